Context: an optimization exercise on an open-source flow, tuned for small area. The choices shown serve that exercise and are no tape-out recipe.
Where RTL was checked, it was by simulation tests only, not by an equivalence proof against the original.
Runs are listed by start time; runs that overlapped did not see each other's results, and the first one shown may already differ from the original design.
The series may have gaps, and a smaller design here may also do less where the tests do not look.
Only the layout flow was run in runs 10, 13 and 14; the RTL was not checked for function there.
Power figures rest on the tool's default switching activity, not on a simulated workload.

$ cat design/flow/run.sh
#!/bin/bash
# synth_recipe.tcl (not shown) runs the flow's synth.tcl, then flattens the netlist and writes it again
# the make line also repeats each setting of config.mk as NAME=value (left out here)
make -C /OpenROAD-flow-scripts/flow DESIGN_CONFIG=/design/flow/config.mk WORK_HOME=/design/flow/orfs CLKGATE_MAP_FILE= SYNTH_SCRIPT=/design/flow/synth_recipe.tcl finish
$ cat design/flow/design.v
`timescale 1ns / 1ps
`default_nettype none
module axis_fir_15 #
    (
        parameter integer C_S00_AXIS_TDATA_WIDTH    = 64,
        parameter integer C_M00_AXIS_TDATA_WIDTH    = 64
    )
    (
        input wire  s00_axis_aclk, s00_axis_aresetn,
        input wire  s00_axis_tlast, s00_axis_tvalid,
        input wire [C_S00_AXIS_TDATA_WIDTH-1 : 0] s00_axis_tdata,
        input wire [(C_S00_AXIS_TDATA_WIDTH/8)-1: 0] s00_axis_tstrb,
        output logic  s00_axis_tready,
        input wire  m00_axis_aclk, m00_axis_aresetn,
        input wire  m00_axis_tready,
        output logic  m00_axis_tvalid, m00_axis_tlast,
        output logic [C_M00_AXIS_TDATA_WIDTH-1 : 0] m00_axis_tdata,
        output logic [(C_M00_AXIS_TDATA_WIDTH/8)-1: 0] m00_axis_tstrb
    );
    localparam integer N = 102;      
    localparam integer AW = 41;    
    logic [31:0] xs [0:N-1];        
    logic [6:0]  cnt;               
    logic signed [AW-1:0] acc;      
    wire accept = s00_axis_tvalid & m00_axis_tready;
    assign s00_axis_tready = m00_axis_tready;
    assign m00_axis_tdata = {{(64-AW){acc[AW-1]}}, acc};
    always_ff @(posedge s00_axis_aclk) begin
        if (accept) begin
            xs[0] <= s00_axis_tdata[63:32];
            for (int i = 1; i < N; i++) xs[i] <= xs[i-1];
        end
    end
    wire signed [AW-1:0] t0 = (cnt > 7'd0) ? AW'($signed(xs[0])) : AW'(0);
    wire signed [AW-1:0] t1 = (cnt > 7'd1) ? AW'($signed(xs[1])) : AW'(0);
    wire signed [AW-1:0] t4 = (cnt > 7'd4) ? AW'($signed(xs[4])) : AW'(0);
    wire signed [AW-1:0] t10 = (cnt > 7'd10) ? AW'($signed(xs[10])) : AW'(0);
    wire signed [AW-1:0] t23 = (cnt > 7'd23) ? AW'($signed(xs[23])) : AW'(0);
    wire signed [AW-1:0] t27 = (cnt > 7'd27) ? AW'($signed(xs[27])) : AW'(0);
    wire signed [AW-1:0] t30 = (cnt > 7'd30) ? AW'($signed(xs[30])) : AW'(0);
    wire signed [AW-1:0] t33 = (cnt > 7'd33) ? AW'($signed(xs[33])) : AW'(0);
    wire signed [AW-1:0] t35 = (cnt > 7'd35) ? AW'($signed(xs[35])) : AW'(0);
    wire signed [AW-1:0] t37 = (cnt > 7'd37) ? AW'($signed(xs[37])) : AW'(0);
    wire signed [AW-1:0] t40 = (cnt > 7'd40) ? AW'($signed(xs[40])) : AW'(0);
    wire signed [AW-1:0] t42 = (cnt > 7'd42) ? AW'($signed(xs[42])) : AW'(0);
    wire signed [AW-1:0] t46 = (cnt > 7'd46) ? AW'($signed(xs[46])) : AW'(0);
    wire signed [AW-1:0] t55 = (cnt > 7'd55) ? AW'($signed(xs[55])) : AW'(0);
    wire signed [AW-1:0] t59 = (cnt > 7'd59) ? AW'($signed(xs[59])) : AW'(0);
    wire signed [AW-1:0] t61 = (cnt > 7'd61) ? AW'($signed(xs[61])) : AW'(0);
    wire signed [AW-1:0] t64 = (cnt > 7'd64) ? AW'($signed(xs[64])) : AW'(0);
    wire signed [AW-1:0] t66 = (cnt > 7'd66) ? AW'($signed(xs[66])) : AW'(0);
    wire signed [AW-1:0] t68 = (cnt > 7'd68) ? AW'($signed(xs[68])) : AW'(0);
    wire signed [AW-1:0] t71 = (cnt > 7'd71) ? AW'($signed(xs[71])) : AW'(0);
    wire signed [AW-1:0] t74 = (cnt > 7'd74) ? AW'($signed(xs[74])) : AW'(0);
    wire signed [AW-1:0] t78 = (cnt > 7'd78) ? AW'($signed(xs[78])) : AW'(0);
    wire signed [AW-1:0] t91 = (cnt > 7'd91) ? AW'($signed(xs[91])) : AW'(0);
    wire signed [AW-1:0] t97 = (cnt > 7'd97) ? AW'($signed(xs[97])) : AW'(0);
    wire signed [AW-1:0] t100 = (cnt > 7'd100) ? AW'($signed(xs[100])) : AW'(0);
    wire signed [AW-1:0] t101 = (cnt > 7'd101) ? AW'($signed(xs[101])) : AW'(0);
    wire signed [AW-1:0] delta = - 3*t0 + 2*t1 - t4 - t10 + t23 + t27 + t30 + t33 + t35 + t37 + t40 + t42 + t46 - t55 - t59 - t61 - t64 - t66 - t68 - t71 - t74 - t78 + t91 + t97 - 2*t100 + 3*t101;
    always_ff @(posedge s00_axis_aclk) begin
        if (s00_axis_aresetn == 0) begin
            m00_axis_tvalid <= 1'b0;
            acc <= '0;
            cnt <= '0;
        end else if (accept) begin
            m00_axis_tvalid <= 1'b1;
            acc <= acc + delta;
            if (cnt != 7'(N)) cnt <= cnt + 7'd1;
        end else if (m00_axis_tvalid & m00_axis_tready) begin
            m00_axis_tvalid <= 1'b0;
        end
    end
    always_ff @(posedge s00_axis_aclk) begin
        if (accept) begin
            m00_axis_tlast <= s00_axis_tlast;
            m00_axis_tstrb <= s00_axis_tstrb;
        end
    end
endmodule
`default_nettype wire
$ cat design/flow/config.mk
export PLATFORM = sky130hd
export DESIGN_NAME = axis_fir_15
export DESIGN_NICKNAME = axis_fir_15
export VERILOG_FILES = /design/flow/design.v
export SDC_FILE = /design/flow/constraint.sdc
export NUM_CORES = 8
export LEC_CHECK = 0
export CAP_MARGIN = 20
export CORE_MARGIN = 2
export CORE_UTILIZATION = 40
export SLEW_MARGIN = 20
$ cat design/flow/constraint.sdc
create_clock -name core_clock -period 12.0 [get_ports {s00_axis_aclk}]
set_input_delay 2.4000 -clock core_clock [delete_from_list [all_inputs] [get_ports {s00_axis_aclk}]]
set_output_delay 2.4000 -clock core_clock [all_outputs]
set_load 0.01 [all_outputs]
==> results of run 1 <==
[layout make-up]
type                    instances  area, um2
fillers                     27168     174000
flip-flops and latches       3322      99300
multi-input cells            2298      26700
clock buffers                 416       8910
well taps                    4305       5390
inverters                     835       3140
repair buffers                204       2040
clock inverters               190       2000
diodes                          9       22.5
[where the power goes]
part,internal [uW],switching (uW),leakage [uW]
Clock,6060,4340,0.00531
Sequential,13300,223,0.0311
Combinational,3760,6360,0.0144
[worst max-delay path: cells and delay by family, from the launching register on]
family	cells	cell delay [ns]
adder cells (fa/ha/maj)	10	4.64
AND/OR/NAND/NOR	7	2.43
AO/OA/AOI/OAI	6	2.40
buffers and inverters	5	0.70
flip-flops	1	0.46
[metal layers]
layer / global-route usage, % / wire, um / vias to the layer above
li1: - / - / 23767
met1: 23.7 / 120000 / 29215
met2: 22.6 / 113000 / 1327
met3: 2.55 / 13300 / 354
met4: 3.82 / 5120 / 0
met5: 0 / 0 / -
[cell usage in the layout, fill, tap and decap left out, types with 17 or more instances in the layout]
cell,instances
buf_4,66
edfxtp_1,3273
clkinv_2,59
a21oi_1,34
inv_1,834
dfxtp_1,49
nor2_1,23
bufinv_16,35
clkinv_1,59
and3_1,22
nand2_1,640
clkbuf_1,70
fa_1,930
xnor2_1,38
and2_1,272
nand3_1,17
o21ai_0,36
clkbuf_16,345
ha_1,127
clkdlybuf4s50_1,118
[per-stage QoR]
| stage | hold slack [ns] | std cells |
|---|---|---|
| 5_1_grt | 0.393 | 11571 |
| 4_1_cts | 0.389 | 11570 |
| 2_1_floorplan | 0.400 | 6581 |
| 3_3_place_gp | 0.400 | 10963 |
| 3_5_place_dp | 0.405 | 10964 |
| 6_report | 0.387 | 11579 |
[cells by family after synthesis]
group,Yosys count,synth area share [%]
mux,2,0.0164
compound gates,159,0.821
simple gates,1027,3.66
flops,3322,76.7
xor+xnor,53,0.359
fa+ha+maj,1057,15.6
buf+inv,961,2.86
[flip-flops by register name (all words and copies together), names as in the netlist]
register,flops
acc,41
m00_axis_tlast,1
m00_axis_tvalid,1
xs,3264
m00_axis_tstrb,8
cnt,7
[path summary, 6_finish.rpt]
check | from | endpoint | slack, ns | depth (start not counted)
max | cnt[1] | acc[36] | 1.27 | 28
min | xs[96][20] | xs[97][20] | 0.39 | 0
max reg2reg | cnt[1] | acc[36] | 1.27 | 28
min reg2reg | xs[96][20] | xs[97][20] | 0.39 | 0
==> impl_metrics.csv, run 1 <==
group,metric,value,unit
sta,tns,0,ns
yosys,synth_top_area_cell,"edfxtp_1",
cts,root_buffer,"clkbuf_16",
grt,grt_pass1_wl,376,mm
cts,cts_hold_buf,0,
yosys,synth_common_cells,"edfxtp_1, fa_1, inv_1, nand2_1, and2_1",
worst_hold_path,hold_class,"reg2reg",
place,gp_congestion,0.836,
sta,setup_viol_count_final,0,
place,placement.io_buffers,119,
drt,drc,0,
floorplanning,coreArea,0.322,mm2
run,maxCapViolCount,0,
setup_path,critical_path.max_stage_delay,0.75,ns
cts,path_clk_slew,0.06,ns
cts,cts_tree,"built",
sta,min_period_over_period,89.4,%
status,status,"no timing/DRC/antenna violations",
cts,cts_sinks,3322,
yosys,synth_seq_cells,3322,
sta,final.setup_skew,0.0552,ns
grt,antenna_found_initial,13,
sta,tightest_slew,1.21,ns
yosys,netlist_top_cells_area,"edfxtp_1, fa_1, inv_1",
place,place_ws,1.25,ns
floorplanning,die_w,573,um
yosys,async_reset_ff_share,0,%
floorplanning,dieArea,0.328,mm2
cts,post_cts_buffers,0,
grt,grt_max_degree,199,
layout,final_cell_area,0.147,mm2
yosys,synth_warnings,2,
sta,hold_viol_final,0,
setup_path,cp.arrival,11.52,ns
cts,cts_buffer_depth,4,
setup_path,cp-end-kind,"register",
drt,totalWireLength,252,mm
yosys,synth_flop_cell,"edfxtp_1",
cts,post_cts_resized,0,
sta,slew_headroom,19.2,%
drt,dr.first_iter.drc_count,5639,
grt,grt_pass1_vias,56964,
yosys,syn_avg_cell_area,19.7,um2
sta,drv_slew,0,
place,place_area,0.136,mm2
pwr,ir_worst_vdd,415,uV
sta,rsz0062_at_grt,"false",
grt,grt_usage,15.3,%
layout,nNetsFinal,8132,
yosys,yosysSeqAreaShare,76.7,%
floorplanning,ios,154,
cts,cts_htree_levels,5,
layout,drive_gt1_share,8.34,%
sta,fin_crit,10.73,ns
layout,fin_util,45.8,%
setup_path,cp_slowest_cell,"a311oi_2",
drt,antenna_left,0,
drt,via_count,54663,
drt,drt-vias-per-instance,4.72,
setup_path,crit_top_cell,"fa_1",
yosys,netlist_instances,6581,
grt,grt_overflow,0,
sta,fin_ws,1.27,ns
cts,clk_latency,0.89,ns
yosys,synth.most_common_cell,"edfxtp_1",
layout,area_delta_synth_final,13.9,%
setup_path,start_kind,"register",
floorplanning,die_h,573,um
setup_path,crit_type,"reg2reg",
pwr,p_leak,0.0508,uW
floorplanning,fp-row-count,208,
setup_path,cp.required,12.80,ns
place,hpwl,165,mm
yosys,syn_area,0.129,mm2
floorplanning,start_util,40.2,%
setup_path,critical_path_peak_fanout,14,
pwr,total_power,34000,uW
sta,max_freq,93.2,MHz
yosys,synth_top_area_share,75.9,%
yosys,synth_edf_count,3273,
cts,cts_buffers,335,
yosys,ys_types,62,
pwr,powerDensity,231,mW/mm2
drt,wire_per_inst,21.7,um
drt,firstDrtPassIters,5,
--- run 2: outline of the changes from run 1 ---
design/flow/design.v: 81 -> 2880 lines; modules unchanged: 0
  axis_fir_15: edited, 78 -> 2873 lines, shown in part
  fa_cell: new, 4 lines
==> module axis_fir_15 as of run 2, first 45 of 2873 lines <==
module axis_fir_15 #
    (
        parameter integer C_S00_AXIS_TDATA_WIDTH    = 64,
        parameter integer C_M00_AXIS_TDATA_WIDTH    = 64
    )
    (
        input wire  s00_axis_aclk, s00_axis_aresetn,
        input wire  s00_axis_tlast, s00_axis_tvalid,
        input wire [C_S00_AXIS_TDATA_WIDTH-1 : 0] s00_axis_tdata,
        input wire [(C_S00_AXIS_TDATA_WIDTH/8)-1: 0] s00_axis_tstrb,
        output logic  s00_axis_tready,
        input wire  m00_axis_aclk, m00_axis_aresetn,
        input wire  m00_axis_tready,
        output logic  m00_axis_tvalid, m00_axis_tlast,
        output logic [C_M00_AXIS_TDATA_WIDTH-1 : 0] m00_axis_tdata,
        output logic [(C_M00_AXIS_TDATA_WIDTH/8)-1: 0] m00_axis_tstrb
    );
    localparam integer N = 102;      
    localparam integer AW = 41;    
    logic [31:0] xs [0:N-1];        
    logic [6:0]  cnt;               
    logic signed [AW-1:0] acc;      
    wire accept = s00_axis_tvalid & m00_axis_tready;
    assign s00_axis_tready = m00_axis_tready;
    assign m00_axis_tdata = {{(64-AW){acc[AW-1]}}, acc};
    always_ff @(posedge s00_axis_aclk) begin
        if (accept) begin
            xs[0] <= s00_axis_tdata[63:32];
            for (int i = 1; i < N; i++) xs[i] <= xs[i-1];
        end
    end
    wire m0 = (cnt > 7'd0);
    wire [31:0] n0 = ~({32{m0}} & xs[0]);   
    wire m1 = (cnt > 7'd1);
    wire [31:0] n1 = ~({32{m1}} & xs[1]);   
    wire m4 = (cnt > 7'd4);
    wire [31:0] n4 = ~({32{m4}} & xs[4]);   
    wire m10 = (cnt > 7'd10);
    wire [31:0] n10 = ~({32{m10}} & xs[10]);   
    wire m23 = (cnt > 7'd23);
    wire [31:0] n23 = ~({32{m23}} & xs[23]);   
    wire m27 = (cnt > 7'd27);
    wire [31:0] n27 = ~({32{m27}} & xs[27]);   
    wire m30 = (cnt > 7'd30);
    wire [31:0] n30 = ~({32{m30}} & xs[30]);   
==> module fa_cell as of run 2 <==
module fa_cell (input wire a, b, c, output wire s, co);
    assign s = a ^ b ^ c;
    assign co = (a & b) | (a & c) | (b & c);
endmodule
--- a/design/flow/config.mk
+++ b/design/flow/config.mk
@@ -7,5 +7,9 @@
 export LEC_CHECK = 0
 export CAP_MARGIN = 20
 export CORE_MARGIN = 2
-export CORE_UTILIZATION = 40
+export CORE_UTILIZATION = 60
+export CTS_BUF_LIST = sky130_fd_sc_hd__clkbuf_4
+export CTS_CLUSTER_DIAMETER = 40
+export CTS_CLUSTER_SIZE = 8
 export SLEW_MARGIN = 20
+export SYNTH_HIERARCHICAL = 1
==> impl_metrics.csv, run 2 <==
group,metric,value,unit
place,place_ws,2.28,ns
drt,drc,0,
drt,dr.first_iter.drc_count,5459,
floorplanning,coreArea,0.207,mm2
sta,drv_slew,0,
layout,final_cell_mix,"edfxtp_1, nand2_1, fa_1",
grt,grt_overflow,0,
run,maxCapViolCount,0,
setup_path,cp-end-kind,"register",
sta,fin_ws,2.13,ns
cts,root_buffer,"clkbuf_4",
yosys,synth_warnings,9,
setup_path,critical-path-top-delay-family,"compound AO/OA/AOI/OAI gates",
sta,setup_viol_count_final,0,
setup_path,crit_type,"reg2reg",
pwr,total_power,24400,uW
grt,antenna_found_initial,10,
yosys,synth_common_cells,"edfxtp_1, nand2_1, fa_1, inv_1, clkbuf_1",
layout,finalNonFillerCells,9326,
setup_path,critical_path_peak_fanout,19,
floorplanning,start_util,60.3,%
place,placement.io_buffers,119,
worst_hold_path,hold_class,"reg2reg",
pwr,p_leak,0.0418,uW
yosys,synth_top_area_cell,"edfxtp_1",
sta,tightest_slew,1.12,ns
sta,slew_headroom,25.4,%
sta,tns,0,ns
grt,grt_usage,23.4,%
place,hpwl,155,mm
grt,grt_max_degree,217,
setup_path,cp.required,13.17,ns
floorplanning,dieArea,0.211,mm2
layout,area_delta_synth_final,8.57,%
cts,post_cts_buffers,0,
setup_path,cp_cell_sequence,"o21ai_0, o21ai_0, nor2b_4, nand2_1, fa_1, fa_1, inv_1, fa_1, fa_1, fa_1, fa_1, fa_1, ha_1, a21oi_1, o211ai_2, o221ai_1, a21oi_1, a211oi_1, o21bai_1, xnor2_1, o21ai_0",
yosys,synth.most_common_cell,"edfxtp_1",
yosys,netlist_top_cells_area,"edfxtp_1, fa_1, nand2_1",
layout,drive_gt1_share,12.0,%
status,status,"no timing/DRC/antenna violations",
floorplanning,die_w,460,um
sta,final.setup_skew,0.0869,ns
yosys,synth_flop_cell,"edfxtp_1",
layout,n_fill_cell,14040,
layout,nNetsFinal,7463,
setup_path,crit_top_cell,"fa_1",
sta,fin_crit,9.87,ns
yosys,syn_avg_cell_area,21.3,um2
setup_path,cp.arrival,11.04,ns
sta,max_freq,101,MHz
drt,drt-vias-per-instance,5.67,
yosys,synth_seq_cells,3322,
cts,cts_hold_buf,0,
yosys,netlist_instances,5857,
cts,clk_latency,1.36,ns
grt,grt_pass1_vias,54293,
drt,firstDrtPassIters,5,
pwr,ir_worst_vdd,155,uV
grt,grt_pass1_wl,353,mm
cts,post_cts_resized,0,
layout,multi_input_area,0.0245,mm2
cts,path_clk_slew,0.09,ns
yosys,ys_types,68,
sta,hold_viol_final,0,
layout,final_common_cell,"edfxtp_1",
floorplanning,die_h,460,um
sta,rsz0062_at_grt,"false",
setup_path,cp_slowest_cell,"nor2b_4",
place,dpl.cell_count,8603,
cts,cts_tree,"built",
yosys,synth_edf_count,3273,
drt,via_count,52925,
yosys,syn_area,0.125,mm2
setup_path,start_kind,"register",
floorplanning,fp-row-count,167,
pwr,powerDensity,180,mW/mm2
cts,cts_htree_levels,6,
floorplanning,ios,154,
yosys,synth_top_area_share,78.8,%
yosys,async_reset_ff_share,0,%
place,gp_congestion,0.850,
cts,cts_buffers,533,
setup_path,critPathBufInv,1,
layout,reg.largest.list,"xs: 3264 flops, acc: 41 flops, m00_axis_tstrb: 8 flops",
cts,cts_buffer_depth,4,
drt,totalWireLength,242,mm
sta,min_period_over_period,82.2,%
setup_path,critical_path.max_stage_delay,0.92,ns
layout,seq_area,0.0993,mm2
yosys,yosysSeqAreaShare,79.6,%
layout,top_register,"xs",
drt,antenna_left,0,
cts,cts_sinks,3322,
drt,wire_per_inst,26.0,um
layout,largest_reg_flops,3264,
-- run 2: changes by cell type in the layout (fill, tap and decap cells not counted), moves of 35 or more --
cell,before,now
ha_1,127,87
and2_1,272,25
clkbuf_16,345,0
inv_1,834,131
fa_1,930,861
clkbuf_4,0,600
nand2_1,640,903
clkinv_2,59,24
clkbuf_1,70,0
-- run 2: final cells by class --
cell class	instances	share of cell area, %
diodes	11	0.0203
repair buffers	187	1.42
clock inverters	110	0.923
multi-input cells	2260	18.1
well taps	2704	2.50
inverters	132	0.372
clock buffers	600	3.33
flip-flops and latches	3322	73.3
-- run 2: final timing paths --
kind / cells past startpoint / from / to / slack, ns
hold reg to reg: 0 / xs[73][17] / xs[74][17] / 0.38
setup reg to reg: 21 / cnt[2] / acc[37] / 2.13
hold / removal: 0 / xs[73][17] / xs[74][17] / 0.38
setup / recovery: 21 / cnt[2] / acc[37] / 2.13
-- run 2: kinds of logic after synthesis --
logic type | Yosys count | synth area share, %
AOI/OAI and AO/OA | 216 | 1.15
xor gates and xnor gates | 28 | 0.197
adders and majority gates | 948 | 14.7
buffers and inverters | 276 | 0.916
DFF | 3322 | 79.6
muxes | 2 | 0.0161
other | 1 | 0.00301
and+or+nand+nor | 1064 | 3.42
-- run 2: report_power, final --
group          switching, uW  internal [uW]
Combinational           2630           1580
Clock                   3750           2980
Sequential               247          13200
-- run 2: routing by layer --
layer | up-vias | track usage (%) | wire (um)
met5 | - | 0 | 0
met4 | 0 | 7.21 | 6460
met3 | 422 | 4.45 | 14800
met2 | 1818 | 34.3 | 110000
met1 | 27989 | 36.4 | 111000
li1 | 22696 | - | -
-- run 2: stage by stage --
stage	utilization, %	hold slack (ns)	area, um2
finish	65.4	0.384	135000
global route	65.4	0.365	135000
CTS	65.4	0.368	135000
detailed placement	62.6	0.405	130000
global placement	62.6	0.400	130000
floorplan	-	0.400	125000
-- run 2: per-module statistics from Yosys (local to each module, per instance) --
module	flops+latches	copies in the design
fa_cell	0	860
axis_fir_15	3322	1
==> run 3, diff against run 2 <==
--- a/design/flow/config.mk
+++ b/design/flow/config.mk
@@ -8,8 +8,8 @@
 export CAP_MARGIN = 20
 export CORE_MARGIN = 2
 export CORE_UTILIZATION = 60
-export CTS_BUF_LIST = sky130_fd_sc_hd__clkbuf_4
-export CTS_CLUSTER_DIAMETER = 40
-export CTS_CLUSTER_SIZE = 8
+export CTS_BUF_LIST = sky130_fd_sc_hd__clkbuf_8
+export CTS_CLUSTER_DIAMETER = 50
+export CTS_CLUSTER_SIZE = 12
 export SLEW_MARGIN = 20
 export SYNTH_HIERARCHICAL = 1
==> impl_metrics.csv, run 3 <==
group,metric,value,unit
setup_path,r2r-end,"acc[37]",
grt,grt_overflow,0,
sta,hold_viol_final,0,
sta,tightest_slew,1.10,ns
yosys,synth.most_common_cell,"edfxtp_1",
yosys,yosysSeqAreaShare,79.6,%
cts,cts_htree_levels,5,
yosys,syn_avg_cell_area,21.3,um2
yosys,ys_types,68,
setup_path,r2r-start,"cnt[2]",
setup_path,cp-endpoint,"acc[37]",
sta,tns,0,ns
floorplanning,start_util,60.3,%
sta,final.setup_skew,0.0487,ns
yosys,synth_top_area_share,78.8,%
pwr,ir_worst_vdd,144,uV
cts,post_cts_buffers,0,
yosys,synth_common_cells,"edfxtp_1, nand2_1, fa_1, inv_1, clkbuf_1",
layout,n_fill_cell,13883,
layout,area_delta_synth_final,8.46,%
layout,final_cell_mix,"edfxtp_1, nand2_1, fa_1",
drt,antenna_left,0,
drt,drc,0,
cts,cts_sinks,3322,
floorplanning,fp-row-count,167,
sta,setup_viol_count_final,0,
cts,cts_hold_buf,0,
yosys,syn_area,0.125,mm2
sta,slew_headroom,26.5,%
grt,grt_max_degree,217,
sta,fin_ws,2.29,ns
yosys,netlist_instances,5857,
setup_path,cp.arrival,10.62,ns
setup_path,cp-end-kind,"register",
sta,holdWs,0.391,ns
layout,drive_gt1_share,8.13,%
yosys,netlist_top_cells_area,"edfxtp_1, fa_1, nand2_1",
sta,fin_crit,9.71,ns
place,gp_congestion,0.850,
layout,final_cell_area,0.135,mm2
grt,grt_pass1_vias,52415,
grt,grt_util_met1,36.5,%
drt,firstDrtPassIters,5,
grt,met2_usage,34.2,%
drt,totalWireLength,240,mm
floorplanning,die_w,460,um
yosys,synth_top_area_cell,"edfxtp_1",
grt,grt_pass1_wl,348,mm
yosys,synth_flop_cell,"edfxtp_1",
cts,post_cts_resized,0,
floorplanning,ios,154,
layout,largest_reg_flops,3264,
run,maxCapViolCount,0,
yosys,synth_warnings,9,
grt,grtUsageMet3,3.49,%
floorplanning,dieArea,0.211,mm2
cts,path_clk_slew,0.09,ns
sta,drv_slew,0,
pwr,p_leak,0.0414,uW
cts,cts_tree,"built",
cts,cts_buffers,348,
setup_path,r2r_slack,2.29,ns
setup_path,crit_type,"reg2reg",
sta,max_freq,103,MHz
setup_path,critPathLaunch,"cnt[2]",
grt,grt.busiest_layer,"met1",
drt,drt-vias-per-instance,5.71,
place,placement.io_buffers,119,
cts,clk_latency,1.06,ns
cts,cts_buffer_depth,4,
pwr,powerDensity,179,mW/mm2
layout,final_common_cell,"edfxtp_1",
drt,wire_per_inst,26.4,um
place,place_area,0.130,mm2
cts,root_buffer,"clkbuf_8",
layout,nNetsFinal,7278,
drt,dr.first_iter.drc_count,5524,
setup_path,cp.required,12.91,ns
layout,reg.largest.list,"xs: 3264 flops, acc: 41 flops, m00_axis_tstrb: 8 flops",
sta,min_period_over_period,80.9,%
place,place_ws,2.28,ns
floorplanning,die_h,460,um
place,hpwl,155,mm
yosys,async_reset_ff_share,0,%
floorplanning,coreArea,0.207,mm2
setup_path,rr_worst_depth,21,
worst_hold_path,hold_class,"reg2reg",
sta,rsz0062_at_grt,"false",
grt,antenna_found_initial,10,
setup_path,start_kind,"register",
grt,grt_usage,23.1,%
yosys,synth_edf_count,3273,
setup_path,critical_path_peak_fanout,19,
layout,fin_util,65.4,%
status,status,"no timing/DRC/antenna violations",
worst_hold_path,holdCritStartpoint,"xs[73][31]",
layout,top_register,"xs",
drt,via_count,51791,
yosys,synth_seq_cells,3322,
[run 3: cell counts after synthesis]
Identical to the previous run, type by type.
[run 3: cells by family (layout without fill, tap and decap cells)]
| logic type | count (synthesis) | count (layout) | synth area share, % |
|---|---|---|---|
| other | 1 | 9 | 0.00301 |
| and+or+nand+nor | 1064 | 1064 | 3.42 |
| muxes | 2 | 2 | 0.0161 |
| AOI/OAI and AO/OA | 216 | 216 | 1.15 |
| xor gates and xnor gates | 28 | 28 | 0.197 |
| DFF | 3322 | 3322 | 79.6 |
| buffers and inverters | 276 | 777 | 0.916 |
| adders and majority gates | 948 | 948 | 14.7 |
[run 3: critical path: stages, from the launching register on]
cell and delay [ns]:
dfxtp_1 0.58, o21ai_0 0.42, o21ai_0 0.36, nor2b_4 0.92, nand2_1 0.29, fa_1 0.47, fa_1 0.55, inv_1 0.06
fa_1 0.55, fa_1 0.43, fa_1 0.42, fa_1 0.55, fa_1 0.42, ha_1 0.36, a21oi_1 0.51, o211ai_2 0.39
o221ai_1 0.84, a21oi_1 0.45, a211oi_1 0.60, o21bai_1 0.15, xnor2_1 0.15, o21ai_0 0.09
[run 3: worst min-delay path by stage]
stage / to / depth (start not counted) / slack [ns]
after floorplan: xs[100][0] / 0 / 0.40
after global placement: xs[10][17] / 0 / 0.40
after detailed placement: xs[10][20] / 0 / 0.40
after CTS: xs[57][29] / 0 / 0.38
after global routing: xs[8][30] / 0 / 0.40
final: xs[74][31] / 0 / 0.39
[run 3: layout make-up]
cell class	count	area, um2	area share, %
antenna	7	17.5	0.0130
clock buffer	355	4890	3.61
clock inverter	103	749	0.554
inverter	132	503	0.372
multi-input combinational	2260	24500	18.1
sequential	3322	99300	73.4
tap	2704	3380	2.50
timing repair buffer	187	1920	1.42
[run 3: per-layer routing]
| metal | share of wire (%) | wire length, um |
|---|---|---|
| met1 | 46 | 110000 |
| met3 | 5.5 | 13100 |
| met5 | 0 | 0 |
| met2 | 46 | 110000 |
| met4 | 2.7 | 6470 |
[run 3: power breakdown]
group	internal, uW	leakage, uW	switching, uW
Clock	2890	0.00303	3670
Sequential	13200	0.0311	245
Combinational	1580	0.00730	2620
Total	17700	0.0414	6530
[run 3: per-module statistics from Yosys (local to each module, per instance)]
| module | cells inside | area (um2) | copies in the design |
|---|---|---|---|
| fa_cell | 1 | 20.0 | 860 |
| axis_fir_15 | 4997 | 107000 | 1 |
[run 3: through the flow]
| stage | cells | total power (uW) |
|---|---|---|
| 6_report | 9070 | 24200 |
| 2_1_floorplan | 5858 | 16600 |
| 3_3_place_gp | 8603 | 17800 |
| 5_1_grt | 9067 | 25300 |
| 3_5_place_dp | 8603 | 17900 |
| 4_1_cts | 9061 | 24500 |
==> run 4, diff against run 3 <==
--- a/design/flow/config.mk
+++ b/design/flow/config.mk
@@ -8,8 +8,8 @@
 export CAP_MARGIN = 20
 export CORE_MARGIN = 2
 export CORE_UTILIZATION = 60
-export CTS_BUF_LIST = sky130_fd_sc_hd__clkbuf_8
-export CTS_CLUSTER_DIAMETER = 50
-export CTS_CLUSTER_SIZE = 12
+export CTS_BUF_LIST = sky130_fd_sc_hd__clkbuf_16
+export CTS_CLUSTER_DIAMETER = 80
+export CTS_CLUSTER_SIZE = 24
 export SLEW_MARGIN = 20
 export SYNTH_HIERARCHICAL = 1
==> impl_metrics.csv, run 4 <==
group,metric,value,unit
yosys,synth.area.mux_share,0.0161,%
sta,fin_ws,2.24,ns
cts,post_cts_resized,0,
floorplanning,die_w,460,um
setup_path,cp_cell_sequence,"o21ai_0, o21ai_0, nor2b_4, nand2_1, fa_1, fa_1, inv_1, fa_1, fa_1, fa_1, fa_1, fa_1, ha_1, a21oi_1, o211ai_2, o221ai_1, a21oi_1, a211oi_1, o21bai_1, xnor2_1, o21ai_0",
sta,min_period_over_period,81.3,%
cts,root_buffer,"clkbuf_16",
layout,top_register,"xs",
floorplanning,fp-row-count,167,
yosys,synth_flop_cell,"edfxtp_1",
sta,rsz0062_at_grt,"false",
yosys,syn_area,0.125,mm2
floorplanning,ios,154,
pwr,p_leak,0.0409,uW
drt,via_count,50623,
setup_path,critical_path.max_stage_delay,0.92,ns
layout,largest_reg_flops,3264,
setup_path,start_kind,"register",
place,hpwl,155,mm
sta,tns,0,ns
pwr,power.switching,6400,uW
cts,path_clk_slew,0.10,ns
grt,grt_overflow,0,
setup_path,r2r-end,"acc[37]",
drt,totalWireLength,236,mm
setup_path,crit_top_cell,"fa_1",
pwr,ir_worst_vdd,166,uV
floorplanning,dieArea,0.211,mm2
place,place_area,0.130,mm2
yosys,synth_compound_area_share,1.15,%
sta,max_freq,103,MHz
place,placement.io_buffers,119,
layout,area_delta_synth_final,7.89,%
drt,wire_per_inst,26.7,um
cts,cts_buffer_depth,3,
pwr,pwr-share-comb,17.5,%
drt,drc,0,
sta,setup_viol_count_final,0,
grt,grt_pass1_wl,342,mm
grt,antenna_found_initial,9,
yosys,netlist_instances,5857,
setup_path,cp.required,12.69,ns
floorplanning,coreArea,0.207,mm2
setup_path,r2r_slack,2.24,ns
yosys,synth_seq_cells,3322,
sta,fin_crit,9.76,ns
grt,grt_pass1_vias,50842,
sta,slew_headroom,23.7,%
layout,final_cell_area,0.135,mm2
layout,nNetsFinal,7097,
sta,tightest_slew,1.14,ns
yosys,ys_types,68,
yosys,synth-xor-area-share,0.197,%
cts,cts_htree_levels,4,
drt,antenna_left,0,
yosys,synth_edf_count,3273,
floorplanning,die_h,460,um
drt,dr.first_iter.drc_count,5501,
drt,drt-vias-per-instance,5.73,
run,maxCapViolCount,0,
cts,cts_buffers,167,
yosys,synth_top_area_cell,"edfxtp_1",
setup_path,cp_slowest_cell,"nor2b_4",
yosys,netlist_top_cells_area,"edfxtp_1, fa_1, nand2_1",
yosys,synth_warnings,9,
yosys,synth-simple-area-share,3.42,%
status,status,"no timing/DRC/antenna violations",
cts,clk_latency,0.84,ns
sta,hold_viol_final,0,
cts,cts_sinks,3322,
grt,grt.busiest_layer,"met1",
layout,final_common_cell,"edfxtp_1",
sta,final.setup_skew,0.0288,ns
pwr,clock_power_share,26.1,%
setup_path,critical-path-top-delay-family,"compound AO/OA/AOI/OAI gates",
place,place_ws,2.28,ns
drt,firstDrtPassIters,5,
pwr,total_power,23900,uW
worst_hold_path,min_to,"xs[80][16]",
yosys,synth_top_family_by_area,"adder cells",
yosys,synth_top_area_share,78.8,%
yosys,async_reset_ff_share,0,%
setup_path,critical_path_peak_fanout,19,
grt,grt_usage,22.7,%
cts,post_cts_buffers,0,
sta,drv_slew,0,
worst_hold_path,holdCritStartpoint,"xs[79][16]",
yosys,syn_avg_cell_area,21.3,um2
floorplanning,start_util,60.3,%
grt,grt_util_met1,36.2,%
layout,n_fill_cell,13849,
worst_hold_path,whs_path_depth,0,
yosys,synth.most_common_cell,"edfxtp_1",
yosys,yosysSeqAreaShare,79.6,%
layout,drive_gt1_share,5.30,%
place,gp_congestion,0.850,
setup_path,critPathBufInv,1,
grt,grt_max_degree,217,
layout,reg.largest.list,"xs: 3264 flops, acc: 41 flops, m00_axis_tstrb: 8 flops",
grt,met2_usage,34.0,%
worst_hold_path,hold_class,"reg2reg",
yosys,synth_fa_ha_area_share,14.7,%
cts,cts_tree,"built",
cts,cts_hold_buf,0,
setup_path,r2r-start,"cnt[2]",
setup_path,cp.arrival,10.45,ns
pwr,internal_power,17500,uW
layout,final_cell_mix,"edfxtp_1, nand2_1, fa_1",
pwr,switching_share,26.7,%
yosys,synth_common_cells,"edfxtp_1, nand2_1, fa_1, inv_1, clkbuf_1",
setup_path,rr_worst_depth,21,
grt,grtUsageMet3,3.06,%
pwr,powerDensity,178,mW/mm2
setup_path,cp-end-kind,"register",
pwr,pwr-share-seq,56.3,%
setup_path,crit_type,"reg2reg",
run 4: cell counts after synthesis:
Identical to the previous run, type by type.
run 4: worst register-to-register path: stages (launching register included):
cell      delay, ns
dfxtp_1        0.59
o21ai_0        0.43
o21ai_0        0.36
nor2b_4        0.92
nand2_1        0.31
fa_1           0.47
fa_1           0.55
inv_1          0.06
fa_1           0.55
fa_1           0.43
fa_1           0.42
fa_1           0.55
fa_1           0.42
ha_1           0.36
a21oi_1        0.50
o211ai_2       0.40
o221ai_1       0.85
a21oi_1        0.46
a211oi_1       0.60
o21bai_1       0.15
xnor2_1        0.15
o21ai_0        0.09
run 4: stage by stage:
step	utilization, %	hold WS [ns]	std cells
floorplan	-	0.400	5858
global placement	62.6	0.400	8603
detailed placement	62.6	0.405	8603
CTS	65.0	0.412	8833
global route	65.0	0.404	8836
finish	65.0	0.408	8838
run 4: logic make-up (layout without fill, tap and decap cells):
group,count (synthesis),in the layout
compound gates,216,216
xor+xnor,28,28
fa+ha+maj,948,948
buf+inv,276,549
flops,3322,3322
mux,2,2
other cells,1,5
simple gates,1064,1064
run 4: Yosys stat by module (local to each module, per instance):
| module | times used | area, um2 | cells | flops+latches |
|---|---|---|---|---|
| fa_cell | 860 | 20.0 | 1 | 0 |
| axis_fir_15 | 1 | 107000 | 4997 | 3322 |
run 4: power by group through the flow:
stage	Sequential (uW)	Clock, uW	Combinational (uW)
2_1_floorplan	13800	0	2820
3_3_place_gp	13700	0	4090
3_5_place_dp	13700	0	4150
4_1_cts	13500	6470	4180
5_1_grt	13500	6820	4580
6_report	13500	6250	4200
run 4: area by class of cell:
class	count	area, um2	share of cell area [%]
diodes	3	7.51	0.00558
clock buffers	167	4180	3.11
clock inverters	63	749	0.557
inverters	132	503	0.374
multi-input cells	2260	24500	18.2
flip-flops and latches	3322	99300	73.8
well taps	2704	3380	2.51
repair buffers	187	1920	1.43
run 4: worst max path at each step:
stage | from | end | slack (ns) | depth (start not counted)
final | cnt[2] | acc[37] | 2.24 | 21
after global routing | cnt[2] | acc[37] | 1.84 | 21
after CTS | cnt[2] | acc[37] | 2.26 | 21
after detailed placement | cnt[2] | acc[37] | 2.28 | 21
after global placement | cnt[2] | acc[37] | 2.35 | 21
after floorplan | s00_axis_tvalid | acc[40] | 0.05 | 6
run 4: per-layer routing:
metal / wire length (um) / part of all wire [%]
met1: 110000 / 47
met2: 108000 / 46
met3: 12000 / 5.1
met4: 5900 / 2.5
met5: 0 / 0
==> run 5, diff against run 4 <==
--- a/design/flow/config.mk
+++ b/design/flow/config.mk
@@ -8,8 +8,8 @@
 export CAP_MARGIN = 20
 export CORE_MARGIN = 2
 export CORE_UTILIZATION = 60
-export CTS_BUF_LIST = sky130_fd_sc_hd__clkbuf_16
-export CTS_CLUSTER_DIAMETER = 80
-export CTS_CLUSTER_SIZE = 24
+export CTS_BUF_LIST = sky130_fd_sc_hd__clkbuf_8
+export CTS_CLUSTER_DIAMETER = 60
+export CTS_CLUSTER_SIZE = 16
 export SLEW_MARGIN = 20
 export SYNTH_HIERARCHICAL = 1
==> impl_metrics.csv, run 5 <==
group,metric,value,unit
setup_path,critical-path-top-delay-family,"compound AO/OA/AOI/OAI gates",
sta,tns,0,ns
cts,cts_buffer_depth,3,
yosys,synth_flop_cell,"edfxtp_1",
setup_path,cp-end-kind,"register",
pwr,internal_power,16800,uW
sta,tightest_slew,1.11,ns
grt,grt_pass1_wl,345,mm
place,gp_congestion,0.850,
drt,antenna_left,0,
yosys,netlist_instances,5857,
setup_path,critPathBufInv,1,
grt,grt_max_degree,217,
grt,grt_overflow,0,
cts,post_cts_resized,0,
setup_path,crit_top_cell,"fa_1",
floorplanning,start_util,60.3,%
layout,drive_gt1_share,6.44,%
floorplanning,fp-row-count,167,
cts,cts_htree_levels,4,
sta,final.setup_skew,0.0501,ns
place,dpl.cell_count,8603,
yosys,synth.most_common_cell,"edfxtp_1",
cts,path_clk_slew,0.11,ns
floorplanning,coreArea,0.207,mm2
yosys,synth_top_area_share,78.8,%
yosys,ys_types,68,
sta,rsz0062_at_grt,"false",
pwr,power.switching,6330,uW
worst_hold_path,hold_class,"reg2reg",
yosys,synth_warnings,9,
yosys,synth_edf_count,3273,
setup_path,critical_path.max_stage_delay,0.91,ns
cts,post_cts_buffers,0,
drt,totalWireLength,238,mm
drt,drc,0,
floorplanning,ios,154,
drt,drt-vias-per-instance,5.71,
setup_path,critical_path_peak_fanout,19,
grt,antenna_found_initial,9,
cts,root_buffer,"clkbuf_8",
yosys,synth_top_area_cell,"edfxtp_1",
setup_path,cp_cell_sequence,"o21ai_0, o21ai_0, nor2b_4, nand2_1, fa_1, fa_1, inv_1, fa_1, fa_1, fa_1, fa_1, fa_1, ha_1, a21oi_1, o211ai_2, o221ai_1, a21oi_1, a211oi_1, o21bai_1, xnor2_1, o21ai_0",
floorplanning,die_w,460,um
setup_path,cp_slowest_cell,"nor2b_4",
run,maxCapViolCount,0,
sta,holdWs,0.393,ns
cts,cts_hold_buf,0,
grt,grt_usage,22.9,%
cts,cts_sinks,3322,
yosys,netlist_top_cells_area,"edfxtp_1, fa_1, nand2_1",
grt,grt_pass1_vias,51487,
layout,reg.largest.list,"xs: 3264 flops, acc: 41 flops, m00_axis_tstrb: 8 flops",
drt,wire_per_inst,26.5,um
yosys,synth_seq_cells,3322,
yosys,syn_avg_cell_area,21.3,um2
pwr,switching_share,27.3,%
sta,min_period_over_period,81.2,%
setup_path,crit_type,"reg2reg",
cts,cts_buffers,238,
setup_path,cp.required,12.91,ns
drt,firstDrtPassIters,6,
sta,hold_viol_final,0,
pwr,pwr-share-seq,58.2,%
yosys,synth_common_cells,"edfxtp_1, nand2_1, fa_1, inv_1, clkbuf_1",
sta,setup_viol_count_final,0,
setup_path,start_kind,"register",
place,placement.io_buffers,119,
sta,max_freq,103,MHz
layout,top_register,"xs",
layout,final_common_cell,"edfxtp_1",
pwr,p_leak,0.0407,uW
layout,largest_reg_flops,3264,
drt,via_count,51170,
cts,cts_tree,"built",
pwr,pwr-share-comb,18.1,%
pwr,clock_power_share,23.7,%
place,hpwl,155,mm
sta,drv_slew,0,
layout,nNetsFinal,7168,
sta,fin_crit,9.75,ns
layout,area_delta_synth_final,7.24,%
setup_path,cp.arrival,10.66,ns
floorplanning,dieArea,0.211,mm2
pwr,powerDensity,173,mW/mm2
yosys,yosysSeqAreaShare,79.6,%
drt,dr.first_iter.drc_count,5500,
pwr,ir_worst_vdd,144,uV
layout,finalNonFillerCells,8960,
layout,final_cell_mix,"edfxtp_1, nand2_1, fa_1",
sta,slew_headroom,26.0,%
yosys,async_reset_ff_share,0,%
status,status,"no timing/DRC/antenna violations",
floorplanning,die_h,460,um
cts,clk_latency,1.04,ns
layout,n_fill_cell,13991,
yosys,syn_area,0.125,mm2
run 5: cell families after synthesis:
group           after synthesis  synth area share [%]
other cells                   1               0.00301
mux                           2                0.0161
simple gates               1064                  3.42
xor+xnor                     28                 0.197
compound gates              216                  1.15
fa+ha+maj                   948                  14.7
flops                      3322                  79.6
buf+inv                     276                 0.916
run 5: per-module statistics from Yosys (local to each module, per instance):
| module | cells inside | times used | cell area, um2 | flip-flops and latches |
|---|---|---|---|---|
| fa_cell | 1 | 860 | 20.0 | 0 |
| axis_fir_15 | 4997 | 1 | 107000 | 3322 |
run 5: layout make-up:
type	instances	area, um2	area share, %
sequential	3322	99300	74.2
multi-input combinational	2260	24500	18.3
timing repair buffer	187	1920	1.44
clock inverter	95	668	0.500
antenna	11	27.5	0.0206
tap	2704	3380	2.53
inverter	132	503	0.376
clock buffer	249	3430	2.56
run 5: worst reg2reg max path, cell delays in order (launching register included):
cell      delay, ns
dfxtp_1        0.58
o21ai_0        0.43
o21ai_0        0.36
nor2b_4        0.91
nand2_1        0.31
fa_1           0.47
fa_1           0.55
inv_1          0.06
fa_1           0.55
fa_1           0.43
fa_1           0.42
fa_1           0.54
fa_1           0.42
ha_1           0.36
a21oi_1        0.56
o211ai_2       0.41
o221ai_1       0.82
a21oi_1        0.46
a211oi_1       0.60
o21bai_1       0.14
xnor2_1        0.15
o21ai_0        0.09
run 5: power groups by stage:
| stage | Clock, uW | Combinational [uW] | Sequential [uW] |
|---|---|---|---|
| floorplan | 0 | 2820 | 13800 |
| global placement | 0 | 4090 | 13700 |
| detailed placement | 0 | 4150 | 13700 |
| CTS | 5710 | 4180 | 13500 |
| global route | 6070 | 4580 | 13500 |
| finish | 5490 | 4200 | 13500 |
run 5: worst paths after layout:
| kind | from | endpoint | slack (ns) | cells past startpoint |
|---|---|---|---|---|
| setup / recovery | cnt[2] | acc[37] | 2.25 | 21 |
| hold / removal | xs[96][9] | xs[97][9] | 0.39 | 0 |
| setup reg to reg | cnt[2] | acc[37] | 2.25 | 21 |
| hold reg to reg | xs[96][9] | xs[97][9] | 0.39 | 0 |
run 5: routing by layer:
metal	wire, um	up-vias	global-route usage [%]
met5	0	-	0
met4	5970	0	5.99
met3	12000	305	3.21
met2	109000	1342	34.1
met1	111000	27691	36.4
li1	-	21832	-
run 5: metrics by stage:
step           cell area (um2)  worst slack, ns  power (uW)  utilization [%]
2_1_floorplan           125000           0.0490       16600                -
3_5_place_dp            130000             2.28       17900             62.6
4_1_cts                 134000             2.29       23400             64.6
5_1_grt                 134000             1.87       24200             64.6
3_3_place_gp            130000             2.35       17800             62.6
6_report                134000             2.25       23200             64.6
==> run 6, diff against run 5 <==
--- a/design/flow/config.mk
+++ b/design/flow/config.mk
@@ -7,9 +7,10 @@
 export LEC_CHECK = 0
 export CAP_MARGIN = 20
 export CORE_MARGIN = 2
-export CORE_UTILIZATION = 60
+export CORE_UTILIZATION = 70
 export CTS_BUF_LIST = sky130_fd_sc_hd__clkbuf_8
 export CTS_CLUSTER_DIAMETER = 60
 export CTS_CLUSTER_SIZE = 16
+export GPL_TIMING_DRIVEN = 0
 export SLEW_MARGIN = 20
 export SYNTH_HIERARCHICAL = 1
==> impl_metrics.csv, run 6 <==
group,metric,value,unit
status,status,"no timing/DRC/antenna violations",
floorplanning,die_h,426,um
layout,area_delta_synth_final,6.92,%
grt,antenna_found_initial,14,
setup_path,crit_type,"reg2reg",
yosys,synth_warnings,9,
setup_path,start_kind,"register",
sta,setup_viol_count_final,0,
yosys,syn_area,0.125,mm2
grt,grt_overflow,0,
cts,cts_buffer_depth,3,
cts,cts_tree,"built",
setup_path,cp_slowest_cell,"o311ai_1",
cts,cts_htree_levels,4,
setup_path,cp.arrival,11.72,ns
grt,grt_pass1_vias,51875,
sta,final.setup_skew,0.0436,ns
layout,final_cell_mix,"edfxtp_1, nand2_1, fa_1",
yosys,synth_top_area_cell,"edfxtp_1",
cts,cts_buffers,234,
layout,largest_reg_flops,3264,
sta,min_period_over_period,90.1,%
yosys,ys_types,68,
yosys,yosysSeqAreaShare,79.6,%
run,maxCapViolCount,0,
drt,firstDrtPassIters,5,
grt,grt_usage,27.1,%
sta,holdWs,0.395,ns
setup_path,cp.required,12.92,ns
cts,cts_sinks,3322,
drt,totalWireLength,239,mm
drt,m1WireLength,105,mm
layout,final_common_cell,"edfxtp_1",
drt,antenna_left,0,
yosys,syn_avg_cell_area,21.3,um2
cts,post_cts_resized,0,
yosys,synth_top_area_share,78.8,%
sta,slew_headroom,18.8,%
floorplanning,ios,154,
place,placement.io_buffers,119,
grt,grt_max_degree,171,
setup_path,rr_worst_depth,24,
drt,routed-wl-met3,21.0,mm
grt,grt_pass1_wl,345,mm
yosys,synth_edf_count,3273,
worst_hold_path,whs_path_depth,0,
layout,finalNonFillerCells,8653,
setup_path,crit_top_cell,"fa_1",
place,place_ws,1.49,ns
sta,tightest_slew,1.22,ns
layout,drive_gt1_share,5.82,%
floorplanning,start_util,70.7,%
setup_path,critical_path.max_stage_delay,0.91,ns
layout,nNetsFinal,7263,
yosys,synth.most_common_cell,"edfxtp_1",
drt,via_count,51800,
place,dpl.cell_count,8340,
floorplanning,coreArea,0.176,mm2
setup_path,critical_path_peak_fanout,10,
sta,max_freq,92.5,MHz
layout,top_register,"xs",
drt,highest_layer,"met5",
place,gp_congestion,0.895,
floorplanning,dieArea,0.182,mm2
drt,drt-vias-per-instance,5.99,
pwr,p_leak,0.0407,uW
pwr,powerDensity,172,mW/mm2
yosys,synth_seq_cells,3322,
drt,dr.first_iter.drc_count,6103,
yosys,synth_common_cells,"edfxtp_1, nand2_1, fa_1, inv_1, clkbuf_1",
yosys,netlist_instances,5857,
sta,hold_viol_final,0,
floorplanning,fp-row-count,154,
layout,reg.largest.list,"xs: 3264 flops, acc: 41 flops, m00_axis_tstrb: 8 flops",
sta,fin_ws,1.19,ns
cts,cts_hold_buf,0,
floorplanning,die_w,426,um
cts,root_buffer,"clkbuf_8",
cts,clk_latency,1.05,ns
pwr,ir_worst_vdd,157,uV
sta,rsz0062_at_grt,"false",
yosys,synth_flop_cell,"edfxtp_1",
cts,path_clk_slew,0.10,ns
place,hpwl,164,mm
drt,drc,0,
drt,wl_met2,107,mm
drt,wire_per_inst,27.6,um
cts,post_cts_buffers,0,
layout,fin_util,75.5,%
sta,drv_slew,0,
setup_path,cp_cell_sequence,"clkbuf_1, inv_1, ha_1, o21ai_1, clkbuf_1, nand2_1, fa_1, fa_1, fa_1, fa_1, inv_1, fa_1, fa_1, fa_1, fa_1, ha_1, o211ai_1, o21ai_0, o211ai_1, o311ai_1, a21boi_0, o311ai_1, mux2i_1, o311ai_0",
yosys,async_reset_ff_share,0,%
setup_path,cp-end-kind,"register",
worst_hold_path,hold_class,"reg2reg",
sta,fin_crit,10.81,ns
yosys,netlist_top_cells_area,"edfxtp_1, fa_1, nand2_1",
run 6: power by group:
| part | switching (uW) | leakage [uW] | total [uW] | internal, uW |
|---|---|---|---|---|
| Clock | 3360 | 0.00204 | 5240 | 1880 |
| Sequential | 244 | 0.0311 | 13500 | 13200 |
| Combinational | 2610 | 0.00750 | 4230 | 1610 |
run 6: path summary, 6_finish.rpt:
check	startpoint	endpoint	slack (ns)
hold / removal	xs[85][7]	xs[86][7]	0.39
setup / recovery	cnt[1]	acc[31]	1.19
setup reg to reg	cnt[1]	acc[31]	1.19
hold reg to reg	xs[85][7]	xs[86][7]	0.39
run 6: cell families (layout without fill, tap and decap cells):
| logic type | count (synthesis) | in the layout | share of synthesized area (%) |
|---|---|---|---|
| buf+inv | 276 | 724 | 0.916 |
| flops | 3322 | 3322 | 79.6 |
| mux | 2 | 2 | 0.0161 |
| simple gates | 1064 | 1064 | 3.42 |
| compound gates | 216 | 216 | 1.15 |
| xor+xnor | 28 | 28 | 0.197 |
| other cells | 1 | 9 | 0.00301 |
| fa+ha+maj | 948 | 948 | 14.7 |
run 6: stage by stage:
| step | setup TNS, ns | power (uW) | area [um2] |
|---|---|---|---|
| after floorplan | 0 | 16600 | 125000 |
| after global placement | -8838.95 | 18000 | 129000 |
| after detailed placement | 0 | 17900 | 130000 |
| after CTS | 0 | 23100 | 133000 |
| after global routing | 0 | 23900 | 133000 |
| final | 0 | 22900 | 133000 |
run 6: Yosys stat by module, one instance, submodules excluded:
module,flip-flops and latches,area (um2)
axis_fir_15,3322,107000
fa_cell,0,20.0
run 6: critical path, delay by kind of cell (launching register included):
kind	cells	cell delay, ns
AO/OA/AOI/OAI	8	3.36
buffers and inverters	4	1.33
adder cells (fa/ha/maj)	10	4.91
AND/OR/NAND/NOR	1	0.43
multiplexers	1	0.24
flip-flops	1	0.37
run 6: metal layers:
metal  vias up  global-route usage (%)
met2      2166                    39.0
li1      22002                       -
met4         2                    6.86
met5         -                       0
met3       320                    5.72
met1     27310                    44.0
run 6: layout make-up:
type / instances / area [um2]
Antenna cell: 7 / 17.5
Buffer: 144 / 698
Clock buffer: 236 / 3250
Clock inverter: 70 / 543
Fill cell: 9615 / 43200
Inverter: 132 / 495
Multi-Input combinational cell: 2260 / 24300
Sequential cell: 3322 / 99300
Tap cell: 2340 / 2930
Timing Repair Buffer: 142 / 1820
==> run 7, diff against run 6 <==
==> design/flow/flow/run.sh (new file) <==
#!/bin/bash
set -euo pipefail
export BUFFER_PORTS_ARGS="-buffer_cell sky130_fd_sc_hd__buf_1"
export CTS_ARGS="-sink_clustering_enable -repair_clock_nets -buf_list sky130_fd_sc_hd__clkbuf_8 -sink_clustering_size 16 -sink_clustering_max_diameter 60 -dont_use_dummy_load"
bash standard.sh > standard.log 2>&1
==> design/flow/standard.sh (new file) <==
#!/bin/bash
# synth_recipe.tcl (not shown) runs the flow's synth.tcl, then flattens the netlist and writes it again
# the make line also repeats each setting of config.mk as NAME=value (left out here)
make -C /OpenROAD-flow-scripts/flow DESIGN_CONFIG=/design/flow/config.mk WORK_HOME=/design/flow/orfs CLKGATE_MAP_FILE= SYNTH_SCRIPT=/design/flow/synth_recipe.tcl "${@:-finish}"
--- a/design/flow/config.mk
+++ b/design/flow/config.mk
@@ -7,10 +7,9 @@
 export LEC_CHECK = 0
 export CAP_MARGIN = 20
 export CORE_MARGIN = 2
-export CORE_UTILIZATION = 70
+export CORE_UTILIZATION = 60
 export CTS_BUF_LIST = sky130_fd_sc_hd__clkbuf_8
 export CTS_CLUSTER_DIAMETER = 60
 export CTS_CLUSTER_SIZE = 16
-export GPL_TIMING_DRIVEN = 0
 export SLEW_MARGIN = 20
 export SYNTH_HIERARCHICAL = 1
removed: design/flow/run.sh
==> impl_metrics.csv, run 7 <==
group,metric,value,unit
grt,grt_pass1_vias,50933,
grt,grt_usage,22.9,%
pwr,p_leak,0.0398,uW
status,status,"no timing/DRC/antenna violations",
floorplanning,die_w,460,um
grt,grt_overflow,0,
layout,final_common_cell,"edfxtp_1",
sta,tns,0,ns
setup_path,r2r-start,"cnt[0]",
drt,totalWireLength,239,mm
yosys,async_reset_ff_share,0,%
sta,slew_headroom,21.7,%
pwr,power.switching,6120,uW
sta,fin_crit,9.81,ns
cts,cts_hold_buf,0,
drt,drc,0,
setup_path,crit_type,"reg2reg",
yosys,synth_seq_cells,3322,
setup_path,cp-end-kind,"register",
worst_hold_path,hold_class,"reg2reg",
layout,final_cell_mix,"edfxtp_1, nand2_1, fa_1",
yosys,netlist_top_cells_area,"edfxtp_1, fa_1, nand2_1",
floorplanning,die_h,460,um
floorplanning,fp-row-count,167,
grt,grt_pass1_wl,344,mm
yosys,synth.most_common_cell,"edfxtp_1",
sta,min_period_over_period,81.8,%
sta,tightest_slew,1.17,ns
place,hpwl,154,mm
sta,holdWs,0.365,ns
sta,max_freq,102,MHz
setup_path,critPathLaunch,"cnt[0]",
worst_hold_path,whs_path_depth,0,
pwr,switching_share,27.0,%
setup_path,r2r-end,"acc[37]",
setup_path,rr_worst_depth,24,
yosys,ys_types,68,
cts,cts_tree,"built",
yosys,synth_warnings,9,
drt,wire_per_inst,27.0,um
drt,drt-vias-per-instance,5.75,
pwr,internal_power,16500,uW
yosys,synth_flop_cell,"edfxtp_1",
run,maxCapViolCount,0,
pwr,powerDensity,171,mW/mm2
cts,post_cts_buffers,0,
sta,setup_viol_count_final,0,
yosys,synth_top_area_cell,"edfxtp_1",
setup_path,r2r_slack,2.19,ns
drt,via_count,50891,
yosys,syn_avg_cell_area,21.3,um2
layout,nNetsFinal,7170,
layout,top_register,"xs",
layout,drive_gt1_share,5.73,%
cts,cts_htree_levels,4,
setup_path,critical_path_peak_fanout,15,
cts,path_clk_slew,0.09,ns
cts,clk_latency,1.01,ns
pwr,pwr-share-comb,18.3,%
grt,antenna_found_initial,14,
drt,firstDrtPassIters,6,
cts,post_cts_resized,0,
grt,grt_max_degree,213,
drt,antenna_left,0,
yosys,synth_common_cells,"edfxtp_1, nand2_1, fa_1, inv_1, clkbuf_1",
yosys,syn_area,0.125,mm2
cts,cts_sinks,3322,
setup_path,start_kind,"register",
yosys,yosysSeqAreaShare,79.6,%
setup_path,cp.arrival,10.62,ns
layout,area_delta_synth_final,6.00,%
layout,reg.largest.list,"xs: 3264 flops, acc: 41 flops, m00_axis_tstrb: 8 flops",
sta,hold_viol_final,0,
pwr,pwr-share-seq,59.5,%
layout,largest_reg_flops,3264,
pwr,clock_power_share,22.2,%
floorplanning,ios,154,
setup_path,cp.required,12.81,ns
sta,final.setup_skew,0.0745,ns
floorplanning,dieArea,0.211,mm2
cts,cts_buffer_depth,3,
cts,cts_buffers,240,
yosys,synth_top_area_share,78.8,%
pwr,ir_worst_vdd,168,uV
place,placement.io_buffers,119,
yosys,synth_edf_count,3273,
setup_path,cp-endpoint,"acc[37]",
place,gp_congestion,0.848,
sta,drv_slew,0,
sta,rsz0062_at_grt,"false",
drt,dr.first_iter.drc_count,5944,
yosys,netlist_instances,5857,
floorplanning,start_util,60.3,%
floorplanning,coreArea,0.207,mm2
cts,root_buffer,"clkbuf_8",
## run 7: cell counts after synthesis
No cell type changed its count.
## run 7: how the worst min path moves through the flow
stage,slack (ns),endpoint,start
floorplan,0.40,xs[100][0],xs[99][0]
global placement,0.40,xs[82][31],xs[81][31]
detailed placement,0.40,xs[100][17],xs[99][17]
CTS,0.34,xs[57][28],xs[56][28]
global route,0.36,xs[68][27],xs[67][27]
finish,0.36,xs[57][28],xs[56][28]
## run 7: per-stage QoR
step / power (uW) / utilization, % / area [um2] / cells / setup slack (ns)
floorplan: 16600 / - / 125000 / 5858 / 0.0490
global placement: 17800 / 62.3 / 129000 / 8602 / 2.08
detailed placement: 17800 / 62.3 / 129000 / 8603 / 2.11
CTS: 22900 / 63.9 / 132000 / 8843 / 2.01
global route: 23700 / 63.9 / 132000 / 8847 / 1.76
finish: 22600 / 63.9 / 132000 / 8852 / 2.19
## run 7: area by class of cell
class                   instances  area [um2]
fillers                     13964       74700
clock buffers                 240        3300
diodes                          7        17.5
multi-input cells            2260       24500
flip-flops and latches       3322       99300
inverters                     132         503
well taps                    2704        3380
repair buffers                187        1190
## run 7: power by group through the flow
stage                     Sequential [uW]  Clock [uW]  Combinational [uW]
after floorplan                     13800           0                2820
after global placement              13700           0                4070
after detailed placement            13700           0                4110
after CTS                           13500        5270                4140
after global routing                13500        5630                4550
final                               13500        5030                4140
## run 7: logic make-up after synthesis
kind of cell / after synthesis / share of synthesized area (%)
buf+inv: 276 / 0.916
flops: 3322 / 79.6
simple gates: 1064 / 3.42
fa+ha+maj: 948 / 14.7
compound gates: 216 / 1.15
mux: 2 / 0.0161
xor+xnor: 28 / 0.197
other cells: 1 / 0.00301
## run 7: per-module statistics from Yosys (local to each module, per instance)
module	area (um2)	flip-flops and latches	copies in the design	cells inside
fa_cell	20.0	0	860	1
axis_fir_15	107000	3322	1	4997
## run 7: layer usage
layer | up-vias | GRT usage (%) | routed length, um
met4 | 0 | 6.21 | 6470
met5 | - | 0 | 0
li1 | 21712 | - | -
met1 | 27316 | 36.6 | 110000
met3 | 356 | 3.58 | 13900
met2 | 1507 | 33.6 | 108000
## run 7: critical path, stage by stage (launching register included)
cell and delay, ns:
dfxtp_1 0.43, ha_1 0.29, inv_1 0.09, a31oi_1 0.25, o21ai_4 0.87, buf_4 0.42, nand2_1 0.11, fa_1 0.48
fa_1 0.50, fa_1 0.51, inv_1 0.07, fa_1 0.55, fa_1 0.44, fa_1 0.43, fa_1 0.55, fa_1 0.43
ha_1 0.36, a21oi_1 0.44, o211ai_2 0.32, o221ai_1 0.62, a21oi_1 0.47, a211oi_1 0.58, o21bai_1 0.14, xnor2_1 0.16
o21ai_0 0.09
==> run 8, diff against run 7 <==
==> design/flow/flow/run.sh (replaced) <==
#!/bin/bash
set -euo pipefail
export BUFFER_PORTS_ARGS="-buffer_cell sky130_fd_sc_hd__buf_1"
export CTS_ARGS="-sink_clustering_enable -repair_clock_nets -buf_list sky130_fd_sc_hd__clkbuf_16 -sink_clustering_size 30 -sink_clustering_max_diameter 80 -dont_use_dummy_load"
bash standard.sh > standard.log 2>&1
==> impl_metrics.csv, run 8 <==
group,metric,value,unit
status,status,"no timing/DRC/antenna violations",
yosys,synth_flop_cell,"edfxtp_1",
sta,fin_crit,9.88,ns
yosys,synth_common_cells,"edfxtp_1, nand2_1, fa_1, inv_1, clkbuf_1",
layout,top_register,"xs",
floorplanning,dieArea,0.211,mm2
cts,cts_sinks,3322,
cts,post_cts_resized,0,
yosys,synth_top_area_cell,"edfxtp_1",
layout,largest_reg_flops,3264,
pwr,pwr-share-comb,18.0,%
drt,wire_per_inst,27.0,um
yosys,ys_types,68,
drt,drc,0,
place,placement.io_buffers,119,
floorplanning,ios,154,
layout,final_common_cell,"edfxtp_1",
drt,dr.first_iter.drc_count,5811,
layout,drive_gt1_share,4.30,%
sta,setup_viol_count_final,0,
yosys,synth_warnings,9,
setup_path,cp.arrival,10.53,ns
grt,grt_pass1_wl,341,mm
pwr,p_leak,0.0399,uW
cts,cts_tree,"built",
layout,final_cell_mix,"edfxtp_1, nand2_1, fa_1",
floorplanning,start_util,60.3,%
sta,slew_headroom,15.7,%
yosys,syn_area,0.125,mm2
pwr,powerDensity,174,mW/mm2
layout,nNetsFinal,7078,
pwr,ir_worst_vdd,166,uV
cts,root_buffer,"clkbuf_16",
pwr,internal_power,17000,uW
worst_hold_path,hold_class,"reg2reg",
drt,drt-vias-per-instance,5.76,
drt,via_count,50403,
place,hpwl,154,mm
sta,final.setup_skew,0.0644,ns
pwr,clock_power_share,23.6,%
setup_path,crit_type,"reg2reg",
grt,grt_usage,22.7,%
drt,firstDrtPassIters,5,
cts,cts_htree_levels,4,
setup_path,critical_path_peak_fanout,15,
yosys,yosysSeqAreaShare,79.6,%
yosys,synth_edf_count,3273,
sta,drv_slew,0,
layout,n_fill_cell,13890,
drt,totalWireLength,237,mm
cts,path_clk_slew,0.11,ns
cts,cts_buffers,148,
layout,reg.largest.list,"xs: 3264 flops, acc: 41 flops, m00_axis_tstrb: 8 flops",
drt,antenna_left,0,
grt,grt_max_degree,213,
sta,min_period_over_period,82.4,%
run,maxCapViolCount,0,
cts,post_cts_buffers,0,
sta,hold_viol_final,0,
place,gp_congestion,0.848,
yosys,synth_seq_cells,3322,
floorplanning,coreArea,0.207,mm2
floorplanning,fp-row-count,167,
pwr,switching_share,26.4,%
floorplanning,die_w,460,um
sta,tightest_slew,1.26,ns
pwr,power.switching,6090,uW
grt,antenna_found_initial,11,
grt,grt_pass1_vias,49965,
yosys,synth_top_area_share,78.8,%
sta,tns,0,ns
yosys,synth.most_common_cell,"edfxtp_1",
cts,clk_latency,0.83,ns
layout,area_delta_synth_final,6.32,%
cts,cts_buffer_depth,3,
sta,max_freq,101,MHz
setup_path,cp.required,12.65,ns
cts,cts_hold_buf,0,
yosys,netlist_instances,5857,
sta,rsz0062_at_grt,"false",
grt,grt_overflow,0,
yosys,async_reset_ff_share,0,%
pwr,total_power,23100,uW
floorplanning,die_h,460,um
yosys,netlist_top_cells_area,"edfxtp_1, fa_1, nand2_1",
yosys,syn_avg_cell_area,21.3,um2
setup_path,cp-end-kind,"register",
pwr,pwr-share-seq,58.4,%
setup_path,start_kind,"register",
## run 8: cell count changes in the layout (fill, tap and decap cells not counted)
cell | previous run | this run
diode_2 | 7 | 3
clkbuf_16 | 0 | 148
clkbuf_8 | 240 | 0
## run 8: area by class of cell
class / instances / area, um2 / area share [%]
clock buffers: 148 / 3700 / 2.79
repair buffers: 187 / 1190 / 0.895
diodes: 3 / 7.51 / 0.00566
flip-flops and latches: 3322 / 99300 / 74.9
inverters: 132 / 503 / 0.379
multi-input cells: 2260 / 24500 / 18.5
well taps: 2704 / 3380 / 2.55
## run 8: worst max-delay path, stage by stage (launching register included)
cell and delay [ns]:
dfxtp_1 0.44, ha_1 0.29, inv_1 0.09, a31oi_1 0.23
o21ai_4 0.90, buf_4 0.43, nand2_1 0.11, fa_1 0.48
fa_1 0.50, fa_1 0.51, inv_1 0.07, fa_1 0.55
fa_1 0.44, fa_1 0.43, fa_1 0.55, fa_1 0.43
ha_1 0.36, a21oi_1 0.46, o211ai_2 0.33, o221ai_1 0.63
a21oi_1 0.49, a211oi_1 0.59, o21bai_1 0.14, xnor2_1 0.16
o21ai_0 0.09
## run 8: final timing paths
check | startpoint | end | slack [ns] | cells past startpoint
setup / recovery | cnt[0] | acc[37] | 2.12 | 24
setup reg to reg | cnt[0] | acc[37] | 2.12 | 24
hold reg to reg | xs[31][29] | xs[32][29] | 0.38 | 0
hold / removal | xs[31][29] | xs[32][29] | 0.38 | 0
## run 8: power by group through the flow
stage | combinational (uW) | clock [uW] | sequential [uW]
4_1_cts | 4140 | 5650 | 13500
3_3_place_gp | 4070 | 0 | 13700
5_1_grt | 4550 | 6000 | 13500
6_report | 4140 | 5440 | 13500
3_5_place_dp | 4110 | 0 | 13700
2_1_floorplan | 2820 | 0 | 13800
## run 8: through the flow
stage | cell area (um2) | hold slack [ns] | setup slack [ns] | cells | util (%)
after floorplan | 125000 | 0.400 | 0.0490 | 5858 | -
after global placement | 129000 | 0.400 | 2.08 | 8602 | 62.3
after detailed placement | 129000 | 0.405 | 2.11 | 8603 | 62.3
after CTS | 133000 | 0.381 | 2.01 | 8751 | 64.1
after global routing | 133000 | 0.381 | 1.81 | 8754 | 64.1
final | 133000 | 0.380 | 2.12 | 8756 | 64.1
## run 8: metal layers
metal | global-route usage, % | routed length [um] | vias to the layer above
met3 | 3.12 | 12700 | 289
met5 | 0 | 0 | -
li1 | - | - | 21571
met1 | 36.5 | 110000 | 27169
met4 | 5.98 | 6410 | 0
met2 | 33.5 | 107000 | 1374
## run 8: logic make-up after synthesis
family | synth area share [%]
xor gates and xnor gates | 0.197
other | 0.00301
and+or+nand+nor | 3.42
AOI/OAI and AO/OA | 1.15
DFF | 79.6
muxes | 0.0161
adders and majority gates | 14.7
buffers and inverters | 0.916
## run 8: Yosys stat by module, one instance, submodules excluded
| module | flip-flops and latches | cell area (um2) | times used |
|---|---|---|---|
| axis_fir_15 | 3322 | 107000 | 1 |
| fa_cell | 0 | 20.0 | 860 |
==> run 9, diff against run 8 <==
==> design/flow/flow/run.sh (replaced) <==
#!/bin/bash
set -euo pipefail
export BUFFER_PORTS_ARGS="-buffer_cell sky130_fd_sc_hd__buf_1"
export CTS_ARGS="-sink_clustering_enable -repair_clock_nets -buf_list sky130_fd_sc_hd__clkbuf_8 -sink_clustering_size 20 -sink_clustering_max_diameter 50 -dont_use_dummy_load"
bash standard.sh > standard.log 2>&1
==> impl_metrics.csv, run 9 <==
group,metric,value,unit
sta,rsz0062_at_grt,"false",
setup_path,cp-end-kind,"register",
grt,met2_usage,33.5,%
yosys,yosysSeqAreaShare,79.6,%
setup_path,critical_path_peak_fanout,15,
floorplanning,coreArea,0.207,mm2
sta,tightest_slew,1.12,ns
yosys,synth-xor-area-share,0.197,%
cts,cts_buffers,283,
pwr,ir_worst_vdd,169,uV
grt,grt_pass1_vias,51238,
yosys,synth_compound_area_share,1.15,%
place,placement.io_buffers,119,
yosys,synth-simple-area-share,3.42,%
layout,largest_reg_flops,3264,
drt,dr.first_iter.drc_count,5636,
yosys,synth_top_family_by_area,"adder cells",
sta,drv_slew,0,
yosys,async_reset_ff_share,0,%
yosys,synth_seq_cells,3322,
place,hpwl,154,mm
cts,post_cts_buffers,0,
place,place_area,0.129,mm2
cts,post_cts_resized,0,
drt,antenna_left,0,
layout,final_cell_mix,"edfxtp_1, nand2_1, fa_1",
place,place_ws,2.11,ns
drt,firstDrtPassIters,6,
cts,cts_hold_buf,0,
grt,grt_util_met1,36.5,%
yosys,synth_fa_ha_area_share,14.7,%
setup_path,start_kind,"register",
layout,reg.largest.list,"xs: 3264 flops, acc: 41 flops, m00_axis_tstrb: 8 flops",
yosys,synth_top_area_share,78.8,%
setup_path,cp.arrival,10.69,ns
cts,cts_sinks,3322,
layout,nNetsFinal,7213,
sta,fin_crit,9.82,ns
layout,top_register,"xs",
layout,n_fill_cell,13885,
drt,drc,0,
yosys,synth.most_common_cell,"edfxtp_1",
yosys,ys_types,68,
yosys,synth_flop_cell,"edfxtp_1",
drt,via_count,51141,
sta,holdWs,0.335,ns
yosys,synth_warnings,9,
yosys,synth_top_area_cell,"edfxtp_1",
drt,wire_per_inst,26.9,um
floorplanning,ios,154,
place,gp_congestion,0.848,
worst_hold_path,hold_class,"reg2reg",
drt,drt-vias-per-instance,5.75,
floorplanning,die_w,460,um
layout,multi_input_area,0.0245,mm2
sta,max_freq,102,MHz
run,maxCapViolCount,0,
yosys,synth.area.mux_share,0.0161,%
layout,area_delta_synth_final,6.48,%
sta,setup_viol_count_final,0,
sta,hold_viol_final,0,
grt,grt.busiest_layer,"met1",
sta,fin_ws,2.18,ns
sta,min_period_over_period,81.8,%
grt,grt_max_degree,213,
pwr,p_leak,0.0402,uW
pwr,powerDensity,174,mW/mm2
layout,final_common_cell,"edfxtp_1",
grt,grtUsageMet3,3.45,%
yosys,netlist_instances,5857,
cts,root_buffer,"clkbuf_8",
grt,antenna_found_initial,12,
layout,fin_util,64.2,%
cts,path_clk_slew,0.11,ns
yosys,syn_avg_cell_area,21.3,um2
grt,grt_usage,23.0,%
yosys,synth_common_cells,"edfxtp_1, nand2_1, fa_1, inv_1, clkbuf_1",
yosys,synth_edf_count,3273,
floorplanning,die_h,460,um
cts,clk_latency,1.04,ns
yosys,netlist_top_cells_area,"edfxtp_1, fa_1, nand2_1",
floorplanning,fp-row-count,167,
grt,grt_overflow,0,
yosys,syn_area,0.125,mm2
grt,grt_pass1_wl,345,mm
cts,cts_buffer_depth,4,
layout,seq_area,0.0993,mm2
sta,slew_headroom,25.1,%
sta,tns,0,ns
setup_path,cp.required,12.87,ns
cts,cts_htree_levels,5,
status,status,"no timing/DRC/antenna violations",
cts,cts_tree,"built",
floorplanning,dieArea,0.211,mm2
layout,final_cell_area,0.133,mm2
sta,final.setup_skew,0.0870,ns
floorplanning,start_util,60.3,%
setup_path,crit_type,"reg2reg",
layout,drive_gt1_share,6.39,%
drt,totalWireLength,240,mm
-- run 9: kinds of logic after synthesis --
logic type,count (synthesis)
adder cells (fa/ha/maj),948
other,1
buffers and inverters,276
AO/OA/AOI/OAI,216
multiplexers,2
XOR/XNOR,28
flip-flops,3322
AND/OR/NAND/NOR,1064
-- run 9: Yosys stat by module, one instance, submodules excluded --
module | area [um2] | flip-flops and latches
axis_fir_15 | 107000 | 3322
fa_cell | 20.0 | 0
-- run 9: per-layer routing --
metal  vias to the layer above  share of wire (%)
li1                      21794                  -
met1                     27260                 46
met2                      1666                 45
met3                       421                6.0
met4                         0                3.3
met5                         -                  0
-- run 9: worst paths after layout --
path              startpoint    endpoint  cells after the start  slack (ns)
hold / removal    xs[63][30]  xs[64][30]                      0        0.33
hold reg to reg   xs[63][30]  xs[64][30]                      0        0.33
setup / recovery      cnt[0]     acc[37]                     24        2.18
setup reg to reg      cnt[0]     acc[37]                     24        2.18
-- run 9: stage by stage --
step | cells | power, uW
after detailed placement | 8603 | 17800
after CTS | 8886 | 23300
after global placement | 8602 | 17800
after floorplan | 5858 | 16600
final | 8896 | 23100
after global routing | 8891 | 24100
-- run 9: layout make-up --
type / count / share of cell area [%]
Antenna cell: 8 / 0.0151
Clock buffer: 283 / 2.93
Inverter: 132 / 0.379
Multi-Input combinational cell: 2260 / 18.5
Sequential cell: 3322 / 74.8
Tap cell: 2704 / 2.55
Timing Repair Buffer: 187 / 0.893
-- run 9: power by group --
| group | leakage, uW | switching (uW) | internal, uW | total [uW] |
|---|---|---|---|---|
| registers | 0.0311 | 230 | 13200 | 13500 |
| clock network | 0.00203 | 3360 | 2120 | 5480 |
| logic | 0.00700 | 2640 | 1510 | 4140 |
| total | 0.0402 | 6230 | 16900 | 23100 |
-- run 9: worst max-delay path, stage by stage (launching register included) --
cell and delay (ns):
dfxtp_1 0.43, ha_1 0.29, inv_1 0.09, a31oi_1 0.23, o21ai_4 0.92, buf_4 0.43, nand2_1 0.11, fa_1 0.48
fa_1 0.50, fa_1 0.51, inv_1 0.07, fa_1 0.55, fa_1 0.44, fa_1 0.43, fa_1 0.55, fa_1 0.43
ha_1 0.36, a21oi_1 0.42, o211ai_2 0.31, o221ai_1 0.62, a21oi_1 0.47, a211oi_1 0.59, o21bai_1 0.14, xnor2_1 0.15
o21ai_0 0.08
==> run 10, diff against run 9 <==
--- a/design/flow/design.v
+++ b/design/flow/design.v
@@ -25,12 +25,17 @@
     wire accept = s00_axis_tvalid & m00_axis_tready;
     assign s00_axis_tready = m00_axis_tready;
     assign m00_axis_tdata = {{(64-AW){acc[AW-1]}}, acc};
-    always_ff @(posedge s00_axis_aclk) begin
-        if (accept) begin
-            xs[0] <= s00_axis_tdata[63:32];
-            for (int i = 1; i < N; i++) xs[i] <= xs[i-1];
+    wire accept_n = ~accept;
+    logic [31:0] xs_d [0:N-1];
+    for (genvar i = 0; i < N; i++) begin : g_line
+        for (genvar j = 0; j < 32; j++) begin : g_bit
+            hold1 u_h (.d(i == 0 ? s00_axis_tdata[32+j] : xs[i-1][j]), .q(xs[i][j]),
+                       .en(accept), .en_n(accept_n), .y(xs_d[i][j]));
         end
     end
+    always_ff @(posedge s00_axis_aclk) begin
+        for (int i = 0; i < N; i++) xs[i] <= xs_d[i];
+    end
     wire m0 = (cnt > 7'd0);
     wire [31:0] n0 = ~({32{m0}} & xs[0]);   
     wire m1 = (cnt > 7'd1);
@@ -395,7 +400,7 @@
     fa_cell u_s185 (.a(n71[4]), .b(n74[4]), .c(n78[4]), .s(s185), .co(c186));
     wire s187;
     wire c188;
-    fa_cell u_s187 (.a(n100[3]), .b(acc[4]), .c(1'b1), .s(s187), .co(c188));
+    fa_cell u_s187 (.a(n100[3]), .b(~n101[3]), .c(acc[4]), .s(s187), .co(c188));
     wire s189;
     wire c190;
     fa_cell u_s189 (.a(c8), .b(s11), .c(n30[5]), .s(s189), .co(c190));
@@ -1195,16 +1200,16 @@
     fa_cell u_s717 (.a(c160), .b(s171), .c(s173), .s(s717), .co(c718));
     wire s719;
     wire c720;
-    fa_cell u_s719 (.a(s175), .b(s177), .c(n101[3]), .s(s719), .co(c720));
+    fa_cell u_s719 (.a(c162), .b(c164), .c(c166), .s(s719), .co(c720));
     wire s721;
     wire c722;
-    fa_cell u_s721 (.a(c162), .b(c164), .c(c166), .s(s721), .co(c722));
+    fa_cell u_s721 (.a(c168), .b(c170), .c(s179), .s(s721), .co(c722));
     wire s723;
     wire c724;
-    fa_cell u_s723 (.a(c168), .b(c170), .c(s179), .s(s723), .co(c724));
+    fa_cell u_s723 (.a(s181), .b(s183), .c(s185), .s(s723), .co(c724));
     wire s725;
     wire c726;
-    fa_cell u_s725 (.a(s181), .b(s183), .c(s185), .s(s725), .co(c726));
+    fa_cell u_s725 (.a(~s175), .b(~s177), .c(s187), .s(s725), .co(c726));
     wire s727;
     wire c728;
     fa_cell u_s727 (.a(c172), .b(c174), .c(c176), .s(s727), .co(c728));
@@ -1752,25 +1757,25 @@
     fa_cell u_s1087 (.a(c704), .b(c706), .c(c708), .s(s1087), .co(c1088));
     wire s1089;
     wire c1090;
-    fa_cell u_s1089 (.a(s715), .b(s717), .c(s719), .s(s1089), .co(c1090));
+    fa_cell u_s1089 (.a(c710), .b(c712), .c(c714), .s(s1089), .co(c1090));
     wire s1091;
     wire c1092;
-    fa_cell u_s1091 (.a(c710), .b(c712), .c(c714), .s(s1091), .co(c1092));
+    fa_cell u_s1091 (.a(s719), .b(s721), .c(s723), .s(s1091), .co(c1092));
     wire s1093;
     wire c1094;
-    fa_cell u_s1093 (.a(s721), .b(s723), .c(s725), .s(s1093), .co(c1094));
+    fa_cell u_s1093 (.a(~s715), .b(~s717), .c(s725), .s(s1093), .co(c1094));
     wire s1095;
     wire c1096;
-    fa_cell u_s1095 (.a(c716), .b(c718), .c(c720), .s(s1095), .co(c1096));
+    fa_cell u_s1095 (.a(c716), .b(c718), .c(s727), .s(s1095), .co(c1096));
     wire s1097;
     wire c1098;
-    fa_cell u_s1097 (.a(s727), .b(s729), .c(s731), .s(s1097), .co(c1098));
+    fa_cell u_s1097 (.a(c720), .b(c722), .c(c724), .s(s1097), .co(c1098));
     wire s1099;
     wire c1100;
-    fa_cell u_s1099 (.a(c722), .b(c724), .c(c726), .s(s1099), .co(c1100));
+    fa_cell u_s1099 (.a(c726), .b(s733), .c(s735), .s(s1099), .co(c1100));
     wire s1101;
     wire c1102;
-    fa_cell u_s1101 (.a(s733), .b(s735), .c(s737), .s(s1101), .co(c1102));
+    fa_cell u_s1101 (.a(~s729), .b(~s731), .c(s737), .s(s1101), .co(c1102));
     wire s1103;
     wire c1104;
     fa_cell u_s1103 (.a(c728), .b(c730), .c(c732), .s(s1103), .co(c1104));
@@ -2136,31 +2141,32 @@
     fa_cell u_s1341 (.a(~c1072), .b(~s1079), .c(acc[3]), .s(s1341), .co(c1342));
     wire s1343;
     wire c1344;
-    fa_cell u_s1343 (.a(c1080), .b(s1087), .c(s1089), .s(s1343), .co(c1344));
+    fa_cell u_s1343 (.a(c1082), .b(c1084), .c(c1086), .s(s1343), .co(c1344));
     wire s1345;
     wire c1346;
-    fa_cell u_s1345 (.a(c1082), .b(c1084), .c(c1086), .s(s1345), .co(c1346));
+    fa_cell u_s1345 (.a(s1089), .b(s1091), .c(s1093), .s(s1345), .co(c1346));
     wire s1347;
     wire c1348;
-    fa_cell u_s1347 (.a(s1091), .b(s1093), .c(s187), .s(s1347), .co(c1348));
+    assign s1347 = ~c1080 ^ ~s1087 ^ 1'b1;
+    assign c1348 = (~c1080 & ~s1087) | (~c1080 & 1'b1) | (~s1087 & 1'b1);
     wire s1349;
     wire c1350;
-    fa_cell u_s1349 (.a(c1088), .b(c1090), .c(s1095), .s(s1349), .co(c1350));
+    fa_cell u_s1349 (.a(c1090), .b(c1092), .c(c1094), .s(s1349), .co(c1350));
     wire s1351;
     wire c1352;
-    fa_cell u_s1351 (.a(c1092), .b(c1094), .c(s1099), .s(s1351), .co(c1352));
+    fa_cell u_s1351 (.a(s1097), .b(s1099), .c(s1101), .s(s1351), .co(c1352));
     wire s1353;
     wire c1354;
-    fa_cell u_s1353 (.a(~s1097), .b(s1101), .c(s205), .s(s1353), .co(c1354));
+    fa_cell u_s1353 (.a(~c1088), .b(~s1095), .c(s205), .s(s1353), .co(c1354));
     wire s1355;
     wire c1356;
-    fa_cell u_s1355 (.a(c1096), .b(c1098), .c(s1103), .s(s1355), .co(c1356));
+    fa_cell u_s1355 (.a(c1096), .b(s1103), .c(s1105), .s(s1355), .co(c1356));
     wire s1357;
     wire c1358;
-    fa_cell u_s1357 (.a(c1100), .b(c1102), .c(s1107), .s(s1357), .co(c1358));
+    fa_cell u_s1357 (.a(c1098), .b(c1100), .c(c1102), .s(s1357), .co(c1358));
     wire s1359;
     wire c1360;
-    fa_cell u_s1359 (.a(~s1105), .b(s1109), .c(s223), .s(s1359), .co(c1360));
+    fa_cell u_s1359 (.a(s1107), .b(s1109), .c(s223), .s(s1359), .co(c1360));
     wire s1361;
     wire c1362;
     fa_cell u_s1361 (.a(c1104), .b(c1106), .c(s1111), .s(s1361), .co(c1362));
@@ -2431,19 +2437,19 @@
     fa_cell u_s1537 (.a(c1338), .b(c1340), .c(c1342), .s(s1537), .co(c1538));
     wire s1539;
     wire c1540;
-    fa_cell u_s1539 (.a(~s1343), .b(s1345), .c(s1347), .s(s1539), .co(c1540));
+    fa_cell u_s1539 (.a(s1343), .b(s1345), .c(s1347), .s(s1539), .co(c1540));
     wire s1541;
     wire c1542;
-    fa_cell u_s1541 (.a(c1346), .b(c1348), .c(s1351), .s(s1541), .co(c1542));
+    fa_cell u_s1541 (.a(c1344), .b(c1346), .c(c1348), .s(s1541), .co(c1542));
     wire s1543;
     wire c1544;
-    fa_cell u_s1543 (.a(~c1344), .b(~s1349), .c(s1353), .s(s1543), .co(c1544));
+    fa_cell u_s1543 (.a(s1349), .b(s1351), .c(s1353), .s(s1543), .co(c1544));
     wire s1545;
     wire c1546;
-    fa_cell u_s1545 (.a(c1352), .b(c1354), .c(s1357), .s(s1545), .co(c1546));
+    fa_cell u_s1545 (.a(c1350), .b(c1352), .c(c1354), .s(s1545), .co(c1546));
     wire s1547;
     wire c1548;
-    fa_cell u_s1547 (.a(~c1350), .b(~s1355), .c(s1359), .s(s1547), .co(c1548));
+    fa_cell u_s1547 (.a(~s1355), .b(s1357), .c(s1359), .s(s1547), .co(c1548));
     wire s1549;
     wire c1550;
     fa_cell u_s1549 (.a(c1358), .b(c1360), .c(s1363), .s(s1549), .co(c1550));
@@ -2834,7 +2840,8 @@
     fa_cell u_s1803 (.a(c1730), .b(s1731), .c(acc[35]), .s(s1803), .co(c1804));
     wire s1805;
     wire c1806;
-    fa_cell u_s1805 (.a(c1732), .b(acc[36]), .c(1'b1), .s(s1805), .co(c1806));
+    assign s1805 = c1732 ^ acc[36] ^ 1'b1;
+    assign c1806 = (c1732 & acc[36]) | (c1732 & 1'b1) | (acc[36] & 1'b1);
     wire s1807;
     wire c1808;
     assign s1807 = acc[37] ^ 1'b1;
@@ -2878,3 +2885,6 @@
     assign s = a ^ b ^ c;
     assign co = (a & b) | (a & c) | (b & c);
 endmodule
+module hold1 (input wire d, q, en, en_n, output wire y);
+    assign y = (d & en) | (q & en_n);
+endmodule
==> design/flow/flow/run.sh (replaced) <==
#!/bin/bash
set -euo pipefail
export BUFFER_PORTS_ARGS="-buffer_cell sky130_fd_sc_hd__buf_1"
export CTS_ARGS="-sink_clustering_enable -repair_clock_nets -buf_list sky130_fd_sc_hd__clkbuf_8 -sink_clustering_size 16 -sink_clustering_max_diameter 60 -dont_use_dummy_load"
bash standard.sh > standard.log 2>&1
==> impl_metrics.csv, run 10 <==
group,metric,value,unit
status,status,"no timing/DRC/antenna violations",
cts,cts_sinks,3322,
cts,post_cts_resized,0,
cts,path_clk_slew,0.10,ns
layout,final_common_cell,"dfxtp_1",
layout,top_register,"xs",
grt,grt_usage,26.6,%
yosys,yosysSeqAreaShare,55.2,%
run,maxCapViolCount,0,
cts,cts_buffers,235,
cts,cts_hold_buf,0,
sta,min_period_over_period,78.6,%
drt,dr.first_iter.drc_count,6786,
floorplanning,start_util,60.3,%
cts,cts_buffer_depth,3,
setup_path,start_kind,"register",
setup_path,cp-end-kind,"register",
pwr,clock_power_share,23.1,%
setup_path,rr_worst_depth,20,
floorplanning,dieArea,0.205,mm2
floorplanning,fp-row-count,164,
grt,grt_max_degree,264,
floorplanning,ios,154,
layout,final_cell_mix,"dfxtp_1, a22o_1, nand2_1",
pwr,powerDensity,170,mW/mm2
yosys,netlist_top_cells_area,"dfxtp_1, a22o_1, fa_1",
drt,via_count,75264,
floorplanning,die_w,452,um
place,gp_congestion,0.869,
grt,grt_overflow,0,
yosys,synth_top_area_share,55.0,%
setup_path,crit_type,"reg2reg",
layout,reg.largest.list,"xs: 3264 flops, acc: 41 flops, m00_axis_tstrb: 8 flops",
sta,drv_slew,0,
cts,cts_htree_levels,4,
sta,tightest_slew,1.24,ns
cts,post_cts_buffers,0,
setup_path,cp.required,12.77,ns
cts,root_buffer,"clkbuf_8",
grt,antenna_found_initial,12,
sta,slew_headroom,17.0,%
drt,firstDrtPassIters,5,
floorplanning,die_h,452,um
yosys,ys_types,67,
yosys,syn_area,0.121,mm2
pwr,switching_share,30.8,%
pwr,pwr-share-seq,54.0,%
yosys,synth_common_cells,"dfxtp_1, a22o_1, nand2_1, fa_1, inv_1",
grt,grt_pass1_wl,432,mm
sta,setup_viol_count_final,0,
yosys,synth_flop_cell,"dfxtp_1",
layout,seq_area,0.0666,mm2
layout,fin_util,64.0,%
place,hpwl,174,mm
layout,drive_gt1_share,3.91,%
yosys,synth_top_area_cell,"dfxtp_1",
layout,area_delta_synth_final,6.13,%
worst_hold_path,hold_class,"reg2reg",
pwr,internal_power,15000,uW
yosys,synth_seq_cells,3322,
sta,rsz0062_at_grt,"false",
yosys,synth_warnings,10,
sta,fin_crit,9.44,ns
cts,cts_tree,"built",
drt,antenna_left,0,
setup_path,critical_path_peak_fanout,32,
place,placement.io_buffers,119,
grt,grt_pass1_vias,73200,
drt,wire_per_inst,22.8,um
drt,totalWireLength,275,mm
setup_path,cp.arrival,10.21,ns
drt,drc,0,
layout,multi_input_area,0.0530,mm2
yosys,synth_edf_count,9,
sta,hold_viol_final,0,
pwr,ir_worst_vdd,223,uV
pwr,p_leak,0.0461,uW
floorplanning,coreArea,0.200,mm2
layout,largest_reg_flops,3264,
layout,nNetsFinal,10446,
yosys,synth.most_common_cell,"dfxtp_1",
layout,n_fill_cell,15441,
sta,max_freq,106,MHz
sta,final.setup_skew,0.105,ns
drt,drt-vias-per-instance,6.23,
yosys,syn_avg_cell_area,13.2,um2
cts,clk_latency,1.01,ns
yosys,netlist_instances,9124,
yosys,async_reset_ff_share,0,%
pwr,power.switching,6710,uW
sta,tns,0,ns
worst_hold_path,whs_path_depth,1,
pwr,pwr-share-comb,22.9,%
[run 10: logic make-up after synthesis]
| kind of cell | Yosys count | synth area share (%) |
|---|---|---|
| adders and majority gates | 948 | 15.2 |
| AOI/OAI and AO/OA | 3475 | 24.9 |
| DFF | 3322 | 55.2 |
| and+or+nand+nor | 1067 | 3.49 |
| muxes | 7 | 0.0581 |
| xor gates and xnor gates | 24 | 0.174 |
| buffers and inverters | 281 | 1.01 |
[run 10: per-module statistics from Yosys, one instance, submodules excluded]
module | cell area [um2] | cells inside | copies in the design | flops+latches
axis_fir_15 | 74800 | 5002 | 1 | 3322
fa_cell | 20.0 | 1 | 858 | 0
hold1 | 8.76 | 1 | 3264 | 0
[run 10: worst paths after layout]
kind | start | end | slack (ns)
worst max register to register | cnt[5] | acc[31] | 2.56
worst min-delay path | xs[39][24] | xs[40][24] | 0.45
worst min register to register | xs[39][24] | xs[40][24] | 0.45
worst max-delay path | cnt[5] | acc[31] | 2.56
[run 10: layout make-up]
| type | instances | share of cell area (%) |
|---|---|---|
| multi-input combinational | 5521 | 41.4 |
| sequential | 3322 | 52.0 |
| timing repair buffer | 200 | 0.999 |
| clock buffer | 235 | 2.53 |
| inverter | 139 | 0.413 |
| antenna | 6 | 0.0117 |
| tap | 2656 | 2.60 |
[run 10: through the flow]
step                      instances  hold slack (ns)  setup WS [ns]  power (uW)  cell area, um2
final                         12079            0.454           2.56       21800          128000
after global routing          12077            0.472           2.28       22800          128000
after CTS                     12072            0.446           2.64       21900          128000
after detailed placement      11837            0.455           2.68       16900          125000
after global placement        11836            0.455           2.72       16800          125000
after floorplan                9124            0.442           2.08       15400          121000
[run 10: power by group through the flow]
stage	clock [uW]	sequential [uW]	combinational, uW
3_5_place_dp	0	12000	4890
3_3_place_gp	0	12000	4830
5_1_grt	5600	11800	5380
2_1_floorplan	0	11900	3530
4_1_cts	5210	11700	4930
6_report	5030	11700	4970
[run 10: per-layer routing]
layer	part of all wire (%)	GRT usage [%]	vias up
li1	-	-	34959
met1	47	39.3	38135
met2	46	41.3	1751
met3	4.4	3.08	419
met4	3.0	8.11	0
met5	0	0	-
[run 10: critical path, stage by stage (launching register included)]
cell and delay [ns]:
dfxtp_1 0.43, nor2_1 0.85, nand3_4 0.94, nand2_1 0.47, ha_1 0.31, fa_1 0.52
fa_1 0.59, fa_1 0.44, fa_1 0.52, fa_1 0.44, fa_1 0.51, fa_1 0.54
ha_1 0.30, a21o_1 0.13, nand4_1 0.37, a21oi_1 0.64, o21ai_1 0.27, a21oi_1 0.34
a21boi_0 0.27, xnor2_1 0.23, a21oi_1 0.09
## Run 11: large edit since run 10, in outline
design/flow/design.v: 2890 -> 3172 lines; modules unchanged: 2
  axis_fir_15: edited, 2880 -> 3162 lines, shown in part
==> module axis_fir_15, changes in run 11, first 41 of 3526 lines <==
@@ -15,1128 +15,1422 @@
         output logic [C_M00_AXIS_TDATA_WIDTH-1 : 0] m00_axis_tdata,
         output logic [(C_M00_AXIS_TDATA_WIDTH/8)-1: 0] m00_axis_tstrb
     );
-    localparam integer N = 102;      
-    localparam integer AW = 41;    
-    logic [31:0] xs [0:N-1];        
-    logic [6:0]  cnt;               
-    logic signed [AW-1:0] acc;      
+    localparam integer N = 102;
+    localparam integer AW = 41;
     wire accept = s00_axis_tvalid & m00_axis_tready;
+    wire rst = ~s00_axis_aresetn;
     assign s00_axis_tready = m00_axis_tready;
-    assign m00_axis_tdata = {{(64-AW){acc[AW-1]}}, acc};
-    wire accept_n = ~accept;
+    logic [6:0] cnt;                 
+    always_ff @(posedge s00_axis_aclk) begin
+        if (rst) cnt <= '0;
+        else if (accept && cnt != 7'(N)) cnt <= cnt + 7'd1;
+    end
+    always_ff @(posedge s00_axis_aclk) begin
+        if (rst) m00_axis_tvalid <= 1'b0;
+        else if (accept) m00_axis_tvalid <= 1'b1;
+        else if (m00_axis_tready) m00_axis_tvalid <= 1'b0;
+    end
+    wire hold = ~accept;
+    wire hold_r = ~accept & ~rst;
+    wire load_r = accept & ~rst;
+    logic [31:0] xs [0:N-1];
     logic [31:0] xs_d [0:N-1];
-    for (genvar i = 0; i < N; i++) begin : g_line
-        for (genvar j = 0; j < 32; j++) begin : g_bit
-            hold1 u_h (.d(i == 0 ? s00_axis_tdata[32+j] : xs[i-1][j]), .q(xs[i][j]),
-                       .en(accept), .en_n(accept_n), .y(xs_d[i][j]));
-        end
+    for (genvar j = 0; j < 32; j++) begin : g_x0
+        hold1 u_h (.d(s00_axis_tdata[32+j]), .q(xs[0][j]), .en(load_r), .en_n(hold_r), .y(xs_d[0][j]));
+    end
+    wire ld1 = load_r & (cnt >= 7'd1);
+    for (genvar j = 0; j < 32; j++) begin : g_x1
==> impl_metrics.csv, run 11 <==
group,metric,value,unit
place,gp_congestion,0.831,
sta,tns,0,ns
yosys,syn_avg_cell_area,14.4,um2
sta,drv_slew,0,
drt,antenna_left,0,
cts,cts_tree,"built",
yosys,yosysSeqAreaShare,56.9,%
pwr,powerDensity,151,mW/mm2
grt,grt_usage,26.9,%
floorplanning,start_util,60.5,%
layout,reg.largest.list,"xs: 3264 flops, acc: 41 flops, m00_axis_tstrb: 8 flops",
pwr,total_power,18800,uW
place,placement.io_buffers,119,
sta,rsz0062_at_grt,"false",
cts,cts_buffers,232,
setup_path,r2r-start,"xs[0][3]",
pwr,ir_worst_vdd,229,uV
worst_hold_path,holdCritStartpoint,"xs[41][3]",
sta,hold_viol_final,0,
floorplanning,die_w,445,um
cts,cts_hold_buf,0,
floorplanning,fp-row-count,161,
yosys,netlist_top_cells_area,"dfxtp_1, a22o_1, fa_1",
cts,cts_htree_levels,4,
worst_hold_path,whs_path_depth,1,
sta,fin_crit,8.05,ns
sta,max_freq,124,MHz
drt,totalWireLength,268,mm
floorplanning,ios,154,
grt,grt_pass1_vias,69760,
run,maxCapViolCount,0,
layout,finalNonFillerCells,11057,
setup_path,critical_path_peak_fanout,6,
layout,final_cell_mix,"dfxtp_1, a22o_1, fa_1",
yosys,synth_flop_cell,"dfxtp_1",
setup_path,r2r-end,"acc[39]",
pwr,p_leak,0.0501,uW
drt,drt-vias-per-instance,6.37,
setup_path,crit_type,"reg2reg",
yosys,ys_types,57,
floorplanning,die_h,445,um
status,status,"no timing/DRC/antenna violations",
yosys,synth_seq_cells,3322,
layout,drive_gt1_share,4.26,%
drt,via_count,70392,
drt,dr.first_iter.drc_count,5862,
setup_path,cp.required,12.89,ns
yosys,synth_top_area_share,56.9,%
grt,antenna_found_initial,6,
floorplanning,coreArea,0.193,mm2
setup_path,rr_worst_depth,20,
layout,top_register,"xs",
sta,setup_viol_count_final,0,
worst_hold_path,hold_class,"reg2reg",
worst_hold_path,min_to,"xs[42][3]",
setup_path,start_kind,"register",
yosys,synth_edf_count,0,
cts,root_buffer,"clkbuf_8",
yosys,synth_warnings,10,
drt,drc,0,
place,dpl.cell_count,10814,
drt,wire_per_inst,24.3,um
layout,largest_reg_flops,3264,
setup_path,cp.arrival,8.94,ns
cts,cts_sinks,3322,
layout,n_fill_cell,14595,
cts,path_clk_slew,0.11,ns
setup_path,r2r_slack,3.95,ns
grt,grt_max_degree,243,
layout,nNetsFinal,9551,
sta,tightest_slew,1.12,ns
layout,final_common_cell,"dfxtp_1",
drt,firstDrtPassIters,5,
cts,post_cts_buffers,0,
yosys,async_reset_ff_share,0,%
sta,final.setup_skew,0.0807,ns
sta,min_period_over_period,67.1,%
sta,slew_headroom,25.3,%
setup_path,cp-end-kind,"register",
yosys,syn_area,0.117,mm2
yosys,synth_common_cells,"dfxtp_1, a22o_1, fa_1, inv_1, ha_1",
floorplanning,dieArea,0.198,mm2
yosys,synth.most_common_cell,"dfxtp_1",
place,hpwl,165,mm
yosys,netlist_instances,8136,
yosys,synth_top_area_cell,"dfxtp_1",
grt,grt_pass1_wl,421,mm
cts,clk_latency,1.04,ns
grt,grt_overflow,0,
layout,area_delta_synth_final,6.51,%
cts,post_cts_resized,0,
cts,cts_buffer_depth,3,
## run 11: report_power, final
part           switching, uW  internal, uW
clock network           3300          1720
registers               86.3         11100
logic                   1690           968
total                   5080         13800
## run 11: how the worst max path moves through the flow
stage / from / endpoint / slack (ns) / depth (start not counted)
3_5_place_dp: xs[0][3] / acc[39] / 3.96 / 20
2_1_floorplan: s00_axis_tvalid / xs[101][0] / -75.64 / 8
5_1_grt: xs[0][3] / acc[39] / 3.74 / 20
6_report: xs[0][3] / acc[39] / 3.95 / 20
3_3_place_gp: xs[0][3] / acc[39] / 4.01 / 20
4_1_cts: xs[0][3] / acc[39] / 3.91 / 20
## run 11: cell type report
type                    count  area (um2)  share of cell area, %
flip-flops and latches   3322       66500                   53.4
clock buffers             232        3190                   2.57
inverters                 188         721                  0.579
well taps                2526        3160                   2.54
repair buffers            198        1270                   1.02
diodes                      9        22.5                 0.0181
multi-input cells        4582       49600                   39.8
## run 11: metal layers
| layer | global-route usage [%] | vias to the layer above | part of all wire, % |
|---|---|---|---|
| met5 | 0 | - | 0 |
| met4 | 7.58 | 0 | 2.8 |
| met3 | 3.51 | 395 | 4.4 |
| met2 | 42.0 | 1608 | 46 |
| met1 | 39.6 | 36221 | 47 |
| li1 | - | 32168 | - |
## run 11: modules after synthesis, one instance, submodules excluded
module	flops+latches	copies in the design
axis_fir_15	3322	1
fa_cell	0	858
hold1	0	3314
## run 11: logic make-up after synthesis
group,Yosys count,share of synthesized area [%]
AOI/OAI and AO/OA,3459,25.7
buffers and inverters,232,0.844
and+or+nand+nor,133,0.546
adders and majority gates,948,15.7
xor gates and xnor gates,42,0.315
DFF,3322,56.9
## run 11: stage by stage
stage,hold slack (ns),instance area (um2),utilization (%),worst slack (ns)
global route,0.437,124000,64.5,3.74
floorplan,0.443,117000,-,-75.64
CTS,0.412,124000,64.4,3.91
detailed placement,0.455,121000,62.8,3.96
global placement,0.454,121000,62.8,4.01
finish,0.430,124000,64.5,3.95
## run 11: critical path, cell delays in order, from the launching register on
cell and delay [ns]:
dfxtp_1 0.54, fa_1 0.50, fa_1 0.49, fa_1 0.51, inv_1 0.08, fa_1 0.58
fa_1 0.44, fa_1 0.43, fa_1 0.56, fa_1 0.42, ha_1 0.33, o21ai_1 0.39
inv_1 0.14, o21ai_1 0.32, nor2_1 0.17, a21oi_1 0.40, o21a_1 0.58, o211ai_1 0.25
a221o_1 0.39, xor2_1 0.15, a22o_1 0.22
==> run 12, diff against run 11 <==
==> design/flow/flow/run.sh (replaced) <==
#!/bin/bash
set -euo pipefail
export BUFFER_PORTS_ARGS="-buffer_cell sky130_fd_sc_hd__buf_1"
export CTS_ARGS="-sink_clustering_enable -repair_clock_nets -buf_list sky130_fd_sc_hd__clkbuf_8 -sink_clustering_size 20 -sink_clustering_max_diameter 60 -dont_use_dummy_load"
bash standard.sh > standard.log 2>&1
--- a/design/flow/config.mk
+++ b/design/flow/config.mk
@@ -7,7 +7,7 @@
 export LEC_CHECK = 0
 export CAP_MARGIN = 20
 export CORE_MARGIN = 2
-export CORE_UTILIZATION = 60
+export CORE_UTILIZATION = 75
 export CTS_BUF_LIST = sky130_fd_sc_hd__clkbuf_8
 export CTS_CLUSTER_DIAMETER = 60
 export CTS_CLUSTER_SIZE = 16
==> impl_metrics.csv, run 12 <==
group,metric,value,unit
sta,tightest_slew,1.32,ns
sta,rsz0062_at_grt,"false",
layout,fin_util,79.8,%
yosys,synth_edf_count,0,
drt,firstDrtPassIters,8,
place,place_area,0.121,mm2
worst_hold_path,whs_path_depth,1,
drt,drc,0,
drt,via_count,71728,
cts,post_cts_resized,0,
sta,drv_slew,0,
sta,final.setup_skew,0.0856,ns
cts,cts_tree,"built",
cts,cts_hold_buf,0,
cts,cts_buffers,194,
pwr,pwr-share-seq,60.5,%
worst_hold_path,holdCritStartpoint,"xs[3][6]",
layout,drive_gt1_share,3.81,%
sta,tns,0,ns
floorplanning,die_w,399,um
sta,min_period_over_period,65.4,%
floorplanning,dieArea,0.159,mm2
cts,cts_sinks,3322,
place,place_ws,4.23,ns
cts,root_buffer,"clkbuf_8",
yosys,synth_seq_cells,3322,
floorplanning,ios,154,
yosys,synth.most_common_cell,"dfxtp_1",
place,placement.io_buffers,119,
yosys,synth_warnings,10,
yosys,syn_avg_cell_area,14.4,um2
yosys,synth_common_cells,"dfxtp_1, a22o_1, fa_1, inv_1, ha_1",
pwr,powerDensity,150,mW/mm2
pwr,ir_worst_vdd,253,uV
yosys,async_reset_ff_share,0,%
sta,fin_crit,7.85,ns
layout,final_cell_mix,"dfxtp_1, a22o_1, fa_1",
pwr,pwr-share-comb,14.5,%
sta,setup_viol_count_final,0,
yosys,ys_types,57,
setup_path,cp.arrival,8.66,ns
run,maxCapViolCount,0,
worst_hold_path,min_to,"xs[4][6]",
layout,final_common_cell,"dfxtp_1",
yosys,netlist_top_cells_area,"dfxtp_1, a22o_1, fa_1",
yosys,synth_flop_cell,"dfxtp_1",
cts,cts_buffer_depth,3,
setup_path,r2r-end,"acc[39]",
floorplanning,coreArea,0.154,mm2
setup_path,start_kind,"register",
setup_path,r2r-start,"xs[0][3]",
floorplanning,start_util,75.7,%
layout,largest_reg_flops,3264,
drt,drt-vias-per-instance,6.81,
sta,fin_ws,4.15,ns
pwr,clock_power_share,25.0,%
pwr,switching_share,26.8,%
yosys,netlist_instances,8136,
cts,clk_latency,0.96,ns
pwr,internal_power,13500,uW
cts,cts_htree_levels,4,
yosys,syn_area,0.117,mm2
drt,antenna_left,0,
sta,slew_headroom,12.1,%
layout,final_cell_area,0.123,mm2
yosys,synth_top_area_cell,"dfxtp_1",
setup_path,crit_type,"reg2reg",
setup_path,cp.required,12.81,ns
grt,grt_overflow,0,
drt,dr.first_iter.drc_count,7146,
grt,grt_usage,33.3,%
sta,max_freq,127,MHz
sta,holdWs,0.437,ns
setup_path,r2r_slack,4.15,ns
setup_path,critical_path_peak_fanout,6,
layout,top_register,"xs",
place,gp_congestion,0.894,
setup_path,rr_worst_depth,20,
layout,nNetsFinal,9511,
grt,grt_max_degree,250,
floorplanning,fp-row-count,144,
layout,reg.largest.list,"xs: 3264 flops, acc: 41 flops, m00_axis_tstrb: 8 flops",
grt,grt_pass1_wl,417,mm
grt,grt_pass1_vias,71073,
place,hpwl,164,mm
sta,hold_viol_final,0,
grt,antenna_found_initial,4,
cts,path_clk_slew,0.11,ns
floorplanning,die_h,399,um
yosys,yosysSeqAreaShare,56.9,%
drt,wire_per_inst,25.1,um
cts,post_cts_buffers,0,
worst_hold_path,hold_class,"reg2reg",
layout,area_delta_synth_final,5.50,%
drt,totalWireLength,264,mm
status,status,"no timing/DRC/antenna violations",
pwr,power.switching,4940,uW
yosys,synth_top_area_share,56.9,%
setup_path,cp-end-kind,"register",
pwr,p_leak,0.0498,uW
## run 12: cell counts after synthesis
Identical to the previous run, type by type.
## run 12: through the flow
stage          power [uW]  std cells
6_report            18400      10532
5_1_grt             19100      10529
4_1_cts             18500      10526
3_5_place_dp        14000      10332
3_3_place_gp        14000      10330
2_1_floorplan       13300       8136
## run 12: per-layer routing
metal | part of all wire [%] | track usage, % | vias up
li1 | - | - | 32079
met1 | 44 | 48.5 | 36805
met2 | 47 | 52.1 | 2355
met3 | 6.2 | 4.84 | 489
met4 | 3.4 | 10.4 | 0
met5 | 0 | 0 | -
## run 12: layout make-up
cell class	instances	area, um2
flip-flops and latches	3322	66500
multi-input cells	4582	49600
fillers	9142	31200
clock buffers	194	2670
well taps	2044	2560
repair buffers	196	1210
inverters	188	721
diodes	6	15.0
## run 12: cells by family (layout without fill, tap and decap cells)
family	Yosys count	count (layout)	share of synthesized area [%]
AOI/OAI and AO/OA	3459	3459	25.7
xor gates and xnor gates	42	42	0.315
buffers and inverters	232	578	0.844
and+or+nand+nor	133	133	0.546
adders and majority gates	948	948	15.7
other	0	6	0
DFF	3322	3322	56.9
## run 12: worst max path at each step
stage / startpoint / to / slack [ns] / cells after the start
3_3_place_gp: xs[0][3] / acc[39] / 4.30 / 20
3_5_place_dp: xs[0][3] / acc[39] / 4.23 / 20
6_report: xs[0][3] / acc[39] / 4.15 / 20
2_1_floorplan: s00_axis_tvalid / xs[101][0] / -75.64 / 8
5_1_grt: xs[0][3] / acc[39] / 3.96 / 20
4_1_cts: xs[0][3] / acc[39] / 4.12 / 20
## run 12: Yosys stat by module, one instance, submodules excluded
module	cells	copies in the design	flip-flops and latches
axis_fir_15	3964	1	3322
hold1	1	3314	0
fa_cell	1	858	0
## run 12: power by group through the flow
stage | logic (uW) | clock network, uW | registers, uW
global placement | 2550 | 0 | 11400
global route | 2890 | 5060 | 11200
finish | 2680 | 4610 | 11200
floorplan | 1890 | 0 | 11400
CTS | 2630 | 4680 | 11200
detailed placement | 2610 | 0 | 11400
## run 12: critical path, stage by stage (launching register included)
cell,delay (ns)
dfxtp_1,0.52
fa_1,0.50
fa_1,0.50
fa_1,0.51
inv_1,0.06
fa_1,0.57
fa_1,0.45
fa_1,0.43
fa_1,0.55
fa_1,0.43
ha_1,0.33
o21ai_1,0.38
inv_1,0.18
o21ai_1,0.26
nor2_1,0.14
a21oi_1,0.35
o21a_1,0.54
o211ai_1,0.23
a221o_1,0.39
xor2_1,0.15
a22o_1,0.23
==> run 13: too many edits to list; what changed since run 12 <==
design/flow/design.v: 3172 -> 3165 lines; modules unchanged: 2
  axis_fir_15: edited, 3162 -> 3155 lines, shown in part
==> module axis_fir_15, changes in run 13, first 42 of 4780 lines <==
@@ -382,2776 +382,2769 @@
     logic [AW-1:0] acc;             
     wire s1;
     wire c2;
-    assign s1 = ~xs[0][1] ^ ~xs[0][0];
-    assign c2 = ~xs[0][1] & ~xs[0][0];
+    fa_cell u_s1 (.a(xs[0][0]), .b(xs[4][0]), .c(xs[10][0]), .s(s1), .co(c2));
     wire s3;
     wire c4;
-    fa_cell u_s3 (.a(xs[0][2]), .b(xs[0][1]), .c(xs[4][2]), .s(s3), .co(c4));
+    fa_cell u_s3 (.a(xs[55][0]), .b(xs[59][0]), .c(xs[61][0]), .s(s3), .co(c4));
     wire s5;
     wire c6;
-    fa_cell u_s5 (.a(xs[0][3]), .b(xs[0][2]), .c(xs[4][3]), .s(s5), .co(c6));
+    fa_cell u_s5 (.a(xs[64][0]), .b(xs[66][0]), .c(xs[68][0]), .s(s5), .co(c6));
     wire s7;
     wire c8;
-    fa_cell u_s7 (.a(xs[0][4]), .b(xs[0][3]), .c(xs[4][4]), .s(s7), .co(c8));
+    fa_cell u_s7 (.a(xs[71][0]), .b(xs[74][0]), .c(xs[78][0]), .s(s7), .co(c8));
     wire s9;
     wire c10;
-    assign s9 = xs[1][3] ^ ~xs[10][4];
-    assign c10 = xs[1][3] & ~xs[10][4];
+    fa_cell u_s9 (.a(xs[0][1]), .b(xs[0][0]), .c(xs[4][1]), .s(s9), .co(c10));
     wire s11;
     wire c12;
-    fa_cell u_s11 (.a(xs[0][5]), .b(xs[0][4]), .c(xs[4][5]), .s(s11), .co(c12));
+    fa_cell u_s11 (.a(xs[10][1]), .b(xs[55][1]), .c(xs[59][1]), .s(s11), .co(c12));
     wire s13;
     wire c14;
-    assign s13 = xs[1][4] ^ ~xs[10][5];
-    assign c14 = xs[1][4] & ~xs[10][5];
+    fa_cell u_s13 (.a(xs[61][1]), .b(xs[64][1]), .c(xs[66][1]), .s(s13), .co(c14));
     wire s15;
     wire c16;
-    fa_cell u_s15 (.a(xs[0][6]), .b(xs[0][5]), .c(xs[4][6]), .s(s15), .co(c16));
+    fa_cell u_s15 (.a(xs[68][1]), .b(xs[71][1]), .c(xs[74][1]), .s(s15), .co(c16));
     wire s17;
     wire c18;
-    assign s17 = xs[1][5] ^ ~xs[10][6];
-    assign c18 = xs[1][5] & ~xs[10][6];
+    fa_cell u_s17 (.a(xs[0][2]), .b(xs[0][1]), .c(xs[4][2]), .s(s17), .co(c18));
==> design/flow/flow/run.sh (replaced) <==
#!/bin/bash
set -euo pipefail
export BUFFER_PORTS_ARGS="-buffer_cell sky130_fd_sc_hd__buf_1"
export CTS_ARGS="-sink_clustering_enable -repair_clock_nets -buf_list sky130_fd_sc_hd__clkbuf_8 -sink_clustering_size 16 -sink_clustering_max_diameter 60 -dont_use_dummy_load"
bash standard.sh > standard.log 2>&1
--- a/design/flow/config.mk
+++ b/design/flow/config.mk
@@ -7,7 +7,7 @@
 export LEC_CHECK = 0
 export CAP_MARGIN = 20
 export CORE_MARGIN = 2
-export CORE_UTILIZATION = 75
+export CORE_UTILIZATION = 60
 export CTS_BUF_LIST = sky130_fd_sc_hd__clkbuf_8
 export CTS_CLUSTER_DIAMETER = 60
 export CTS_CLUSTER_SIZE = 16
==> impl_metrics.csv, run 13 <==
group,metric,value,unit
drt,via_count,69856,
pwr,switching_share,27.7,%
layout,reg.largest.list,"xs: 3264 flops, acc: 41 flops, m00_axis_tstrb: 8 flops",
floorplanning,die_w,444,um
yosys,synth_seq_cells,3322,
setup_path,cp-end-kind,"register",
drt,dr.first_iter.drc_count,6535,
sta,min_period_over_period,86.1,%
sta,slew_headroom,12.4,%
pwr,powerDensity,155,mW/mm2
place,gp_congestion,0.861,
layout,fin_util,64.3,%
grt,grt_usage,27.0,%
floorplanning,dieArea,0.197,mm2
layout,multi_input_area,0.0493,mm2
cts,cts_buffer_depth,3,
setup_path,critPathBufInv,1,
drt,totalWireLength,267,mm
setup_path,critical-path-top-delay-family,"adder cells",
cts,cts_htree_levels,4,
yosys,synth_edf_count,0,
setup_path,cp-endpoint,"acc[34]",
sta,rsz0062_at_grt,"false",
setup_path,cp.required,12.89,ns
grt,grt_overflow,0,
cts,cts_buffers,231,
setup_path,critical_path_depth,23,
cts,post_cts_buffers,0,
setup_path,crit_type,"reg2reg",
worst_hold_path,hold_class,"reg2reg",
grt,grt_max_degree,265,
sta,fin_crit,10.34,ns
cts,root_buffer,"clkbuf_8",
yosys,synth.most_common_cell,"dfxtp_1",
grt,grt_pass1_wl,420,mm
pwr,pwr-share-seq,58.2,%
setup_path,critPathLaunch,"xs[0][3]",
yosys,ys_types,58,
layout,final_cell_area,0.124,mm2
drt,antenna_left,0,
pwr,p_leak,0.0506,uW
setup_path,critical_path_peak_fanout,5,
setup_path,crit_top_cell,"fa_1",
setup_path,cp.arrival,11.23,ns
yosys,synth_top_area_cell,"dfxtp_1",
floorplanning,start_util,60.3,%
layout,area_delta_synth_final,6.48,%
pwr,internal_power,13900,uW
sta,tns,0,ns
sta,tightest_slew,1.31,ns
layout,top_register,"xs",
drt,drt-vias-per-instance,6.38,
layout,n_fill_cell,14534,
status,status,"no timing/DRC/antenna violations",
place,placement.io_buffers,119,
grt,antenna_found_initial,10,
sta,drv_slew,0,
drt,firstDrtPassIters,5,
grt,grt_pass1_vias,69029,
pwr,pwr-share-comb,15.7,%
yosys,synth_common_cells,"dfxtp_1, a22o_1, fa_1, inv_1, ha_1",
setup_path,start_kind,"register",
sta,hold_viol_final,0,
setup_path,r2r-end,"acc[34]",
setup_path,critical_path.max_stage_delay,0.87,ns
pwr,power.switching,5330,uW
run,maxCapViolCount,0,
yosys,netlist_instances,8031,
floorplanning,ios,154,
sta,max_freq,96.7,MHz
setup_path,rr_worst_depth,23,
layout,drive_gt1_share,4.23,%
pwr,total_power,19200,uW
drt,drc,0,
yosys,async_reset_ff_share,0,%
floorplanning,fp-row-count,161,
cts,cts_hold_buf,0,
pwr,clock_power_share,26.1,%
floorplanning,coreArea,0.193,mm2
sta,final.setup_skew,0.0958,ns
layout,largest_reg_flops,3264,
yosys,synth_top_area_share,57.2,%
cts,path_clk_slew,0.11,ns
sta,setup_viol_count_final,0,
place,hpwl,162,mm
floorplanning,die_h,444,um
yosys,yosysSeqAreaShare,57.2,%
yosys,netlist_top_cells_area,"dfxtp_1, a22o_1, fa_1",
setup_path,r2r_slack,1.66,ns
layout,final_cell_mix,"dfxtp_1, a22o_1, fa_1",
yosys,synth_flop_cell,"dfxtp_1",
cts,clk_latency,1.05,ns
drt,wire_per_inst,24.4,um
pwr,ir_worst_vdd,109,uV
layout,seq_area,0.0665,mm2
yosys,syn_area,0.116,mm2
setup_path,cp_cell_sequence,"fa_1, fa_1, fa_1, fa_1, fa_1, fa_1, inv_1, fa_1, fa_1, fa_1, fa_1, fa_1, fa_1, ha_1, o211ai_1, o21ai_2, nand4_1, a311oi_1, o2111ai_1, a21oi_1, a31oi_1, xnor2_1, a22o_1",
cts,cts_sinks,3322,
yosys,syn_avg_cell_area,14.5,um2
layout,nNetsFinal,9400,
yosys,synth_warnings,10,
cts,cts_tree,"built",
place,place_area,0.120,mm2
setup_path,r2r-start,"xs[0][3]",
cts,post_cts_resized,0,
layout,final_common_cell,"dfxtp_1",
setup_path,cp_slowest_cell,"a21oi_1",
run 13: cell types whose count changed after synthesis, sizes merged, moves of 3 or more:
cell | before | now
o21ai | 28 | 23
nor2 | 41 | 33
ha | 89 | 52
nand2 | 34 | 38
xnor2 | 29 | 33
buf | 33 | 40
a31oi | 4 | 11
clkbuf | 11 | 16
inv | 188 | 84
nand2b | 4 | 8
or3 | 4 | 1
nand4 | 7 | 16
and3 | 4 | 12
run 13: stage by stage:
| stage | setup slack [ns] | cells | hold slack [ns] |
|---|---|---|---|
| 2_1_floorplan | -75.54 | 8031 | 0.443 |
| 3_3_place_gp | 1.86 | 10699 | 0.454 |
| 3_5_place_dp | 1.82 | 10701 | 0.455 |
| 4_1_cts | 1.81 | 10932 | 0.421 |
| 5_1_grt | 1.55 | 10939 | 0.445 |
| 6_report | 1.66 | 10942 | 0.431 |
run 13: area by class of cell:
class / count / area share, %
diodes: 9 / 0.0182
clock buffers: 231 / 2.57
inverters: 84 / 0.267
multi-input cells: 4569 / 39.8
flip-flops and latches: 3322 / 53.7
well taps: 2526 / 2.55
repair buffers: 201 / 1.02
run 13: kinds of logic (layout without fill, tap and decap cells):
group / count (synthesis) / in the layout / synth area share, %
xor gates and xnor gates: 46 / 46 / 0.347
AOI/OAI and AO/OA: 3462 / 3462 / 25.8
buffers and inverters: 140 / 516 / 0.572
other: 0 / 9 / 0
adders and majority gates: 912 / 912 / 15.4
muxes: 1 / 1 / 0.00861
and+or+nand+nor: 148 / 148 / 0.639
DFF: 3322 / 3322 / 57.2
run 13: metal layers:
layer	share of wire, %	routed length [um]	track usage, %	up-vias
li1	-	-	-	31923
met1	47	125000	40.5	35868
met2	45	121000	41.3	1705
met4	2.7	7100	7.18	0
met5	0	0	0	-
met3	5.0	13300	3.64	360
run 13: Yosys stat by module, one instance, submodules excluded:
module / cell area (um2) / cells inside
axis_fir_15: 70000 / 3858
fa_cell: 20.0 / 1
hold1: 8.76 / 1
run 13: worst min path at each step:
stage	from	end	slack (ns)	cells after the start
after detailed placement	xs[21][0]	xs[21][0]	0.46	1
after global routing	xs[38][13]	xs[39][13]	0.45	1
after floorplan	xs[12][0]	xs[12][0]	0.44	1
final	xs[38][13]	xs[39][13]	0.43	1
after CTS	xs[38][13]	xs[39][13]	0.42	1
after global placement	m00_axis_tstrb[5]	m00_axis_tstrb[5]	0.45	1
run 13: worst register-to-register path, cell delays in order, from the launching register on:
cell,delay [ns]
dfxtp_1,0.49
fa_1,0.47
fa_1,0.49
fa_1,0.43
fa_1,0.61
fa_1,0.46
fa_1,0.52
inv_1,0.06
fa_1,0.52
fa_1,0.58
fa_1,0.44
fa_1,0.43
fa_1,0.56
fa_1,0.43
ha_1,0.39
o211ai_1,0.13
o21ai_2,0.30
nand4_1,0.29
a311oi_1,0.78
o2111ai_1,0.29
a21oi_1,0.87
a31oi_1,0.24
xnor2_1,0.19
a22o_1,0.24
run 13: power by group through the flow:
stage               Combinational [uW]  Sequential, uW  Clock [uW]
floorplan                         2120           11400           0
global placement                  2950           11400           0
detailed placement                2980           11400           0
CTS                               3000           11200        5160
global route                      3280           11200        5550
finish                            3010           11200        5010
==> run 14, diff against run 13 <==
--- a/design/flow/config.mk
+++ b/design/flow/config.mk
@@ -5,11 +5,11 @@
 export SDC_FILE = /design/flow/constraint.sdc
 export NUM_CORES = 8
 export LEC_CHECK = 0
-export CAP_MARGIN = 20
+export CAP_MARGIN = 0
 export CORE_MARGIN = 2
 export CORE_UTILIZATION = 60
 export CTS_BUF_LIST = sky130_fd_sc_hd__clkbuf_8
 export CTS_CLUSTER_DIAMETER = 60
 export CTS_CLUSTER_SIZE = 16
-export SLEW_MARGIN = 20
+export SLEW_MARGIN = 0
 export SYNTH_HIERARCHICAL = 1
==> impl_metrics.csv, run 14 <==
group,metric,value,unit
sta,slew_headroom,9.74,%
setup_path,cp_cell_sequence,"fa_1, fa_1, fa_1, fa_1, fa_1, fa_1, inv_1, fa_1, fa_1, fa_1, fa_1, fa_1, fa_1, ha_1, o211ai_1, o21ai_2, nand4_1, a311oi_1, o2111ai_1, a21oi_1, a31oi_1, xnor2_1, a22o_1",
yosys,async_reset_ff_share,0,%
grt,antenna_found_initial,9,
layout,final_common_cell,"dfxtp_1",
setup_path,critical-path-top-delay-family,"adder cells",
sta,max_freq,96.1,MHz
yosys,synth_warnings,10,
layout,largest_reg_flops,3264,
setup_path,cp.arrival,11.29,ns
sta,min_period_over_period,86.7,%
sta,final.setup_skew,0.0807,ns
yosys,synth_edf_count,0,
yosys,synth_flop_cell,"dfxtp_1",
yosys,synth_common_cells,"dfxtp_1, a22o_1, fa_1, inv_1, ha_1",
grt,grt_max_degree,265,
drt,totalWireLength,268,mm
setup_path,crit_type,"reg2reg",
setup_path,r2r-end,"acc[34]",
floorplanning,start_util,60.3,%
setup_path,rr_worst_depth,23,
cts,cts_sinks,3322,
grt,grt_pass1_wl,421,mm
drt,antenna_left,0,
pwr,internal_power,13900,uW
setup_path,start_kind,"register",
floorplanning,fp-row-count,161,
layout,seq_area,0.0665,mm2
layout,multi_input_area,0.0493,mm2
drt,wire_per_inst,24.5,um
cts,cts_htree_levels,4,
sta,rsz0062_at_grt,"false",
floorplanning,ios,154,
sta,setup_viol_count_final,0,
drt,drc,0,
setup_path,r2r_slack,1.60,ns
sta,tightest_slew,1.35,ns
worst_hold_path,min_to,"xs[80][3]",
yosys,ys_types,58,
place,placement.io_buffers,119,
sta,drv_slew,0,
setup_path,cp.required,12.89,ns
place,hpwl,161,mm
layout,reg.largest.list,"xs: 3264 flops, acc: 41 flops, m00_axis_tstrb: 8 flops",
cts,cts_buffers,233,
cts,post_cts_resized,0,
pwr,ir_worst_vdd,110,uV
grt,grt_overflow,0,
setup_path,cp-end-kind,"register",
sta,fin_crit,10.40,ns
cts,clk_latency,1.04,ns
yosys,netlist_top_cells_area,"dfxtp_1, a22o_1, fa_1",
pwr,pwr-share-comb,15.7,%
pwr,pwr-share-seq,58.1,%
yosys,yosysSeqAreaShare,57.2,%
pwr,power.switching,5340,uW
setup_path,cp_slowest_cell,"a21oi_1",
yosys,synth_top_area_cell,"dfxtp_1",
worst_hold_path,hold_class,"reg2reg",
layout,nNetsFinal,9399,
yosys,syn_avg_cell_area,14.5,um2
layout,top_register,"xs",
cts,cts_tree,"built",
floorplanning,die_w,444,um
cts,post_cts_buffers,0,
drt,dr.first_iter.drc_count,6219,
drt,drt-vias-per-instance,6.37,
setup_path,critPathBufInv,1,
grt,grt_usage,27.1,%
cts,path_clk_slew,0.09,ns
floorplanning,dieArea,0.197,mm2
setup_path,crit_top_cell,"fa_1",
yosys,netlist_instances,8031,
worst_hold_path,holdCritStartpoint,"xs[79][3]",
floorplanning,coreArea,0.193,mm2
drt,via_count,69660,
worst_hold_path,whs_path_depth,1,
pwr,switching_share,27.8,%
status,status,"no timing/DRC/antenna violations",
cts,cts_buffer_depth,3,
yosys,synth.most_common_cell,"dfxtp_1",
cts,cts_hold_buf,0,
setup_path,critical_path_peak_fanout,5,
layout,area_delta_synth_final,6.43,%
yosys,syn_area,0.116,mm2
floorplanning,die_h,444,um
pwr,clock_power_share,26.2,%
layout,fin_util,64.2,%
cts,root_buffer,"clkbuf_8",
setup_path,critical_path.max_stage_delay,0.84,ns
pwr,powerDensity,155,mW/mm2
place,gp_congestion,0.861,
layout,n_fill_cell,14543,
pwr,p_leak,0.0506,uW
setup_path,r2r-start,"xs[0][3]",
yosys,synth_top_area_share,57.2,%
yosys,synth_seq_cells,3322,
sta,hold_viol_final,0,
sta,tns,0,ns
place,place_area,0.120,mm2
grt,grt_pass1_vias,69108,
run,maxCapViolCount,0,
layout,final_cell_area,0.124,mm2
drt,firstDrtPassIters,5,
layout,final_cell_mix,"dfxtp_1, a22o_1, fa_1",
layout,drive_gt1_share,4.22,%
run 14: cell counts after synthesis:
No cell type changed its count.
run 14: how the worst max path moves through the flow:
| stage | from | end | depth (start not counted) |
|---|---|---|---|
| floorplan | s00_axis_tvalid | xs[97][0] | 8 |
| global placement | xs[0][1] | acc[34] | 23 |
| detailed placement | xs[0][0] | acc[38] | 23 |
| CTS | xs[0][3] | acc[34] | 23 |
| global route | xs[0][3] | acc[34] | 23 |
| finish | xs[0][3] | acc[34] | 23 |
run 14: metrics by stage:
| stage | cells | hold WS [ns] | total power, uW | setup WS (ns) |
|---|---|---|---|---|
| final | 10938 | 0.443 | 19200 | 1.60 |
| after floorplan | 8031 | 0.443 | 13500 | -75.54 |
| after global placement | 10699 | 0.454 | 14400 | 1.86 |
| after global routing | 10936 | 0.453 | 20100 | 1.47 |
| after CTS | 10932 | 0.445 | 19400 | 1.76 |
| after detailed placement | 10699 | 0.452 | 14400 | 1.83 |
run 14: cell families (layout without fill, tap and decap cells):
logic type / after synthesis / in the layout / synth area share (%)
xor+xnor: 46 / 46 / 0.347
compound gates: 3462 / 3462 / 25.8
flops: 3322 / 3322 / 57.2
mux: 1 / 1 / 0.00861
buf+inv: 140 / 515 / 0.572
other cells: 0 / 6 / 0
simple gates: 148 / 148 / 0.639
fa+ha+maj: 912 / 912 / 15.4
run 14: power groups by stage:
stage | clock network [uW] | registers, uW | logic [uW]
after global placement | 0 | 11400 | 2950
final | 5040 | 11200 | 3010
after CTS | 5190 | 11200 | 3000
after detailed placement | 0 | 11400 | 2980
after floorplan | 0 | 11400 | 2120
after global routing | 5580 | 11200 | 3280
run 14: modules after synthesis, one instance, submodules excluded:
module       cell area, um2  times used  cells inside
axis_fir_15           70000           1          3858
hold1                  8.76        3314             1
fa_cell                20.0         859             1
run 14: layer usage:
metal  part of all wire, %  GRT usage, %  vias to the layer above  wire [um]
met4                   2.3          6.45                        0       6080
met1                    47          40.8                    35819     126000
li1                      -             -                    31882          -
met3                   4.9          3.49                      351      13100
met2                    46          41.8                     1608     123000
met5                     0             0                        -          0
run 14: area by class of cell:
class	instances	share of cell area [%]
Clock buffer	233	2.59
Timing Repair Buffer	198	0.952
Multi-Input combinational cell	4569	39.8
Sequential cell	3322	53.8
Inverter	84	0.267
Antenna cell	6	0.0121
Tap cell	2526	2.56
run 14: worst register-to-register path: cells and delay by family, from the launching register on:
family	cells	cell delay, ns
compound gates	7	2.90
xor+xnor	1	0.19
fa+ha+maj	13	6.35
buf+inv	1	0.06
flops	1	0.49
simple gates	1	0.26
## Run 15: large edit since run 14, in outline
design/flow/design.v: 3165 -> 3148 lines; modules unchanged: 2
  axis_fir_15: edited, 3155 -> 3138 lines, shown in part
==> module axis_fir_15 as of run 15, first 43 of 3138 lines <==
module axis_fir_15 #
    (
        parameter integer C_S00_AXIS_TDATA_WIDTH    = 64,
        parameter integer C_M00_AXIS_TDATA_WIDTH    = 64
    )
    (
        input wire  s00_axis_aclk, s00_axis_aresetn,
        input wire  s00_axis_tlast, s00_axis_tvalid,
        input wire [C_S00_AXIS_TDATA_WIDTH-1 : 0] s00_axis_tdata,
        input wire [(C_S00_AXIS_TDATA_WIDTH/8)-1: 0] s00_axis_tstrb,
        output logic  s00_axis_tready,
        input wire  m00_axis_aclk, m00_axis_aresetn,
        input wire  m00_axis_tready,
        output logic  m00_axis_tvalid, m00_axis_tlast,
        output logic [C_M00_AXIS_TDATA_WIDTH-1 : 0] m00_axis_tdata,
        output logic [(C_M00_AXIS_TDATA_WIDTH/8)-1: 0] m00_axis_tstrb
    );
    localparam integer N = 102;
    localparam integer AW = 41;
    wire accept = s00_axis_tvalid & m00_axis_tready;
    wire rst = ~s00_axis_aresetn;
    assign s00_axis_tready = m00_axis_tready;
    logic [6:0] cnt;                 
    always_ff @(posedge s00_axis_aclk) begin
        if (rst) cnt <= '0;
        else if (accept && cnt != 7'(N)) cnt <= cnt + 7'd1;
    end
    always_ff @(posedge s00_axis_aclk) begin
        if (rst) m00_axis_tvalid <= 1'b0;
        else if (accept) m00_axis_tvalid <= 1'b1;
        else if (m00_axis_tready) m00_axis_tvalid <= 1'b0;
    end
    wire hold = ~accept;
    wire hold_r = ~accept & ~rst;
    wire load_r = accept & ~rst;
    logic [31:0] xs [0:N-1];
    logic [31:0] xs_d [0:N-1];
    for (genvar j = 0; j < 32; j++) begin : g_x0
        hold1 u_h (.d(s00_axis_tdata[32+j]), .q(xs[0][j]), .en(load_r), .en_n(hold_r), .y(xs_d[0][j]));
    end
    wire ld1 = load_r & (cnt >= 7'd1);
    for (genvar j = 0; j < 32; j++) begin : g_x1
        hold1 u_h (.d(xs[0][j]), .q(xs[1][j]), .en(ld1), .en_n(hold_r), .y(xs_d[1][j]));
--- a/design/flow/config.mk
+++ b/design/flow/config.mk
@@ -5,11 +5,11 @@
 export SDC_FILE = /design/flow/constraint.sdc
 export NUM_CORES = 8
 export LEC_CHECK = 0
-export CAP_MARGIN = 0
+export CAP_MARGIN = 20
 export CORE_MARGIN = 2
 export CORE_UTILIZATION = 60
 export CTS_BUF_LIST = sky130_fd_sc_hd__clkbuf_8
 export CTS_CLUSTER_DIAMETER = 60
 export CTS_CLUSTER_SIZE = 16
-export SLEW_MARGIN = 0
+export SLEW_MARGIN = 20
 export SYNTH_HIERARCHICAL = 1
==> impl_metrics.csv, run 15 <==
group,metric,value,unit
drt,firstDrtPassIters,5,
yosys,async_reset_ff_share,0,%
sta,fin_ws,4.26,ns
cts,cts_tree,"built",
yosys,synth_edf_count,0,
sta,final.setup_skew,0.0879,ns
place,gp_congestion,0.919,
layout,drive_gt1_share,4.10,%
floorplanning,start_util,60.3,%
yosys,synth_top_area_share,57.4,%
cts,cts_sinks,3322,
sta,rsz0062_at_grt,"false",
grt,grt_pass1_vias,69975,
run,maxCapViolCount,0,
setup_path,r2r_slack,4.26,ns
floorplanning,die_w,444,um
pwr,clock_power_share,26.2,%
floorplanning,ios,154,
pwr,internal_power,13800,uW
grt,antenna_found_initial,11,
drt,drt-vias-per-instance,6.38,
cts,post_cts_buffers,0,
sta,max_freq,129,MHz
setup_path,cp-end-kind,"register",
cts,clk_latency,1.04,ns
setup_path,start_kind,"register",
sta,tns,0,ns
yosys,synth.most_common_cell,"dfxtp_1",
sta,tightest_slew,1.16,ns
setup_path,cp-endpoint,"acc[38]",
pwr,switching_share,27.6,%
layout,finalNonFillerCells,10917,
pwr,ir_worst_vdd,216,uV
layout,area_delta_synth_final,6.51,%
drt,wire_per_inst,25.6,um
setup_path,cp.required,12.87,ns
yosys,synth_flop_cell,"dfxtp_1",
sta,fin_crit,7.74,ns
yosys,synth_seq_cells,3322,
layout,final_cell_area,0.123,mm2
pwr,pwr-share-comb,15.3,%
yosys,netlist_top_cells_area,"dfxtp_1, a22o_1, fa_1",
setup_path,r2r-start,"xs[0][1]",
pwr,powerDensity,155,mW/mm2
layout,nNetsFinal,9367,
place,hpwl,176,mm
yosys,ys_types,53,
layout,fin_util,64.2,%
sta,hold_viol_final,0,
drt,via_count,69703,
yosys,syn_avg_cell_area,14.5,um2
status,status,"no timing/DRC/antenna violations",
cts,cts_buffers,232,
yosys,synth_top_area_cell,"dfxtp_1",
setup_path,cp.arrival,8.61,ns
grt,grt_overflow,0,
sta,drv_slew,0,
drt,totalWireLength,279,mm
cts,path_clk_slew,0.10,ns
setup_path,cp_slowest_cell,"fa_1",
cts,root_buffer,"clkbuf_8",
yosys,yosysSeqAreaShare,57.4,%
pwr,power.switching,5280,uW
cts,post_cts_resized,0,
setup_path,crit_type,"reg2reg",
setup_path,critPathLaunch,"xs[0][1]",
floorplanning,dieArea,0.197,mm2
floorplanning,die_h,444,um
pwr,pwr-share-seq,58.4,%
worst_hold_path,hold_class,"reg2reg",
setup_path,critical_path_peak_fanout,4,
place,dpl.cell_count,10675,
floorplanning,coreArea,0.192,mm2
place,placement.io_buffers,119,
setup_path,critical_path.max_stage_delay,0.61,ns
setup_path,critical-path-top-delay-family,"adder cells",
worst_hold_path,whs_path_depth,1,
drt,dr.first_iter.drc_count,5462,
layout,largest_reg_flops,3264,
layout,final_common_cell,"dfxtp_1",
cts,cts_htree_levels,4,
setup_path,r2r-end,"acc[38]",
grt,grt_usage,28.2,%
sta,min_period_over_period,64.5,%
cts,cts_hold_buf,0,
setup_path,cp_cell_sequence,"fa_1, fa_1, fa_1, fa_1, fa_1, inv_1, fa_1, fa_1, fa_1, inv_1, fa_1, nor2b_1, o2111ai_1, nand2_1, a21oi_2, a21oi_1, a31oi_1, o221ai_1, xor2_1, a22o_1",
yosys,syn_area,0.116,mm2
cts,cts_buffer_depth,3,
place,place_ws,4.48,ns
setup_path,crit_top_cell,"fa_1",
grt,grt_max_degree,248,
drt,drc,0,
layout,reg.largest.list,"xs: 3264 flops, acc: 41 flops, m00_axis_tstrb: 8 flops",
yosys,synth_warnings,10,
setup_path,rr_worst_depth,20,
grt,grt_pass1_wl,432,mm
floorplanning,fp-row-count,161,
place,place_area,0.120,mm2
layout,final_cell_mix,"dfxtp_1, a22o_1, fa_1",
layout,n_fill_cell,14475,
yosys,netlist_instances,8005,
setup_path,critPathBufInv,2,
layout,top_register,"xs",
drt,antenna_left,0,
pwr,p_leak,0.0507,uW
yosys,synth_common_cells,"dfxtp_1, a22o_1, fa_1, inv_1, a21oi_1",
sta,setup_viol_count_final,0,
sta,slew_headroom,22.4,%
setup_path,critical_path_depth,20,
## run 15: cell types whose count changed in the layout (fill, tap and decap cells not counted), moves of 4 or more
cell,change
buf_4,-11
or3_1,+4
fa_1,+5
nor2b_1,+6
xnor2_1,-9
inv_1,+5
ha_1,-13
a21o_1,-12
a21oi_1,+6
a31oi_1,-5
nor2_1,+15
and3_1,-8
## run 15: worst min-delay path by stage
stage                           start           endpoint  slack [ns]
detailed placement  m00_axis_tstrb[7]  m00_axis_tstrb[7]        0.45
global placement    m00_axis_tstrb[4]  m00_axis_tstrb[4]        0.45
CTS                        xs[29][31]         xs[30][31]        0.44
floorplan                   xs[12][0]          xs[12][0]        0.44
finish                     xs[43][23]         xs[44][23]        0.44
global route                xs[39][9]          xs[40][9]        0.45
## run 15: kinds of logic after synthesis
| kind of cell | after synthesis | share of synthesized area [%] |
|---|---|---|
| buffers and inverters | 136 | 0.541 |
| AOI/OAI and AO/OA | 3448 | 25.8 |
| adders and majority gates | 904 | 15.4 |
| DFF | 3322 | 57.4 |
| muxes | 3 | 0.0259 |
| xor gates and xnor gates | 39 | 0.295 |
| and+or+nand+nor | 153 | 0.630 |
## run 15: through the flow
step	hold WS [ns]	power (uW)
4_1_cts	0.438	19200
3_5_place_dp	0.454	14300
5_1_grt	0.446	19900
3_3_place_gp	0.454	14300
2_1_floorplan	0.443	13500
6_report	0.436	19100
## run 15: cell type report
type	count	area (um2)	area share, %
flip-flops and latches	3322	66500	53.9
multi-input cells	4547	49000	39.7
clock buffers	232	3190	2.59
well taps	2526	3160	2.56
repair buffers	192	1180	0.960
inverters	89	349	0.283
diodes	9	22.5	0.0182
## run 15: routing by layer
layer	track usage [%]	routed length (um)
met1	37.2	117000
met3	3.48	11400
met2	47.3	138000
met4	11.6	12600
met5	0	0
## run 15: modules after synthesis (local to each module, per instance)
module	area, um2	cells inside	copies in the design	flip-flops and latches
axis_fir_15	69600	3827	1	3322
hold1	8.76	1	3314	0
fa_cell	20.0	1	864	0
## run 15: power by group through the flow
stage / Combinational (uW) / Sequential (uW) / Clock, uW
2_1_floorplan: 2070 / 11400 / 0
3_3_place_gp: 2830 / 11400 / 0
3_5_place_dp: 2850 / 11400 / 0
4_1_cts: 2870 / 11200 / 5170
5_1_grt: 3180 / 11200 / 5540
6_report: 2930 / 11200 / 5020
==> run 16, diff against run 15 <==
==> design/flow/flow/run.sh (replaced) <==
#!/bin/bash
set -euo pipefail
export BUFFER_PORTS_ARGS="-buffer_cell sky130_fd_sc_hd__buf_1"
export CTS_ARGS="-sink_clustering_enable -repair_clock_nets -buf_list sky130_fd_sc_hd__clkbuf_8 -sink_clustering_size 18 -sink_clustering_max_diameter 60 -dont_use_dummy_load"
bash standard.sh > standard.log 2>&1
--- a/design/flow/config.mk
+++ b/design/flow/config.mk
@@ -7,7 +7,7 @@
 export LEC_CHECK = 0
 export CAP_MARGIN = 20
 export CORE_MARGIN = 2
-export CORE_UTILIZATION = 60
+export CORE_UTILIZATION = 75
 export CTS_BUF_LIST = sky130_fd_sc_hd__clkbuf_8
 export CTS_CLUSTER_DIAMETER = 60
 export CTS_CLUSTER_SIZE = 16
==> impl_metrics.csv, run 16 <==
group,metric,value,unit
grt,grt_pass1_vias,71495,
floorplanning,coreArea,0.154,mm2
cts,clk_latency,0.95,ns
pwr,pwr-share-seq,59.2,%
drt,routed-wl-met3,15.3,mm
pwr,p_leak,0.0506,uW
drt,wire_per_inst,25.9,um
sta,drv_slew,0,
sta,hold_viol_final,0,
yosys,async_reset_ff_share,0,%
drt,totalWireLength,270,mm
drt,drt-vias-per-instance,6.83,
drt,dr.first_iter.drc_count,6396,
sta,fin_crit,7.85,ns
layout,area_delta_synth_final,5.68,%
setup_path,crit_type,"reg2reg",
place,placement.io_buffers,119,
yosys,synth.most_common_cell,"dfxtp_1",
layout,largest_reg_flops,3264,
setup_path,start_kind,"register",
yosys,netlist_top_cells_area,"dfxtp_1, a22o_1, fa_1",
layout,final_cell_area,0.122,mm2
yosys,yosysSeqAreaShare,57.4,%
layout,multi_input_area,0.0490,mm2
yosys,netlist_instances,8005,
drt,drc,0,
place,gp_congestion,0.928,
layout,n_fill_cell,9078,
pwr,power.switching,5190,uW
floorplanning,start_util,75.4,%
setup_path,cp.required,12.76,ns
layout,final_cell_mix,"dfxtp_1, a22o_1, fa_1",
yosys,synth_top_area_cell,"dfxtp_1",
worst_hold_path,hold_class,"reg2reg",
drt,highest_layer,"met5",
floorplanning,fp-row-count,144,
place,place_area,0.120,mm2
cts,post_cts_buffers,0,
setup_path,cp.arrival,8.61,ns
cts,cts_buffer_depth,3,
cts,cts_buffers,210,
drt,via_count,71058,
pwr,powerDensity,154,mW/mm2
cts,root_buffer,"clkbuf_8",
cts,cts_hold_buf,0,
layout,nNetsFinal,9341,
yosys,synth_warnings,10,
cts,post_cts_resized,0,
grt,grt_overflow,0,
cts,cts_sinks,3322,
grt,grt_pass1_wl,421,mm
yosys,synth_top_area_share,57.4,%
sta,tightest_slew,1.26,ns
run,maxCapViolCount,0,
sta,tns,0,ns
sta,setup_viol_count_final,0,
yosys,ys_types,53,
pwr,ir_worst_vdd,248,uV
layout,reg.largest.list,"xs: 3264 flops, acc: 41 flops, m00_axis_tstrb: 8 flops",
layout,drive_gt1_share,3.81,%
yosys,syn_area,0.116,mm2
drt,antenna_left,0,
pwr,clock_power_share,25.2,%
cts,cts_tree,"built",
floorplanning,dieArea,0.158,mm2
sta,min_period_over_period,65.4,%
setup_path,critical_path_peak_fanout,4,
floorplanning,die_h,397,um
layout,final_common_cell,"dfxtp_1",
cts,cts_htree_levels,4,
pwr,pwr-share-comb,15.6,%
floorplanning,ios,154,
drt,firstDrtPassIters,6,
pwr,internal_power,13700,uW
layout,seq_area,0.0665,mm2
cts,path_clk_slew,0.10,ns
drt,wl_met2,131,mm
drt,m1WireLength,109,mm
sta,final.setup_skew,0.0948,ns
pwr,switching_share,27.5,%
place,hpwl,170,mm
yosys,synth_seq_cells,3322,
sta,max_freq,127,MHz
sta,rsz0062_at_grt,"false",
grt,grt_usage,34.2,%
grt,antenna_found_initial,5,
yosys,synth_edf_count,0,
floorplanning,die_w,397,um
status,status,"no timing/DRC/antenna violations",
sta,slew_headroom,16.1,%
setup_path,cp-end-kind,"register",
yosys,synth_flop_cell,"dfxtp_1",
grt,grt_max_degree,258,
layout,top_register,"xs",
yosys,synth_common_cells,"dfxtp_1, a22o_1, fa_1, inv_1, a21oi_1",
yosys,syn_avg_cell_area,14.5,um2
## run 16: cell types whose count changed in the layout (fill, tap and decap cells not counted), sizes merged
| cell | delta |
|---|---|
| clkbuf | -22 |
| diode | -7 |
| buf | -4 |
## run 16: worst paths after layout
path	from	end	slack [ns]	cells past startpoint
worst max register to register	xs[0][1]	acc[38]	4.15	20
worst min register to register	xs[87][25]	xs[88][25]	0.44	1
worst min-delay path	xs[87][25]	xs[88][25]	0.44	1
worst max-delay path	xs[0][1]	acc[38]	4.15	20
## run 16: routing by layer
| metal | vias up | track usage, % |
|---|---|---|
| met2 | 2233 | 55.6 |
| met5 | - | 0 |
| met3 | 578 | 5.28 |
| met4 | 6 | 16.5 |
| met1 | 36513 | 45.4 |
| li1 | 31728 | - |
## run 16: worst max-delay path, stage by stage, from the launching register on
cell and delay [ns]:
dfxtp_1 0.53, fa_1 0.50, fa_1 0.50, fa_1 0.56
fa_1 0.51, fa_1 0.47, fa_1 0.55, inv_1 0.05
fa_1 0.45, fa_1 0.63, inv_1 0.10, fa_1 0.45
nor2b_1 0.21, o2111ai_1 0.30, nand2_1 0.30, a21oi_2 0.16
a21oi_1 0.46, a31oi_1 0.30, o221ai_1 0.28, xor2_1 0.11
a22o_1 0.23
## run 16: logic make-up after synthesis
group,after synthesis,synth area share [%]
AOI/OAI and AO/OA,3448,25.8
xor gates and xnor gates,39,0.295
adders and majority gates,904,15.4
buffers and inverters,136,0.541
DFF,3322,57.4
muxes,3,0.0259
and+or+nand+nor,153,0.630
## run 16: cell type report
cell class                      instances  share of cell area [%]
Timing Repair Buffer                  188                   0.943
Tap cell                             2044                    2.09
Antenna cell                            2                 0.00409
Multi-Input combinational cell       4547                    40.0
Inverter                               89                   0.285
Sequential cell                      3322                    54.3
Clock buffer                          210                    2.36
## run 16: per-stage QoR
step	utilization [%]	total power, uW	hold WS, ns	instances	worst slack (ns)
2_1_floorplan	-	13500	0.443	8005	-75.56
3_3_place_gp	77.8	14200	0.454	10189	4.34
3_5_place_dp	77.8	14300	0.455	10189	4.22
4_1_cts	79.7	18800	0.436	10399	4.28
5_1_grt	79.7	19600	0.451	10402	3.98
6_report	79.7	18900	0.437	10402	4.15
## run 16: modules after synthesis, one instance, submodules excluded
module,area (um2),times used,cells inside
hold1,8.76,3314,1
fa_cell,20.0,864,1
axis_fir_15,69600,1,3827
## run 16: power groups by stage
stage | combinational [uW] | clock (uW) | sequential, uW
finish | 2940 | 4760 | 11200
global route | 3170 | 5220 | 11200
CTS | 2850 | 4830 | 11200
detailed placement | 2830 | 0 | 11400
global placement | 2800 | 0 | 11400
floorplan | 2070 | 0 | 11400
==> run 17, diff against run 16 <==
--- a/design/flow/design.v
+++ b/design/flow/design.v
@@ -3130,7 +3130,14 @@
     assign c1805 = acc[40] & 1'b1;
     wire [AW-1:0] ra = {c1803, c1801, c1799, c1797, s1796, c1787, c1785, c1783, c1781, c1779, c1777, c1775, c1773, c1771, c1769, c1767, c1765, c1763, c1761, c1759, c1757, c1755, c1753, c1751, c1749, c1747, c1745, c1743, c1741, c1739, c1737, c1735, c1733, c1731, c1729, c1795, s1794, s1792, s1790, s1726, s1662};
     wire [AW-1:0] rb = {s1804, s1802, s1800, s1798, 1'b1, s1788, s1786, s1784, s1782, s1780, s1778, s1776, s1774, s1772, s1770, s1768, s1766, s1764, s1762, s1760, s1758, s1756, s1754, s1752, s1750, s1748, s1746, s1744, s1742, s1740, s1738, s1736, s1734, s1732, s1730, s1728, 1'b1, 1'b0, 1'b0, 1'b0, 1'b0};
-    wire [AW-1:0] sum = ra + rb;
+    wire [11:0] rc;
+    wire [AW-1:0] sum;
+    assign sum[0] = ra[0] ^ rb[0];
+    assign rc[0] = ra[0] & rb[0];
+    for (genvar j = 1; j < 12; j++) begin : g_rip
+        fa_cell u_r (.a(ra[j]), .b(rb[j]), .c(rc[j-1]), .s(sum[j]), .co(rc[j]));
+    end
+    assign sum[AW-1:12] = ra[AW-1:12] + rb[AW-1:12] + {{(AW-12-1){1'b0}}, rc[11]};
     logic [AW-1:0] acc_d;
     for (genvar j = 0; j < AW; j++) begin : g_acc
         hold1 u_h (.d(sum[j]), .q(acc[j]), .en(load_r), .en_n(hold_r), .y(acc_d[j]));
==> impl_metrics.csv, run 17 <==
group,metric,value,unit
cts,cts_hold_buf,0,
floorplanning,ios,154,
layout,reg.largest.list,"xs: 3264 flops, acc: 41 flops, m00_axis_tstrb: 8 flops",
floorplanning,die_h,396,um
drt,via_count,70215,
cts,path_clk_slew,0.12,ns
yosys,synth_top_area_share,57.6,%
place,gp_congestion,0.906,
drt,routed-wl-met3,14.2,mm
cts,cts_htree_levels,4,
setup_path,cp.arrival,11.69,ns
sta,final.setup_skew,0.0689,ns
place,hpwl,172,mm
drt,wire_per_inst,26.0,um
cts,post_cts_buffers,0,
setup_path,critical_path_peak_fanout,4,
yosys,synth_seq_cells,3322,
sta,hold_viol_final,0,
layout,finalNonFillerCells,10319,
cts,clk_latency,0.95,ns
floorplanning,coreArea,0.154,mm2
layout,nNetsFinal,9259,
yosys,async_reset_ff_share,0,%
floorplanning,fp-row-count,144,
yosys,synth_top_area_cell,"dfxtp_1",
grt,grt_overflow,0,
sta,setup_viol_count_final,0,
grt,grt_usage,34.3,%
drt,m1WireLength,108,mm
pwr,powerDensity,150,mW/mm2
drt,drc,0,
yosys,synth_flop_cell,"dfxtp_1",
drt,wl_met2,128,mm
setup_path,cp-end-kind,"register",
cts,post_cts_resized,0,
grt,grt_max_degree,267,
grt,grt_pass1_vias,71188,
yosys,synth_warnings,10,
drt,highest_layer,"met4",
setup_path,cp.required,12.81,ns
floorplanning,start_util,75.3,%
status,status,"no timing/DRC/antenna violations",
sta,tns,0,ns
sta,rsz0062_at_grt,"false",
sta,min_period_over_period,90.7,%
sta,max_freq,91.9,MHz
drt,antenna_left,0,
cts,cts_buffers,208,
setup_path,crit_type,"reg2reg",
yosys,synth_edf_count,0,
grt,grt_pass1_wl,422,mm
drt,dr.first_iter.drc_count,6328,
layout,final_common_cell,"dfxtp_1",
place,dpl.cell_count,10105,
cts,cts_buffer_depth,3,
layout,final_cell_mix,"dfxtp_1, a22o_1, fa_1",
yosys,syn_avg_cell_area,14.6,um2
yosys,ys_types,59,
sta,slew_headroom,18.2,%
drt,firstDrtPassIters,6,
layout,largest_reg_flops,3264,
sta,tightest_slew,1.23,ns
drt,drt-vias-per-instance,6.80,
layout,drive_gt1_share,3.92,%
yosys,synth_common_cells,"dfxtp_1, a22o_1, fa_1, inv_1, nor2_1",
yosys,syn_area,0.116,mm2
sta,drv_slew,0,
yosys,yosysSeqAreaShare,57.6,%
floorplanning,die_w,396,um
pwr,total_power,18300,uW
cts,cts_tree,"built",
drt,totalWireLength,269,mm
pwr,ir_worst_vdd,150,uV
pwr,p_leak,0.0504,uW
yosys,netlist_top_cells_area,"dfxtp_1, a22o_1, fa_1",
setup_path,start_kind,"register",
layout,top_register,"xs",
sta,fin_crit,10.88,ns
place,placement.io_buffers,119,
grt,antenna_found_initial,4,
worst_hold_path,hold_class,"reg2reg",
yosys,synth.most_common_cell,"dfxtp_1",
floorplanning,dieArea,0.157,mm2
layout,area_delta_synth_final,5.69,%
yosys,netlist_instances,7907,
cts,cts_sinks,3322,
cts,root_buffer,"clkbuf_8",
run,maxCapViolCount,0,
[run 17: cell count changes after synthesis, sizes merged, moves of 7 or more]
| cell | change |
|---|---|
| a21oi | -22 |
| buf | -8 |
| fa | +12 |
| ha | -8 |
| inv | -10 |
| nand2 | -11 |
| nor2b | -7 |
[run 17: layer usage]
layer	up-vias	track usage (%)
li1	31427	-
met1	35959	45.5
met2	2208	54.8
met3	621	4.78
met4	0	19.7
met5	-	0
[run 17: worst max-delay path, stage by stage (launching register included)]
cell and delay (ns):
dfxtp_1 0.49, fa_1 0.48, fa_1 0.50, fa_1 0.56
fa_1 0.46, fa_1 0.53, inv_1 0.05, fa_1 0.41
fa_1 0.46, fa_1 0.56, fa_1 0.48, fa_1 0.40
fa_1 0.44, fa_1 0.40, fa_1 0.43, fa_1 0.44
fa_1 0.41, fa_1 0.41, fa_1 0.45, fa_1 0.43
a21o_1 0.22, a221oi_2 0.62, nor2_1 0.09, o21ba_1 0.26
o22ai_2 0.25, o41ai_2 0.09, xor2_1 0.15, a22o_1 0.24
[run 17: Yosys stat by module, one instance, submodules excluded]
module,cells inside,flip-flops and latches,copies in the design,cell area (um2)
fa_cell,1,0,875,20.0
hold1,1,0,3314,8.76
axis_fir_15,3718,3322,1,69000
[run 17: cell families (layout without fill, tap and decap cells)]
kind of cell / count (synthesis) / in the layout / share of synthesized area, %
other cells: 2 / 10 / 0.00650
fa+ha+maj: 908 / 908 / 15.5
xor+xnor: 34 / 34 / 0.258
mux: 1 / 1 / 0.00866
flops: 3322 / 3322 / 57.6
simple gates: 119 / 119 / 0.499
buf+inv: 115 / 475 / 0.467
compound gates: 3406 / 3406 / 25.7
[run 17: power by group]
group / leakage (uW) / switching (uW) / total [uW] / internal (uW)
clock: 0.00150 / 3200 / 4750 / 1550
combinational: 0.0221 / 1510 / 2390 / 881
sequential: 0.0268 / 89.0 / 11200 / 11100
total: 0.0504 / 4800 / 18300 / 13500
[run 17: path summary, 6_finish.rpt]
path	slack, ns	cells past startpoint	endpoint	from
hold / removal	0.44	1	xs[6][25]	xs[5][25]
setup reg to reg	1.12	27	acc[38]	xs[0][1]
hold reg to reg	0.44	1	xs[6][25]	xs[5][25]
setup / recovery	1.12	27	acc[38]	xs[0][1]
[run 17: stage by stage]
step	hold slack, ns	setup slack [ns]	utilization (%)	area (um2)
floorplan	0.443	-75.55	-	116000
global placement	0.454	1.41	77.6	119000
detailed placement	0.453	1.30	77.6	119000
CTS	0.445	1.12	79.5	122000
global route	0.470	0.839	79.5	122000
finish	0.444	1.12	79.5	122000
[run 17: layout make-up]
class,instances,area [um2]
fill,9123,31400
clock buffer,208,2860
sequential,3322,66500
inverter,79,312
antenna,5,12.5
tap,2044,2560
multi-input combinational,4473,48700
timing repair buffer,188,1130
==> run 18, diff against run 17 <==
==> design/flow/flow/run.sh (replaced) <==
#!/bin/bash
set -euo pipefail
export BUFFER_PORTS_ARGS="-buffer_cell sky130_fd_sc_hd__buf_1"
export CTS_ARGS="-sink_clustering_enable -repair_clock_nets -buf_list sky130_fd_sc_hd__clkbuf_16 -sink_clustering_size 32 -sink_clustering_max_diameter 60 -dont_use_dummy_load"
bash standard.sh > standard.log 2>&1
==> impl_metrics.csv, run 18 <==
group,metric,value,unit
status,status,"no timing/DRC/antenna violations",
layout,fin_util,80.2,%
place,hpwl,172,mm
cts,post_cts_buffers,0,
sta,final.setup_skew,0.0843,ns
cts,cts_tree,"built",
drt,firstDrtPassIters,6,
cts,cts_hold_buf,0,
yosys,syn_area,0.116,mm2
sta,fin_crit,10.78,ns
layout,final_cell_mix,"dfxtp_1, a22o_1, fa_1",
yosys,yosysSeqAreaShare,57.6,%
cts,root_buffer,"clkbuf_16",
grt,grt_overflow,0,
yosys,async_reset_ff_share,0,%
yosys,synth_seq_cells,3322,
place,gp_congestion,0.906,
floorplanning,ios,154,
setup_path,start_kind,"register",
drt,wire_per_inst,26.3,um
layout,top_register,"xs",
pwr,total_power,19100,uW
yosys,netlist_instances,7907,
cts,path_clk_slew,0.11,ns
grt,grt_max_degree,267,
sta,tns,0,ns
cts,post_cts_resized,0,
layout,final_common_cell,"dfxtp_1",
sta,max_freq,92.8,MHz
grt,grt_pass1_vias,70735,
yosys,syn_avg_cell_area,14.6,um2
layout,multi_input_area,0.0487,mm2
grt,grt_usage,34.4,%
sta,slew_headroom,9.38,%
pwr,powerDensity,156,mW/mm2
pwr,p_leak,0.0508,uW
cts,cts_buffers,157,
drt,drt-vias-per-instance,6.83,
sta,setup_viol_count_final,0,
yosys,synth_common_cells,"dfxtp_1, a22o_1, fa_1, inv_1, nor2_1",
floorplanning,die_h,396,um
yosys,synth_flop_cell,"dfxtp_1",
cts,clk_latency,0.83,ns
cts,cts_sinks,3322,
drt,routed-wl-met3,13.8,mm
layout,nNetsFinal,9207,
drt,antenna_left,0,
grt,antenna_found_initial,3,
yosys,synth_warnings,10,
setup_path,crit_type,"reg2reg",
drt,dr.first_iter.drc_count,6686,
drt,m1WireLength,109,mm
layout,n_fill_cell,8919,
yosys,ys_types,59,
floorplanning,start_util,75.3,%
layout,drive_gt1_share,3.31,%
sta,rsz0062_at_grt,"false",
drt,wl_met2,129,mm
yosys,netlist_top_cells_area,"dfxtp_1, a22o_1, fa_1",
sta,hold_viol_final,0,
drt,highest_layer,"met4",
place,placement.io_buffers,119,
yosys,synth.most_common_cell,"dfxtp_1",
layout,reg.largest.list,"xs: 3264 flops, acc: 41 flops, m00_axis_tstrb: 8 flops",
yosys,synth_top_area_cell,"dfxtp_1",
grt,grt_pass1_wl,423,mm
yosys,synth_top_area_share,57.6,%
sta,tightest_slew,1.36,ns
floorplanning,die_w,396,um
layout,finalNonFillerCells,10263,
cts,cts_htree_levels,4,
sta,min_period_over_period,89.8,%
drt,via_count,70087,
layout,largest_reg_flops,3264,
cts,cts_buffer_depth,3,
floorplanning,dieArea,0.157,mm2
yosys,synth_edf_count,0,
pwr,ir_worst_vdd,160,uV
worst_hold_path,hold_class,"reg2reg",
place,dpl.cell_count,10105,
drt,drc,0,
layout,area_delta_synth_final,6.58,%
setup_path,critical_path_peak_fanout,4,
setup_path,cp.required,12.67,ns
setup_path,cp.arrival,11.45,ns
setup_path,cp-end-kind,"register",
floorplanning,coreArea,0.154,mm2
drt,totalWireLength,270,mm
floorplanning,fp-row-count,144,
layout,seq_area,0.0665,mm2
run,maxCapViolCount,0,
sta,drv_slew,0,
==> run 18: cell count changes in the layout (fill, tap and decap cells not counted), sizes merged <==
cell    previous run  this run
diode              5         1
buf              188       187
clkbuf           208       157
==> run 18: worst max-delay path: stages, from the launching register on <==
cell	delay, ns
dfxtp_1	0.40
fa_1	0.48
fa_1	0.56
fa_1	0.59
fa_1	0.46
fa_1	0.53
inv_1	0.05
fa_1	0.41
fa_1	0.46
fa_1	0.53
fa_1	0.46
fa_1	0.40
fa_1	0.43
fa_1	0.40
fa_1	0.41
fa_1	0.42
fa_1	0.41
fa_1	0.41
fa_1	0.45
fa_1	0.43
a21o_1	0.22
a221oi_2	0.65
nor2_1	0.09
o21ba_1	0.26
o22ai_2	0.25
o41ai_2	0.09
xor2_1	0.15
a22o_1	0.25
==> run 18: cell families after synthesis <==
group | share of synthesized area (%)
adders and majority gates | 15.5
buffers and inverters | 0.467
other | 0.00650
and+or+nand+nor | 0.499
xor gates and xnor gates | 0.258
muxes | 0.00866
AOI/OAI and AO/OA | 25.7
DFF | 57.6
==> run 18: worst paths after layout <==
check,from,end,slack (ns),depth (start not counted)
worst min-delay path,xs[93][9],xs[94][9],0.44,1
worst max register to register,xs[0][1],acc[38],1.22,27
worst max-delay path,xs[0][1],acc[38],1.22,27
worst min register to register,xs[93][9],xs[94][9],0.44,1
==> run 18: layout make-up <==
class,count,area share (%)
Tap cell,2044,2.08
Clock buffer,157,3.19
Multi-Input combinational cell,4473,39.6
Sequential cell,3322,54.0
Antenna cell,1,0.00203
Inverter,79,0.253
Timing Repair Buffer,187,0.892
==> run 18: per-module statistics from Yosys, one instance, submodules excluded <==
module	flops+latches	cells
axis_fir_15	3322	3718
fa_cell	0	1
hold1	0	1
==> run 18: metrics by stage <==
| step | instance area, um2 | setup slack [ns] | hold slack, ns |
|---|---|---|---|
| final | 123000 | 1.22 | 0.439 |
| after detailed placement | 119000 | 1.30 | 0.453 |
| after floorplan | 116000 | -75.55 | 0.443 |
| after global routing | 123000 | 0.941 | 0.438 |
| after CTS | 123000 | 1.23 | 0.441 |
| after global placement | 119000 | 1.41 | 0.454 |
==> run 18: per-layer routing <==
layer	up-vias	GRT usage (%)
li1	31366	-
met1	35944	45.5
met2	2180	55.0
met3	597	4.61
met4	0	20.2
met5	-	0
==> run 18: where the power goes <==
group	internal [uW]	switching (uW)	leakage [uW]	total [uW]
sequential	11100	88.2	0.0268	11200
combinational	879	1510	0.0221	2390
clock	2340	3250	0.00193	5590
total	14300	4850	0.0508	19100
==> run 19, diff against run 18 <==
==> design/flow/flow/run.sh (replaced) <==
#!/bin/bash
set -euo pipefail
export BUFFER_PORTS_ARGS="-buffer_cell sky130_fd_sc_hd__buf_1"
export CTS_ARGS="-sink_clustering_enable -repair_clock_nets -buf_list {sky130_fd_sc_hd__clkbuf_4 sky130_fd_sc_hd__clkbuf_8} -sink_clustering_buffer sky130_fd_sc_hd__clkbuf_4 -sink_clustering_size 10 -sink_clustering_max_diameter 40 -dont_use_dummy_load"
bash standard.sh > standard.log 2>&1
==> impl_metrics.csv, run 19 <==
group,metric,value,unit
yosys,synth_fa_ha_area_share,15.5,%
drt,wire_per_inst,25.8,um
setup_path,r2r-start,"xs[0][1]",
yosys,synth_common_cells,"dfxtp_1, a22o_1, fa_1, inv_1, nor2_1",
grt,grt_max_degree,267,
cts,path_clk_slew,0.10,ns
yosys,synth-simple-area-share,0.499,%
setup_path,crit_type,"reg2reg",
cts,cts_htree_levels,5,
layout,reg.largest.list,"xs: 3264 flops, acc: 41 flops, m00_axis_tstrb: 8 flops",
run,maxCapViolCount,0,
sta,rsz0062_at_grt,"false",
grt,grt_pass1_vias,72729,
grt,grt_overflow,0,
drt,via_count,71496,
cts,cts_buffers,411,
floorplanning,ios,154,
drt,drt-vias-per-instance,6.80,
floorplanning,start_util,75.3,%
layout,multi_input_area,0.0487,mm2
cts,cts_sinks,3322,
layout,area_delta_synth_final,6.18,%
setup_path,start_kind,"register",
sta,drv_slew,0,
layout,largest_reg_flops,3264,
yosys,async_reset_ff_share,0,%
floorplanning,fp-row-count,144,
yosys,synth_edf_count,0,
sta,hold_viol_final,0,
sta,tns,0,ns
yosys,netlist_instances,7907,
yosys,synth.most_common_cell,"dfxtp_1",
yosys,synth_top_family_by_area,"compound AO/OA/AOI/OAI gates",
setup_path,critical_path_peak_fanout,4,
setup_path,critical-path-top-delay-family,"adder cells",
sta,min_period_over_period,89.8,%
cts,root_buffer,"clkbuf_8",
setup_path,cp.arrival,11.63,ns
cts,cts_buffer_depth,4,
cts,cts_tree,"built",
cts,post_cts_resized,0,
drt,dr.first_iter.drc_count,6525,
drt,drc,0,
grt,grt_pass1_wl,426,mm
yosys,synth_warnings,10,
yosys,syn_avg_cell_area,14.6,um2
yosys,synth_flop_cell,"dfxtp_1",
floorplanning,die_w,396,um
layout,top_register,"xs",
yosys,syn_area,0.116,mm2
layout,nNetsFinal,9464,
place,gp_congestion,0.906,
status,status,"no timing/DRC/antenna violations",
setup_path,critical_path.max_stage_delay,0.63,ns
layout,n_fill_cell,9088,
cts,clk_latency,1.03,ns
floorplanning,die_h,396,um
sta,tightest_slew,1.24,ns
cts,post_cts_buffers,0,
worst_hold_path,hold_class,"reg2reg",
yosys,synth.area.mux_share,0.00866,%
place,place_area,0.119,mm2
cts,cts_hold_buf,0,
floorplanning,coreArea,0.154,mm2
drt,firstDrtPassIters,8,
pwr,powerDensity,152,mW/mm2
setup_path,cp.required,12.85,ns
worst_hold_path,min_to,"xs[64][28]",
pwr,total_power,18700,uW
sta,slew_headroom,17.3,%
sta,setup_viol_count_final,0,
setup_path,r2r_slack,1.22,ns
layout,final_cell_mix,"dfxtp_1, a22o_1, fa_1",
sta,max_freq,92.8,MHz
yosys,ys_types,59,
grt,grt_usage,34.6,%
layout,fin_util,79.9,%
drt,antenna_left,0,
sta,final.setup_skew,0.0803,ns
place,placement.io_buffers,119,
yosys,yosysSeqAreaShare,57.6,%
setup_path,cp-end-kind,"register",
setup_path,crit_top_cell,"fa_1",
setup_path,critPathBufInv,1,
layout,drive_gt1_share,6.24,%
drt,totalWireLength,271,mm
yosys,synth_compound_area_share,25.7,%
yosys,synth-xor-area-share,0.258,%
floorplanning,dieArea,0.157,mm2
layout,seq_area,0.0665,mm2
layout,final_common_cell,"dfxtp_1",
yosys,synth_seq_cells,3322,
setup_path,rr_worst_depth,27,
yosys,synth_top_area_cell,"dfxtp_1",
worst_hold_path,holdCritStartpoint,"xs[63][28]",
grt,antenna_found_initial,6,
place,hpwl,172,mm
setup_path,r2r-end,"acc[40]",
yosys,netlist_top_cells_area,"dfxtp_1, a22o_1, fa_1",
pwr,ir_worst_vdd,150,uV
sta,fin_crit,10.78,ns
worst_hold_path,whs_path_depth,1,
yosys,synth_top_area_share,57.6,%
layout,final_cell_area,0.123,mm2
pwr,p_leak,0.0509,uW
setup_path,cp_slowest_cell,"a221oi_2",
-- run 19: cell count changes in the layout (fill, tap and decap cells not counted), sizes merged --
cell | before | now
clkbuf | 157 | 411
buf | 187 | 190
diode | 1 | 2
-- run 19: worst max-delay path by stage --
stage	cells past startpoint	endpoint	startpoint
finish	27	acc[40]	xs[0][1]
global route	27	acc[38]	xs[0][1]
CTS	27	acc[40]	xs[0][1]
detailed placement	27	acc[38]	xs[0][1]
global placement	27	acc[38]	xs[0][1]
floorplan	8	xs[100][0]	s00_axis_tvalid
-- run 19: per-module statistics from Yosys (local to each module, per instance) --
module | cells inside | flip-flops and latches
axis_fir_15 | 3718 | 3322
fa_cell | 1 | 0
hold1 | 1 | 0
-- run 19: kinds of logic after synthesis --
logic type | Yosys count
flip-flops | 3322
other | 2
AND/OR/NAND/NOR | 119
AO/OA/AOI/OAI | 3406
multiplexers | 1
buffers and inverters | 115
adder cells (fa/ha/maj) | 908
XOR/XNOR | 34
-- run 19: stage by stage --
stage	instances	hold WS (ns)	setup slack [ns]
2_1_floorplan	7910	0.443	-75.55
3_3_place_gp	10105	0.454	1.41
3_5_place_dp	10105	0.453	1.30
4_1_cts	10516	0.416	1.21
5_1_grt	10521	0.430	0.922
6_report	10521	0.429	1.22
-- run 19: routing by layer --
| layer | vias to the layer above | global-route usage, % | part of all wire, % |
|---|---|---|---|
| met3 | 669 | 5.19 | 5.3 |
| li1 | 31962 | - | - |
| met4 | 2 | 20.7 | 6.7 |
| met2 | 2403 | 55.0 | 48 |
| met5 | - | 0 | 0.0066 |
| met1 | 36460 | 45.5 | 40 |
-- run 19: worst register-to-register path, delay by kind of cell (launching register included) --
family	cells	cell delay (ns)
fa+ha+maj	18	8.16
compound gates	6	1.66
flops	1	0.49
buf+inv	1	0.05
xor+xnor	1	0.16
simple gates	1	0.12
-- run 19: cell type report --
type,instances,area share [%]
multi-input combinational,4473,39.7
clock buffer,411,2.77
tap,2044,2.08
sequential,3322,54.2
antenna,2,0.00408
inverter,79,0.254
timing repair buffer,190,0.963
-- run 19: power breakdown --
group	switching [uW]	internal, uW	total (uW)	leakage (uW)
sequential	88.9	11100	11200	0.0268
clock	3370	1770	5140	0.00202
combinational	1510	881	2390	0.0221
total	4970	13700	18700	0.0509
==> run 20, diff against run 19 <==
--- a/design/flow/design.v
+++ b/design/flow/design.v
@@ -22,351 +22,23 @@
     wire accept = s00_axis_tvalid & m00_axis_tready;
     wire rst = ~s00_axis_aresetn;
     assign s00_axis_tready = m00_axis_tready;
-    logic [6:0] cnt;                 
-    always_ff @(posedge s00_axis_aclk) begin
-        if (rst) cnt <= '0;
-        else if (accept && cnt != 7'(N)) cnt <= cnt + 7'd1;
-    end
     always_ff @(posedge s00_axis_aclk) begin
         if (rst) m00_axis_tvalid <= 1'b0;
         else if (accept) m00_axis_tvalid <= 1'b1;
         else if (m00_axis_tready) m00_axis_tvalid <= 1'b0;
     end
-    wire hold = ~accept;
     wire hold_r = ~accept & ~rst;
     wire load_r = accept & ~rst;
     logic [31:0] xs [0:N-1];
     logic [31:0] xs_d [0:N-1];
-    for (genvar j = 0; j < 32; j++) begin : g_x0
-        hold1 u_h (.d(s00_axis_tdata[32+j]), .q(xs[0][j]), .en(load_r), .en_n(hold_r), .y(xs_d[0][j]));
-    end
-    wire ld1 = load_r & (cnt >= 7'd1);
-    for (genvar j = 0; j < 32; j++) begin : g_x1
-        hold1 u_h (.d(xs[0][j]), .q(xs[1][j]), .en(ld1), .en_n(hold_r), .y(xs_d[1][j]));
-    end
-    for (genvar j = 0; j < 32; j++) begin : g_x2
-        hold1 u_h (.d(xs[1][j]), .q(xs[2][j]), .en(accept), .en_n(hold), .y(xs_d[2][j]));
-    end
-    for (genvar j = 0; j < 32; j++) begin : g_x3
-        hold1 u_h (.d(xs[2][j]), .q(xs[3][j]), .en(accept), .en_n(hold), .y(xs_d[3][j]));
-    end
-    wire ld4 = load_r & (cnt >= 7'd4);
-    for (genvar j = 0; j < 32; j++) begin : g_x4
-        hold1 u_h (.d(xs[3][j]), .q(xs[4][j]), .en(ld4), .en_n(hold_r), .y(xs_d[4][j]));
-    end
-    for (genvar j = 0; j < 32; j++) begin : g_x5
-        hold1 u_h (.d(xs[4][j]), .q(xs[5][j]), .en(accept), .en_n(hold), .y(xs_d[5][j]));
-    end
-    for (genvar j = 0; j < 32; j++) begin : g_x6
-        hold1 u_h (.d(xs[5][j]), .q(xs[6][j]), .en(accept), .en_n(hold), .y(xs_d[6][j]));
-    end
-    for (genvar j = 0; j < 32; j++) begin : g_x7
-        hold1 u_h (.d(xs[6][j]), .q(xs[7][j]), .en(accept), .en_n(hold), .y(xs_d[7][j]));
-    end
-    for (genvar j = 0; j < 32; j++) begin : g_x8
-        hold1 u_h (.d(xs[7][j]), .q(xs[8][j]), .en(accept), .en_n(hold), .y(xs_d[8][j]));
-    end
-    for (genvar j = 0; j < 32; j++) begin : g_x9
-        hold1 u_h (.d(xs[8][j]), .q(xs[9][j]), .en(accept), .en_n(hold), .y(xs_d[9][j]));
-    end
-    wire ld10 = load_r & (cnt >= 7'd10);
-    for (genvar j = 0; j < 32; j++) begin : g_x10
-        hold1 u_h (.d(xs[9][j]), .q(xs[10][j]), .en(ld10), .en_n(hold_r), .y(xs_d[10][j]));
-    end
-    for (genvar j = 0; j < 32; j++) begin : g_x11
-        hold1 u_h (.d(xs[10][j]), .q(xs[11][j]), .en(accept), .en_n(hold), .y(xs_d[11][j]));
-    end
-    for (genvar j = 0; j < 32; j++) begin : g_x12
-        hold1 u_h (.d(xs[11][j]), .q(xs[12][j]), .en(accept), .en_n(hold), .y(xs_d[12][j]));
-    end
-    for (genvar j = 0; j < 32; j++) begin : g_x13
-        hold1 u_h (.d(xs[12][j]), .q(xs[13][j]), .en(accept), .en_n(hold), .y(xs_d[13][j]));
-    end
-    for (genvar j = 0; j < 32; j++) begin : g_x14
-        hold1 u_h (.d(xs[13][j]), .q(xs[14][j]), .en(accept), .en_n(hold), .y(xs_d[14][j]));
-    end
-    for (genvar j = 0; j < 32; j++) begin : g_x15
-        hold1 u_h (.d(xs[14][j]), .q(xs[15][j]), .en(accept), .en_n(hold), .y(xs_d[15][j]));
-    end
-    for (genvar j = 0; j < 32; j++) begin : g_x16
-        hold1 u_h (.d(xs[15][j]), .q(xs[16][j]), .en(accept), .en_n(hold), .y(xs_d[16][j]));
-    end
-    for (genvar j = 0; j < 32; j++) begin : g_x17
-        hold1 u_h (.d(xs[16][j]), .q(xs[17][j]), .en(accept), .en_n(hold), .y(xs_d[17][j]));
-    end
-    for (genvar j = 0; j < 32; j++) begin : g_x18
-        hold1 u_h (.d(xs[17][j]), .q(xs[18][j]), .en(accept), .en_n(hold), .y(xs_d[18][j]));
-    end
-    for (genvar j = 0; j < 32; j++) begin : g_x19
-        hold1 u_h (.d(xs[18][j]), .q(xs[19][j]), .en(accept), .en_n(hold), .y(xs_d[19][j]));
-    end
-    for (genvar j = 0; j < 32; j++) begin : g_x20
-        hold1 u_h (.d(xs[19][j]), .q(xs[20][j]), .en(accept), .en_n(hold), .y(xs_d[20][j]));
-    end
-    for (genvar j = 0; j < 32; j++) begin : g_x21
-        hold1 u_h (.d(xs[20][j]), .q(xs[21][j]), .en(accept), .en_n(hold), .y(xs_d[21][j]));
-    end
-    for (genvar j = 0; j < 32; j++) begin : g_x22
-        hold1 u_h (.d(xs[21][j]), .q(xs[22][j]), .en(accept), .en_n(hold), .y(xs_d[22][j]));
-    end
-    wire ld23 = load_r & (cnt >= 7'd23);
-    for (genvar j = 0; j < 32; j++) begin : g_x23
-        hold1 u_h (.d(xs[22][j]), .q(xs[23][j]), .en(ld23), .en_n(hold_r), .y(xs_d[23][j]));
-    end
-    for (genvar j = 0; j < 32; j++) begin : g_x24
-        hold1 u_h (.d(xs[23][j]), .q(xs[24][j]), .en(accept), .en_n(hold), .y(xs_d[24][j]));
-    end
-    for (genvar j = 0; j < 32; j++) begin : g_x25
-        hold1 u_h (.d(xs[24][j]), .q(xs[25][j]), .en(accept), .en_n(hold), .y(xs_d[25][j]));
-    end
-    for (genvar j = 0; j < 32; j++) begin : g_x26
-        hold1 u_h (.d(xs[25][j]), .q(xs[26][j]), .en(accept), .en_n(hold), .y(xs_d[26][j]));
-    end
-    wire ld27 = load_r & (cnt >= 7'd27);
-    for (genvar j = 0; j < 32; j++) begin : g_x27
-        hold1 u_h (.d(xs[26][j]), .q(xs[27][j]), .en(ld27), .en_n(hold_r), .y(xs_d[27][j]));
-    end
-    for (genvar j = 0; j < 32; j++) begin : g_x28
-        hold1 u_h (.d(xs[27][j]), .q(xs[28][j]), .en(accept), .en_n(hold), .y(xs_d[28][j]));
-    end
-    for (genvar j = 0; j < 32; j++) begin : g_x29
-        hold1 u_h (.d(xs[28][j]), .q(xs[29][j]), .en(accept), .en_n(hold), .y(xs_d[29][j]));
-    end
-    wire ld30 = load_r & (cnt >= 7'd30);
-    for (genvar j = 0; j < 32; j++) begin : g_x30
-        hold1 u_h (.d(xs[29][j]), .q(xs[30][j]), .en(ld30), .en_n(hold_r), .y(xs_d[30][j]));
-    end
-    for (genvar j = 0; j < 32; j++) begin : g_x31
-        hold1 u_h (.d(xs[30][j]), .q(xs[31][j]), .en(accept), .en_n(hold), .y(xs_d[31][j]));
-    end
-    for (genvar j = 0; j < 32; j++) begin : g_x32
-        hold1 u_h (.d(xs[31][j]), .q(xs[32][j]), .en(accept), .en_n(hold), .y(xs_d[32][j]));
-    end
-    wire ld33 = load_r & (cnt >= 7'd33);
-    for (genvar j = 0; j < 32; j++) begin : g_x33
-        hold1 u_h (.d(xs[32][j]), .q(xs[33][j]), .en(ld33), .en_n(hold_r), .y(xs_d[33][j]));
-    end
-    for (genvar j = 0; j < 32; j++) begin : g_x34
-        hold1 u_h (.d(xs[33][j]), .q(xs[34][j]), .en(accept), .en_n(hold), .y(xs_d[34][j]));
-    end
-    wire ld35 = load_r & (cnt >= 7'd35);
-    for (genvar j = 0; j < 32; j++) begin : g_x35
-        hold1 u_h (.d(xs[34][j]), .q(xs[35][j]), .en(ld35), .en_n(hold_r), .y(xs_d[35][j]));
-    end
-    for (genvar j = 0; j < 32; j++) begin : g_x36
-        hold1 u_h (.d(xs[35][j]), .q(xs[36][j]), .en(accept), .en_n(hold), .y(xs_d[36][j]));
-    end
-    wire ld37 = load_r & (cnt >= 7'd37);
-    for (genvar j = 0; j < 32; j++) begin : g_x37
-        hold1 u_h (.d(xs[36][j]), .q(xs[37][j]), .en(ld37), .en_n(hold_r), .y(xs_d[37][j]));
-    end
-    for (genvar j = 0; j < 32; j++) begin : g_x38
-        hold1 u_h (.d(xs[37][j]), .q(xs[38][j]), .en(accept), .en_n(hold), .y(xs_d[38][j]));
-    end
-    for (genvar j = 0; j < 32; j++) begin : g_x39
-        hold1 u_h (.d(xs[38][j]), .q(xs[39][j]), .en(accept), .en_n(hold), .y(xs_d[39][j]));
-    end
-    wire ld40 = load_r & (cnt >= 7'd40);
-    for (genvar j = 0; j < 32; j++) begin : g_x40
-        hold1 u_h (.d(xs[39][j]), .q(xs[40][j]), .en(ld40), .en_n(hold_r), .y(xs_d[40][j]));
-    end
-    for (genvar j = 0; j < 32; j++) begin : g_x41
-        hold1 u_h (.d(xs[40][j]), .q(xs[41][j]), .en(accept), .en_n(hold), .y(xs_d[41][j]));
-    end
-    wire ld42 = load_r & (cnt >= 7'd42);
-    for (genvar j = 0; j < 32; j++) begin : g_x42
-        hold1 u_h (.d(xs[41][j]), .q(xs[42][j]), .en(ld42), .en_n(hold_r), .y(xs_d[42][j]));
-    end
-    for (genvar j = 0; j < 32; j++) begin : g_x43
-        hold1 u_h (.d(xs[42][j]), .q(xs[43][j]), .en(accept), .en_n(hold), .y(xs_d[43][j]));
-    end
-    for (genvar j = 0; j < 32; j++) begin : g_x44
-        hold1 u_h (.d(xs[43][j]), .q(xs[44][j]), .en(accept), .en_n(hold), .y(xs_d[44][j]));
-    end
-    for (genvar j = 0; j < 32; j++) begin : g_x45
-        hold1 u_h (.d(xs[44][j]), .q(xs[45][j]), .en(accept), .en_n(hold), .y(xs_d[45][j]));
-    end
-    wire ld46 = load_r & (cnt >= 7'd46);
-    for (genvar j = 0; j < 32; j++) begin : g_x46
-        hold1 u_h (.d(xs[45][j]), .q(xs[46][j]), .en(ld46), .en_n(hold_r), .y(xs_d[46][j]));
-    end
-    for (genvar j = 0; j < 32; j++) begin : g_x47
-        hold1 u_h (.d(xs[46][j]), .q(xs[47][j]), .en(accept), .en_n(hold), .y(xs_d[47][j]));
-    end
-    for (genvar j = 0; j < 32; j++) begin : g_x48
-        hold1 u_h (.d(xs[47][j]), .q(xs[48][j]), .en(accept), .en_n(hold), .y(xs_d[48][j]));
-    end
-    for (genvar j = 0; j < 32; j++) begin : g_x49
-        hold1 u_h (.d(xs[48][j]), .q(xs[49][j]), .en(accept), .en_n(hold), .y(xs_d[49][j]));
-    end
-    for (genvar j = 0; j < 32; j++) begin : g_x50
-        hold1 u_h (.d(xs[49][j]), .q(xs[50][j]), .en(accept), .en_n(hold), .y(xs_d[50][j]));
-    end
-    for (genvar j = 0; j < 32; j++) begin : g_x51
-        hold1 u_h (.d(xs[50][j]), .q(xs[51][j]), .en(accept), .en_n(hold), .y(xs_d[51][j]));
-    end
-    for (genvar j = 0; j < 32; j++) begin : g_x52
-        hold1 u_h (.d(xs[51][j]), .q(xs[52][j]), .en(accept), .en_n(hold), .y(xs_d[52][j]));
-    end
-    for (genvar j = 0; j < 32; j++) begin : g_x53
-        hold1 u_h (.d(xs[52][j]), .q(xs[53][j]), .en(accept), .en_n(hold), .y(xs_d[53][j]));
-    end
-    for (genvar j = 0; j < 32; j++) begin : g_x54
-        hold1 u_h (.d(xs[53][j]), .q(xs[54][j]), .en(accept), .en_n(hold), .y(xs_d[54][j]));
-    end
-    wire ld55 = load_r & (cnt >= 7'd55);
-    for (genvar j = 0; j < 32; j++) begin : g_x55
-        hold1 u_h (.d(xs[54][j]), .q(xs[55][j]), .en(ld55), .en_n(hold_r), .y(xs_d[55][j]));
-    end
-    for (genvar j = 0; j < 32; j++) begin : g_x56
-        hold1 u_h (.d(xs[55][j]), .q(xs[56][j]), .en(accept), .en_n(hold), .y(xs_d[56][j]));
-    end
-    for (genvar j = 0; j < 32; j++) begin : g_x57
-        hold1 u_h (.d(xs[56][j]), .q(xs[57][j]), .en(accept), .en_n(hold), .y(xs_d[57][j]));
-    end
-    for (genvar j = 0; j < 32; j++) begin : g_x58
-        hold1 u_h (.d(xs[57][j]), .q(xs[58][j]), .en(accept), .en_n(hold), .y(xs_d[58][j]));
-    end
-    wire ld59 = load_r & (cnt >= 7'd59);
-    for (genvar j = 0; j < 32; j++) begin : g_x59
-        hold1 u_h (.d(xs[58][j]), .q(xs[59][j]), .en(ld59), .en_n(hold_r), .y(xs_d[59][j]));
-    end
-    for (genvar j = 0; j < 32; j++) begin : g_x60
-        hold1 u_h (.d(xs[59][j]), .q(xs[60][j]), .en(accept), .en_n(hold), .y(xs_d[60][j]));
-    end
-    wire ld61 = load_r & (cnt >= 7'd61);
-    for (genvar j = 0; j < 32; j++) begin : g_x61
-        hold1 u_h (.d(xs[60][j]), .q(xs[61][j]), .en(ld61), .en_n(hold_r), .y(xs_d[61][j]));
-    end
-    for (genvar j = 0; j < 32; j++) begin : g_x62
-        hold1 u_h (.d(xs[61][j]), .q(xs[62][j]), .en(accept), .en_n(hold), .y(xs_d[62][j]));
-    end
-    for (genvar j = 0; j < 32; j++) begin : g_x63
-        hold1 u_h (.d(xs[62][j]), .q(xs[63][j]), .en(accept), .en_n(hold), .y(xs_d[63][j]));
-    end
-    wire ld64 = load_r & (cnt >= 7'd64);
-    for (genvar j = 0; j < 32; j++) begin : g_x64
-        hold1 u_h (.d(xs[63][j]), .q(xs[64][j]), .en(ld64), .en_n(hold_r), .y(xs_d[64][j]));
-    end
-    for (genvar j = 0; j < 32; j++) begin : g_x65
-        hold1 u_h (.d(xs[64][j]), .q(xs[65][j]), .en(accept), .en_n(hold), .y(xs_d[65][j]));
-    end
-    wire ld66 = load_r & (cnt >= 7'd66);
-    for (genvar j = 0; j < 32; j++) begin : g_x66
-        hold1 u_h (.d(xs[65][j]), .q(xs[66][j]), .en(ld66), .en_n(hold_r), .y(xs_d[66][j]));
-    end
-    for (genvar j = 0; j < 32; j++) begin : g_x67
-        hold1 u_h (.d(xs[66][j]), .q(xs[67][j]), .en(accept), .en_n(hold), .y(xs_d[67][j]));
-    end
-    wire ld68 = load_r & (cnt >= 7'd68);
-    for (genvar j = 0; j < 32; j++) begin : g_x68
-        hold1 u_h (.d(xs[67][j]), .q(xs[68][j]), .en(ld68), .en_n(hold_r), .y(xs_d[68][j]));
-    end
-    for (genvar j = 0; j < 32; j++) begin : g_x69
-        hold1 u_h (.d(xs[68][j]), .q(xs[69][j]), .en(accept), .en_n(hold), .y(xs_d[69][j]));
-    end
-    for (genvar j = 0; j < 32; j++) begin : g_x70
-        hold1 u_h (.d(xs[69][j]), .q(xs[70][j]), .en(accept), .en_n(hold), .y(xs_d[70][j]));
-    end
-    wire ld71 = load_r & (cnt >= 7'd71);
-    for (genvar j = 0; j < 32; j++) begin : g_x71
-        hold1 u_h (.d(xs[70][j]), .q(xs[71][j]), .en(ld71), .en_n(hold_r), .y(xs_d[71][j]));
-    end
-    for (genvar j = 0; j < 32; j++) begin : g_x72
-        hold1 u_h (.d(xs[71][j]), .q(xs[72][j]), .en(accept), .en_n(hold), .y(xs_d[72][j]));
-    end
-    for (genvar j = 0; j < 32; j++) begin : g_x73
-        hold1 u_h (.d(xs[72][j]), .q(xs[73][j]), .en(accept), .en_n(hold), .y(xs_d[73][j]));
-    end
-    wire ld74 = load_r & (cnt >= 7'd74);
-    for (genvar j = 0; j < 32; j++) begin : g_x74
-        hold1 u_h (.d(xs[73][j]), .q(xs[74][j]), .en(ld74), .en_n(hold_r), .y(xs_d[74][j]));
-    end
-    for (genvar j = 0; j < 32; j++) begin : g_x75
-        hold1 u_h (.d(xs[74][j]), .q(xs[75][j]), .en(accept), .en_n(hold), .y(xs_d[75][j]));
-    end
-    for (genvar j = 0; j < 32; j++) begin : g_x76
-        hold1 u_h (.d(xs[75][j]), .q(xs[76][j]), .en(accept), .en_n(hold), .y(xs_d[76][j]));
-    end
-    for (genvar j = 0; j < 32; j++) begin : g_x77
-        hold1 u_h (.d(xs[76][j]), .q(xs[77][j]), .en(accept), .en_n(hold), .y(xs_d[77][j]));
-    end
-    wire ld78 = load_r & (cnt >= 7'd78);
-    for (genvar j = 0; j < 32; j++) begin : g_x78
-        hold1 u_h (.d(xs[77][j]), .q(xs[78][j]), .en(ld78), .en_n(hold_r), .y(xs_d[78][j]));
-    end
-    for (genvar j = 0; j < 32; j++) begin : g_x79
-        hold1 u_h (.d(xs[78][j]), .q(xs[79][j]), .en(accept), .en_n(hold), .y(xs_d[79][j]));
-    end
-    for (genvar j = 0; j < 32; j++) begin : g_x80
-        hold1 u_h (.d(xs[79][j]), .q(xs[80][j]), .en(accept), .en_n(hold), .y(xs_d[80][j]));
-    end
-    for (genvar j = 0; j < 32; j++) begin : g_x81
-        hold1 u_h (.d(xs[80][j]), .q(xs[81][j]), .en(accept), .en_n(hold), .y(xs_d[81][j]));
-    end
-    for (genvar j = 0; j < 32; j++) begin : g_x82
-        hold1 u_h (.d(xs[81][j]), .q(xs[82][j]), .en(accept), .en_n(hold), .y(xs_d[82][j]));
-    end
-    for (genvar j = 0; j < 32; j++) begin : g_x83
-        hold1 u_h (.d(xs[82][j]), .q(xs[83][j]), .en(accept), .en_n(hold), .y(xs_d[83][j]));
-    end
-    for (genvar j = 0; j < 32; j++) begin : g_x84
-        hold1 u_h (.d(xs[83][j]), .q(xs[84][j]), .en(accept), .en_n(hold), .y(xs_d[84][j]));
-    end
-    for (genvar j = 0; j < 32; j++) begin : g_x85
-        hold1 u_h (.d(xs[84][j]), .q(xs[85][j]), .en(accept), .en_n(hold), .y(xs_d[85][j]));
-    end
-    for (genvar j = 0; j < 32; j++) begin : g_x86
-        hold1 u_h (.d(xs[85][j]), .q(xs[86][j]), .en(accept), .en_n(hold), .y(xs_d[86][j]));
-    end
-    for (genvar j = 0; j < 32; j++) begin : g_x87
-        hold1 u_h (.d(xs[86][j]), .q(xs[87][j]), .en(accept), .en_n(hold), .y(xs_d[87][j]));
-    end
-    for (genvar j = 0; j < 32; j++) begin : g_x88
-        hold1 u_h (.d(xs[87][j]), .q(xs[88][j]), .en(accept), .en_n(hold), .y(xs_d[88][j]));
-    end
-    for (genvar j = 0; j < 32; j++) begin : g_x89
-        hold1 u_h (.d(xs[88][j]), .q(xs[89][j]), .en(accept), .en_n(hold), .y(xs_d[89][j]));
-    end
-    for (genvar j = 0; j < 32; j++) begin : g_x90
-        hold1 u_h (.d(xs[89][j]), .q(xs[90][j]), .en(accept), .en_n(hold), .y(xs_d[90][j]));
-    end
-    wire ld91 = load_r & (cnt >= 7'd91);
-    for (genvar j = 0; j < 32; j++) begin : g_x91
-        hold1 u_h (.d(xs[90][j]), .q(xs[91][j]), .en(ld91), .en_n(hold_r), .y(xs_d[91][j]));
-    end
-    for (genvar j = 0; j < 32; j++) begin : g_x92
-        hold1 u_h (.d(xs[91][j]), .q(xs[92][j]), .en(accept), .en_n(hold), .y(xs_d[92][j]));
-    end
-    for (genvar j = 0; j < 32; j++) begin : g_x93
-        hold1 u_h (.d(xs[92][j]), .q(xs[93][j]), .en(accept), .en_n(hold), .y(xs_d[93][j]));
-    end
-    for (genvar j = 0; j < 32; j++) begin : g_x94
-        hold1 u_h (.d(xs[93][j]), .q(xs[94][j]), .en(accept), .en_n(hold), .y(xs_d[94][j]));
-    end
-    for (genvar j = 0; j < 32; j++) begin : g_x95
-        hold1 u_h (.d(xs[94][j]), .q(xs[95][j]), .en(accept), .en_n(hold), .y(xs_d[95][j]));
-    end
-    for (genvar j = 0; j < 32; j++) begin : g_x96
-        hold1 u_h (.d(xs[95][j]), .q(xs[96][j]), .en(accept), .en_n(hold), .y(xs_d[96][j]));
-    end
-    wire ld97 = load_r & (cnt >= 7'd97);
-    for (genvar j = 0; j < 32; j++) begin : g_x97
-        hold1 u_h (.d(xs[96][j]), .q(xs[97][j]), .en(ld97), .en_n(hold_r), .y(xs_d[97][j]));
-    end
-    for (genvar j = 0; j < 32; j++) begin : g_x98
-        hold1 u_h (.d(xs[97][j]), .q(xs[98][j]), .en(accept), .en_n(hold), .y(xs_d[98][j]));
-    end
-    for (genvar j = 0; j < 32; j++) begin : g_x99
-        hold1 u_h (.d(xs[98][j]), .q(xs[99][j]), .en(accept), .en_n(hold), .y(xs_d[99][j]));
-    end
-    wire ld100 = load_r & (cnt >= 7'd100);
-    for (genvar j = 0; j < 32; j++) begin : g_x100
-        hold1 u_h (.d(xs[99][j]), .q(xs[100][j]), .en(ld100), .en_n(hold_r), .y(xs_d[100][j]));
-    end
-    wire ld101 = load_r & (cnt >= 7'd101);
-    for (genvar j = 0; j < 32; j++) begin : g_x101
-        hold1 u_h (.d(xs[100][j]), .q(xs[101][j]), .en(ld101), .en_n(hold_r), .y(xs_d[101][j]));
+    for (genvar i = 0; i < N; i++) begin : g_line
+        for (genvar j = 0; j < 32; j++) begin : g_bit
+            if (i == 0) begin : g_in
+                hold1 u_h (.d(s00_axis_tdata[32+j]), .q(xs[0][j]), .en(load_r), .en_n(hold_r), .y(xs_d[0][j]));
+            end else begin : g_shift
+                hold1 u_h (.d(xs[i-1][j]), .q(xs[i][j]), .en(load_r), .en_n(hold_r), .y(xs_d[i][j]));
+            end
+        end
     end
     always_ff @(posedge s00_axis_aclk) begin
         for (int i = 0; i < N; i++) xs[i] <= xs_d[i];
@@ -374,9 +46,9 @@
     logic [7:0] strb_d;
     logic last_d;
     for (genvar j = 0; j < 8; j++) begin : g_strb
-        hold1 u_h (.d(s00_axis_tstrb[j]), .q(m00_axis_tstrb[j]), .en(accept), .en_n(hold), .y(strb_d[j]));
+        hold1 u_h (.d(s00_axis_tstrb[j]), .q(m00_axis_tstrb[j]), .en(load_r), .en_n(hold_r), .y(strb_d[j]));
     end
-    hold1 u_last (.d(s00_axis_tlast), .q(m00_axis_tlast), .en(accept), .en_n(hold), .y(last_d));
+    hold1 u_last (.d(s00_axis_tlast), .q(m00_axis_tlast), .en(load_r), .en_n(hold_r), .y(last_d));
     always_ff @(posedge s00_axis_aclk) begin
         m00_axis_tstrb <= strb_d;
         m00_axis_tlast <= last_d;
==> design/flow/flow/run.sh (replaced) <==
#!/bin/bash
set -euo pipefail
export BUFFER_PORTS_ARGS="-buffer_cell sky130_fd_sc_hd__buf_1"
export CTS_ARGS="-sink_clustering_enable -repair_clock_nets -buf_list sky130_fd_sc_hd__clkbuf_8 -sink_clustering_size 18 -sink_clustering_max_diameter 60 -dont_use_dummy_load"
bash standard.sh > standard.log 2>&1
==> impl_metrics.csv, run 20 <==
group,metric,value,unit
grt,grt_pass1_vias,65480,
run,maxCapViolCount,0,
grt,grt_max_degree,276,
pwr,powerDensity,147,mW/mm2
drt,antenna_left,0,
layout,top_register,"xs",
yosys,synth_seq_cells,3315,
grt,grt_pass1_wl,352,mm
drt,drt-vias-per-instance,6.50,
worst_hold_path,hold_class,"reg2reg",
floorplanning,fp-row-count,143,
floorplanning,start_util,75.6,%
cts,post_cts_resized,0,
layout,final_cell_area,0.121,mm2
layout,reg.largest.list,"xs: 3264 flops, acc: 41 flops, m00_axis_tstrb: 8 flops",
sta,max_freq,93.8,MHz
status,status,"no timing/DRC/antenna violations",
sta,min_period_over_period,88.8,%
grt,antenna_found_initial,2,
yosys,synth.most_common_cell,"dfxtp_1",
layout,drive_gt1_share,3.22,%
cts,cts_hold_buf,0,
sta,slew_headroom,21.4,%
floorplanning,die_h,396,um
cts,path_clk_slew,0.10,ns
place,gp_congestion,0.884,
yosys,netlist_top_cells_area,"dfxtp_1, a22o_1, fa_1",
yosys,synth_flop_cell,"dfxtp_1",
floorplanning,dieArea,0.156,mm2
cts,root_buffer,"clkbuf_8",
sta,tightest_slew,1.18,ns
layout,multi_input_area,0.0481,mm2
layout,finalNonFillerCells,10192,
drt,wire_per_inst,20.7,um
drt,drc,0,
grt,grt_usage,27.1,%
setup_path,cp.arrival,11.48,ns
pwr,p_leak,0.0499,uW
yosys,netlist_instances,7826,
yosys,synth_top_area_cell,"dfxtp_1",
cts,cts_buffers,207,
yosys,synth_top_area_share,57.7,%
floorplanning,coreArea,0.152,mm2
sta,hold_viol_final,0,
cts,cts_htree_levels,4,
layout,largest_reg_flops,3264,
sta,rsz0062_at_grt,"false",
setup_path,critical_path_peak_fanout,6,
cts,cts_sinks,3315,
drt,totalWireLength,211,mm
floorplanning,die_w,396,um
drt,via_count,66269,
cts,clk_latency,0.96,ns
cts,post_cts_buffers,0,
setup_path,start_kind,"register",
yosys,syn_avg_cell_area,14.7,um2
layout,nNetsFinal,9145,
cts,cts_tree,"built",
grt,grt_overflow,0,
sta,drv_slew,0,
setup_path,crit_type,"reg2reg",
pwr,ir_worst_vdd,125,uV
yosys,ys_types,52,
layout,n_fill_cell,9019,
yosys,yosysSeqAreaShare,57.7,%
yosys,synth_warnings,10,
yosys,syn_area,0.115,mm2
sta,fin_crit,10.66,ns
place,placement.io_buffers,119,
place,place_area,0.118,mm2
sta,setup_viol_count_final,0,
drt,dr.first_iter.drc_count,5278,
place,hpwl,137,mm
yosys,async_reset_ff_share,0,%
sta,tns,0,ns
setup_path,cp.required,12.82,ns
layout,final_cell_mix,"dfxtp_1, a22o_1, fa_1",
place,dpl.cell_count,9982,
layout,seq_area,0.0664,mm2
cts,cts_buffer_depth,3,
sta,final.setup_skew,0.0835,ns
floorplanning,ios,154,
yosys,synth_edf_count,0,
setup_path,cp-end-kind,"register",
layout,final_common_cell,"dfxtp_1",
drt,firstDrtPassIters,6,
yosys,synth_common_cells,"dfxtp_1, a22o_1, fa_1, inv_1, buf_4",
layout,area_delta_synth_final,5.46,%
setup_path,r2r_slack,1.34,ns
layout,fin_util,79.8,%
-- run 20: path summary, 6_finish.rpt --
check	from	end	cells after the start
max	xs[0][0]	acc[38]	27
min	xs[86][28]	xs[87][28]	1
max reg2reg	xs[0][0]	acc[38]	27
min reg2reg	xs[86][28]	xs[87][28]	1
-- run 20: report_power, final --
group / switching (uW) / leakage [uW] / total [uW] / internal [uW]
registers: 79.7 / 0.0267 / 11100 / 11000
clock network: 3140 / 0.00149 / 4690 / 1550
logic: 1290 / 0.0217 / 2050 / 752
-- run 20: final cells by class --
| type | count | share of cell area (%) |
|---|---|---|
| Antenna cell | 2 | 0.00413 |
| Clock buffer | 207 | 2.35 |
| Inverter | 75 | 0.232 |
| Multi-Input combinational cell | 4402 | 39.7 |
| Sequential cell | 3315 | 54.7 |
| Tap cell | 2030 | 2.09 |
| Timing Repair Buffer | 161 | 0.913 |
-- run 20: metrics by stage --
step	total power, uW	setup slack, ns	hold slack, ns
after detailed placement	13400	1.29	0.453
after CTS	18000	1.26	0.445
after global placement	13300	1.44	0.453
after global routing	18600	0.999	0.478
final	17900	1.34	0.445
after floorplan	13000	-33.68	0.443
-- run 20: cell families (layout without fill, tap and decap cells) --
kind of cell	after synthesis	count (layout)	synth area share (%)
AO/OA/AOI/OAI	3399	3399	25.8
flip-flops	3315	3315	57.7
adder cells (fa/ha/maj)	904	904	15.6
buffers and inverters	112	443	0.459
AND/OR/NAND/NOR	67	67	0.306
XOR/XNOR	25	25	0.190
other	2	7	0.00653
multiplexers	2	2	0.0174
-- run 20: worst max-delay path, stage by stage (launching register included) --
cell	delay, ns
dfxtp_1	0.50
fa_1	0.49
fa_1	0.50
fa_1	0.52
fa_1	0.46
fa_1	0.46
fa_1	0.55
inv_1	0.06
fa_1	0.40
fa_1	0.52
fa_1	0.45
fa_1	0.40
fa_1	0.43
fa_1	0.41
fa_1	0.44
fa_1	0.42
fa_1	0.41
fa_1	0.39
fa_1	0.47
fa_1	0.45
a21oi_2	0.20
o22ai_2	0.17
o211ai_2	0.24
a31oi_4	0.22
a211o_1	0.42
a21oi_1	0.17
o311ai_1	0.11
a22o_1	0.26
-- run 20: modules after synthesis (local to each module, per instance) --
module / cell area [um2] / copies in the design / flip-flops and latches
axis_fir_15: 68500 / 1 / 3315
fa_cell: 20.0 / 875 / 0
hold1: 8.76 / 3314 / 0
-- run 20: metal layers --
metal / wire length, um / share of wire [%] / vias up / GRT usage (%)
met5: 12 / 0.0057 / - / 0
met4: 5290 / 2.5 / 2 / 7.24
met3: 7390 / 3.5 / 341 / 3.68
met2: 102000 / 48 / 1150 / 42.9
met1: 96900 / 46 / 33674 / 39.7
li1: - / - / 31102 / -
==> run 21, diff against run 20 <==
--- a/design/flow/design.v
+++ b/design/flow/design.v
@@ -2802,14 +2802,14 @@
     assign c1805 = acc[40] & 1'b1;
     wire [AW-1:0] ra = {c1803, c1801, c1799, c1797, s1796, c1787, c1785, c1783, c1781, c1779, c1777, c1775, c1773, c1771, c1769, c1767, c1765, c1763, c1761, c1759, c1757, c1755, c1753, c1751, c1749, c1747, c1745, c1743, c1741, c1739, c1737, c1735, c1733, c1731, c1729, c1795, s1794, s1792, s1790, s1726, s1662};
     wire [AW-1:0] rb = {s1804, s1802, s1800, s1798, 1'b1, s1788, s1786, s1784, s1782, s1780, s1778, s1776, s1774, s1772, s1770, s1768, s1766, s1764, s1762, s1760, s1758, s1756, s1754, s1752, s1750, s1748, s1746, s1744, s1742, s1740, s1738, s1736, s1734, s1732, s1730, s1728, 1'b1, 1'b0, 1'b0, 1'b0, 1'b0};
-    wire [11:0] rc;
+    wire [13:0] rc;
     wire [AW-1:0] sum;
     assign sum[0] = ra[0] ^ rb[0];
     assign rc[0] = ra[0] & rb[0];
-    for (genvar j = 1; j < 12; j++) begin : g_rip
+    for (genvar j = 1; j < 14; j++) begin : g_rip
         fa_cell u_r (.a(ra[j]), .b(rb[j]), .c(rc[j-1]), .s(sum[j]), .co(rc[j]));
     end
-    assign sum[AW-1:12] = ra[AW-1:12] + rb[AW-1:12] + {{(AW-12-1){1'b0}}, rc[11]};
+    assign sum[AW-1:14] = ra[AW-1:14] + rb[AW-1:14] + {{(AW-14-1){1'b0}}, rc[13]};
     logic [AW-1:0] acc_d;
     for (genvar j = 0; j < AW; j++) begin : g_acc
         hold1 u_h (.d(sum[j]), .q(acc[j]), .en(load_r), .en_n(hold_r), .y(acc_d[j]));
==> impl_metrics.csv, run 21 <==
group,metric,value,unit
place,gp_congestion,0.896,
yosys,netlist_instances,7819,
setup_path,rr_worst_depth,28,
layout,top_register,"xs",
layout,drive_gt1_share,3.21,%
drt,antenna_left,0,
yosys,synth_flop_cell,"dfxtp_1",
drt,totalWireLength,209,mm
yosys,syn_avg_cell_area,14.7,um2
yosys,synth_warnings,10,
floorplanning,coreArea,0.152,mm2
sta,slew_headroom,20.3,%
setup_path,r2r_slack,0.51,ns
pwr,switching_share,25.1,%
setup_path,start_kind,"register",
layout,area_delta_synth_final,5.38,%
cts,cts_hold_buf,0,
sta,fin_crit,11.49,ns
setup_path,cp.required,12.79,ns
grt,grt_pass1_wl,348,mm
setup_path,cp.arrival,12.29,ns
layout,n_fill_cell,8995,
setup_path,cp-end-kind,"register",
layout,reg.largest.list,"xs: 3264 flops, acc: 41 flops, m00_axis_tstrb: 8 flops",
cts,cts_buffer_depth,3,
layout,fin_util,79.6,%
pwr,powerDensity,147,mW/mm2
setup_path,critical_path.max_stage_delay,0.55,ns
drt,drc,0,
run,maxCapViolCount,0,
setup_path,crit_top_cell,"fa_1",
sta,tns,0,ns
floorplanning,die_h,395,um
cts,cts_tree,"built",
sta,tightest_slew,1.20,ns
place,hpwl,134,mm
place,placement.io_buffers,119,
pwr,pwr-share-seq,62.5,%
sta,final.setup_skew,0.0608,ns
sta,min_period_over_period,95.8,%
yosys,netlist_top_cells_area,"dfxtp_1, a22o_1, fa_1",
pwr,internal_power,13300,uW
drt,via_count,66014,
sta,setup_viol_count_final,0,
yosys,ys_types,53,
sta,drv_slew,0,
layout,nNetsFinal,9139,
cts,path_clk_slew,0.11,ns
setup_path,critical_path_peak_fanout,4,
yosys,synth_common_cells,"a22o_1, dfxtp_1, fa_1, inv_1, a21oi_1",
setup_path,r2r-start,"xs[0][2]",
cts,cts_buffers,206,
pwr,ir_worst_vdd,124,uV
setup_path,crit_type,"reg2reg",
yosys,async_reset_ff_share,0,%
cts,root_buffer,"clkbuf_8",
worst_hold_path,min_to,"xs[4][4]",
yosys,synth_top_area_share,57.7,%
yosys,syn_area,0.115,mm2
sta,max_freq,87.0,MHz
cts,clk_latency,0.94,ns
grt,grt_max_degree,272,
worst_hold_path,hold_class,"reg2reg",
worst_hold_path,holdCritStartpoint,"xs[3][4]",
cts,cts_htree_levels,4,
floorplanning,fp-row-count,143,
grt,grt_overflow,0,
pwr,clock_power_share,26.2,%
cts,cts_sinks,3315,
floorplanning,start_util,75.6,%
worst_hold_path,whs_path_depth,1,
yosys,yosysSeqAreaShare,57.7,%
setup_path,cp_slowest_cell,"fa_1",
layout,final_cell_mix,"a22o_1, dfxtp_1, fa_1",
yosys,synth_edf_count,0,
drt,wire_per_inst,20.5,um
status,status,"no timing/DRC/antenna violations",
drt,firstDrtPassIters,5,
drt,drt-vias-per-instance,6.48,
sta,rsz0062_at_grt,"false",
pwr,p_leak,0.0497,uW
grt,grt_pass1_vias,64848,
layout,largest_reg_flops,3264,
grt,grt_usage,26.7,%
floorplanning,ios,154,
cts,post_cts_buffers,0,
pwr,power.switching,4460,uW
floorplanning,die_w,395,um
cts,post_cts_resized,0,
pwr,pwr-share-comb,11.3,%
sta,hold_viol_final,0,
floorplanning,dieArea,0.156,mm2
setup_path,r2r-end,"acc[38]",
yosys,synth_seq_cells,3315,
drt,dr.first_iter.drc_count,5428,
yosys,synth_top_area_cell,"dfxtp_1",
grt,antenna_found_initial,1,
[run 21: logic make-up (layout without fill, tap and decap cells)]
group                      after synthesis  after routing  share of synthesized area (%)
AOI/OAI and AO/OA                     3395           3395                           25.7
DFF                                   3315           3315                           57.7
adders and majority gates              904            904                           15.6
buffers and inverters                  107            439                          0.468
and+or+nand+nor                         72             72                          0.324
xor gates and xnor gates                23             23                          0.175
other                                    2              6                        0.00653
muxes                                    1              1                        0.00871
[run 21: metal layers]
| layer | vias to the layer above | GRT usage, % | wire length (um) |
|---|---|---|---|
| li1 | 31031 | - | - |
| met1 | 33514 | 41.4 | 99900 |
| met2 | 1198 | 40.1 | 96500 |
| met3 | 271 | 3.70 | 8080 |
| met4 | 0 | 6.25 | 4470 |
| met5 | - | 0 | 0 |
[run 21: metrics by stage]
stage / hold slack [ns] / setup WS (ns) / power, uW / cells / area, um2
final: 0.454 / 0.507 / 17800 / 10185 / 121000
after global routing: 0.462 / 0.105 / 18500 / 10185 / 121000
after CTS: 0.450 / 0.461 / 17900 / 10184 / 121000
after detailed placement: 0.455 / 0.492 / 13400 / 9978 / 118000
after global placement: 0.454 / 0.677 / 13300 / 9978 / 118000
after floorplan: 0.443 / -33.68 / 12900 / 7822 / 115000
[run 21: worst max-delay path by stage]
stage	from	end	slack [ns]
finish	xs[0][2]	acc[38]	0.51
global placement	xs[0][2]	acc[38]	0.68
floorplan	s00_axis_tvalid	acc[0]	-33.68
global route	xs[0][2]	acc[38]	0.10
detailed placement	xs[0][2]	acc[38]	0.49
CTS	xs[0][2]	acc[38]	0.46
[run 21: critical path, delay by kind of cell (launching register included)]
family / cells / cell delay (ns)
fa+ha+maj: 20 / 9.03
compound gates: 7 / 1.75
flops: 1 / 0.51
buf+inv: 1 / 0.05
[run 21: modules after synthesis (local to each module, per instance)]
module | cells inside | cell area [um2] | flip-flops and latches | copies in the design
hold1 | 1 | 8.76 | 0 | 3314
axis_fir_15 | 3628 | 68400 | 3315 | 1
fa_cell | 1 | 20.0 | 0 | 877
[run 21: layout make-up]
class	count	area, um2	share of cell area [%]
antenna	1	2.50	0.00207
clock buffer	206	2840	2.34
inverter	73	274	0.226
multi-input combinational	4400	48100	39.7
sequential	3315	66400	54.8
tap	2030	2540	2.10
timing repair buffer	160	1040	0.862
[run 21: power groups by stage]
stage,clock network (uW),logic (uW),registers (uW)
finish,4660,2010,11100
global route,5170,2230,11100
CTS,4790,2000,11100
detailed placement,0,1980,11400
global placement,0,1940,11400
floorplan,0,1570,11400
==> run 22, diff against run 21 <==
--- a/design/flow/config.mk
+++ b/design/flow/config.mk
@@ -7,7 +7,7 @@
 export LEC_CHECK = 0
 export CAP_MARGIN = 20
 export CORE_MARGIN = 2
-export CORE_UTILIZATION = 75
+export CORE_UTILIZATION = 70
 export CTS_BUF_LIST = sky130_fd_sc_hd__clkbuf_8
 export CTS_CLUSTER_DIAMETER = 60
 export CTS_CLUSTER_SIZE = 16
==> impl_metrics.csv, run 22 <==
group,metric,value,unit
yosys,netlist_instances,7819,
grt,grt_max_degree,272,
cts,cts_buffer_depth,3,
floorplanning,dieArea,0.167,mm2
yosys,synth_seq_cells,3315,
sta,setup_viol_count_final,0,
yosys,async_reset_ff_share,0,%
pwr,p_leak,0.0498,uW
layout,fin_util,74.5,%
setup_path,cp-end-kind,"register",
run,maxCapViolCount,0,
layout,drive_gt1_share,3.33,%
cts,cts_buffers,208,
setup_path,critPathLaunch,"xs[0][0]",
cts,post_cts_resized,0,
yosys,ys_types,53,
place,hpwl,135,mm
grt,grt_pass1_wl,351,mm
setup_path,cp_slowest_cell,"fa_1",
place,placement.io_buffers,119,
sta,fin_ws,0.748,ns
yosys,synth_flop_cell,"dfxtp_1",
drt,totalWireLength,210,mm
yosys,netlist_top_cells_area,"dfxtp_1, a22o_1, fa_1",
layout,top_register,"xs",
yosys,syn_area,0.115,mm2
drt,dr.first_iter.drc_count,5439,
yosys,syn_avg_cell_area,14.7,um2
sta,hold_viol_final,0,
yosys,synth_warnings,10,
setup_path,cp.required,12.88,ns
sta,slew_headroom,23.4,%
layout,area_delta_synth_final,5.61,%
sta,rsz0062_at_grt,"false",
cts,clk_latency,0.98,ns
drt,antenna_left,0,
layout,final_cell_mix,"a22o_1, dfxtp_1, fa_1",
setup_path,crit_type,"reg2reg",
floorplanning,start_util,70.5,%
worst_hold_path,min_to,"xs[18][21]",
worst_hold_path,whs_path_depth,1,
setup_path,critical_path.max_stage_delay,0.56,ns
layout,final_cell_area,0.121,mm2
yosys,synth_edf_count,0,
grt,grt_pass1_vias,64952,
grt,antenna_found_initial,2,
drt,drt-vias-per-instance,6.39,
worst_hold_path,hold_class,"reg2reg",
yosys,yosysSeqAreaShare,57.7,%
layout,reg.largest.list,"xs: 3264 flops, acc: 41 flops, m00_axis_tstrb: 8 flops",
cts,cts_tree,"built",
status,status,"no timing/DRC/antenna violations",
sta,max_freq,88.9,MHz
cts,root_buffer,"clkbuf_8",
layout,nNetsFinal,9149,
drt,drc,0,
drt,wire_per_inst,20.3,um
floorplanning,die_w,409,um
setup_path,start_kind,"register",
floorplanning,coreArea,0.163,mm2
setup_path,r2r-start,"xs[0][0]",
cts,path_clk_slew,0.11,ns
pwr,ir_worst_vdd,141,uV
drt,via_count,66119,
yosys,synth_top_area_cell,"dfxtp_1",
grt,grt_overflow,0,
floorplanning,ios,154,
place,gp_congestion,0.868,
worst_hold_path,holdCritStartpoint,"xs[17][21]",
sta,min_period_over_period,93.8,%
setup_path,r2r_slack,0.75,ns
yosys,synth_top_area_share,57.7,%
cts,cts_sinks,3315,
sta,final.setup_skew,0.0559,ns
layout,largest_reg_flops,3264,
setup_path,critical_path_peak_fanout,4,
sta,tns,0,ns
sta,fin_crit,11.25,ns
yosys,synth_common_cells,"a22o_1, dfxtp_1, fa_1, inv_1, a21oi_1",
grt,grt_usage,25.1,%
setup_path,rr_worst_depth,29,
cts,cts_htree_levels,4,
sta,tightest_slew,1.15,ns
place,place_ws,0.694,ns
setup_path,crit_top_cell,"fa_1",
setup_path,cp.arrival,12.13,ns
sta,drv_slew,0,
cts,post_cts_buffers,0,
floorplanning,die_h,409,um
pwr,total_power,17800,uW
floorplanning,fp-row-count,148,
place,place_area,0.118,mm2
cts,cts_hold_buf,0,
setup_path,r2r-end,"acc[38]",
drt,firstDrtPassIters,5,
pwr,powerDensity,147,mW/mm2
==> run 22: cell types whose count changed in the layout (fill, tap and decap cells not counted) <==
cell      previous run  this run
buf_4               15        26
diode_2              1         4
buf_12              22        20
buf_6                4         2
clkbuf_8           206       208
buf_16               0         1
==> run 22: cell families after synthesis <==
logic type	share of synthesized area, %
and+or+nand+nor	0.324
xor gates and xnor gates	0.175
other	0.00653
DFF	57.7
buffers and inverters	0.468
AOI/OAI and AO/OA	25.7
muxes	0.00871
adders and majority gates	15.6
==> run 22: worst max-delay path by stage <==
stage / endpoint / slack (ns) / cells past startpoint
CTS: acc[38] / 0.70 / 29
floorplan: acc[0] / -33.68 / 2
detailed placement: acc[38] / 0.69 / 29
global placement: acc[38] / 0.77 / 29
finish: acc[38] / 0.75 / 29
global route: acc[38] / 0.43 / 29
==> run 22: per-stage QoR <==
step / instances / hold slack, ns
6_report: 10343 / 0.449
5_1_grt: 10343 / 0.460
4_1_cts: 10338 / 0.451
3_5_place_dp: 10130 / 0.455
3_3_place_gp: 10130 / 0.454
2_1_floorplan: 7822 / 0.443
==> run 22: area by class of cell <==
cell class / instances / area (um2)
fillers: 10552 / 41600
well taps: 2175 / 2720
flip-flops and latches: 3315 / 66400
inverters: 73 / 274
repair buffers: 168 / 1090
diodes: 4 / 10.0
multi-input cells: 4400 / 48100
clock buffers: 208 / 2860
==> run 22: critical path: cells and delay by family, from the launching register on <==
family / cells / cell delay, ns
AOI/OAI and AO/OA: 7 / 1.41
adders and majority gates: 20 / 9.05
buffers and inverters: 2 / 0.23
DFF: 1 / 0.47
==> run 22: Yosys stat by module, one instance, submodules excluded <==
module,cell area [um2],copies in the design
axis_fir_15,68400,1
hold1,8.76,3314
fa_cell,20.0,877
==> run 22: power breakdown <==
part	total (uW)	switching (uW)	internal [uW]
Combinational	2040	1290	744
Clock	4700	3150	1550
Sequential	11100	70.8	11000
Total	17800	4510	13300
==> run 22: per-layer routing <==
layer / global-route usage (%) / share of wire [%] / vias up
li1: - / - / 31057
met1: 38.3 / 48 / 33712
met2: 38.3 / 46 / 1089
met3: 3.68 / 3.7 / 261
met4: 5.94 / 2.0 / 0
met5: 0 / 0 / -
==> run 23, diff against run 22 <==
==> design/flow/flow/run.sh (replaced) <==
#!/bin/bash
set -euo pipefail
export BUFFER_PORTS_ARGS="-buffer_cell sky130_fd_sc_hd__buf_1"
export CTS_ARGS="-sink_clustering_enable -repair_clock_nets -buf_list sky130_fd_sc_hd__clkbuf_8 -sink_clustering_size 19 -sink_clustering_max_diameter 60 -dont_use_dummy_load"
bash standard.sh > standard.log 2>&1
--- a/design/flow/config.mk
+++ b/design/flow/config.mk
@@ -7,7 +7,7 @@
 export LEC_CHECK = 0
 export CAP_MARGIN = 20
 export CORE_MARGIN = 2
-export CORE_UTILIZATION = 70
+export CORE_UTILIZATION = 75
 export CTS_BUF_LIST = sky130_fd_sc_hd__clkbuf_8
 export CTS_CLUSTER_DIAMETER = 60
 export CTS_CLUSTER_SIZE = 16
==> impl_metrics.csv, run 23 <==
group,metric,value,unit
status,status,"no timing/DRC/antenna violations",
yosys,ys_types,53,
layout,largest_reg_flops,3264,
worst_hold_path,hold_class,"reg2reg",
drt,drt-vias-per-instance,6.49,
run,maxCapViolCount,0,
drt,totalWireLength,209,mm
yosys,synth_warnings,10,
cts,cts_htree_levels,4,
worst_hold_path,min_to,"xs[64][2]",
drt,via_count,66057,
yosys,yosysSeqAreaShare,57.7,%
grt,grt_pass1_vias,64755,
drt,firstDrtPassIters,8,
setup_path,r2r_slack,0.49,ns
place,placement.io_buffers,119,
sta,fin_crit,11.51,ns
layout,reg.largest.list,"xs: 3264 flops, acc: 41 flops, m00_axis_tstrb: 8 flops",
yosys,synth_top_area_cell,"dfxtp_1",
sta,max_freq,86.9,MHz
setup_path,cp.arrival,12.32,ns
sta,min_period_over_period,95.9,%
yosys,netlist_instances,7819,
cts,cts_sinks,3315,
pwr,powerDensity,146,mW/mm2
cts,root_buffer,"clkbuf_8",
sta,tns,0,ns
layout,drive_gt1_share,3.15,%
pwr,ir_worst_vdd,132,uV
yosys,synth_edf_count,0,
sta,hold_viol_final,0,
floorplanning,ios,154,
place,hpwl,134,mm
grt,antenna_found_initial,2,
drt,wire_per_inst,20.5,um
yosys,synth_seq_cells,3315,
setup_path,rr_worst_depth,28,
yosys,netlist_top_cells_area,"dfxtp_1, a22o_1, fa_1",
sta,tightest_slew,1.26,ns
setup_path,crit_top_cell,"fa_1",
setup_path,cp-end-kind,"register",
layout,nNetsFinal,9134,
floorplanning,dieArea,0.156,mm2
grt,grt_max_degree,272,
yosys,syn_area,0.115,mm2
sta,drv_slew,0,
cts,cts_tree,"built",
floorplanning,die_w,395,um
setup_path,crit_type,"reg2reg",
cts,cts_buffer_depth,3,
layout,final_cell_mix,"a22o_1, dfxtp_1, fa_1",
pwr,p_leak,0.0497,uW
setup_path,r2r-end,"acc[38]",
sta,final.setup_skew,0.0855,ns
sta,setup_viol_count_final,0,
layout,final_cell_area,0.121,mm2
place,gp_congestion,0.896,
setup_path,start_kind,"register",
cts,post_cts_resized,0,
setup_path,critical_path.max_stage_delay,0.55,ns
setup_path,critical_path_peak_fanout,4,
floorplanning,start_util,75.6,%
setup_path,cp_slowest_cell,"fa_1",
yosys,async_reset_ff_share,0,%
worst_hold_path,holdCritStartpoint,"xs[63][2]",
floorplanning,coreArea,0.152,mm2
cts,path_clk_slew,0.11,ns
sta,slew_headroom,16.1,%
yosys,synth_flop_cell,"dfxtp_1",
cts,clk_latency,0.94,ns
drt,dr.first_iter.drc_count,5537,
layout,area_delta_synth_final,5.33,%
grt,grt_overflow,0,
layout,n_fill_cell,8995,
drt,antenna_left,0,
grt,grt_pass1_wl,347,mm
cts,cts_hold_buf,0,
place,place_area,0.118,mm2
yosys,synth_common_cells,"a22o_1, dfxtp_1, fa_1, inv_1, a21oi_1",
setup_path,cp.required,12.81,ns
setup_path,r2r-start,"xs[0][2]",
grt,grt_usage,26.6,%
worst_hold_path,whs_path_depth,1,
yosys,syn_avg_cell_area,14.7,um2
cts,post_cts_buffers,0,
drt,drc,0,
floorplanning,die_h,395,um
floorplanning,fp-row-count,143,
sta,rsz0062_at_grt,"false",
layout,top_register,"xs",
cts,cts_buffers,200,
yosys,synth_top_area_share,57.7,%
-- run 23: cell counts after synthesis --
No cell type changed its count.
-- run 23: cells by family after synthesis --
| logic type | count (synthesis) | share of synthesized area, % |
|---|---|---|
| xor gates and xnor gates | 23 | 0.175 |
| muxes | 1 | 0.00871 |
| other | 2 | 0.00653 |
| buffers and inverters | 107 | 0.468 |
| AOI/OAI and AO/OA | 3395 | 25.7 |
| adders and majority gates | 904 | 15.6 |
| and+or+nand+nor | 72 | 0.324 |
| DFF | 3315 | 57.7 |
-- run 23: through the flow --
step	utilization [%]	total power (uW)	hold slack (ns)	setup WS [ns]	instances
after detailed placement	77.8	13400	0.455	0.492	9978
after global placement	77.8	13300	0.454	0.677	9978
after CTS	79.6	17800	0.450	0.452	10178
after global routing	79.6	18500	0.470	0.136	10180
final	79.6	17700	0.446	0.488	10181
after floorplan	-	12900	0.443	-33.68	7822
-- run 23: cell type report --
type,instances,area [um2],area share [%]
multi-input cells,4400,48100,39.7
flip-flops and latches,3315,66400,54.8
clock buffers,200,2750,2.27
well taps,2030,2540,2.10
repair buffers,161,1060,0.876
inverters,73,274,0.226
diodes,2,5.00,0.00413
-- run 23: critical path, delay by kind of cell (launching register included) --
kind | cells | cell delay, ns
AO/OA/AOI/OAI | 7 | 1.75
adder cells (fa/ha/maj) | 20 | 9.04
buffers and inverters | 1 | 0.05
flip-flops | 1 | 0.50
-- run 23: routing by layer --
layer | routed length (um) | vias up | GRT usage, % | share of wire, %
met5 | 13 | - | 0 | 0.0062
met4 | 4300 | 2 | 6.02 | 2.1
met3 | 8300 | 275 | 3.74 | 4.0
met2 | 96400 | 1216 | 40.0 | 46
met1 | 99600 | 33534 | 41.5 | 48
li1 | - | 31030 | - | -
-- run 23: per-module statistics from Yosys, one instance, submodules excluded --
module | times used | flops+latches | area (um2) | cells
fa_cell | 877 | 0 | 20.0 | 1
axis_fir_15 | 1 | 3315 | 68400 | 3628
hold1 | 3314 | 0 | 8.76 | 1
-- run 23: report_power, final --
part           total (uW)  leakage (uW)  switching [uW]  internal, uW
Combinational        2010        0.0215            1280           737
Sequential          11100        0.0267            70.8         11000
Clock                4600       0.00144            3100          1500
Total               17700        0.0497            4450         13300
-- run 23: worst max-delay path by stage --
stage / end / start / depth (start not counted) / slack, ns
6_report: acc[38] / xs[0][2] / 28 / 0.49
5_1_grt: acc[38] / xs[0][2] / 28 / 0.14
4_1_cts: acc[38] / xs[0][2] / 28 / 0.45
3_5_place_dp: acc[38] / xs[0][2] / 28 / 0.49
3_3_place_gp: acc[38] / xs[0][2] / 28 / 0.68
2_1_floorplan: acc[0] / s00_axis_tvalid / 2 / -33.68

==> static timing again, ports no longer ideal <==
The results above use ideal ports. As a check the final layouts listed here were re-extracted and re-timed, cells and wires unchanged. Step 1, drivers: a clkbuf_16 drives s00_axis_aclk and a buf_2 each remaining input, both assumed. Step 2 times the ports against the registers' clock, not the clock port: input delays grow and output delays shrink by t, the midpoint of the rising clock arrivals with the driver on. Three values: no drivers, after step 1, after step 2; two values: the first two.
run | t (ns) | setup WS [ns] | pins driven straight from the clock port
run 1 | 0.960 | 1.275 / 1.275 / 1.275 | 1
run 2 | 1.392 | 2.134 / 2.134 / 2.134 | 1
run 3 | 1.113 | 2.290 / 2.290 / 2.290 | 1
run 4 | 0.916 | 2.244 / 2.244 / 2.244 | 1
run 5 | 1.099 | 2.253 / 2.253 / 2.253 | 1
run 6 | 1.123 | 1.192 / 1.192 / 1.192 | 1
run 7 | 1.044 | 2.187 / 2.187 / 2.187 | 1
run 8 | 0.883 | 2.117 / 2.117 / 2.117 | 1
run 9 | 1.091 | 2.180 / 2.180 / 2.180 | 1
run 10 | 1.058 | 2.564 / 2.564 / 2.564 | 1
run 11 | 1.086 | 3.949 / 3.949 / 3.949 | 1
run 12 | 1.000 | 4.148 / 4.148 / 4.148 | 1
run 13 | 1.081 | 1.663 / 1.663 / 1.663 | 1
run 14 | 1.087 | 1.595 / 1.595 / 1.595 | 1
run 15 | 1.083 | 4.265 / 4.265 / 4.265 | 1
run 16 | 0.992 | 4.154 / 4.154 / 4.084 | 1
run 17 | 0.996 | 1.119 / 1.119 / 1.119 | 1
run 18 | 0.875 | 1.219 / 1.219 / 1.219 | 1
run 19 | 1.064 | 1.219 / 1.219 / 1.219 | 1
run 20 | 0.996 | 1.344 / 1.344 / 1.344 | 1
run 21 | 0.987 | 0.507 / 0.507 / 0.507 | 1
run 22 | 1.049 | 0.748 / 0.748 / 0.748 | 1
run 23 | 0.983 | 0.488 / 0.488 / 0.488 | 1
After both steps every run listed still meets setup and hold. The setup slack of run 16, which loses most, moves by 0.000 ns with the drivers and by -0.070 ns with both steps.
